What follows belongs to an exercise in optimizing a design on an open flow for small area; a production flow would make more cautious choices. In this exercise RTL edits were held to simulation tests only and were not proved equivalent to the original. Runs are listed by start time; runs that overlapped did not see each other's results, and the first one shown may already differ from the original design. Not every run is shown, and edits may drop behaviour that the tests do not exercise. In runs 9 and 12 the design's own scripts or RTL, not TritonCTS, make the clock network. The clock input has no modelled driver; a real chip could not lean on it and would need a root buffer or a full tree. Power and IR drop assume default switching activity.

==> flow/design.v <==
module MainLogic(
    clk_50M,rst,clear,start,stop,CounterFlag,ErrorFlag,LED,LED_InRuning
);
input clk_50M,rst,clear,start,stop;
output reg [1:0]CounterFlag;
output reg ErrorFlag;
output reg LED;
output reg LED_InRuning;
localparam [21:0] RAND_RANGE = 22'd200000;   
localparam [21:0] RAND_BASE  = 22'd100000;   
reg [21:0]RandomGenerator;
reg [21:0]RandomNum;
reg clear_temp,start_temp,stop_temp;
reg [21:0]counter;
always @(posedge clk_50M) begin
    if (rst) begin
        clear_temp <= 1'b0;
        start_temp <= 1'b0;
        stop_temp <= 1'b0;
        CounterFlag <= 2'b00;
        ErrorFlag <= 1'b0;
        LED <= 1'b0;
        LED_InRuning <= 1'b0;
        counter <= 22'b0;
        RandomNum <= 22'b0;
        RandomGenerator <= 22'b0;
    end else begin
    RandomGenerator <= RandomGenerator + 1;
    if(clear_temp == 1'b0 && clear == 1'b1) begin
        CounterFlag <= 2'b00;
        ErrorFlag <= 1'b0;
        LED <= 1'b0;
        LED_InRuning <= 1'b0;
        counter <= 22'b0;
        RandomNum <= 22'b0;
    end
    if(start_temp == 1'b0 && start == 1'b1) begin
        LED_InRuning <= 1'b1;
        RandomNum <= RandomGenerator % RAND_RANGE + RAND_BASE;
    end
    if(stop_temp == 1'b0 && stop == 1'b1) begin
        CounterFlag <= 2'b01;
        LED_InRuning <= 1'b0;
        LED <= 1'b0;
    end
    if (RandomNum != 0 && counter == RandomNum && CounterFlag == 2'b00) begin
        CounterFlag <= 2'b10;
        LED <= 1'b1;
    end
    else if (RandomNum != 0 && counter != RandomNum && CounterFlag == 2'b00) begin
        counter <= counter + 1;
    end
    else if (RandomNum != 0 && CounterFlag == 2'b01) begin
        if (counter < RandomNum) begin
            ErrorFlag <= 1'b1;
        end
        else begin
            ErrorFlag <= 1'b0;
        end
    end
    clear_temp <= clear;
    start_temp <= start;
    stop_temp <= stop;
    end
end
endmodule
module Counter(
    clk_50M,rst,CounterFlag,CounterOut
);
input clk_50M,rst;
input [1:0]CounterFlag;
output reg [9:0]CounterOut;
localparam [31:0] MS_LAST = 32'd50;
reg [31:0]counter;
always @(posedge clk_50M) begin
    if (rst) begin
        counter <= 32'b0;
        CounterOut <= 10'b0;
    end else
    case(CounterFlag)
        2'b00:begin
            counter <= 32'b0;
            CounterOut <= 10'b0;
        end
        2'b01:begin
            counter <= counter;
            CounterOut <= CounterOut;
        end
        2'b10:begin
            if (counter != MS_LAST) begin
                counter <= counter + 1;
            end
            else begin
                counter <= 32'b0;
                if (CounterOut != 10'd999) begin
                    CounterOut <= CounterOut + 1;
                end
                else begin
                    CounterOut <= 10'd999;
                end
            end
        end
        default:begin
            counter <= counter;
            CounterOut <= CounterOut;
        end
    endcase
end
endmodule
module DynamicScanTubes(clk_50M, rst, DataIn, ErrorFlag, DIG, codeout);
    input clk_50M;
    input rst;
    input ErrorFlag;      
    input [9:0] DataIn;   
    output reg[7:0] DIG;
    output reg[6:0] codeout;
    localparam [15:0] SCAN_LAST = 16'd15;
    reg [1:0] SEL;
    reg [9:0] Y;
    reg new_clk;
    reg [15:0] counter;
    always @(posedge clk_50M) begin
        if (rst) begin
            counter <= 0;
            new_clk <= 0;
            SEL <= 2'b00;
        end else begin
            if (counter == SCAN_LAST) begin
                counter <= 0;
                new_clk <= ~new_clk;
            end else begin
                counter <= counter + 1;
            end
            if (counter == SCAN_LAST && new_clk == 1'b0) begin
                if (SEL == 2'd2)
                    SEL <= 2'd0;
                else
                    SEL <= SEL + 1;
            end
        end
    end
    always @(*)
    begin
        case (SEL)
            2'd0: Y = DataIn % 10;           
            2'd1: Y = (DataIn / 10) % 10;    
            2'd2: Y = DataIn / 100;          
            default: Y = 4'b0000;
        endcase
    end
    always @(*)
    begin
        if (ErrorFlag == 1)
            codeout = 7'b1111001; 
        else
            case(Y)
            4'd0 : codeout = 7'b0111111; 
            4'd1 : codeout = 7'b0000110;
            4'd2 : codeout = 7'b1011011;
            4'd3 : codeout = 7'b1001111;
            4'd4 : codeout = 7'b1100110;
            4'd5 : codeout = 7'b1101101;
            4'd6 : codeout = 7'b1111101;
            4'd7 : codeout = 7'b0000111;
            4'd8 : codeout = 7'b1111111;
            4'd9 : codeout = 7'b1101111;
            default: codeout = 7'b0000000;
            endcase
    end
    always @(*)
    begin
        case (SEL)
            2'd0: DIG = 8'b0000_0001;
            2'd1: DIG = 8'b0000_0010;
            2'd2: DIG = 8'b0000_0100;
            default: DIG = 8'b0000_0000;
        endcase
    end
endmodule
module FinalDesign (
    clk_50M,rst,clear,start,stop,DIG,codeout,LED,LED_InRuning
);
input clk_50M,rst,clear,start,stop;
output wire[7:0] DIG;
output wire[6:0] codeout;
output wire LED;
output wire LED_InRuning;
wire [9:0]CounterOut_wire;
wire [1:0]CounterFlag_wire;
wire ErrorFlag_wire;
MainLogic ML(
    .clk_50M(clk_50M),
    .rst(rst),
    .clear(clear),
    .start(start),
    .stop(stop),
    .CounterFlag(CounterFlag_wire),
    .ErrorFlag(ErrorFlag_wire),
    .LED(LED),
    .LED_InRuning(LED_InRuning)
);
Counter C(
    .clk_50M(clk_50M),
    .rst(rst),
    .CounterFlag(CounterFlag_wire),
    .CounterOut(CounterOut_wire)
);
DynamicScanTubes DST(
    .clk_50M(clk_50M),
    .rst(rst),
    .DataIn(CounterOut_wire),
    .ErrorFlag(ErrorFlag_wire),
    .DIG(DIG),
    .codeout(codeout)
);
endmodule
==> flow/constraint.sdc <==
create_clock -name core_clock -period 25.0 [get_ports {clk_50M}]
set_input_delay 5.0000 -clock core_clock [delete_from_list [all_inputs] [get_ports {clk_50M}]]
set_output_delay 5.0000 -clock core_clock [all_outputs]
set_load 0.01 [all_outputs]
==> flow/config.mk <==
export PLATFORM = sky130hd
export DESIGN_NAME = FinalDesign
export DESIGN_NICKNAME = FinalDesign
export VERILOG_FILES = /design/flow/design.v
export SDC_FILE = /design/flow/constraint.sdc
export NUM_CORES = 4
export LEC_CHECK = 0
export CAP_MARGIN = 20
export CORE_MARGIN = 2
export CORE_UTILIZATION = 40
export SLEW_MARGIN = 20
==> flow/run.sh <==
#!/bin/bash
# synth_recipe.tcl (not shown) runs the flow's synth.tcl, then flattens the netlist and writes it again
# the make line also repeats each setting of config.mk as NAME=value (left out here)
make -C /OpenROAD-flow-scripts/flow DESIGN_CONFIG=/design/flow/config.mk WORK_HOME=/design/flow/orfs CLKGATE_MAP_FILE= SYNTH_SCRIPT=/design/flow/synth_recipe.tcl finish
==> results of run 1 <==
## kinds of logic after synthesis
family                     count (synthesis)  share of synthesized area (%)
xor gates and xnor gates                 134                           8.74
AOI/OAI and AO/OA                        529                           28.6
adders and majority gates                 52                           4.74
buffers and inverters                    183                           5.77
DFF                                      134                           20.0
muxes                                     33                           2.75
other                                      1                         0.0279
and+or+nand+nor                          789                           29.4
## power breakdown
| part | internal [mW] | switching (mW) | leakage [nW] |
|---|---|---|---|
| clock network | 0.172 | 0.0944 | 0.299 |
| registers | 0.217 | 0.00520 | 1.08 |
| logic | 0.0120 | 0.0198 | 3.85 |
| total | 0.402 | 0.119 | 5.24 |
## metal layers
metal / global-route usage [%] / vias to the layer above
met5: 0 / -
met4: 5.98 / 0
met3: 2.57 / 74
met2: 35.4 / 371
met1: 26.8 / 6354
li1: - / 6696
## path summary, 6_finish.rpt
kind                                              from                to  slack [ps]  cells past startpoint
worst min register to register          DST.counter[0]    DST.counter[0]         470                      1
worst max register to register  ML.RandomGenerator[18]  ML.RandomNum[17]       17060                     25
worst max-delay path                   C.CounterOut[6]        codeout[4]        9980                     32
worst min-delay path                    DST.counter[0]    DST.counter[0]         470                      1
## final cells by class
cell class | instances | area (µm²)
fillers | 3433 | 18900
clock inverters | 11 | 174
repair buffers | 27 | 238
multi-input cells | 1542 | 9980
well taps | 448 | 561
clock buffers | 21 | 460
flip-flops and latches | 134 | 2680
inverters | 75 | 282
## placed cells by master (no fill, tap or decap), types with 9 or more instances in the layout
| cell | netlist | final |
|---|---|---|
| o22ai_1 | 13 | 13 |
| nor4_1 | 23 | 23 |
| o21a_1 | 18 | 18 |
| and2_1 | 22 | 22 |
| nor2b_1 | 27 | 27 |
| nand4_1 | 38 | 38 |
| nor3_1 | 60 | 60 |
| or3_1 | 32 | 32 |
| buf_4 | 10 | 11 |
| a22oi_1 | 17 | 17 |
| clkbuf_16 | 0 | 17 |
| a311oi_1 | 9 | 9 |
| o211ai_1 | 20 | 20 |
| a221oi_1 | 9 | 9 |
| inv_1 | 68 | 68 |
| clkdlybuf4s50_1 | 0 | 15 |
| o31ai_1 | 18 | 18 |
| a22o_1 | 9 | 9 |
| nand2_1 | 157 | 157 |
| a31oi_1 | 22 | 22 |
| a21oi_1 | 104 | 104 |
| a211oi_1 | 21 | 21 |
| xor2_1 | 65 | 65 |
| dfxtp_1 | 134 | 134 |
| nand2b_1 | 17 | 17 |
| o21ai_0 | 95 | 95 |
| xnor2_1 | 69 | 69 |
| nor2_1 | 228 | 228 |
| or2_2 | 17 | 17 |
| nand3_1 | 84 | 84 |
| o21ai_1 | 10 | 10 |
| a21o_1 | 22 | 22 |
| and3_1 | 29 | 29 |
| mux2i_1 | 23 | 23 |
| ha_1 | 46 | 46 |
## cell usage after synthesis, drive strengths merged, types with 23 or more instances
library cell	number
a211oi	24
a21o	23
a21oi	110
a31oi	23
and2	23
and3	29
buf	46
clkbuf	62
dfxtp	134
ha	46
inv	71
mux2i	25
nand2	160
nand3	87
nand4	38
nor2	230
nor2b	27
nor3	64
nor4	24
o21ai	110
or3	33
xnor2	69
xor2	65
## sequential cells by signal, summed over array words and instances (netlist names)
signal and count:
DST.SEL 2, ML.LED_InRuning 1, DST.new_clk 1, C.CounterOut 10, ML.ErrorFlag 1, ML.RandomNum 22, ML.CounterFlag 2, ML.start_temp 1
ML.counter 22, C.counter 32, ML.RandomGenerator 22, DST.counter 16, ML.stop_temp 1, ML.clear_temp 1
## through the flow
stage / hold slack, ps / util (%) / instance area (µm²) / power, mW / cells
after global routing: 507 / 43.2 / 14400 / 0.542 / 2258
final: 468 / 43.2 / 14400 / 0.521 / 2258
after CTS: 469 / 43.2 / 14400 / 0.527 / 2258
after floorplan: 426 / - / 13400 / 0.250 / 1859
after detailed placement: 454 / 41.3 / 13700 / 0.259 / 2226
after global placement: 444 / 41.3 / 13700 / 0.258 / 2226
==> report_table.html, run 1 <==
<table>
<tr><th>Metric</th><th>Value</th></tr>
<tr><th colspan="2">Routing</th></tr>
<tr><td>Wirelength per Cell</td><td>16.4 µm</td></tr>
<tr><td>Post-DRT Antenna Nets</td><td>0</td></tr>
<tr><td>Wire length on met2</td><td>around 18 mm</td></tr>
<tr><td>Total routed wirelength</td><td>37.1 mm</td></tr>
<tr><td>Total DRC errors in the routed layout</td><td>0</td></tr>
<tr><td>Met3 WL</td><td>approximately 1.4 mm</td></tr>
<tr><td>Total iterations of the first detailed-routing run</td><td>5</td></tr>
<tr><td>Ratio of routed vias to standard cells</td><td>approximately 6.0</td></tr>
<tr><td>Detailed Route Iter0 Violations</td><td>roughly 990</td></tr>
<tr><td>Max layer used</td><td>met4</td></tr>
<tr><td>Sum of routed wire segments on met1</td><td>17.3 mm</td></tr>
<tr><td>Total via count after detailed routing</td><td>13,500</td></tr>
<tr><th colspan="2">Place</th></tr>
<tr><td>Number of buffer cells added on primary ports</td><td>16</td></tr>
<tr><td>Final GP Congestion</td><td>around 0.91</td></tr>
<tr><td>Setup slack after placement</td><td>~11,000 ps</td></tr>
<tr><td>Detail Placement HPWL</td><td>between 20 and 30 mm</td></tr>
<tr><th colspan="2">Worst setup path</th></tr>
<tr><td>Required time of the worst setup path</td><td>around 20,000 ps</td></tr>
<tr><td>Cell family with the largest share of critical-path delay</td><td>simple AND/OR/NAND/NOR gates</td></tr>
<tr><td>Longest individual stage delay on the worst path</td><td>980 ps</td></tr>
<tr><td>Worst Setup Path Type</td><td>reg2out</td></tr>
<tr><td>Total buffers and inverters traversed by the critical path</td><td>4</td></tr>
<tr><td>Crit path DAT</td><td>~10,000 ps</td></tr>
<tr><td>Worst-path fanout max</td><td>31</td></tr>
<tr><td>Most frequent CP cell</td><td>ha_1</td></tr>
<tr><td>Worst Setup Start Kind</td><td>flip-flop</td></tr>
<tr><td>Element type at the critical path end</td><td>output port</td></tr>
<tr><td>Critical path's slowest cell</td><td>dfxtp_1</td></tr>
<tr><th colspan="2">Synth</th></tr>
<tr><td>Mean area per synthesized cell</td><td>7.24 µm²</td></tr>
<tr><td>Biggest area consumer among synthesized cells</td><td>dfxtp_1</td></tr>
<tr><td>Proportion of synthesized flip-flops having asynchronous set or reset</td><td>0%</td></tr>
<tr><td>Count of warnings emitted by yosys</td><td>3</td></tr>
<tr><td>Most frequently used flop master after synthesis</td><td>dfxtp_1</td></tr>
<tr><td>Area contributors post-synth</td><td>dfxtp_1, nor2_1, xnor2_1</td></tr>
<tr><td>Post-synthesis sequential element count</td><td>~130</td></tr>
<tr><td>Post-synthesis instance area</td><td>around 13,000 µm²</td></tr>
<tr><td>Share of the synthesized area in the top cell type</td><td>20.0%</td></tr>
<tr><td>Register area share after synthesis</td><td>20.0%</td></tr>
<tr><td>Count of cell types in the netlist</td><td>about 120</td></tr>
<tr><td>Number of synthesized flops with an enable pin</td><td>0</td></tr>
<tr><td>Synth Instances</td><td>between 1,500 and 2,000</td></tr>
<tr><th colspan="2">Layout</th></tr>
<tr><td>Ant diodes</td><td>0</td></tr>
<tr><td>Area Overhead vs Synth</td><td>7.11%</td></tr>
<tr><td>Final net count</td><td>around 1,800</td></tr>
<tr><td>Layout cells sized above 1</td><td>7.46%</td></tr>
<tr><th colspan="2">Clocking</th></tr>
<tr><td>Cts bufs inserted</td><td>17</td></tr>
<tr><td>H-tree depth reported by CTS</td><td>4</td></tr>
<tr><td>Clock tree from TritonCTS</td><td>built</td></tr>
<tr><td>Post-CTS clock slew at the launch and capture registers of the worst setup and hold paths</td><td>roughly 60 ps</td></tr>
<tr><td>Root buffer selected by CTS</td><td>clkbuf_16</td></tr>
<tr><td>Clock sink count</td><td>134</td></tr>
<tr><td>Longest Clk Path Bufs</td><td>2</td></tr>
<tr><td>Hold-fix buffer count after cts</td><td>0</td></tr>
<tr><td>Total of cells resized after clock tree synthesis</td><td>0</td></tr>
<tr><td>Clk Latency, worst-skew pair</td><td>420 ps</td></tr>
<tr><td>Number of buffers inserted to repair setup after CTS</td><td>0</td></tr>
<tr><th colspan="2">Run status</th></tr>
<tr><td>Result of the run</td><td>complete, no violations</td></tr>
<tr><th colspan="2">Global routing</th></tr>
<tr><td>Maximum number of pins on one net before global-route repair</td><td>60</td></tr>
<tr><td>First-pass GRT wire length</td><td>61.5 mm</td></tr>
<tr><td>Gr ovfl total</td><td>0</td></tr>
<tr><td>Initial antenna violation count</td><td>0</td></tr>
<tr><td>Number of global-route vias before repair</td><td>12,400</td></tr>
<tr><td>Global-route usage over all layers</td><td>between 20% and 30%</td></tr>
<tr><th colspan="2">Floorplanning</th></tr>
<tr><td>Effective utilization at floorplan</td><td>40.3%</td></tr>
<tr><td>Core Box Area</td><td>roughly 33,000 µm²</td></tr>
<tr><td>Row Count</td><td>67</td></tr>
<tr><td>Number of placed I/O pins</td><td>22</td></tr>
<tr><td>Y dimension of the die</td><td>roughly 190 µm</td></tr>
<tr><td>Die Width</td><td>187 µm</td></tr>
<tr><td>Die ar.</td><td>around 35,000 µm²</td></tr>
<tr><th colspan="2">STA</th></tr>
<tr><td>Maximum clock rate</td><td>approximately 67 MHz</td></tr>
<tr><td>Number of pins with negative max-slew slack in the final report</td><td>0</td></tr>
<tr><td>Final setup fails</td><td>0</td></tr>
<tr><td>Number of endpoints with negative hold slack in the final report</td><td>0</td></tr>
<tr><td>Worst clock skew</td><td>~7.5 ps</td></tr>
<tr><td>RSZ-0062 raised after global routing</td><td>no</td></tr>
<tr><td>Worst setup margin</td><td>around 10000 ps</td></tr>
<tr><td>Worst Max-Slew Pin Slew</td><td>~1100 ps</td></tr>
<tr><td>Final Cycle Share</td><td>about three fifths</td></tr>
<tr><td>Setup TNS</td><td>0 ps</td></tr>
<tr><td>Clock period minus final worst setup slack</td><td>about 15,000 ps</td></tr>
<tr><td>Worst max-slew margin expressed relative to the limit</td><td>between 20% and 30%</td></tr>
<tr><th colspan="2">Pwr</th></tr>
<tr><td>Static leakage</td><td>5.24 nW</td></tr>
<tr><td>Highest ir drop seen on vdd</td><td>48.9 µV</td></tr>
<tr><td>Total power per unit cell area</td><td>about 36 nW/µm²</td></tr>
<tr><th colspan="2">Flow run</th></tr>
<tr><td>Max-cap violations</td><td>0</td></tr>
<tr><th colspan="2">Worst hold path</th></tr>
<tr><td>Hold Crit Class</td><td>reg2reg</td></tr>
</table>
==> run 2: changes to the inputs <==
==> flow/design.v (replaced) <==
module MainLogic(
    clk_50M,rst,clear,start,stop,CounterFlag,ErrorFlag,LED,LED_InRuning,ScanCnt
);
input clk_50M,rst,clear,start,stop;
output reg [1:0]CounterFlag;
output reg ErrorFlag;
output wire LED;
output reg LED_InRuning;
output wire [4:0]ScanCnt;
localparam [13:0] HP_FIRST = 14'd3125;    
localparam [13:0] HP_LAST  = 14'd9374;    
localparam [13:0] HP_WRAP  = 14'd9196;    
localparam [4:0]  Q_WRAP   = 5'd20;
reg [4:0]Lo;
reg [13:0]Hp;
reg [4:0]Q;
reg [18:0]RandomNum;
reg clear_temp,start_temp,stop_temp;
reg [21:0]counter;
assign LED = CounterFlag[1];
assign ScanCnt = Lo;
wire clear_e = clear & ~clear_temp;
wire start_e = start & ~start_temp;
wire stop_e  = stop & ~stop_temp;
wire drawn = |RandomNum[18:16];
wire idle  = ~CounterFlag[1] & ~CounterFlag[0];
wire stopped = CounterFlag[0];
wire hit   = (counter == {3'b000, RandomNum});
wire early = (counter < {3'b000, RandomNum});
always @(posedge clk_50M) begin
    if (rst) begin
        Lo <= 5'd0;
        Hp <= HP_FIRST;
        Q <= 5'd0;
    end else begin
        Lo <= Lo + 5'd1;
        if (&Lo) begin
            if (Q == Q_WRAP && Hp == HP_WRAP) begin
                Hp <= HP_FIRST;
                Q <= 5'd0;
            end else if (Hp == HP_LAST) begin
                Hp <= HP_FIRST;
                Q <= Q + 5'd1;
            end else begin
                Hp <= Hp + 14'd1;
            end
        end
    end
end
always @(posedge clk_50M) begin
    if (start_e)
        RandomNum[15:0] <= {Hp[10:0], Lo};
end
always @(posedge clk_50M) begin
    if (rst) begin
        clear_temp <= 1'b0;
        start_temp <= 1'b0;
        stop_temp <= 1'b0;
        CounterFlag <= 2'b00;
        ErrorFlag <= 1'b0;
        LED_InRuning <= 1'b0;
        counter <= 22'b0;
        RandomNum[18:16] <= 3'b0;
    end else begin
        if (clear_e) begin
            CounterFlag <= 2'b00;
            ErrorFlag <= 1'b0;
            LED_InRuning <= 1'b0;
            counter <= 22'b0;
            RandomNum[18:16] <= 3'b0;
        end
        if (start_e) begin
            LED_InRuning <= 1'b1;
            RandomNum[18:16] <= Hp[13:11];
        end
        if (stop_e) begin
            CounterFlag <= 2'b01;
            LED_InRuning <= 1'b0;
        end
        if (drawn && idle) begin
            if (hit)
                CounterFlag <= 2'b10;
            else
                counter <= counter + 22'd1;
        end else if (drawn && stopped) begin
            ErrorFlag <= early;
        end
        clear_temp <= clear;
        start_temp <= start;
        stop_temp <= stop;
    end
end
endmodule
module Counter(
    clk_50M,rst,CounterFlag,CounterOut
);
input clk_50M,rst;
input [1:0]CounterFlag;
output reg [11:0]CounterOut;
reg [5:0]counter;
wire run = CounterFlag[1];
wire idle = ~CounterFlag[1] & ~CounterFlag[0];
wire tick = counter[5] & counter[4] & counter[1];
wire nine0 = CounterOut[3] & CounterOut[0];
wire nine1 = CounterOut[7] & CounterOut[4];
wire nine2 = CounterOut[11] & CounterOut[8];
always @(posedge clk_50M) begin
    if (run)
        counter <= tick ? 6'd0 : counter + 6'd1;
    else
        counter <= 6'd0;
end
always @(posedge clk_50M) begin
    if (rst || idle) begin
        CounterOut <= 12'b0;
    end else if (run && tick && !(nine0 && nine1 && nine2)) begin
        if (!nine0) begin
            CounterOut[3:0] <= CounterOut[3:0] + 4'd1;
        end else begin
            CounterOut[3:0] <= 4'd0;
            if (!nine1) begin
                CounterOut[7:4] <= CounterOut[7:4] + 4'd1;
            end else begin
                CounterOut[7:4] <= 4'd0;
                CounterOut[11:8] <= CounterOut[11:8] + 4'd1;
            end
        end
    end
end
endmodule
module DynamicScanTubes(clk_50M, rst, DataIn, ErrorFlag, ScanCnt, DIG, codeout);
    input clk_50M;
    input rst;
    input ErrorFlag;      
    input [11:0] DataIn;  
    input [4:0] ScanCnt;  
    output wire [7:0] DIG;
    output wire [6:0] codeout;
    reg [1:0] SEL;
    always @(posedge clk_50M) begin
        if (rst)
            SEL <= 2'b00;
        else if (ScanCnt == 5'd15)
            SEL <= {SEL[0], ~SEL[1] & ~SEL[0]};
    end
    wire [3:0] Y = SEL[1] ? DataIn[11:8] : (SEL[0] ? DataIn[7:4] : DataIn[3:0]);
    wire A = Y[3], B = Y[2], C = Y[1], D = Y[0];
    wire sa = A | C | (B & D) | (~B & ~D);
    wire sb = ~B | (~C & ~D) | (C & D);
    wire sc = B | ~C | D;
    wire sd = A | (~B & ~D) | (C & ~D) | (B & ~C & D) | (~B & C);
    wire se = (~B & ~D) | (C & ~D);
    wire sf = A | (~C & ~D) | (B & ~C) | (B & ~D);
    wire sg = A | (B & ~C) | (~B & C) | (C & ~D);
    assign codeout = ErrorFlag ? 7'b1111001 : {sg, sf, se, sd, sc, sb, sa};
    assign DIG = {5'b00000, SEL[1], SEL[0], ~SEL[1] & ~SEL[0]};
endmodule
module FinalDesign (
    clk_50M,rst,clear,start,stop,DIG,codeout,LED,LED_InRuning
);
input clk_50M,rst,clear,start,stop;
output wire[7:0] DIG;
output wire[6:0] codeout;
output wire LED;
output wire LED_InRuning;
wire [11:0]CounterOut_wire;
wire [1:0]CounterFlag_wire;
wire ErrorFlag_wire;
wire [4:0]ScanCnt_wire;
MainLogic ML(
    .clk_50M(clk_50M),
    .rst(rst),
    .clear(clear),
    .start(start),
    .stop(stop),
    .CounterFlag(CounterFlag_wire),
    .ErrorFlag(ErrorFlag_wire),
    .LED(LED),
    .LED_InRuning(LED_InRuning),
    .ScanCnt(ScanCnt_wire)
);
Counter C(
    .clk_50M(clk_50M),
    .rst(rst),
    .CounterFlag(CounterFlag_wire),
    .CounterOut(CounterOut_wire)
);
DynamicScanTubes DST(
    .clk_50M(clk_50M),
    .rst(rst),
    .DataIn(CounterOut_wire),
    .ErrorFlag(ErrorFlag_wire),
    .ScanCnt(ScanCnt_wire),
    .DIG(DIG),
    .codeout(codeout)
);
endmodule
--- a/flow/config.mk
+++ b/flow/config.mk
@@ -5,6 +5,7 @@
 export SDC_FILE = /design/flow/constraint.sdc
 export NUM_CORES = 4
 export LEC_CHECK = 0
+export ABC_AREA = 1
 export CAP_MARGIN = 20
 export CORE_MARGIN = 2
 export CORE_UTILIZATION = 40
==> run 2 against run 1 <==
Against the previous run:
- still clean
- via count shrank 67%
- clock power shrank 48%
- routed wire length shrank 70%
- flip-flop and latch count shrank 42
- critical endpoint is now codeout[1]
- highest routed layer unchanged
==> report_table.html, run 2 <==
<table>
<tr><th>Metric</th><th>Value</th></tr>
<tr><th colspan="2">Synth</th></tr>
<tr><td>Proportion of synthesized flip-flops having asynchronous set or reset</td><td>0%</td></tr>
<tr><td>Number of synthesized flops with an enable pin</td><td>16</td></tr>
<tr><td>Biggest area consumer among synthesized cells</td><td>dfxtp_1</td></tr>
<tr><td>Post-synthesis sequential element count</td><td>slightly above 90</td></tr>
<tr><td>Most frequently used flop master after synthesis</td><td>dfxtp_1</td></tr>
<tr><td>Count of warnings emitted by yosys</td><td>3</td></tr>
<tr><td>Mean area per synthesized cell</td><td>slightly above 7 µm²</td></tr>
<tr><td>Count of cell types in the netlist</td><td>38</td></tr>
<tr><td>Post-synthesis instance area</td><td>between 5000 and 6000 µm²</td></tr>
<tr><td>Most common cell in the netlist</td><td>nand2_1</td></tr>
<tr><td>Synth Instances</td><td>approximately 710</td></tr>
<tr><td>Share of the synthesized area in the top cell type</td><td>~30%</td></tr>
<tr><td>Area contributors post-synth</td><td>dfxtp_1, nand2_1, edfxtp_1</td></tr>
<tr><td>Register area share after synthesis</td><td>just under 40%</td></tr>
<tr><td>Top cells by instance count after synthesis</td><td>nand2_1, inv_1, nor2_1</td></tr>
<tr><th colspan="2">Worst setup path</th></tr>
<tr><td>Total buffers and inverters traversed by the critical path</td><td>3</td></tr>
<tr><td>Cell family with the largest share of critical-path delay</td><td>buffers and inverters</td></tr>
<tr><td>Longest individual stage delay on the worst path</td><td>about 520 ps</td></tr>
<tr><td>Element type at the critical path end</td><td>output port</td></tr>
<tr><td>Required time of the worst setup path</td><td>approximately 20,000 ps</td></tr>
<tr><td>Critical path cell sequence</td><td>nand2_1 -&gt; o211ai_1 -&gt; o21ai_0 -&gt; inv_1 -&gt; nor2_1 -&gt; o21ai_0 -&gt; nand2_1 -&gt; inv_1 -&gt; clkdlybuf4s50_1</td></tr>
<tr><td>Worst Setup Start Kind</td><td>flip-flop</td></tr>
<tr><td>Worst Setup Path Type</td><td>reg2out</td></tr>
<tr><td>Crit path DAT</td><td>between 2000 and 2500 ps</td></tr>
<tr><td>Critical path's slowest cell</td><td>dfxtp_1</td></tr>
<tr><td>Worst-path fanout max</td><td>12</td></tr>
<tr><th colspan="2">Floorplanning</th></tr>
<tr><td>Effective utilization at floorplan</td><td>40.9%</td></tr>
<tr><td>Number of placed I/O pins</td><td>22</td></tr>
<tr><td>Row Count</td><td>~40</td></tr>
<tr><td>Die Width</td><td>117 µm</td></tr>
<tr><td>Core Box Area</td><td>~13,000 µm²</td></tr>
<tr><td>Die ar.</td><td>between 10,000 and 15,000 µm²</td></tr>
<tr><td>Y dimension of the die</td><td>117 µm</td></tr>
<tr><th colspan="2">Layout</th></tr>
<tr><td>Most common cell after layout, fill and taps aside</td><td>nand2_1</td></tr>
<tr><td>Layout cells sized above 1</td><td>6.28%</td></tr>
<tr><td>Final net count</td><td>between 700 and 800</td></tr>
<tr><td>Final std cell area, no fill</td><td>approximately 5700 µm²</td></tr>
<tr><td>Biggest regs</td><td>ML.counter x22, ML.RandomNum x19, ML.Hp x14</td></tr>
<tr><td>Final Core Density</td><td>a little under half</td></tr>
<tr><td>Number of flip-flops in the largest register</td><td>22</td></tr>
<tr><td>Top reg by flops</td><td>ML.counter</td></tr>
<tr><td>Highest-count cells in the layout ignoring fill and taps</td><td>nand2_1, inv_1, nor2_1</td></tr>
<tr><td>Area Overhead vs Synth</td><td>11.8%</td></tr>
<tr><td>Ant diodes</td><td>0</td></tr>
<tr><th colspan="2">Pwr</th></tr>
<tr><td>Static leakage</td><td>about 2.4 nW</td></tr>
<tr><td>Total chip power</td><td>just over 0.3 mW</td></tr>
<tr><td>Highest ir drop seen on vdd</td><td>approximately 37 µV</td></tr>
<tr><td>Total power per unit cell area</td><td>between 50 and 60 nW/µm²</td></tr>
<tr><th colspan="2">Routing</th></tr>
<tr><td>Wirelength per Cell</td><td>around 12 µm</td></tr>
<tr><td>Ratio of routed vias to standard cells</td><td>just under 5</td></tr>
<tr><td>Total DRC errors in the routed layout</td><td>0</td></tr>
<tr><td>Total routed wirelength</td><td>around 11 mm</td></tr>
<tr><td>Total via count after detailed routing</td><td>approximately 4,500</td></tr>
<tr><td>Total iterations of the first detailed-routing run</td><td>4</td></tr>
<tr><td>Detailed Route Iter0 Violations</td><td>222</td></tr>
<tr><td>Post-DRT Antenna Nets</td><td>0</td></tr>
<tr><th colspan="2">Worst hold path</th></tr>
<tr><td>Hold Crit Class</td><td>reg2reg</td></tr>
<tr><th colspan="2">Clocking</th></tr>
<tr><td>Longest Clk Path Bufs</td><td>2</td></tr>
<tr><td>Clock sink count</td><td>just over 90</td></tr>
<tr><td>Total of cells resized after clock tree synthesis</td><td>0</td></tr>
<tr><td>Hold-fix buffer count after cts</td><td>0</td></tr>
<tr><td>Clk Latency, worst-skew pair</td><td>around 350 ps</td></tr>
<tr><td>H-tree depth reported by CTS</td><td>3</td></tr>
<tr><td>Clock tree from TritonCTS</td><td>built</td></tr>
<tr><td>Root buffer selected by CTS</td><td>clkbuf_16</td></tr>
<tr><td>Number of buffers inserted to repair setup after CTS</td><td>0</td></tr>
<tr><td>Post-CTS clock slew at the launch and capture registers of the worst setup and hold paths</td><td>70 ps</td></tr>
<tr><td>Cts bufs inserted</td><td>9</td></tr>
<tr><th colspan="2">Place</th></tr>
<tr><td>Number of buffer cells added on primary ports</td><td>16</td></tr>
<tr><td>Detail Placement HPWL</td><td>between 8 and 9 mm</td></tr>
<tr><td>Final GP Congestion</td><td>~0.90</td></tr>
<tr><td>Placement-stage cell area</td><td>5440 µm²</td></tr>
<tr><th colspan="2">STA</th></tr>
<tr><td>Worst clock skew</td><td>slightly above 10 ps</td></tr>
<tr><td>Setup TNS</td><td>0 ps</td></tr>
<tr><td>Worst Max-Slew Pin Slew</td><td>between 700 and 800 ps</td></tr>
<tr><td>Number of endpoints with negative hold slack in the final report</td><td>0</td></tr>
<tr><td>Clock period minus final worst setup slack</td><td>approximately 7400 ps</td></tr>
<tr><td>Final setup fails</td><td>0</td></tr>
<tr><td>Maximum clock rate</td><td>~140 MHz</td></tr>
<tr><td>Final Cycle Share</td><td>roughly 30%</td></tr>
<tr><td>Number of pins with negative max-slew slack in the final report</td><td>0</td></tr>
<tr><td>Worst max-slew margin expressed relative to the limit</td><td>approximately 52%</td></tr>
<tr><td>RSZ-0062 raised after global routing</td><td>no</td></tr>
<tr><th colspan="2">Global routing</th></tr>
<tr><td>Global-route usage over all layers</td><td>between 10% and 20%</td></tr>
<tr><td>Gr ovfl total</td><td>0</td></tr>
<tr><td>Initial antenna violation count</td><td>0</td></tr>
<tr><td>First-pass GRT wire length</td><td>around 19 mm</td></tr>
<tr><td>Number of global-route vias before repair</td><td>between 4,000 and 5,000</td></tr>
<tr><td>Maximum number of pins on one net before global-route repair</td><td>32</td></tr>
<tr><th colspan="2">Run status</th></tr>
<tr><td>Result of the run</td><td>complete, no violations</td></tr>
<tr><th colspan="2">Flow run</th></tr>
<tr><td>Max-cap violations</td><td>0</td></tr>
</table>
==> run 2: changes by cell type after synthesis, sizes merged, moves of 36 or more <==
cell / before / now
clkbuf: 62 / 6
inv: 71 / 118
dfxtp: 134 / 76
o21ai: 110 / 48
xnor2: 69 / 0
buf: 46 / 10
xor2: 65 / 10
a21oi: 110 / 47
nor2: 230 / 102
nand3: 87 / 43
==> run 2: area by class of cell <==
| type | count | area (µm²) |
|---|---|---|
| fill | 1271 | 6820 |
| multi-input combinational | 488 | 2600 |
| sequential | 92 | 2000 |
| inverter | 119 | 447 |
| clock buffer | 10 | 250 |
| tap | 172 | 215 |
| timing repair buffer | 18 | 175 |
| clock inverter | 6 | 61.3 |
==> run 2: kinds of logic after synthesis <==
logic type | count (synthesis) | synth area share [%]
flip-flops | 92 | 38.9
AO/OA/AOI/OAI | 108 | 11.3
XOR/XNOR | 10 | 1.70
adder cells (fa/ha/maj) | 32 | 7.79
other | 1 | 0.0729
AND/OR/NAND/NOR | 333 | 29.3
buffers and inverters | 135 | 10.9
==> run 2: layer usage <==
layer | vias to the layer above | track usage, % | share of wire (%)
met2 | 92 | 29.1 | 48
met4 | 0 | 6.33 | 2.0
met1 | 2033 | 21.4 | 46
met3 | 19 | 3.36 | 4.2
met5 | - | 0 | 0
li1 | 2328 | - | -
==> run 2: final timing paths <==
path | from | end | slack [ps] | cells after the start
setup reg to reg | ML.Lo[0] | ML.Hp[10] | 22810 | 11
hold / removal | C.counter[0] | C.counter[0] | 460 | 1
setup / recovery | DST.SEL[0] | codeout[1] | 17620 | 9
hold reg to reg | C.counter[0] | C.counter[0] | 460 | 1
==> run 2: metrics by stage <==
step	hold slack (ps)	setup WS, ps	instances
floorplan	403	18650	715
global placement	432	17880	889
detailed placement	445	17890	889
CTS	459	17610	905
global route	472	17350	905
finish	458	17620	905
==> run 2: power by group <==
part | leakage [nW] | internal [mW] | switching [mW]
Combinational | 1.44 | 0.00533 | 0.0110
Sequential | 0.765 | 0.153 | 0.00191
Clock | 0.150 | 0.0760 | 0.0642
Total | 2.36 | 0.234 | 0.0771
==> run 3: changes to the inputs <==
--- a/flow/config.mk
+++ b/flow/config.mk
@@ -5,7 +5,6 @@
 export SDC_FILE = /design/flow/constraint.sdc
 export NUM_CORES = 4
 export LEC_CHECK = 0
-export ABC_AREA = 1
 export CAP_MARGIN = 20
 export CORE_MARGIN = 2
 export CORE_UTILIZATION = 40
==> run 3 against run 2 <==
Against the previous run:
- still clean
- non-clock buffer count unchanged
- synthesized cell count fell by 27%
- setup slack worse by 340 ps
==> report_table.html, run 3 <==
<table>
<tr><th>Metric</th><th>Value</th></tr>
<tr><th colspan="2">Run status</th></tr>
<tr><td>Result of the run</td><td>complete, no violations</td></tr>
<tr><th colspan="2">Floorplanning</th></tr>
<tr><td>Die ar.</td><td>about 13,000 µm²</td></tr>
<tr><td>Die Width</td><td>113 µm</td></tr>
<tr><td>Effective utilization at floorplan</td><td>approximately two fifths</td></tr>
<tr><td>Number of placed I/O pins</td><td>22</td></tr>
<tr><td>Core Box Area</td><td>around 11,000 µm²</td></tr>
<tr><td>Row Count</td><td>39</td></tr>
<tr><td>Y dimension of the die</td><td>113 µm</td></tr>
<tr><th colspan="2">Clocking</th></tr>
<tr><td>Clock sink count</td><td>between 90 and 100</td></tr>
<tr><td>Total of cells resized after clock tree synthesis</td><td>0</td></tr>
<tr><td>Post-CTS clock slew at the launch and capture registers of the worst setup and hold paths</td><td>about 60 ps</td></tr>
<tr><td>Number of buffers inserted to repair setup after CTS</td><td>0</td></tr>
<tr><td>Clock tree from TritonCTS</td><td>built</td></tr>
<tr><td>Hold-fix buffer count after cts</td><td>0</td></tr>
<tr><td>Root buffer selected by CTS</td><td>clkbuf_16</td></tr>
<tr><td>Clk Latency, worst-skew pair</td><td>around 340 ps</td></tr>
<tr><td>Longest Clk Path Bufs</td><td>2</td></tr>
<tr><td>H-tree depth reported by CTS</td><td>3</td></tr>
<tr><td>Cts bufs inserted</td><td>9</td></tr>
<tr><th colspan="2">Routing</th></tr>
<tr><td>Wirelength per Cell</td><td>14.4 µm</td></tr>
<tr><td>Ratio of routed vias to standard cells</td><td>5.38</td></tr>
<tr><td>Detailed Route Iter0 Violations</td><td>approximately 270</td></tr>
<tr><td>Total iterations of the first detailed-routing run</td><td>4</td></tr>
<tr><td>Post-DRT Antenna Nets</td><td>0</td></tr>
<tr><td>Total routed wirelength</td><td>around 10 mm</td></tr>
<tr><td>Total DRC errors in the routed layout</td><td>0</td></tr>
<tr><td>Total via count after detailed routing</td><td>between 3,000 and 4,000</td></tr>
<tr><th colspan="2">Synth</th></tr>
<tr><td>Proportion of synthesized flip-flops having asynchronous set or reset</td><td>0%</td></tr>
<tr><td>Count of warnings emitted by yosys</td><td>3</td></tr>
<tr><td>Area contributors post-synth</td><td>dfxtp_1, edfxtp_1, ha_1</td></tr>
<tr><td>Share of the synthesized area in the top cell type</td><td>between 30% and 40%</td></tr>
<tr><td>Most common cell in the netlist</td><td>dfxtp_1</td></tr>
<tr><td>Count of cell types in the netlist</td><td>a little under 60</td></tr>
<tr><td>Most frequently used flop master after synthesis</td><td>dfxtp_1</td></tr>
<tr><td>Register area share after synthesis</td><td>approximately 42%</td></tr>
<tr><td>Biggest area consumer among synthesized cells</td><td>dfxtp_1</td></tr>
<tr><td>Post-synthesis instance area</td><td>4730 µm²</td></tr>
<tr><td>Post-synthesis sequential element count</td><td>between 90 and 100</td></tr>
<tr><td>Number of synthesized flops with an enable pin</td><td>16</td></tr>
<tr><td>Mean area per synthesized cell</td><td>9.10 µm²</td></tr>
<tr><td>Synth Instances</td><td>520</td></tr>
<tr><td>Top cells by instance count after synthesis</td><td>dfxtp_1, nor2_1, nand2_1</td></tr>
<tr><th colspan="2">Worst setup path</th></tr>
<tr><td>Required time of the worst setup path</td><td>~20,000 ps</td></tr>
<tr><td>Cell family with the largest share of critical-path delay</td><td>multiplexers</td></tr>
<tr><td>Crit path DAT</td><td>about 2700 ps</td></tr>
<tr><td>Worst Setup Path Type</td><td>reg2out</td></tr>
<tr><td>Longest individual stage delay on the worst path</td><td>560 ps</td></tr>
<tr><td>Worst Setup Start Kind</td><td>flip-flop</td></tr>
<tr><td>Element type at the critical path end</td><td>output port</td></tr>
<tr><td>Worst-path fanout max</td><td>8</td></tr>
<tr><td>Critical path's slowest cell</td><td>clkdlybuf4s50_1</td></tr>
<tr><td>Critical path cell sequence</td><td>mux2_2 -&gt; mux2i_1 -&gt; nand2_1 -&gt; nor3b_1 -&gt; o21ai_0 -&gt; clkdlybuf4s50_1</td></tr>
<tr><td>Total buffers and inverters traversed by the critical path</td><td>1</td></tr>
<tr><th colspan="2">Pwr</th></tr>
<tr><td>Total power per unit cell area</td><td>56.4 nW/µm²</td></tr>
<tr><td>Highest ir drop seen on vdd</td><td>approximately 47 µV</td></tr>
<tr><td>Static leakage</td><td>about 2.0 nW</td></tr>
<tr><th colspan="2">Global routing</th></tr>
<tr><td>Met3 GRT Util</td><td>under 10%</td></tr>
<tr><td>Met1 capacity usage during global routing</td><td>about 22%</td></tr>
<tr><td>First-pass GRT wire length</td><td>16.6 mm</td></tr>
<tr><td>Most crowded layer after global routing</td><td>met2</td></tr>
<tr><td>Global-route usage over all layers</td><td>about 16%</td></tr>
<tr><td>Gr ovfl total</td><td>0</td></tr>
<tr><td>Number of global-route vias before repair</td><td>approximately 3,400</td></tr>
<tr><td>Initial antenna violation count</td><td>0</td></tr>
<tr><td>Met2 layer usage reported by global route</td><td>between 20% and 30%</td></tr>
<tr><td>Maximum number of pins on one net before global-route repair</td><td>31</td></tr>
<tr><th colspan="2">Layout</th></tr>
<tr><td>Highest-count cells in the layout ignoring fill and taps</td><td>dfxtp_1, nor2_1, nand2_1</td></tr>
<tr><td>Top reg by flops</td><td>ML.counter</td></tr>
<tr><td>Biggest regs</td><td>ML.counter x22, ML.RandomNum x19, ML.Hp x14</td></tr>
<tr><td>Area Overhead vs Synth</td><td>11.9%</td></tr>
<tr><td>Number of flip-flops in the largest register</td><td>22</td></tr>
<tr><td>Number of fill cells</td><td>between 1,000 and 1,500</td></tr>
<tr><td>Ant diodes</td><td>0</td></tr>
<tr><td>Layout cells sized above 1</td><td>just under 7%</td></tr>
<tr><td>Most common cell after layout, fill and taps aside</td><td>dfxtp_1</td></tr>
<tr><td>Area used by sequential logic in the layout</td><td>around 2000 µm²</td></tr>
<tr><td>Total area of multi-input combinational cells</td><td>2510 µm²</td></tr>
<tr><td>Final std cell area, no fill</td><td>about 5300 µm²</td></tr>
<tr><td>Final net count</td><td>570</td></tr>
<tr><th colspan="2">STA</th></tr>
<tr><td>RSZ-0062 raised after global routing</td><td>no</td></tr>
<tr><td>Clock period minus final worst setup slack</td><td>a little under 8000 ps</td></tr>
<tr><td>Number of pins with negative max-slew slack in the final report</td><td>0</td></tr>
<tr><td>Number of endpoints with negative hold slack in the final report</td><td>0</td></tr>
<tr><td>Final setup fails</td><td>0</td></tr>
<tr><td>Setup TNS</td><td>0 ps</td></tr>
<tr><td>Worst clock skew</td><td>roughly 5 ps</td></tr>
<tr><td>Maximum clock rate</td><td>130 MHz</td></tr>
<tr><td>Worst max-slew margin expressed relative to the limit</td><td>between 40% and 50%</td></tr>
<tr><td>Final Cycle Share</td><td>30.9%</td></tr>
<tr><td>Worst Max-Slew Pin Slew</td><td>about 870 ps</td></tr>
<tr><th colspan="2">Flow run</th></tr>
<tr><td>Max-cap violations</td><td>0</td></tr>
<tr><th colspan="2">Worst hold path</th></tr>
<tr><td>Hold Crit Class</td><td>reg2reg</td></tr>
<tr><th colspan="2">Place</th></tr>
<tr><td>Placement-stage cell area</td><td>~5000 µm²</td></tr>
<tr><td>Number of buffer cells added on primary ports</td><td>16</td></tr>
<tr><td>Detail Placement HPWL</td><td>just over 7 mm</td></tr>
<tr><td>Final GP Congestion</td><td>0.823</td></tr>
</table>
==> run 3: cell count changes in the layout (fill, tap and decap cells not counted), moves of 15 or more <==
cell     before  now
inv_1       115   33
nor3_1       24    9
o21ai_0      46    8
nor2_1       95   60
xnor2_1       0   17
nand3_1      41   22
nand2_1     131   41
==> run 3: cell type report <==
type | instances | area share [%]
Sequential cell | 92 | 37.8
Inverter | 33 | 2.34
Clock inverter | 4 | 0.591
Timing Repair Buffer | 18 | 3.31
Multi-Input combinational cell | 379 | 47.5
Tap cell | 143 | 3.38
Clock buffer | 12 | 5.04
==> run 3: per-layer routing <==
layer | vias up | share of wire, %
li1 | 1881 | -
met1 | 1715 | 49
met2 | 57 | 45
met3 | 12 | 3.6
met4 | 0 | 1.5
met5 | - | 0
==> run 3: cell families (layout without fill, tap and decap cells) <==
kind of cell | after synthesis | after routing | share of synthesized area [%]
compound gates | 85 | 85 | 11.5
xor+xnor | 31 | 31 | 5.74
fa+ha+maj | 32 | 32 | 8.47
buf+inv | 53 | 67 | 4.92
flops | 92 | 92 | 42.3
mux | 17 | 17 | 3.78
other cells | 1 | 5 | 0.0793
simple gates | 209 | 209 | 23.1
==> run 3: worst register-to-register path, delay by kind of cell (launching register included) <==
family                     cells  cell delay (ps)
buffers and inverters          1               70
muxes                          1              290
adders and majority gates      1              280
DFF                            1              420
and+or+nand+nor                3              920
AOI/OAI and AO/OA              1              770
==> run 3: power breakdown <==
group	leakage (nW)	internal [mW]	switching, mW	total [mW]
logic	1.09	0.00386	0.00697	0.0108
registers	0.756	0.153	0.00127	0.154
clock network	0.149	0.0761	0.0576	0.134
total	2.00	0.233	0.0659	0.298
==> run 3: path summary, 6_finish.rpt <==
kind            startpoint             end  slack (ps)  depth (start not counted)
min           C.counter[0]    C.counter[0]         450                          1
max reg2reg  ML.counter[0]  ML.counter[18]       22140                          7
min reg2reg   C.counter[0]    C.counter[0]         450                          1
max             DST.SEL[0]      codeout[3]       17280                          6
==> run 3: through the flow <==
step           setup slack [ps]  instances  total power, mW  hold slack [ps]  utilization [%]
4_1_cts                   17280        681            0.302              454             46.1
6_report                  17280        681            0.298              450             46.1
3_5_place_dp              17650        665            0.168              440             43.5
5_1_grt                   17090        681            0.309              481             46.1
2_1_floorplan             18090        524            0.165              418                -
3_3_place_gp              17720        665            0.168              430             43.5
==> run 4: changes to the inputs <==
--- a/flow/design.v
+++ b/flow/design.v
@@ -8,12 +8,13 @@
 output reg LED_InRuning;
 output wire [4:0]ScanCnt;
 localparam [13:0] HP_FIRST = 14'd3125;    
-localparam [13:0] HP_LAST  = 14'd9374;    
-localparam [13:0] HP_WRAP  = 14'd9196;    
-localparam [4:0]  Q_WRAP   = 5'd20;
 reg [4:0]Lo;
 reg [13:0]Hp;
 reg [4:0]Q;
+wire hp_last = Hp[13] & Hp[10] & Hp[7] & Hp[4] & Hp[3] & Hp[2] & Hp[1];
+wire hp_wrap = Hp[13] & Hp[9] & Hp[8] & Hp[7] & Hp[6] & Hp[5] & Hp[3] & Hp[2]
+             & ~Hp[4] & ~Hp[1] & ~Hp[0];
+wire q_last = Q[4] & ~Q[3] & ~Q[1] & ~Q[0];
 reg [18:0]RandomNum;
 reg clear_temp,start_temp,stop_temp;
 reg [21:0]counter;
@@ -35,12 +36,12 @@
     end else begin
         Lo <= Lo + 5'd1;
         if (&Lo) begin
-            if (Q == Q_WRAP && Hp == HP_WRAP) begin
+            if (q_last && hp_wrap) begin
                 Hp <= HP_FIRST;
                 Q <= 5'd0;
-            end else if (Hp == HP_LAST) begin
+            end else if (hp_last) begin
                 Hp <= HP_FIRST;
-                Q <= Q + 5'd1;
+                Q <= {Q[3:0], ~(Q[4] ^ Q[0])};
             end else begin
                 Hp <= Hp + 14'd1;
             end
@@ -100,13 +101,13 @@
 reg [5:0]counter;
 wire run = CounterFlag[1];
 wire idle = ~CounterFlag[1] & ~CounterFlag[0];
-wire tick = counter[5] & counter[4] & counter[1];
+wire tick = counter[5] & counter[2] & counter[1] & counter[0];
 wire nine0 = CounterOut[3] & CounterOut[0];
 wire nine1 = CounterOut[7] & CounterOut[4];
 wire nine2 = CounterOut[11] & CounterOut[8];
 always @(posedge clk_50M) begin
     if (run)
-        counter <= tick ? 6'd0 : counter + 6'd1;
+        counter <= tick ? 6'd0 : {counter[4:0], ~(counter[5] ^ counter[0])};
     else
         counter <= 6'd0;
 end
==> flow/flow/run.sh (new file) <==
#!/bin/bash
# Standard ORFS layout with smaller port buffers and a clock tree without dummy loads.
bash standard.sh \
  BUFFER_PORTS_ARGS="-buffer_cell sky130_fd_sc_hd__buf_1" \
  CTS_ARGS="-sink_clustering_enable -repair_clock_nets -dont_use_dummy_load -buf_list sky130_fd_sc_hd__clkbuf_8" \
  finish > standard.log 2>&1
==> flow/standard.sh (new file) <==
#!/bin/bash
# synth_recipe.tcl (not shown) runs the flow's synth.tcl, then flattens the netlist and writes it again
# the make line also repeats each setting of config.mk as NAME=value (left out here)
make -C /OpenROAD-flow-scripts/flow DESIGN_CONFIG=/design/flow/config.mk WORK_HOME=/design/flow/orfs CLKGATE_MAP_FILE= SYNTH_SCRIPT=/design/flow/synth_recipe.tcl "${@:-finish}"
removed: flow/run.sh
==> run 4 against run 3 <==
Against the previous run:
- still clean
- design area is 8.5% lower
- worst hold slack better by 10 ps
- routed wire length is 6.5% lower
- sequential power hardly changed
- clock-buffer cell count is 3 lower
- synthesized cell count is 5.8% lower
- clock skew is 20 ps higher
- fmax is 4.4% higher
- register-to-register slack better by 90 ps
- die area is 3.4% lower
- largest power group unchanged
==> report_table.html, run 4 <==
<table>
<tr><th>Metric</th><th>Value</th></tr>
<tr><th colspan="2">Synth</th></tr>
<tr><td>Register area share after synthesis</td><td>between 40 and 50%</td></tr>
<tr><td>Synthesized-area fraction occupied by adder cells</td><td>roughly 7.4%</td></tr>
<tr><td>Simple-gate share of the synthesized area</td><td>between 20 and 25%</td></tr>
<tr><td>Count of warnings emitted by yosys</td><td>3</td></tr>
<tr><td>Number of synthesized flops with an enable pin</td><td>16</td></tr>
<tr><td>Share of the synthesized area in the top cell type</td><td>roughly a third</td></tr>
<tr><td>Mux share of post-synthesis cell area</td><td>3.90%</td></tr>
<tr><td>Area contributors post-synth</td><td>dfxtp_1, edfxtp_1, ha_1</td></tr>
<tr><td>Post-synthesis instance area</td><td>around 4600 µm²</td></tr>
<tr><td>Synth Instances</td><td>490</td></tr>
<tr><td>Most frequently used flop master after synthesis</td><td>dfxtp_1</td></tr>
<tr><td>Top cells by instance count after synthesis</td><td>dfxtp_1, nor2_1, nand2_1</td></tr>
<tr><td>Count of cell types in the netlist</td><td>51</td></tr>
<tr><td>XOR/XNOR share of the synthesized area</td><td>under 10%</td></tr>
<tr><td>Post-synthesis sequential element count</td><td>92</td></tr>
<tr><td>Biggest area consumer among synthesized cells</td><td>dfxtp_1</td></tr>
<tr><td>Mean area per synthesized cell</td><td>approximately 9.3 µm²</td></tr>
<tr><td>Proportion of synthesized flip-flops having asynchronous set or reset</td><td>0%</td></tr>
<tr><td>Fraction of the mapped netlist area in compound gates</td><td>a little under an eighth</td></tr>
<tr><td>Most common cell in the netlist</td><td>dfxtp_1</td></tr>
<tr><td>Main combinational cell family by area after synthesis</td><td>simple AND/OR/NAND/NOR gates</td></tr>
<tr><th colspan="2">STA</th></tr>
<tr><td>Worst clock skew</td><td>about 24 ps</td></tr>
<tr><td>Maximum clock rate</td><td>approximately 140 MHz</td></tr>
<tr><td>Setup TNS</td><td>0 ps</td></tr>
<tr><td>RSZ-0062 raised after global routing</td><td>no</td></tr>
<tr><td>Clock period minus final worst setup slack</td><td>between 7000 and 8000 ps</td></tr>
<tr><td>Number of pins with negative max-slew slack in the final report</td><td>0</td></tr>
<tr><td>Worst max-slew margin expressed relative to the limit</td><td>45.9%</td></tr>
<tr><td>Final setup fails</td><td>0</td></tr>
<tr><td>Number of endpoints with negative hold slack in the final report</td><td>0</td></tr>
<tr><td>Worst Max-Slew Pin Slew</td><td>805 ps</td></tr>
<tr><td>Final Cycle Share</td><td>29.6%</td></tr>
<tr><th colspan="2">Layout</th></tr>
<tr><td>Number of fill cells</td><td>~1,100</td></tr>
<tr><td>Most common cell after layout, fill and taps aside</td><td>dfxtp_1</td></tr>
<tr><td>Final std cell area, no fill</td><td>4840 µm²</td></tr>
<tr><td>Ant diodes</td><td>0</td></tr>
<tr><td>Cell Count, Final, Fillers Out</td><td>around 640</td></tr>
<tr><td>Area Overhead vs Synth</td><td>6.12%</td></tr>
<tr><td>Biggest regs</td><td>ML.counter x22, ML.RandomNum x19, ML.Hp x14</td></tr>
<tr><td>Top reg by flops</td><td>ML.counter</td></tr>
<tr><td>Number of flip-flops in the largest register</td><td>22</td></tr>
<tr><td>Final net count</td><td>~540</td></tr>
<tr><td>Highest-count cells in the layout ignoring fill and taps</td><td>dfxtp_1, nor2_1, nand2_1</td></tr>
<tr><td>Layout cells sized above 1</td><td>under 10%</td></tr>
<tr><th colspan="2">Global routing</th></tr>
<tr><td>Initial antenna violation count</td><td>0</td></tr>
<tr><td>First-pass GRT wire length</td><td>about 16 mm</td></tr>
<tr><td>Global-route usage over all layers</td><td>15.6%</td></tr>
<tr><td>Maximum number of pins on one net before global-route repair</td><td>27</td></tr>
<tr><td>Gr ovfl total</td><td>0</td></tr>
<tr><td>Number of global-route vias before repair</td><td>~3,200</td></tr>
<tr><th colspan="2">Clocking</th></tr>
<tr><td>H-tree depth reported by CTS</td><td>3</td></tr>
<tr><td>Hold-fix buffer count after cts</td><td>0</td></tr>
<tr><td>Total of cells resized after clock tree synthesis</td><td>0</td></tr>
<tr><td>Clk Latency, worst-skew pair</td><td>approximately 360 ps</td></tr>
<tr><td>Longest Clk Path Bufs</td><td>2</td></tr>
<tr><td>Post-CTS clock slew at the launch and capture registers of the worst setup and hold paths</td><td>around 90 ps</td></tr>
<tr><td>Cts bufs inserted</td><td>9</td></tr>
<tr><td>Clock sink count</td><td>92</td></tr>
<tr><td>Root buffer selected by CTS</td><td>clkbuf_8</td></tr>
<tr><td>Number of buffers inserted to repair setup after CTS</td><td>0</td></tr>
<tr><td>Clock tree from TritonCTS</td><td>built</td></tr>
<tr><th colspan="2">Worst setup path</th></tr>
<tr><td>Cell family with the largest share of critical-path delay</td><td>multiplexers</td></tr>
<tr><td>Worst Reg2Reg Path Length in Cells</td><td>7</td></tr>
<tr><td>Crit path DAT</td><td>about 2400 ps</td></tr>
<tr><td>FF-to-FF setup slack</td><td>around 22,000 ps</td></tr>
<tr><td>Worst-path fanout max</td><td>9</td></tr>
<tr><td>Element type at the critical path end</td><td>output port</td></tr>
<tr><td>Cell count along the critical path</td><td>6</td></tr>
<tr><td>Worst Setup Start Kind</td><td>flip-flop</td></tr>
<tr><td>Required time of the worst setup path</td><td>around 20,000 ps</td></tr>
<tr><td>Critical path's slowest cell</td><td>dfxtp_1</td></tr>
<tr><td>Critical path cell sequence</td><td>mux2_2 -&gt; mux2i_1 -&gt; nand2_1 -&gt; nor3b_1 -&gt; o21ai_0 -&gt; buf_1</td></tr>
<tr><td>Destination of the critical timing path</td><td>codeout[3]</td></tr>
<tr><td>Longest individual stage delay on the worst path</td><td>approximately 510 ps</td></tr>
<tr><td>Timing startpoint of the critical path</td><td>DST.SEL[0]</td></tr>
<tr><td>Worst Setup Path Type</td><td>reg2out</td></tr>
<tr><td>Total buffers and inverters traversed by the critical path</td><td>1</td></tr>
<tr><td>Capture point of the worst reg-to-reg path</td><td>ML.counter[20]</td></tr>
<tr><td>R2r startpoint</td><td>ML.RandomNum[16]</td></tr>
<tr><th colspan="2">Routing</th></tr>
<tr><td>Total iterations of the first detailed-routing run</td><td>4</td></tr>
<tr><td>Wirelength per Cell</td><td>about 14 µm</td></tr>
<tr><td>Detailed Route Iter0 Violations</td><td>around 240</td></tr>
<tr><td>Post-DRT Antenna Nets</td><td>0</td></tr>
<tr><td>Total routed wirelength</td><td>~9.1 mm</td></tr>
<tr><td>Ratio of routed vias to standard cells</td><td>5.37</td></tr>
<tr><td>Total via count after detailed routing</td><td>3,450</td></tr>
<tr><td>Total DRC errors in the routed layout</td><td>0</td></tr>
<tr><th colspan="2">Run status</th></tr>
<tr><td>Result of the run</td><td>complete, no violations</td></tr>
<tr><th colspan="2">Pwr</th></tr>
<tr><td>Total chip power</td><td>0.240 mW</td></tr>
<tr><td>Total power per unit cell area</td><td>between 40 and 50 nW/µm²</td></tr>
<tr><td>Static leakage</td><td>~1.8 nW</td></tr>
<tr><td>Highest ir drop seen on vdd</td><td>~27 µV</td></tr>
<tr><th colspan="2">Floorplanning</th></tr>
<tr><td>Y dimension of the die</td><td>111 µm</td></tr>
<tr><td>Row Count</td><td>38</td></tr>
<tr><td>Number of placed I/O pins</td><td>22</td></tr>
<tr><td>Die Width</td><td>111 µm</td></tr>
<tr><td>Effective utilization at floorplan</td><td>approximately two fifths</td></tr>
<tr><td>Die ar.</td><td>~12,000 µm²</td></tr>
<tr><td>Core Box Area</td><td>~11,000 µm²</td></tr>
<tr><th colspan="2">Worst hold path</th></tr>
<tr><td>Hold Crit Class</td><td>reg2reg</td></tr>
<tr><th colspan="2">Place</th></tr>
<tr><td>Final GP Congestion</td><td>0.829</td></tr>
<tr><td>Placed cells</td><td>between 600 and 700</td></tr>
<tr><td>Placement-stage cell area</td><td>4720 µm²</td></tr>
<tr><td>Detail Placement HPWL</td><td>about 6.6 mm</td></tr>
<tr><td>Number of buffer cells added on primary ports</td><td>16</td></tr>
<tr><th colspan="2">Flow run</th></tr>
<tr><td>Max-cap violations</td><td>0</td></tr>
</table>
## run 4: changes by cell type after synthesis, moves of 3 or more
cell and delta:
or4_1 -4, ha_1 -5, nand3_1 -7, o31ai_1 -5, nand4_1 -3, a21o_1 -3
nor2_1 -8, or3_1 +4, and3_1 +10, o21ai_0 +7, inv_1 -4
## run 4: area by class of cell
| type | instances | area [µm²] | area share, % |
|---|---|---|---|
| flip-flops and latches | 92 | 2000 | 41.4 |
| clock buffers | 9 | 124 | 2.56 |
| inverters | 29 | 109 | 2.25 |
| multi-input cells | 352 | 2340 | 48.3 |
| well taps | 140 | 175 | 3.62 |
| repair buffers | 20 | 90.1 | 1.86 |
## run 4: worst reg2reg max path: cells and delay by family, from the launching register on
kind | cells | cell delay, ps
buffers and inverters | 1 | 50
DFF | 1 | 360
and+or+nand+nor | 3 | 960
adders and majority gates | 1 | 280
muxes | 1 | 280
AOI/OAI and AO/OA | 1 | 720
## run 4: where the power goes
group | leakage [nW] | total, mW | switching, mW | internal (mW)
registers | 0.756 | 0.154 | 0.00117 | 0.153
logic | 0.977 | 0.00968 | 0.00674 | 0.00294
clock network | 0.0647 | 0.0771 | 0.0448 | 0.0323
total | 1.80 | 0.240 | 0.0527 | 0.188
## run 4: layer usage
layer	up-vias	part of all wire [%]	GRT usage, %
met3	10	4.3	3.66
met1	1622	50	22.6
li1	1763	-	-
met4	0	1.1	4.17
met2	55	44	23.3
met5	-	0	0
## run 4: worst min path at each step
stage | startpoint | to | slack (ps) | cells past startpoint
2_1_floorplan | ML.Lo[0] | ML.Lo[0] | 410 | 1
3_3_place_gp | ML.Lo[0] | ML.Lo[0] | 430 | 1
3_5_place_dp | ML.Lo[0] | ML.Lo[0] | 440 | 1
4_1_cts | ML.Lo[0] | ML.Lo[0] | 460 | 1
5_1_grt | ML.Lo[0] | ML.Lo[0] | 470 | 1
6_report | ML.Lo[0] | ML.Lo[0] | 460 | 1
## run 4: through the flow
stage                     utilization (%)  setup slack (ps)  hold WS [ps]
after global routing                 44.1             17410           474
after detailed placement             42.9             18020           442
after floorplan                         -             18060           407
after global placement               42.9             18130           427
final                                44.1             17610           460
after CTS                            44.1             17620           465
## run 4: logic make-up (layout without fill, tap and decap cells)
group           Yosys count  count (layout)
simple gates            190             190
fa+ha+maj                27              27
compound gates           82              82
mux                      17              17
buf+inv                  50              58
xor+xnor                 31              31
flops                    92              92
other cells               1               5
==> run 5: changes to the inputs <==
==> flow/run.sh (new file) <==
#!/bin/bash
# synth_recipe.tcl (not shown) runs the flow's synth.tcl, then flattens the netlist and writes it again
# the make line also repeats each setting of config.mk as NAME=value (left out here)
make -C /OpenROAD-flow-scripts/flow DESIGN_CONFIG=/design/flow/config.mk WORK_HOME=/design/flow/orfs CLKGATE_MAP_FILE= SYNTH_SCRIPT=/design/flow/synth_recipe.tcl finish
--- a/flow/config.mk
+++ b/flow/config.mk
@@ -7,5 +7,6 @@
 export LEC_CHECK = 0
 export CAP_MARGIN = 20
 export CORE_MARGIN = 2
-export CORE_UTILIZATION = 40
+export CORE_UTILIZATION = 70
+export PLACE_DENSITY = 0.85
 export SLEW_MARGIN = 20
removed: flow/flow/run.sh
removed: flow/standard.sh
==> run 5 against run 4 <==
Against the previous run:
- still clean
- fmax fell by 6.2%
- utilization rose by 34 points
- synthesized cell count did not move
- design area rose by 1.3%
- combinational power rose by 11%
- worst hold slack improved by 15 ps
- synthesized area did not move
- non-clock buffer count did not move
- largest cell class unchanged
- highest routed layer unchanged
==> report_table.html, run 5 <==
<table>
<tr><th>Metric</th><th>Value</th></tr>
<tr><th colspan="2">Global routing</th></tr>
<tr><td>Met1 capacity usage during global routing</td><td>36.3%</td></tr>
<tr><td>Initial antenna violation count</td><td>0</td></tr>
<tr><td>Met3 GRT Util</td><td>~4.6%</td></tr>
<tr><td>Gr ovfl total</td><td>0</td></tr>
<tr><td>First-pass GRT wire length</td><td>between 15 and 20 mm</td></tr>
<tr><td>Most crowded layer after global routing</td><td>met2</td></tr>
<tr><td>Met2 layer usage reported by global route</td><td>between 40 and 50%</td></tr>
<tr><td>Number of global-route vias before repair</td><td>3,489</td></tr>
<tr><td>Maximum number of pins on one net before global-route repair</td><td>26</td></tr>
<tr><td>Global-route usage over all layers</td><td>27.9%</td></tr>
<tr><th colspan="2">Routing</th></tr>
<tr><td>Ratio of routed vias to standard cells</td><td>6.33</td></tr>
<tr><td>Total iterations of the first detailed-routing run</td><td>5</td></tr>
<tr><td>Total routed wirelength</td><td>just under 10 mm</td></tr>
<tr><td>Post-DRT Antenna Nets</td><td>0</td></tr>
<tr><td>Wirelength per Cell</td><td>16.4 µm</td></tr>
<tr><td>Total via count after detailed routing</td><td>3,708</td></tr>
<tr><td>Detailed Route Iter0 Violations</td><td>240</td></tr>
<tr><td>Total DRC errors in the routed layout</td><td>0</td></tr>
<tr><th colspan="2">Clocking</th></tr>
<tr><td>Longest Clk Path Bufs</td><td>2</td></tr>
<tr><td>H-tree depth reported by CTS</td><td>3</td></tr>
<tr><td>Post-CTS clock slew at the launch and capture registers of the worst setup and hold paths</td><td>approximately 90 ps</td></tr>
<tr><td>Number of buffers inserted to repair setup after CTS</td><td>0</td></tr>
<tr><td>Total of cells resized after clock tree synthesis</td><td>0</td></tr>
<tr><td>Clk Latency, worst-skew pair</td><td>between 300 and 400 ps</td></tr>
<tr><td>Root buffer selected by CTS</td><td>clkbuf_8</td></tr>
<tr><td>Cts bufs inserted</td><td>9</td></tr>
<tr><td>Hold-fix buffer count after cts</td><td>0</td></tr>
<tr><td>Clock tree from TritonCTS</td><td>built</td></tr>
<tr><td>Clock sink count</td><td>roughly 90</td></tr>
<tr><th colspan="2">STA</th></tr>
<tr><td>Number of pins with negative max-slew slack in the final report</td><td>0</td></tr>
<tr><td>Worst Max-Slew Pin Slew</td><td>796 ps</td></tr>
<tr><td>RSZ-0062 raised after global routing</td><td>no</td></tr>
<tr><td>Number of endpoints with negative hold slack in the final report</td><td>0</td></tr>
<tr><td>Maximum clock rate</td><td>127 MHz</td></tr>
<tr><td>Final setup fails</td><td>0</td></tr>
<tr><td>Worst clock skew</td><td>~13 ps</td></tr>
<tr><td>Setup TNS</td><td>0 ps</td></tr>
<tr><td>Worst hold margin</td><td>approximately 480 ps</td></tr>
<tr><td>Clock period minus final worst setup slack</td><td>7880 ps</td></tr>
<tr><td>Final Cycle Share</td><td>31.5%</td></tr>
<tr><td>Worst max-slew margin expressed relative to the limit</td><td>46.6%</td></tr>
<tr><th colspan="2">Place</th></tr>
<tr><td>Number of buffer cells added on primary ports</td><td>16</td></tr>
<tr><td>Detail Placement HPWL</td><td>roughly 7 mm</td></tr>
<tr><td>Placed cells</td><td>between 500 and 600</td></tr>
<tr><td>Final GP Congestion</td><td>roughly 0.9</td></tr>
<tr><th colspan="2">Pwr</th></tr>
<tr><td>Highest ir drop seen on vdd</td><td>between 30 and 40 µV</td></tr>
<tr><td>Static leakage</td><td>~1.9 nW</td></tr>
<tr><td>Total power per unit cell area</td><td>roughly 52 nW/µm²</td></tr>
<tr><td>Total chip power</td><td>0.253 mW</td></tr>
<tr><th colspan="2">Worst setup path</th></tr>
<tr><td>Crit path DAT</td><td>between 2000 and 3000 ps</td></tr>
<tr><td>Total buffers and inverters traversed by the critical path</td><td>1</td></tr>
<tr><td>Worst Setup Path Type</td><td>reg2out</td></tr>
<tr><td>R2r startpoint</td><td>ML.counter[14]</td></tr>
<tr><td>Required time of the worst setup path</td><td>roughly 20,000 ps</td></tr>
<tr><td>Worst-path fanout max</td><td>9</td></tr>
<tr><td>Element type at the critical path end</td><td>output port</td></tr>
<tr><td>FF-to-FF setup slack</td><td>about 22,000 ps</td></tr>
<tr><td>Capture point of the worst reg-to-reg path</td><td>ML.counter[16]</td></tr>
<tr><td>Critical path's slowest cell</td><td>clkdlybuf4s50_1</td></tr>
<tr><td>Worst Reg2Reg Path Length in Cells</td><td>6</td></tr>
<tr><td>Longest individual stage delay on the worst path</td><td>roughly 570 ps</td></tr>
<tr><td>Critical path cell sequence</td><td>mux2_2 -&gt; mux2i_1 -&gt; nand2_1 -&gt; nor3b_1 -&gt; o21ai_0 -&gt; clkdlybuf4s50_1</td></tr>
<tr><td>Worst Setup Start Kind</td><td>flip-flop</td></tr>
<tr><td>Cell family with the largest share of critical-path delay</td><td>multiplexers</td></tr>
<tr><th colspan="2">Run status</th></tr>
<tr><td>Result of the run</td><td>complete, no violations</td></tr>
<tr><th colspan="2">Synth</th></tr>
<tr><td>Mean area per synthesized cell</td><td>9.31 µm²</td></tr>
<tr><td>Most frequently used flop master after synthesis</td><td>dfxtp_1</td></tr>
<tr><td>Number of synthesized flops with an enable pin</td><td>16</td></tr>
<tr><td>Biggest area consumer among synthesized cells</td><td>dfxtp_1</td></tr>
<tr><td>Synth Instances</td><td>490</td></tr>
<tr><td>Proportion of synthesized flip-flops having asynchronous set or reset</td><td>0%</td></tr>
<tr><td>Top cells by instance count after synthesis</td><td>dfxtp_1, nor2_1, nand2_1</td></tr>
<tr><td>Count of cell types in the netlist</td><td>between 50 and 60</td></tr>
<tr><td>Share of the synthesized area in the top cell type</td><td>between 30% and 40%</td></tr>
<tr><td>Post-synthesis instance area</td><td>approximately 4600 µm²</td></tr>
<tr><td>Post-synthesis sequential element count</td><td>92</td></tr>
<tr><td>Most common cell in the netlist</td><td>dfxtp_1</td></tr>
<tr><td>Register area share after synthesis</td><td>43.9%</td></tr>
<tr><td>Area contributors post-synth</td><td>dfxtp_1, edfxtp_1, ha_1</td></tr>
<tr><td>Count of warnings emitted by yosys</td><td>3</td></tr>
<tr><th colspan="2">Layout</th></tr>
<tr><td>Highest-count cells in the layout ignoring fill and taps</td><td>dfxtp_1, nor2_1, nand2_1</td></tr>
<tr><td>Number of fill cells</td><td>between 400 and 500</td></tr>
<tr><td>Ant diodes</td><td>0</td></tr>
<tr><td>Cell Count, Final, Fillers Out</td><td>between 500 and 600</td></tr>
<tr><td>Most common cell after layout, fill and taps aside</td><td>dfxtp_1</td></tr>
<tr><td>Number of flip-flops in the largest register</td><td>22</td></tr>
<tr><td>Area Overhead vs Synth</td><td>7.54%</td></tr>
<tr><td>Top reg by flops</td><td>ML.counter</td></tr>
<tr><td>Final net count</td><td>536</td></tr>
<tr><td>Biggest regs</td><td>ML.counter x22, ML.RandomNum x19, ML.Hp x14</td></tr>
<tr><td>Layout cells sized above 1</td><td>6.29%</td></tr>
<tr><td>Final Core Density</td><td>around 78%</td></tr>
<tr><th colspan="2">Flow run</th></tr>
<tr><td>Max-cap violations</td><td>0</td></tr>
<tr><th colspan="2">Worst hold path</th></tr>
<tr><td>Number of cells traversed by the worst hold path</td><td>1</td></tr>
<tr><td>Hold Crit Class</td><td>reg2reg</td></tr>
<tr><td>Worst hold path startpoint</td><td>C.counter[3]</td></tr>
<tr><td>Endpoint of the worst hold path</td><td>C.counter[4]</td></tr>
<tr><th colspan="2">Floorplanning</th></tr>
<tr><td>Die Width</td><td>approximately 85 µm</td></tr>
<tr><td>Core Box Area</td><td>~6300 µm²</td></tr>
<tr><td>Row Count</td><td>29</td></tr>
<tr><td>Die ar.</td><td>7180 µm²</td></tr>
<tr><td>Y dimension of the die</td><td>84.7 µm</td></tr>
<tr><td>Number of placed I/O pins</td><td>22</td></tr>
<tr><td>Effective utilization at floorplan</td><td>between 70% and 80%</td></tr>
</table>
-- run 5: cell families after synthesis --
group,Yosys count,share of synthesized area (%)
multiplexers,17,3.90
other,1,0.0822
flip-flops,92,43.9
AND/OR/NAND/NOR,190,22.0
buffers and inverters,50,5.13
AO/OA/AOI/OAI,82,11.6
adder cells (fa/ha/maj),27,7.41
XOR/XNOR,31,5.95
-- run 5: report_power, final --
group / switching [mW] / total (mW) / internal (mW)
Clock: 0.0527 / 0.0889 / 0.0362
Sequential: 0.00122 / 0.154 / 0.153
Combinational: 0.00698 / 0.0107 / 0.00369
-- run 5: worst max path at each step --
stage	startpoint	endpoint	slack (ps)	depth (start not counted)
2_1_floorplan	DST.SEL[0]	codeout[3]	18060	6
3_3_place_gp	DST.SEL[0]	codeout[3]	17750	6
3_5_place_dp	DST.SEL[0]	codeout[6]	17580	6
4_1_cts	DST.SEL[0]	codeout[3]	17180	6
5_1_grt	DST.SEL[0]	codeout[6]	17040	6
6_report	DST.SEL[0]	codeout[3]	17120	6
-- run 5: metrics by stage --
| step | worst slack (ps) | cell area (µm²) |
|---|---|---|
| after floorplan | 18060 | 4580 |
| after detailed placement | 17580 | 4740 |
| after global placement | 17750 | 4740 |
| after CTS | 17180 | 4900 |
| final | 17120 | 4900 |
| after global routing | 17040 | 4900 |
-- run 5: cell type report --
cell class              instances  area [µm²]  share of cell area, %
clock buffers                  10         128                   2.60
flip-flops and latches         92        2000                   40.8
clock inverters                 6        40.0                  0.816
inverters                      29         109                   2.22
multi-input cells             352        2340                   47.7
well taps                      77        96.3                   1.96
repair buffers                 20         190                   3.88
-- run 5: layer usage --
layer | up-vias | routed length (µm)
met5 | - | 0
met4 | 0 | 322
met3 | 34 | 631
met2 | 171 | 4580
met1 | 1740 | 4090
li1 | 1763 | -
==> run 6: changes to the inputs <==
==> flow/flow/run.sh (new file) <==
#!/bin/bash
# Standard ORFS layout with smaller port buffers, a clock tree without dummy
# loads, and gate downsizing where timing allows.
bash standard.sh \
  BUFFER_PORTS_ARGS="-buffer_cell sky130_fd_sc_hd__buf_1" \
  CTS_ARGS="-sink_clustering_enable -repair_clock_nets -dont_use_dummy_load -buf_list sky130_fd_sc_hd__clkbuf_8" \
  RECOVER_POWER=100 \
  finish > standard.log 2>&1
==> flow/standard.sh (new file) <==
#!/bin/bash
# synth_recipe.tcl (not shown) runs the flow's synth.tcl, then flattens the netlist and writes it again
# the make line also repeats each setting of config.mk as NAME=value (left out here)
make -C /OpenROAD-flow-scripts/flow DESIGN_CONFIG=/design/flow/config.mk WORK_HOME=/design/flow/orfs CLKGATE_MAP_FILE= SYNTH_SCRIPT=/design/flow/synth_recipe.tcl "${@:-finish}"
--- a/flow/config.mk
+++ b/flow/config.mk
@@ -8,5 +8,6 @@
 export CAP_MARGIN = 20
 export CORE_MARGIN = 2
 export CORE_UTILIZATION = 70
+export GPL_TIMING_DRIVEN = 0
 export PLACE_DENSITY = 0.85
 export SLEW_MARGIN = 20
removed: flow/run.sh
==> run 6 against run 5 <==
Against the previous run:
- clock skew rose by 11 ps
- die area unchanged
- sequential power hardly changed
==> report_table.html, run 6 <==
<table>
<tr><th>Metric</th><th>Value</th></tr>
<tr><th colspan="2">Run status</th></tr>
<tr><td>Result of the run</td><td>complete, no violations</td></tr>
<tr><th colspan="2">Clocking</th></tr>
<tr><td>Number of buffers inserted to repair setup after CTS</td><td>0</td></tr>
<tr><td>Longest Clk Path Bufs</td><td>2</td></tr>
<tr><td>H-tree depth reported by CTS</td><td>3</td></tr>
<tr><td>Clock tree from TritonCTS</td><td>built</td></tr>
<tr><td>Clk Latency, worst-skew pair</td><td>~360 ps</td></tr>
<tr><td>Post-CTS clock slew at the launch and capture registers of the worst setup and hold paths</td><td>around 90 ps</td></tr>
<tr><td>Root buffer selected by CTS</td><td>clkbuf_8</td></tr>
<tr><td>Hold-fix buffer count after cts</td><td>0</td></tr>
<tr><td>Total of cells resized after clock tree synthesis</td><td>0</td></tr>
<tr><td>Clock sink count</td><td>92</td></tr>
<tr><td>Cts bufs inserted</td><td>9</td></tr>
<tr><th colspan="2">Synth</th></tr>
<tr><td>Post-synthesis instance area</td><td>between 4000 and 5000 µm²</td></tr>
<tr><td>Most frequently used flop master after synthesis</td><td>dfxtp_1</td></tr>
<tr><td>Post-synthesis sequential element count</td><td>92</td></tr>
<tr><td>Biggest area consumer among synthesized cells</td><td>dfxtp_1</td></tr>
<tr><td>Synth Instances</td><td>490</td></tr>
<tr><td>Most common cell in the netlist</td><td>dfxtp_1</td></tr>
<tr><td>Proportion of synthesized flip-flops having asynchronous set or reset</td><td>0%</td></tr>
<tr><td>Register area share after synthesis</td><td>between 40% and 50%</td></tr>
<tr><td>Top cells by instance count after synthesis</td><td>dfxtp_1, nor2_1, nand2_1</td></tr>
<tr><td>Share of the synthesized area in the top cell type</td><td>between 30% and 40%</td></tr>
<tr><td>Count of warnings emitted by yosys</td><td>3</td></tr>
<tr><td>Mean area per synthesized cell</td><td>approximately 9.3 µm²</td></tr>
<tr><td>Area contributors post-synth</td><td>dfxtp_1, edfxtp_1, ha_1</td></tr>
<tr><td>Number of synthesized flops with an enable pin</td><td>16</td></tr>
<tr><td>Count of cell types in the netlist</td><td>51</td></tr>
<tr><th colspan="2">STA</th></tr>
<tr><td>Worst Max-Slew Pin Slew</td><td>900 ps</td></tr>
<tr><td>Setup TNS</td><td>0 ps</td></tr>
<tr><td>Number of endpoints with negative hold slack in the final report</td><td>0</td></tr>
<tr><td>Worst max-slew margin expressed relative to the limit</td><td>between 40% and 50%</td></tr>
<tr><td>Final setup fails</td><td>0</td></tr>
<tr><td>Worst setup margin</td><td>about 17,000 ps</td></tr>
<tr><td>Maximum clock rate</td><td>roughly 130 MHz</td></tr>
<tr><td>Final Cycle Share</td><td>a little over 30%</td></tr>
<tr><td>Number of pins with negative max-slew slack in the final report</td><td>0</td></tr>
<tr><td>Clock period minus final worst setup slack</td><td>around 7600 ps</td></tr>
<tr><td>Worst clock skew</td><td>around 24 ps</td></tr>
<tr><td>RSZ-0062 raised after global routing</td><td>no</td></tr>
<tr><th colspan="2">Layout</th></tr>
<tr><td>Ant diodes</td><td>0</td></tr>
<tr><td>Biggest regs</td><td>ML.counter x22, ML.RandomNum x19, ML.Hp x14</td></tr>
<tr><td>Top reg by flops</td><td>ML.counter</td></tr>
<tr><td>Number of fill cells</td><td>443</td></tr>
<tr><td>Layout cells sized above 1</td><td>a little over 6%</td></tr>
<tr><td>Final std cell area, no fill</td><td>between 4000 and 5000 µm²</td></tr>
<tr><td>Area used by sequential logic in the layout</td><td>around 2000 µm²</td></tr>
<tr><td>Final net count</td><td>553</td></tr>
<tr><td>Number of flip-flops in the largest register</td><td>22</td></tr>
<tr><td>Most common cell after layout, fill and taps aside</td><td>dfxtp_1</td></tr>
<tr><td>Total area of multi-input combinational cells</td><td>2340 µm²</td></tr>
<tr><td>Highest-count cells in the layout ignoring fill and taps</td><td>dfxtp_1, nor2_1, nand2_1</td></tr>
<tr><td>Area Overhead vs Synth</td><td>6.42%</td></tr>
<tr><th colspan="2">Global routing</th></tr>
<tr><td>Met1 capacity usage during global routing</td><td>36.6%</td></tr>
<tr><td>Met3 GRT Util</td><td>~6.6%</td></tr>
<tr><td>Most crowded layer after global routing</td><td>met2</td></tr>
<tr><td>Gr ovfl total</td><td>0</td></tr>
<tr><td>First-pass GRT wire length</td><td>between 15 and 20 mm</td></tr>
<tr><td>Met2 layer usage reported by global route</td><td>a little over two fifths</td></tr>
<tr><td>Initial antenna violation count</td><td>0</td></tr>
<tr><td>Maximum number of pins on one net before global-route repair</td><td>19</td></tr>
<tr><td>Number of global-route vias before repair</td><td>3,464</td></tr>
<tr><td>Global-route usage over all layers</td><td>27.3%</td></tr>
<tr><th colspan="2">Worst setup path</th></tr>
<tr><td>Worst Setup Path Type</td><td>reg2out</td></tr>
<tr><td>Worst Setup Start Kind</td><td>flip-flop</td></tr>
<tr><td>Required time of the worst setup path</td><td>~20,000 ps</td></tr>
<tr><td>Crit path DAT</td><td>~2600 ps</td></tr>
<tr><td>Worst-path fanout max</td><td>8</td></tr>
<tr><td>Element type at the critical path end</td><td>output port</td></tr>
<tr><th colspan="2">Floorplanning</th></tr>
<tr><td>Core Box Area</td><td>approximately 6300 µm²</td></tr>
<tr><td>Y dimension of the die</td><td>between 80 and 90 µm</td></tr>
<tr><td>Number of placed I/O pins</td><td>22</td></tr>
<tr><td>Die ar.</td><td>between 7000 and 8000 µm²</td></tr>
<tr><td>Die Width</td><td>~85 µm</td></tr>
<tr><td>Row Count</td><td>29</td></tr>
<tr><td>Effective utilization at floorplan</td><td>between 70% and 80%</td></tr>
<tr><th colspan="2">Place</th></tr>
<tr><td>Number of buffer cells added on primary ports</td><td>15</td></tr>
<tr><td>Setup slack after placement</td><td>17,810 ps</td></tr>
<tr><td>Final GP Congestion</td><td>0.899</td></tr>
<tr><td>Placement-stage cell area</td><td>between 4000 and 5000 µm²</td></tr>
<tr><td>Detail Placement HPWL</td><td>6.73 mm</td></tr>
<tr><th colspan="2">Pwr</th></tr>
<tr><td>Total power per unit cell area</td><td>~50 nW/µm²</td></tr>
<tr><td>Static leakage</td><td>around 1.8 nW</td></tr>
<tr><td>Highest ir drop seen on vdd</td><td>51.4 µV</td></tr>
<tr><td>Total chip power</td><td>between 0.2 and 0.25 mW</td></tr>
<tr><th colspan="2">Routing</th></tr>
<tr><td>Total iterations of the first detailed-routing run</td><td>5</td></tr>
<tr><td>Total via count after detailed routing</td><td>approximately 3,600</td></tr>
<tr><td>Total DRC errors in the routed layout</td><td>0</td></tr>
<tr><td>Post-DRT Antenna Nets</td><td>0</td></tr>
<tr><td>Ratio of routed vias to standard cells</td><td>between 6 and 7</td></tr>
<tr><td>Wirelength per Cell</td><td>15.6 µm</td></tr>
<tr><td>Total routed wirelength</td><td>9.31 mm</td></tr>
<tr><td>Detailed Route Iter0 Violations</td><td>210</td></tr>
<tr><th colspan="2">Worst hold path</th></tr>
<tr><td>Hold Crit Class</td><td>reg2reg</td></tr>
<tr><th colspan="2">Flow run</th></tr>
<tr><td>Max-cap violations</td><td>0</td></tr>
</table>
[run 6: cell count changes in the layout (fill, tap and decap cells not counted)]
| cell | change |
|---|---|
| buf_1 | +15 |
| buf_2 | +2 |
| buf_4 | +1 |
| buf_6 | +3 |
| clkbuf_1 | +11 |
| clkdlybuf4s50_1 | -16 |
| clkinv_2 | -3 |
| clkinv_4 | -1 |
| clkinvlp_4 | -1 |
| inv_6 | -1 |
[run 6: final timing paths]
path               endpoint  depth (start not counted)     startpoint  slack (ps)
max              codeout[3]                          7     DST.SEL[0]       17390
min                ML.Lo[0]                          1       ML.Lo[0]         450
max reg2reg  ML.counter[20]                          7  ML.counter[7]       22540
min reg2reg        ML.Lo[0]                          1       ML.Lo[0]         450
[run 6: cell type report]
type / instances / area share [%]
Multi-Input combinational cell: 352 / 48.2
Sequential cell: 92 / 41.2
Clock buffer: 9 / 2.55
Buffer: 21 / 2.53
Inverter: 29 / 2.24
Tap cell: 77 / 1.99
Timing Repair Buffer: 16 / 1.24
[run 6: layer usage]
metal  part of all wire, %  up-vias
li1                      -     1791
met2                    46      105
met1                    46     1685
met4                   2.4        0
met5                     0        -
met3                   5.8       29
[run 6: worst max-delay path, cell delays in order, from the launching register on]
cell      delay [ps]
dfxtp_1          330
clkbuf_1         340
mux2_2           390
mux2i_1          490
nand2_1          150
nor3b_1          170
o21ai_0          190
buf_1            180
[run 6: logic make-up (layout without fill, tap and decap cells)]
kind of cell    after synthesis  after routing  share of synthesized area [%]
fa+ha+maj                    27             27                           7.41
buf+inv                      50             75                           5.13
flops                        92             92                           43.9
xor+xnor                     31             31                           5.95
mux                          17             17                           3.90
simple gates                190            190                           22.0
compound gates               82             82                           11.6
other cells                   1              5                         0.0822
[run 6: stage by stage]
stage	hold WS (ps)	instances	util, %
2_1_floorplan	407	494	-
3_3_place_gp	424	586	74.9
3_5_place_dp	433	587	75.1
4_1_cts	449	596	77.1
5_1_grt	493	596	76.9
6_report	448	596	76.9
[run 6: power by group]
group	switching, mW	internal (mW)	total, mW
registers	0.00125	0.153	0.154
logic	0.00718	0.00344	0.0106
clock network	0.0448	0.0323	0.0771
==> run 7: changes to the inputs <==
==> flow/flow/run.sh (replaced) <==
#!/bin/bash
# The standard ORFS layout (standard.sh), with these changes:
# - synthesis maps logic with an area-oriented ABC script and without ORFS's
#   half/full-adder cells (registers are mapped as in the standard synthesis)
# - port buffers are buf_1
# - the clock tree uses clkbuf_8 and no dummy loads
# Each tool's output goes to the ORFS logs under orfs/logs; make's output to standard.log.
set -euo pipefail
here=$(pwd)
export MY_ABC_SCRIPT=$here/flow/area.abc
bash standard.sh \
  SYNTH_SCRIPT=$here/flow/synth.tcl \
  ADDER_MAP_FILE= \
  REMOVE_ABC_BUFFERS=1 \
  BUFFER_PORTS_ARGS="-buffer_cell sky130_fd_sc_hd__buf_1" \
  CTS_ARGS="-sink_clustering_enable -repair_clock_nets -dont_use_dummy_load -buf_list sky130_fd_sc_hd__clkbuf_8" \
  finish > standard.log 2>&1
==> flow/flow/area.abc (new file) <==
strash; dc2; dc2; strash; &get -n; &dch -f; &nf -R 1000; &put; strash; dc2; strash; &get -n; &dch -f; &nf -R 1000; &put; strash; dc2; strash; &get -n; &dch -f; &nf -R 1000; &put;
==> flow/flow/synth.tcl (new file) <==
# synth_recipe.tcl with an area-oriented ABC script in place of ORFS's speed script.
# Registers are mapped exactly as in the standard synthesis; only the
# combinational mapping differs.
proc synth {args} { yosys synth -nofsm -noshare {*}$args }
proc abc {args} {
  set i [lsearch -exact $args -script]
  if {$i >= 0} { set args [lreplace $args $i [expr {$i + 1}] -script $::env(MY_ABC_SCRIPT)] }
  yosys abc {*}$args
}
source $::env(SCRIPTS_DIR)/synth.tcl
# left out here: clear keep_hierarchy, flatten, clean up, hide names made inside functions, write 1_2_yosys.v
--- a/flow/config.mk
+++ b/flow/config.mk
@@ -7,7 +7,7 @@
 export LEC_CHECK = 0
 export CAP_MARGIN = 20
 export CORE_MARGIN = 2
-export CORE_UTILIZATION = 70
+export CORE_UTILIZATION = 60
 export GPL_TIMING_DRIVEN = 0
-export PLACE_DENSITY = 0.85
+export PLACE_DENSITY = 0.75
 export SLEW_MARGIN = 20
==> run 7 against run 6 <==
Against the previous run:
- global-route usage is 5.9 points lower
- die area decreased by 3.8%
- flip-flop and latch count stayed put
- sequential share of layout area up 8.5 points
- clock skew rose by 12 ps
- first-iteration DRC count down 37%
- clock power decreased by 3.1%
- worst hold slack worse by 21 ps
- non-clock buffer count shrank 20
- critical path depth increased by 1
==> report_table.html, run 7 <==
<table>
<tr><th>Metric</th><th>Value</th></tr>
<tr><th colspan="2">Run status</th></tr>
<tr><td>Result of the run</td><td>complete, no violations</td></tr>
<tr><th colspan="2">Worst setup path</th></tr>
<tr><td>Element type at the critical path end</td><td>output port</td></tr>
<tr><td>Cell count along the critical path</td><td>8</td></tr>
<tr><td>Worst-path fanout max</td><td>8</td></tr>
<tr><td>Longest individual stage delay on the worst path</td><td>550 ps</td></tr>
<tr><td>Capture point of the worst reg-to-reg path</td><td>ML.counter[20]</td></tr>
<tr><td>Critical path cell sequence</td><td>mux2i_1 -&gt; nor2_1 -&gt; a21oi_1 -&gt; nor2_1 -&gt; nor2_1 -&gt; nand2_1 -&gt; a211o_1 -&gt; buf_1</td></tr>
<tr><td>Crit path DAT</td><td>around 2400 ps</td></tr>
<tr><td>FF-to-FF setup slack</td><td>just under 20,000 ps</td></tr>
<tr><td>Worst Reg2Reg Path Length in Cells</td><td>18</td></tr>
<tr><td>Cell family with the largest share of critical-path delay</td><td>compound AO/OA/AOI/OAI gates</td></tr>
<tr><td>Destination of the critical timing path</td><td>codeout[3]</td></tr>
<tr><td>Worst Setup Path Type</td><td>reg2out</td></tr>
<tr><td>Worst Setup Start Kind</td><td>flip-flop</td></tr>
<tr><td>Total buffers and inverters traversed by the critical path</td><td>1</td></tr>
<tr><td>Timing startpoint of the critical path</td><td>DST.SEL[0]</td></tr>
<tr><td>R2r startpoint</td><td>ML.RandomNum[18]</td></tr>
<tr><td>Most frequent CP cell</td><td>nor2_1</td></tr>
<tr><td>Critical path's slowest cell</td><td>dfxtp_1</td></tr>
<tr><td>Required time of the worst setup path</td><td>roughly 20,000 ps</td></tr>
<tr><th colspan="2">Layout</th></tr>
<tr><td>Number of fill cells</td><td>between 400 and 500</td></tr>
<tr><td>Highest-count cells in the layout ignoring fill and taps</td><td>dfxtp_1, a21oi_1, nor2_1</td></tr>
<tr><td>Area Overhead vs Synth</td><td>7.20%</td></tr>
<tr><td>Most common cell after layout, fill and taps aside</td><td>dfxtp_1</td></tr>
<tr><td>Ant diodes</td><td>0</td></tr>
<tr><td>Layout cells sized above 1</td><td>between 2 and 3%</td></tr>
<tr><td>Final net count</td><td>around 450</td></tr>
<tr><td>Biggest regs</td><td>ML.counter x22, ML.RandomNum x19, ML.Hp x14</td></tr>
<tr><td>Number of flip-flops in the largest register</td><td>22</td></tr>
<tr><td>Top reg by flops</td><td>ML.counter</td></tr>
<tr><th colspan="2">STA</th></tr>
<tr><td>RSZ-0062 raised after global routing</td><td>no</td></tr>
<tr><td>Final Cycle Share</td><td>between 20% and 30%</td></tr>
<tr><td>Number of pins with negative max-slew slack in the final report</td><td>0</td></tr>
<tr><td>Setup TNS</td><td>0 ps</td></tr>
<tr><td>Maximum clock rate</td><td>136 MHz</td></tr>
<tr><td>Worst Max-Slew Pin Slew</td><td>930 ps</td></tr>
<tr><td>Worst clock skew</td><td>36.1 ps</td></tr>
<tr><td>Worst setup margin</td><td>17,620 ps</td></tr>
<tr><td>Final setup fails</td><td>0</td></tr>
<tr><td>Worst max-slew margin expressed relative to the limit</td><td>between 30% and 40%</td></tr>
<tr><td>Number of endpoints with negative hold slack in the final report</td><td>0</td></tr>
<tr><td>Clock period minus final worst setup slack</td><td>roughly 7400 ps</td></tr>
<tr><th colspan="2">Synth</th></tr>
<tr><td>Mean area per synthesized cell</td><td>approximately 9.0 µm²</td></tr>
<tr><td>Number of synthesized flops with an enable pin</td><td>16</td></tr>
<tr><td>Biggest area consumer among synthesized cells</td><td>dfxtp_1</td></tr>
<tr><td>Most common cell in the netlist</td><td>dfxtp_1</td></tr>
<tr><td>Proportion of synthesized flip-flops having asynchronous set or reset</td><td>0%</td></tr>
<tr><td>Top cells by instance count after synthesis</td><td>dfxtp_1, a21oi_1, nor2_1</td></tr>
<tr><td>Most frequently used flop master after synthesis</td><td>dfxtp_1</td></tr>
<tr><td>Register area share after synthesis</td><td>between 50% and 60%</td></tr>
<tr><td>Area contributors post-synth</td><td>dfxtp_1, edfxtp_1, a21oi_1</td></tr>
<tr><td>Count of cell types in the netlist</td><td>between 40 and 50</td></tr>
<tr><td>Share of the synthesized area in the top cell type</td><td>40.5%</td></tr>
<tr><td>Synth Instances</td><td>a little over 400</td></tr>
<tr><td>Post-synthesis sequential element count</td><td>just over 90</td></tr>
<tr><td>Post-synthesis instance area</td><td>between 3000 and 4000 µm²</td></tr>
<tr><td>Count of warnings emitted by yosys</td><td>3</td></tr>
<tr><th colspan="2">Place</th></tr>
<tr><td>Final GP Congestion</td><td>around 0.81</td></tr>
<tr><td>Setup slack after placement</td><td>between 15,000 and 20,000 ps</td></tr>
<tr><td>Detail Placement HPWL</td><td>between 5 and 6 mm</td></tr>
<tr><td>Number of buffer cells added on primary ports</td><td>16</td></tr>
<tr><th colspan="2">Global routing</th></tr>
<tr><td>Global-route usage over all layers</td><td>between 20% and 30%</td></tr>
<tr><td>Initial antenna violation count</td><td>0</td></tr>
<tr><td>Number of global-route vias before repair</td><td>2,609</td></tr>
<tr><td>Gr ovfl total</td><td>0</td></tr>
<tr><td>First-pass GRT wire length</td><td>between 10 and 15 mm</td></tr>
<tr><td>Maximum number of pins on one net before global-route repair</td><td>42</td></tr>
<tr><th colspan="2">Floorplanning</th></tr>
<tr><td>Core Box Area</td><td>between 5000 and 6000 µm²</td></tr>
<tr><td>Row Count</td><td>28</td></tr>
<tr><td>Die Width</td><td>approximately 83 µm</td></tr>
<tr><td>Effective utilization at floorplan</td><td>about 63%</td></tr>
<tr><td>Y dimension of the die</td><td>between 80 and 90 µm</td></tr>
<tr><td>Die ar.</td><td>roughly 7000 µm²</td></tr>
<tr><td>Number of placed I/O pins</td><td>22</td></tr>
<tr><th colspan="2">Pwr</th></tr>
<tr><td>Static leakage</td><td>roughly 1.5 nW</td></tr>
<tr><td>Highest ir drop seen on vdd</td><td>roughly 38 µV</td></tr>
<tr><td>Total power per unit cell area</td><td>between 50 and 60 nW/µm²</td></tr>
<tr><th colspan="2">Routing</th></tr>
<tr><td>Ratio of routed vias to standard cells</td><td>~5.7</td></tr>
<tr><td>Total routed wirelength</td><td>6.96 mm</td></tr>
<tr><td>Post-DRT Antenna Nets</td><td>0</td></tr>
<tr><td>Detailed Route Iter0 Violations</td><td>132</td></tr>
<tr><td>Wirelength per Cell</td><td>around 14 µm</td></tr>
<tr><td>Total DRC errors in the routed layout</td><td>0</td></tr>
<tr><td>Total via count after detailed routing</td><td>about 3,000</td></tr>
<tr><td>Total iterations of the first detailed-routing run</td><td>4</td></tr>
<tr><th colspan="2">Clocking</th></tr>
<tr><td>Total of cells resized after clock tree synthesis</td><td>0</td></tr>
<tr><td>Clock sink count</td><td>slightly above 90</td></tr>
<tr><td>Longest Clk Path Bufs</td><td>2</td></tr>
<tr><td>Cts bufs inserted</td><td>9</td></tr>
<tr><td>Post-CTS clock slew at the launch and capture registers of the worst setup and hold paths</td><td>roughly 100 ps</td></tr>
<tr><td>H-tree depth reported by CTS</td><td>3</td></tr>
<tr><td>Clock tree from TritonCTS</td><td>built</td></tr>
<tr><td>Root buffer selected by CTS</td><td>clkbuf_8</td></tr>
<tr><td>Clk Latency, worst-skew pair</td><td>approximately 360 ps</td></tr>
<tr><td>Number of buffers inserted to repair setup after CTS</td><td>0</td></tr>
<tr><td>Hold-fix buffer count after cts</td><td>0</td></tr>
<tr><th colspan="2">Worst hold path</th></tr>
<tr><td>Hold Crit Class</td><td>reg2reg</td></tr>
<tr><th colspan="2">Flow run</th></tr>
<tr><td>Max-cap violations</td><td>0</td></tr>
</table>
run 7: cell count changes in the layout (fill, tap and decap cells not counted), moves of 10 or more:
| cell | change |
|---|---|
| inv_1 | -29 |
| nor3_1 | +16 |
| o21ai_0 | +13 |
| nand2_1 | -14 |
| ha_1 | -27 |
| xnor2_1 | -13 |
| xor2_1 | -12 |
| and2_0 | +10 |
| clkinv_1 | +25 |
| clkbuf_1 | -12 |
| a21oi_1 | +12 |
run 7: cell type report:
cell class,count,area [µm²],share of cell area (%)
timing repair buffer,17,72.6,1.80
tap,75,93.8,2.33
sequential,92,2000,49.7
inverter,25,93.8,2.33
clock buffer,9,124,3.08
multi-input combinational,297,1640,40.7
run 7: how the worst min path moves through the flow:
stage	from	end	slack (ps)	cells past startpoint
6_report	ML.Lo[2]	ML.RandomNum[2]	430	0
5_1_grt	ML.Lo[2]	ML.RandomNum[2]	440	0
4_1_cts	ML.Lo[2]	ML.RandomNum[2]	420	0
3_5_place_dp	ML.Lo[2]	ML.RandomNum[2]	440	0
3_3_place_gp	ML.Lo[2]	ML.RandomNum[2]	440	0
2_1_floorplan	ML.Lo[2]	ML.RandomNum[2]	420	0
run 7: metal layers:
| metal | global-route usage (%) | wire length [µm] | part of all wire, % |
|---|---|---|---|
| met5 | 0 | 0 | 0 |
| met4 | 6.56 | 73 | 1.0 |
| met3 | 5.47 | 323 | 4.6 |
| met2 | 33.0 | 3100 | 45 |
| met1 | 30.0 | 3450 | 50 |
run 7: power breakdown:
part           switching (mW)  leakage, nW  internal (mW)
Combinational         0.00615        0.637        0.00260
Sequential            0.00123        0.764          0.153
Clock                  0.0424       0.0647         0.0323
run 7: logic make-up after synthesis:
logic type | Yosys count | share of synthesized area (%)
AND/OR/NAND/NOR | 170 | 22.8
AO/OA/AOI/OAI | 111 | 17.5
flip-flops | 92 | 53.3
buffers and inverters | 30 | 3.50
XOR/XNOR | 6 | 1.40
multiplexers | 4 | 1.07
adder cells (fa/ha/maj) | 1 | 0.267
other | 1 | 0.0999
run 7: per-stage QoR:
step           total power [mW]  utilization (%)  hold WS [ps]  cell area, µm²  instances
4_1_cts                   0.239             67.2           424            4030        515
3_5_place_dp              0.166             65.1           439            3900        506
2_1_floorplan             0.163                -           423            3730        414
5_1_grt                   0.247             67.2           438            4030        515
6_report                  0.237             67.2           427            4030        515
3_3_place_gp              0.166             64.9           436            3890        505
==> run 8: changes to the inputs <==
==> flow/flow/run.sh (replaced) <==
#!/bin/bash
# The standard ORFS layout (standard.sh), with these changes:
# - synthesis maps logic with an area-oriented ABC script and without ORFS's
#   half/full-adder cells (registers are mapped as in the standard synthesis)
# - port buffers are buf_1
# - the clock tree uses clkbuf_8 and no dummy loads; after CTS its buffers are
#   downsized while the flip-flop clock-pin slew stays under 115 ps (estimate)
# - one tie cell drives all the constant outputs
# Each tool's output goes to the ORFS logs under orfs/logs; make's output to standard.log.
set -euo pipefail
here=$(pwd)
export MY_ABC_SCRIPT=$here/flow/area.abc
export CLK_SLEW_TARGET_PS=115
bash standard.sh \
  SYNTH_SCRIPT=$here/flow/synth.tcl \
  ADDER_MAP_FILE= \
  REMOVE_ABC_BUFFERS=1 \
  SKIP_REPAIR_TIE_FANOUT=1 \
  BUFFER_PORTS_ARGS="-buffer_cell sky130_fd_sc_hd__buf_1" \
  CTS_ARGS="-sink_clustering_enable -repair_clock_nets -dont_use_dummy_load -buf_list sky130_fd_sc_hd__clkbuf_8" \
  POST_CTS_TCL=$here/flow/post_cts.tcl \
  finish > standard.log 2>&1
==> flow/flow/post_cts.tcl (new file) <==
# Downsize clock-tree buffers while every flip-flop clock pin keeps a slew
# (placement estimate) below the target, leaves first, then the root.
proc clk_pin_slew_max {} {
  worst_slack -max
  set mx 0
  foreach pin [all_registers -clock_pins -edge_triggered] {
    foreach e {rise fall} {
      foreach an {min max} {
        set s [sta::time_ui_sta [get_property $pin slew_${an}_$e]]
        if {$s > $mx} { set mx $s }
      }
    }
  }
  return $mx
}
set clk_slew_target [expr {([info exists ::env(CLK_SLEW_TARGET_PS)] ? $::env(CLK_SLEW_TARGET_PS) : 100) * 1e-12}]
estimate_parasitics -placement
set before [clk_pin_slew_max]
puts "clock slew before downsizing: [expr {$before * 1e12}] ps"
if {$before > $clk_slew_target} { set clk_slew_target $before }
set bufs [get_cells -filter "ref_name=~sky130_fd_sc_hd__clkbuf_*"]
set leaves {}
set roots {}
foreach b $bufs {
  if {![string match "clkbuf_*" [get_name $b]]} { continue }
  if {[string match "clkbuf_0_*" [get_name $b]]} { lappend roots $b } else { lappend leaves $b }
}
foreach b [concat $leaves $roots] {
  set orig [get_property $b ref_name]
  foreach size {1 2 4 8 16} {
    set cell sky130_fd_sc_hd__clkbuf_$size
    if {$cell eq $orig} { break }
    replace_cell $b $cell
    estimate_parasitics -placement
    if {[clk_pin_slew_max] <= $clk_slew_target} { break }
    replace_cell $b $orig
  }
  puts "clock buffer [get_name $b]: $orig -> [get_property $b ref_name]"
}
puts "clock slew after downsizing: [expr {[clk_pin_slew_max] * 1e12}] ps"
==> run 8 against run 7 <==
Against the previous run:
- register-to-register slack improved by 90 ps
- utilization fell by 0.81 points
- synthesized cell count did not move
- cell count fell by 0.78%
- non-clock buffer count did not move
- die area did not move
- sequential share of layout area rose by 0.61 points
- total power fell by 3.9%
- critical path depth did not move
- fmax fell by 2.0%
- synthesized area did not move
- combinational power fell by 0.5%
- largest cell class unchanged
==> report_table.html, run 8 <==
<table>
<tr><th>Metric</th><th>Value</th></tr>
<tr><th colspan="2">Routing</th></tr>
<tr><td>Total routed wirelength</td><td>just over 7 mm</td></tr>
<tr><td>Ratio of routed vias to standard cells</td><td>between 5 and 6</td></tr>
<tr><td>Wirelength per Cell</td><td>approximately 14 µm</td></tr>
<tr><td>Total DRC errors in the routed layout</td><td>0</td></tr>
<tr><td>Total iterations of the first detailed-routing run</td><td>4</td></tr>
<tr><td>Total via count after detailed routing</td><td>between 2,000 and 3,000</td></tr>
<tr><td>Detailed Route Iter0 Violations</td><td>approximately 180</td></tr>
<tr><td>Post-DRT Antenna Nets</td><td>0</td></tr>
<tr><th colspan="2">Layout</th></tr>
<tr><td>Ant diodes</td><td>0</td></tr>
<tr><td>Final Core Density</td><td>66.4%</td></tr>
<tr><td>Layout cells sized above 1</td><td>2.75%</td></tr>
<tr><td>Top reg by flops</td><td>ML.counter</td></tr>
<tr><td>Final net count</td><td>between 400 and 500</td></tr>
<tr><td>Area Overhead vs Synth</td><td>5.90%</td></tr>
<tr><td>Biggest regs</td><td>ML.counter x22, ML.RandomNum x19, ML.Hp x14</td></tr>
<tr><td>Most common cell after layout, fill and taps aside</td><td>dfxtp_1</td></tr>
<tr><td>Final std cell area, no fill</td><td>a little under 4000 µm²</td></tr>
<tr><td>Area used by sequential logic in the layout</td><td>2000 µm²</td></tr>
<tr><td>Number of fill cells</td><td>~510</td></tr>
<tr><td>Number of flip-flops in the largest register</td><td>22</td></tr>
<tr><td>Highest-count cells in the layout ignoring fill and taps</td><td>dfxtp_1, a21oi_1, nor2_1</td></tr>
<tr><td>Total area of multi-input combinational cells</td><td>1620 µm²</td></tr>
<tr><th colspan="2">Global routing</th></tr>
<tr><td>First-pass GRT wire length</td><td>12.5 mm</td></tr>
<tr><td>Global-route usage over all layers</td><td>between 20% and 30%</td></tr>
<tr><td>Initial antenna violation count</td><td>0</td></tr>
<tr><td>Number of global-route vias before repair</td><td>between 2,000 and 3,000</td></tr>
<tr><td>Maximum number of pins on one net before global-route repair</td><td>42</td></tr>
<tr><td>Gr ovfl total</td><td>0</td></tr>
<tr><th colspan="2">STA</th></tr>
<tr><td>Final Cycle Share</td><td>between 30 and 40%</td></tr>
<tr><td>Worst Max-Slew Pin Slew</td><td>around 860 ps</td></tr>
<tr><td>Worst max-slew margin expressed relative to the limit</td><td>around 41%</td></tr>
<tr><td>Number of pins with negative max-slew slack in the final report</td><td>0</td></tr>
<tr><td>Maximum clock rate</td><td>approximately 130 MHz</td></tr>
<tr><td>Final setup fails</td><td>0</td></tr>
<tr><td>RSZ-0062 raised after global routing</td><td>no</td></tr>
<tr><td>Worst clock skew</td><td>a little under 30 ps</td></tr>
<tr><td>Setup TNS</td><td>0 ps</td></tr>
<tr><td>Clock period minus final worst setup slack</td><td>between 7000 and 8000 ps</td></tr>
<tr><td>Number of endpoints with negative hold slack in the final report</td><td>0</td></tr>
<tr><th colspan="2">Synth</th></tr>
<tr><td>Most common cell in the netlist</td><td>dfxtp_1</td></tr>
<tr><td>Register area share after synthesis</td><td>53.3%</td></tr>
<tr><td>Top cells by instance count after synthesis</td><td>dfxtp_1, a21oi_1, nor2_1</td></tr>
<tr><td>Count of cell types in the netlist</td><td>43</td></tr>
<tr><td>Share of the synthesized area in the top cell type</td><td>around two fifths</td></tr>
<tr><td>Count of warnings emitted by yosys</td><td>3</td></tr>
<tr><td>Mean area per synthesized cell</td><td>~9.0 µm²</td></tr>
<tr><td>Biggest area consumer among synthesized cells</td><td>dfxtp_1</td></tr>
<tr><td>Number of synthesized flops with an enable pin</td><td>16</td></tr>
<tr><td>Post-synthesis instance area</td><td>3750 µm²</td></tr>
<tr><td>Area contributors post-synth</td><td>dfxtp_1, edfxtp_1, a21oi_1</td></tr>
<tr><td>Most frequently used flop master after synthesis</td><td>dfxtp_1</td></tr>
<tr><td>Post-synthesis sequential element count</td><td>a little over 90</td></tr>
<tr><td>Synth Instances</td><td>415</td></tr>
<tr><td>Proportion of synthesized flip-flops having asynchronous set or reset</td><td>0%</td></tr>
<tr><th colspan="2">Worst setup path</th></tr>
<tr><td>Worst Setup Path Type</td><td>reg2out</td></tr>
<tr><td>Crit path DAT</td><td>between 2000 and 3000 ps</td></tr>
<tr><td>Element type at the critical path end</td><td>output port</td></tr>
<tr><td>Worst Setup Start Kind</td><td>flip-flop</td></tr>
<tr><td>Worst-path fanout max</td><td>8</td></tr>
<tr><td>Required time of the worst setup path</td><td>about 20,000 ps</td></tr>
<tr><td>FF-to-FF setup slack</td><td>~20,000 ps</td></tr>
<tr><th colspan="2">Clocking</th></tr>
<tr><td>Post-CTS clock slew at the launch and capture registers of the worst setup and hold paths</td><td>about 100 ps</td></tr>
<tr><td>Clock tree from TritonCTS</td><td>built</td></tr>
<tr><td>Clk Latency, worst-skew pair</td><td>530 ps</td></tr>
<tr><td>Clock sink count</td><td>between 90 and 100</td></tr>
<tr><th colspan="2">Pwr</th></tr>
<tr><td>Static leakage</td><td>around 1.4 nW</td></tr>
<tr><td>Highest ir drop seen on vdd</td><td>around 41 µV</td></tr>
<tr><td>Total power per unit cell area</td><td>around 57 nW/µm²</td></tr>
<tr><th colspan="2">Worst hold path</th></tr>
<tr><td>Hold Crit Class</td><td>reg2reg</td></tr>
<tr><th colspan="2">Floorplanning</th></tr>
<tr><td>Die ar.</td><td>just under 7000 µm²</td></tr>
<tr><td>Row Count</td><td>28</td></tr>
<tr><td>Core Box Area</td><td>5990 µm²</td></tr>
<tr><td>Y dimension of the die</td><td>between 80 and 90 µm</td></tr>
<tr><td>Number of placed I/O pins</td><td>22</td></tr>
<tr><td>Effective utilization at floorplan</td><td>a little over three fifths</td></tr>
<tr><td>Die Width</td><td>~83 µm</td></tr>
<tr><th colspan="2">Flow run</th></tr>
<tr><td>Max-cap violations</td><td>0</td></tr>
<tr><th colspan="2">Run status</th></tr>
<tr><td>Result of the run</td><td>complete, no violations</td></tr>
<tr><th colspan="2">Place</th></tr>
<tr><td>Detail Placement HPWL</td><td>between 5 and 6 mm</td></tr>
<tr><td>Number of buffer cells added on primary ports</td><td>16</td></tr>
<tr><td>Placement-stage cell area</td><td>roughly 3900 µm²</td></tr>
<tr><td>Final GP Congestion</td><td>0.821</td></tr>
</table>
## run 8: cell counts after synthesis
Identical to the previous run, type by type.
## run 8: per-layer routing
layer | global-route usage, % | part of all wire (%) | vias up
met5 | 0 | 0 | -
met4 | 9.09 | 1.8 | 0
met3 | 3.78 | 4.3 | 13
met2 | 33.1 | 45 | 46
met1 | 31.5 | 49 | 1343
li1 | - | - | 1533
## run 8: area by class of cell
cell class / instances / area share (%)
clock buffer: 9 / 2.27
timing repair buffer: 17 / 1.83
sequential: 92 / 50.3
multi-input combinational: 293 / 40.8
inverter: 25 / 2.36
tap: 75 / 2.36
## run 8: cells by family after synthesis
family                     after synthesis  share of synthesized area (%)
and+or+nand+nor                        170                           22.8
AOI/OAI and AO/OA                      111                           17.5
DFF                                     92                           53.3
buffers and inverters                   30                           3.50
xor gates and xnor gates                 6                           1.40
muxes                                    4                           1.07
adders and majority gates                1                          0.267
other                                    1                         0.0999
## run 8: metrics by stage
step | power [mW] | setup slack [ps] | hold slack [ps] | cells
floorplan | 0.163 | 18270 | 423 | 410
global placement | 0.165 | 17600 | 436 | 501
detailed placement | 0.166 | 18050 | 452 | 502
global route | 0.237 | 17280 | 488 | 511
finish | 0.228 | 17470 | 465 | 511
## run 8: final timing paths
kind | endpoint | depth (start not counted) | start
worst max-delay path | codeout[3] | 8 | DST.SEL[0]
worst min-delay path | ML.Q[3] | 2 | ML.Q[3]
worst max register to register | ML.counter[20] | 18 | ML.RandomNum[18]
worst min register to register | ML.Q[3] | 2 | ML.Q[3]
## run 8: worst max-delay path: stages, from the launching register on
cell	delay, ps
dfxtp_1	530
mux2i_1	230
nor2_1	70
a21oi_1	470
nor2_1	140
nor2_1	160
nand2_1	90
a211o_1	220
buf_1	120
## run 8: power breakdown
part	switching [mW]	leakage (nW)	internal (mW)
combinational	0.00612	0.624	0.00260
clock	0.0431	0.0513	0.0224
sequential	0.00126	0.764	0.153
total	0.0505	1.44	0.178
==> run 9: changes to the inputs <==
--- a/flow/flow/run.sh
+++ b/flow/flow/run.sh
@@ -3,7 +3,8 @@
 # - synthesis maps logic with an area-oriented ABC script and without ORFS's
 #   half/full-adder cells (registers are mapped as in the standard synthesis)
 # - port buffers are buf_1
-# - the clock tree uses clkbuf_8 and no dummy loads; after CTS its buffers are
+# - after CTS, its tree is replaced by CLK_K clkbuf_16 buffers on the clock port,
+#   each driving one cluster of flip-flops; they are then
 #   downsized while the flip-flop clock-pin slew stays under 115 ps (estimate)
 # - one tie cell drives all the constant outputs
 # Each tool's output goes to the ORFS logs under orfs/logs; make's output to standard.log.
@@ -11,6 +12,8 @@
 here=$(pwd)
 export MY_ABC_SCRIPT=$here/flow/area.abc
 export CLK_SLEW_TARGET_PS=115
+export CLK_K=3
+export CLK_LEAF=sky130_fd_sc_hd__clkbuf_16
 bash standard.sh \
   SYNTH_SCRIPT=$here/flow/synth.tcl \
   ADDER_MAP_FILE= \
--- a/flow/flow/post_cts.tcl
+++ b/flow/flow/post_cts.tcl
@@ -1,5 +1,70 @@
-# Downsize clock-tree buffers while every flip-flop clock pin keeps a slew
-# (placement estimate) below the target, leaves first, then the root.
+# Replace CTS's clock tree by one level of CLK_K buffers (CLK_LEAF cells), each
+# driving the flip-flops of one k-means cluster of their positions and driven by
+# the clock port. CLK_K must stay within the clock port's fanout limit (4).
+proc kmeans {pts k iters} {
+  # pts: list of {x y item}; returns list of k groups (lists of pts)
+  set n [llength $pts]
+  set sorted [lsort -integer -index 0 $pts]
+  set cents {}
+  for {set i 0} {$i < $k} {incr i} {
+    set p [lindex $sorted [expr {int(($i + 0.5) * $n / $k)}]]
+    lappend cents [list [lindex $p 0] [lindex $p 1]]
+  }
+  for {set it 0} {$it < $iters} {incr it} {
+    set groups {}
+    for {set i 0} {$i < $k} {incr i} { lappend groups {} }
+    foreach p $pts {
+      set best 0; set bd 1e30
+      for {set i 0} {$i < $k} {incr i} {
+        set c [lindex $cents $i]
+        set d [expr {abs([lindex $p 0] - [lindex $c 0]) + abs([lindex $p 1] - [lindex $c 1])}]
+        if {$d < $bd} { set bd $d; set best $i }
+      }
+      lset groups $best [concat [lindex $groups $best] [list $p]]
+    }
+    set cents {}
+    foreach g $groups {
+      set sx 0; set sy 0
+      foreach p $g { set sx [expr {$sx + [lindex $p 0]}]; set sy [expr {$sy + [lindex $p 1]}] }
+      set m [expr {max(1, [llength $g])}]
+      lappend cents [list [expr {$sx / $m}] [expr {$sy / $m}]]
+    }
+  }
+  return [list $groups $cents]
+}
+set block [ord::get_db_block]
+set dbu [$block getDbUnitsPerMicron]
+# remove the existing clock buffers
+set old {}
+foreach inst [$block getInsts] {
+  if {[string match "clkbuf_*" [$inst getName]]} { lappend old [get_cells [$inst getName]] }
+}
+if {[llength $old]} { remove_buffers $old }
+set clknet [$block findNet clk_50M]
+set pts {}
+foreach it [$clknet getITerms] {
+  if {![$it isInputSignal]} { continue }
+  set inst [$it getInst]
+  set bb [$inst getBBox]
+  lappend pts [list [expr {([$bb xMin] + [$bb xMax]) / 2}] [expr {([$bb yMin] + [$bb yMax]) / 2}] "[$inst getName]/[[$it getMTerm] getName]"]
+}
+puts "clock sinks [llength $pts]"
+set K $::env(CLK_K)
+lassign [kmeans $pts $K 20] groups cents
+set i 0
+set rx 0; set ry 0
+foreach g $groups c $cents {
+  set pins {}
+  foreach p $g { lappend pins [get_pins [lindex $p 2]] }
+  insert_buffer -buffer_cell $::env(CLK_LEAF) -net clk_50M -load_pins $pins -location [list [expr {[lindex $c 0] / double($dbu)}] [expr {[lindex $c 1] / double($dbu)}]] -buffer_name clkleaf_$i -net_name clk_leaf_$i
+  puts "leaf $i: [llength $g] sinks"
+  set rx [expr {$rx + [lindex $c 0]}]; set ry [expr {$ry + [lindex $c 1]}]
+  incr i
+}
+detailed_placement
+
+# Then downsize the clock buffers while every flip-flop clock pin keeps a slew
+# (placement estimate) below CLK_SLEW_TARGET_PS.
 proc clk_pin_slew_max {} {
   worst_slack -max
   set mx 0
@@ -22,8 +87,8 @@
 set leaves {}
 set roots {}
 foreach b $bufs {
-  if {![string match "clkbuf_*" [get_name $b]]} { continue }
-  if {[string match "clkbuf_0_*" [get_name $b]]} { lappend roots $b } else { lappend leaves $b }
+  if {![string match "clkleaf*" [get_name $b]]} { continue }
+  if {[string match "clkroot*" [get_name $b]]} { lappend roots $b } else { lappend leaves $b }
 }
 foreach b [concat $leaves $roots] {
   set orig [get_property $b ref_name]
==> run 9 against run 8 <==
Against the previous run:
- utilization is 1.5 points lower
- largest cell class unchanged
- synthesized area stayed put
- synthesized cell count stayed put
- combinational power is 19% lower
- via count is 2.2% higher
- still clean
- sequential share of layout area is 1.1 points higher
- cell count is 4.5% lower
- critical endpoint unchanged
==> report_table.html, run 9 <==
<table>
<tr><th>Metric</th><th>Value</th></tr>
<tr><th colspan="2">STA</th></tr>
<tr><td>Clock period minus final worst setup slack</td><td>7240 ps</td></tr>
<tr><td>Final Cycle Share</td><td>between 20% and 30%</td></tr>
<tr><td>Setup TNS</td><td>0 ps</td></tr>
<tr><td>Maximum clock rate</td><td>138 MHz</td></tr>
<tr><td>Worst max-slew margin expressed relative to the limit</td><td>38.9%</td></tr>
<tr><td>Worst clock skew</td><td>roughly 9.7 ps</td></tr>
<tr><td>Number of endpoints with negative hold slack in the final report</td><td>0</td></tr>
<tr><td>Final setup fails</td><td>0</td></tr>
<tr><td>RSZ-0062 raised after global routing</td><td>no</td></tr>
<tr><td>Worst Max-Slew Pin Slew</td><td>slightly below 900 ps</td></tr>
<tr><td>Number of pins with negative max-slew slack in the final report</td><td>0</td></tr>
<tr><th colspan="2">Layout</th></tr>
<tr><td>Ant diodes</td><td>0</td></tr>
<tr><td>Layout cells sized above 1</td><td>less than 1%</td></tr>
<tr><td>Biggest regs</td><td>ML.counter x22, ML.RandomNum x19, ML.Hp x14</td></tr>
<tr><td>Number of flip-flops in the largest register</td><td>22</td></tr>
<tr><td>Highest-count cells in the layout ignoring fill and taps</td><td>dfxtp_1, a21oi_1, nor2_1</td></tr>
<tr><td>Most common cell after layout, fill and taps aside</td><td>dfxtp_1</td></tr>
<tr><td>Final net count</td><td>420</td></tr>
<tr><td>Number of fill cells</td><td>between 500 and 600</td></tr>
<tr><td>Area Overhead vs Synth</td><td>3.57%</td></tr>
<tr><td>Cell Count, Final, Fillers Out</td><td>a little under 500</td></tr>
<tr><td>Final std cell area, no fill</td><td>around 4000 µm²</td></tr>
<tr><td>Top reg by flops</td><td>ML.counter</td></tr>
<tr><th colspan="2">Synth</th></tr>
<tr><td>Post-synthesis sequential element count</td><td>about 90</td></tr>
<tr><td>Mean area per synthesized cell</td><td>around 9 µm²</td></tr>
<tr><td>Top cells by instance count after synthesis</td><td>dfxtp_1, a21oi_1, nor2_1</td></tr>
<tr><td>Count of cell types in the netlist</td><td>43</td></tr>
<tr><td>Register area share after synthesis</td><td>a little over half</td></tr>
<tr><td>Synth Instances</td><td>around 420</td></tr>
<tr><td>Share of the synthesized area in the top cell type</td><td>around two fifths</td></tr>
<tr><td>Most frequently used flop master after synthesis</td><td>dfxtp_1</td></tr>
<tr><td>Most common cell in the netlist</td><td>dfxtp_1</td></tr>
<tr><td>Number of synthesized flops with an enable pin</td><td>16</td></tr>
<tr><td>Proportion of synthesized flip-flops having asynchronous set or reset</td><td>0%</td></tr>
<tr><td>Post-synthesis instance area</td><td>~3800 µm²</td></tr>
<tr><td>Area contributors post-synth</td><td>dfxtp_1, edfxtp_1, a21oi_1</td></tr>
<tr><td>Count of warnings emitted by yosys</td><td>3</td></tr>
<tr><td>Biggest area consumer among synthesized cells</td><td>dfxtp_1</td></tr>
<tr><th colspan="2">Place</th></tr>
<tr><td>Number of buffer cells added on primary ports</td><td>16</td></tr>
<tr><td>Placed cells</td><td>about 500</td></tr>
<tr><td>Placement-stage cell area</td><td>just under 4000 µm²</td></tr>
<tr><td>Detail Placement HPWL</td><td>between 5 and 6 mm</td></tr>
<tr><td>Final GP Congestion</td><td>between 0.8 and 0.9</td></tr>
<tr><th colspan="2">Pwr</th></tr>
<tr><td>Total chip power</td><td>0.218 mW</td></tr>
<tr><td>Highest ir drop seen on vdd</td><td>82.4 µV</td></tr>
<tr><td>Static leakage</td><td>about 1.4 nW</td></tr>
<tr><td>Total power per unit cell area</td><td>56.1 nW/µm²</td></tr>
<tr><th colspan="2">Worst setup path</th></tr>
<tr><td>FF-to-FF setup slack</td><td>just under 20,000 ps</td></tr>
<tr><td>Worst Setup Path Type</td><td>reg2out</td></tr>
<tr><td>Crit path DAT</td><td>~2200 ps</td></tr>
<tr><td>Worst-path fanout max</td><td>8</td></tr>
<tr><td>R2r startpoint</td><td>ML.RandomNum[18]</td></tr>
<tr><td>Required time of the worst setup path</td><td>approximately 20,000 ps</td></tr>
<tr><td>Element type at the critical path end</td><td>output port</td></tr>
<tr><td>Worst Reg2Reg Path Length in Cells</td><td>19</td></tr>
<tr><td>Capture point of the worst reg-to-reg path</td><td>ML.counter[21]</td></tr>
<tr><td>Worst Setup Start Kind</td><td>flip-flop</td></tr>
<tr><th colspan="2">Routing</th></tr>
<tr><td>Wirelength per Cell</td><td>14.7 µm</td></tr>
<tr><td>Met3 WL</td><td>between 400 and 500 µm</td></tr>
<tr><td>Post-DRT Antenna Nets</td><td>0</td></tr>
<tr><td>Detailed Route Iter0 Violations</td><td>slightly below 400</td></tr>
<tr><td>Total DRC errors in the routed layout</td><td>0</td></tr>
<tr><td>Wire length on met2</td><td>roughly 3.3 mm</td></tr>
<tr><td>Total iterations of the first detailed-routing run</td><td>8</td></tr>
<tr><td>Max layer used</td><td>met4</td></tr>
<tr><td>Ratio of routed vias to standard cells</td><td>between 6 and 7</td></tr>
<tr><td>Total via count after detailed routing</td><td>~3,000</td></tr>
<tr><td>Sum of routed wire segments on met1</td><td>3.28 mm</td></tr>
<tr><td>Total routed wirelength</td><td>about 7 mm</td></tr>
<tr><th colspan="2">Run status</th></tr>
<tr><td>Result of the run</td><td>complete, no violations</td></tr>
<tr><th colspan="2">Clocking</th></tr>
<tr><td>Clk Latency, worst-skew pair</td><td>approximately 170 ps</td></tr>
<tr><td>Post-CTS clock slew at the launch and capture registers of the worst setup and hold paths</td><td>100 ps</td></tr>
<tr><td>Clock sink count</td><td>92</td></tr>
<tr><th colspan="2">Floorplanning</th></tr>
<tr><td>Effective utilization at floorplan</td><td>62.7%</td></tr>
<tr><td>Die Width</td><td>between 80 and 90 µm</td></tr>
<tr><td>Y dimension of the die</td><td>~83 µm</td></tr>
<tr><td>Number of placed I/O pins</td><td>22</td></tr>
<tr><td>Die ar.</td><td>6910 µm²</td></tr>
<tr><td>Core Box Area</td><td>5990 µm²</td></tr>
<tr><td>Row Count</td><td>28</td></tr>
<tr><th colspan="2">Worst hold path</th></tr>
<tr><td>Number of cells traversed by the worst hold path</td><td>2</td></tr>
<tr><td>Worst hold path startpoint</td><td>ML.Q[3]</td></tr>
<tr><td>Hold Crit Class</td><td>reg2reg</td></tr>
<tr><td>Endpoint of the worst hold path</td><td>ML.Q[3]</td></tr>
<tr><th colspan="2">Global routing</th></tr>
<tr><td>Number of global-route vias before repair</td><td>about 2,600</td></tr>
<tr><td>Gr ovfl total</td><td>0</td></tr>
<tr><td>Global-route usage over all layers</td><td>roughly a quarter</td></tr>
<tr><td>Maximum number of pins on one net before global-route repair</td><td>42</td></tr>
<tr><td>First-pass GRT wire length</td><td>12.2 mm</td></tr>
<tr><td>Initial antenna violation count</td><td>0</td></tr>
<tr><th colspan="2">Flow run</th></tr>
<tr><td>Max-cap violations</td><td>0</td></tr>
</table>
## run 9: cell types whose count changed in the layout (fill, tap and decap cells not counted)
cell,before,now
buf_1,15,0
buf_2,1,0
buf_6,1,0
clkbuf_16,0,3
clkbuf_2,1,0
clkbuf_4,4,0
clkbuf_8,4,0
## run 9: logic make-up after synthesis
| logic type | share of synthesized area, % |
|---|---|
| AO/OA/AOI/OAI | 17.5 |
| buffers and inverters | 3.50 |
| AND/OR/NAND/NOR | 22.8 |
| multiplexers | 1.07 |
| adder cells (fa/ha/maj) | 0.267 |
| other | 0.0999 |
| XOR/XNOR | 1.40 |
| flip-flops | 53.3 |
## run 9: critical path, cell delays in order, from the launching register on
cell and delay (ps):
dfxtp_1 590, mux2i_1 240, nor2_1 70, a21oi_1 470
nor2_1 140, nor2_1 150, nand2_1 140, a211o_1 290
## run 9: per-stage QoR
step | util (%) | setup slack, ps | hold slack (ps)
after floorplan | - | 18270 | 423
after global placement | 64.6 | 17600 | 436
after detailed placement | 64.9 | 18050 | 452
after global routing | 64.9 | 17580 | 487
final | 64.9 | 17760 | 466
## run 9: worst max path at each step
stage	from	endpoint	slack, ps	depth (start not counted)
after floorplan	DST.SEL[0]	codeout[3]	18270	7
after global placement	rst	ML.Q[2]	17600	3
after detailed placement	DST.SEL[0]	codeout[3]	18050	8
after global routing	DST.SEL[0]	codeout[3]	17580	7
final	DST.SEL[0]	codeout[3]	17760	7
## run 9: power breakdown
group / switching, mW / internal [mW] / leakage [nW]
clock: 0.0350 / 0.0223 / 0.0370
sequential: 0.00132 / 0.153 / 0.764
combinational: 0.00489 / 0.00218 / 0.596
## run 9: layout make-up, clock buffers not listed
| cell class | count | area (µm²) | area share (%) |
|---|---|---|---|
| Sequential cell | 92 | 2000 | 51.5 |
| Tap cell | 75 | 93.8 | 2.41 |
| Multi-Input combinational cell | 293 | 1620 | 41.8 |
| Inverter | 25 | 93.8 | 2.41 |
## run 9: per-layer routing
metal  global-route usage, %  up-vias
met2                    38.0      124
met4                    4.92        0
met3                    2.98       13
li1                        -     1495
met1                    37.1     1369
met5                       0        -
==> run 10: changes to the inputs <==
--- a/flow/flow/run.sh
+++ b/flow/flow/run.sh
@@ -3,8 +3,7 @@
 # - synthesis maps logic with an area-oriented ABC script and without ORFS's
 #   half/full-adder cells (registers are mapped as in the standard synthesis)
 # - port buffers are buf_1
-# - after CTS, its tree is replaced by CLK_K clkbuf_16 buffers on the clock port,
-#   each driving one cluster of flip-flops; they are then
+# - the clock tree uses clkbuf_8 and no dummy loads; after CTS its buffers are
 #   downsized while the flip-flop clock-pin slew stays under 115 ps (estimate)
 # - one tie cell drives all the constant outputs
 # Each tool's output goes to the ORFS logs under orfs/logs; make's output to standard.log.
@@ -12,8 +11,6 @@
 here=$(pwd)
 export MY_ABC_SCRIPT=$here/flow/area.abc
 export CLK_SLEW_TARGET_PS=115
-export CLK_K=3
-export CLK_LEAF=sky130_fd_sc_hd__clkbuf_16
 bash standard.sh \
   SYNTH_SCRIPT=$here/flow/synth.tcl \
   ADDER_MAP_FILE= \
==> flow/flow/post_cts.tcl (replaced) <==
# Downsize clock-tree buffers while every flip-flop clock pin keeps a slew
# (placement estimate) below the target, leaves first, then the root.
proc clk_pin_slew_max {} {
  worst_slack -max
  set mx 0
  foreach pin [all_registers -clock_pins -edge_triggered] {
    foreach e {rise fall} {
      foreach an {min max} {
        set s [sta::time_ui_sta [get_property $pin slew_${an}_$e]]
        if {$s > $mx} { set mx $s }
      }
    }
  }
  return $mx
}
set clk_slew_target [expr {([info exists ::env(CLK_SLEW_TARGET_PS)] ? $::env(CLK_SLEW_TARGET_PS) : 100) * 1e-12}]
estimate_parasitics -placement
set before [clk_pin_slew_max]
puts "clock slew before downsizing: [expr {$before * 1e12}] ps"
if {$before > $clk_slew_target} { set clk_slew_target $before }
set bufs [get_cells -filter "ref_name=~sky130_fd_sc_hd__clkbuf_*"]
set leaves {}
set roots {}
foreach b $bufs {
  if {![string match "clkbuf_*" [get_name $b]]} { continue }
  if {[string match "clkbuf_0_*" [get_name $b]]} { lappend roots $b } else { lappend leaves $b }
}
foreach b [concat $leaves $roots] {
  set orig [get_property $b ref_name]
  foreach size {1 2 4 8 16} {
    set cell sky130_fd_sc_hd__clkbuf_$size
    if {$cell eq $orig} { break }
    replace_cell $b $cell
    estimate_parasitics -placement
    if {[clk_pin_slew_max] <= $clk_slew_target} { break }
    replace_cell $b $orig
  }
  puts "clock buffer [get_name $b]: $orig -> [get_property $b ref_name]"
}
puts "clock slew after downsizing: [expr {[clk_pin_slew_max] * 1e12}] ps"
--- a/flow/config.mk
+++ b/flow/config.mk
@@ -5,9 +5,9 @@
 export SDC_FILE = /design/flow/constraint.sdc
 export NUM_CORES = 4
 export LEC_CHECK = 0
-export CAP_MARGIN = 20
+export CAP_MARGIN = 0
 export CORE_MARGIN = 2
 export CORE_UTILIZATION = 60
 export GPL_TIMING_DRIVEN = 0
 export PLACE_DENSITY = 0.75
-export SLEW_MARGIN = 20
+export SLEW_MARGIN = 0
==> run 10 against run 9 <==
Against the previous run:
- setup slack worse by 120 ps
- register-to-register slack better by 40 ps
- fmax down 1.6%
- worst hold slack worse by 14 ps
- utilization up 1.3 points
- largest power group unchanged
==> report_table.html, run 10 <==
<table>
<tr><th>Metric</th><th>Value</th></tr>
<tr><th colspan="2">Synth</th></tr>
<tr><td>Most common cell in the netlist</td><td>dfxtp_1</td></tr>
<tr><td>Post-synthesis instance area</td><td>3750 µm²</td></tr>
<tr><td>Count of warnings emitted by yosys</td><td>3</td></tr>
<tr><td>Post-synthesis sequential element count</td><td>between 90 and 100</td></tr>
<tr><td>Biggest area consumer among synthesized cells</td><td>dfxtp_1</td></tr>
<tr><td>Proportion of synthesized flip-flops having asynchronous set or reset</td><td>0%</td></tr>
<tr><td>Mean area per synthesized cell</td><td>between 9 and 10 µm²</td></tr>
<tr><td>Most frequently used flop master after synthesis</td><td>dfxtp_1</td></tr>
<tr><td>Share of the synthesized area in the top cell type</td><td>approximately two fifths</td></tr>
<tr><td>Synth Instances</td><td>~420</td></tr>
<tr><td>Count of cell types in the netlist</td><td>43</td></tr>
<tr><td>Area contributors post-synth</td><td>dfxtp_1, edfxtp_1, a21oi_1</td></tr>
<tr><td>Top cells by instance count after synthesis</td><td>dfxtp_1, a21oi_1, nor2_1</td></tr>
<tr><td>Number of synthesized flops with an enable pin</td><td>16</td></tr>
<tr><td>Register area share after synthesis</td><td>53.3%</td></tr>
<tr><th colspan="2">Global routing</th></tr>
<tr><td>Initial antenna violation count</td><td>0</td></tr>
<tr><td>Gr ovfl total</td><td>0</td></tr>
<tr><td>Maximum number of pins on one net before global-route repair</td><td>42</td></tr>
<tr><td>Number of global-route vias before repair</td><td>approximately 2,700</td></tr>
<tr><td>First-pass GRT wire length</td><td>around 12 mm</td></tr>
<tr><td>Global-route usage over all layers</td><td>between 20% and 30%</td></tr>
<tr><th colspan="2">STA</th></tr>
<tr><td>Maximum clock rate</td><td>roughly 140 MHz</td></tr>
<tr><td>Final setup fails</td><td>0</td></tr>
<tr><td>Worst max-slew margin expressed relative to the limit</td><td>40.6%</td></tr>
<tr><td>Clock period minus final worst setup slack</td><td>about 7400 ps</td></tr>
<tr><td>Worst Max-Slew Pin Slew</td><td>between 800 and 900 ps</td></tr>
<tr><td>Final Cycle Share</td><td>29.4%</td></tr>
<tr><td>Setup TNS</td><td>0 ps</td></tr>
<tr><td>Number of pins with negative max-slew slack in the final report</td><td>0</td></tr>
<tr><td>Worst clock skew</td><td>37.0 ps</td></tr>
<tr><td>RSZ-0062 raised after global routing</td><td>no</td></tr>
<tr><td>Number of endpoints with negative hold slack in the final report</td><td>0</td></tr>
<tr><th colspan="2">Place</th></tr>
<tr><td>Number of buffer cells added on primary ports</td><td>16</td></tr>
<tr><td>Final GP Congestion</td><td>0.821</td></tr>
<tr><td>Placement-stage cell area</td><td>a little under 4000 µm²</td></tr>
<tr><td>Detail Placement HPWL</td><td>roughly 5 mm</td></tr>
<tr><td>Placed cells</td><td>501</td></tr>
<tr><th colspan="2">Clocking</th></tr>
<tr><td>Clock sink count</td><td>92</td></tr>
<tr><td>Clk Latency, worst-skew pair</td><td>about 360 ps</td></tr>
<tr><td>Post-CTS clock slew at the launch and capture registers of the worst setup and hold paths</td><td>~120 ps</td></tr>
<tr><td>Clock tree from TritonCTS</td><td>built</td></tr>
<tr><th colspan="2">Layout</th></tr>
<tr><td>Area used by sequential logic in the layout</td><td>roughly 2000 µm²</td></tr>
<tr><td>Number of fill cells</td><td>approximately 510</td></tr>
<tr><td>Area Overhead vs Synth</td><td>5.66%</td></tr>
<tr><td>Final Core Density</td><td>66.2%</td></tr>
<tr><td>Final std cell area, no fill</td><td>3970 µm²</td></tr>
<tr><td>Total area of multi-input combinational cells</td><td>1620 µm²</td></tr>
<tr><td>Layout cells sized above 1</td><td>~2.5%</td></tr>
<tr><td>Ant diodes</td><td>0</td></tr>
<tr><td>Number of flip-flops in the largest register</td><td>22</td></tr>
<tr><td>Most common cell after layout, fill and taps aside</td><td>dfxtp_1</td></tr>
<tr><td>Biggest regs</td><td>ML.counter x22, ML.RandomNum x19, ML.Hp x14</td></tr>
<tr><td>Final net count</td><td>about 440</td></tr>
<tr><td>Highest-count cells in the layout ignoring fill and taps</td><td>dfxtp_1, a21oi_1, nor2_1</td></tr>
<tr><td>Top reg by flops</td><td>ML.counter</td></tr>
<tr><td>Cell Count, Final, Fillers Out</td><td>510</td></tr>
<tr><th colspan="2">Routing</th></tr>
<tr><td>Ratio of routed vias to standard cells</td><td>5.74</td></tr>
<tr><td>Wirelength per Cell</td><td>roughly 14 µm</td></tr>
<tr><td>Total routed wirelength</td><td>7.02 mm</td></tr>
<tr><td>Detailed Route Iter0 Violations</td><td>180</td></tr>
<tr><td>Post-DRT Antenna Nets</td><td>0</td></tr>
<tr><td>Total iterations of the first detailed-routing run</td><td>4</td></tr>
<tr><td>Total DRC errors in the routed layout</td><td>0</td></tr>
<tr><td>Total via count after detailed routing</td><td>just under 3,000</td></tr>
<tr><th colspan="2">Worst setup path</th></tr>
<tr><td>Worst-path fanout max</td><td>8</td></tr>
<tr><td>Element type at the critical path end</td><td>output port</td></tr>
<tr><td>Worst Setup Start Kind</td><td>flip-flop</td></tr>
<tr><td>Crit path DAT</td><td>~2400 ps</td></tr>
<tr><td>Required time of the worst setup path</td><td>approximately 20,000 ps</td></tr>
<tr><td>Worst Setup Path Type</td><td>reg2out</td></tr>
<tr><td>R2r startpoint</td><td>ML.RandomNum[18]</td></tr>
<tr><td>Timing startpoint of the critical path</td><td>DST.SEL[0]</td></tr>
<tr><th colspan="2">Pwr</th></tr>
<tr><td>Switching pwr</td><td>between 0.04 and 0.05 mW</td></tr>
<tr><td>Static leakage</td><td>1.43 nW</td></tr>
<tr><td>Part of the power in registers</td><td>67.5%</td></tr>
<tr><td>Relative contribution of combinational cells to total power</td><td>under 10%</td></tr>
<tr><td>Switching Fraction</td><td>21.5%</td></tr>
<tr><td>Highest ir drop seen on vdd</td><td>56.5 µV</td></tr>
<tr><td>Total power per unit cell area</td><td>57.5 nW/µm²</td></tr>
<tr><td>Total chip power</td><td>0.228 mW</td></tr>
<tr><td>Clock share of power</td><td>28.8%</td></tr>
<tr><td>Internal power component</td><td>about 0.18 mW</td></tr>
<tr><th colspan="2">Floorplanning</th></tr>
<tr><td>Core Box Area</td><td>5990 µm²</td></tr>
<tr><td>Row Count</td><td>28</td></tr>
<tr><td>Y dimension of the die</td><td>around 83 µm</td></tr>
<tr><td>Die Width</td><td>just over 80 µm</td></tr>
<tr><td>Die ar.</td><td>6910 µm²</td></tr>
<tr><td>Number of placed I/O pins</td><td>22</td></tr>
<tr><td>Effective utilization at floorplan</td><td>~63%</td></tr>
<tr><th colspan="2">Run status</th></tr>
<tr><td>Result of the run</td><td>complete, no violations</td></tr>
<tr><th colspan="2">Flow run</th></tr>
<tr><td>Max-cap violations</td><td>0</td></tr>
<tr><th colspan="2">Worst hold path</th></tr>
<tr><td>Hold Crit Class</td><td>reg2reg</td></tr>
<tr><td>Worst hold path startpoint</td><td>ML.Q[2]</td></tr>
</table>
-- run 10: changes by cell type in the layout (fill, tap and decap cells not counted), sizes merged --
| cell | change |
|---|---|
| buf | +16 |
| clkbuf | +6 |
-- run 10: power groups by stage --
stage               logic (mW)  registers, mW  clock network [mW]
finish                 0.00850          0.154              0.0656
global route           0.00968          0.154              0.0744
floorplan              0.00561          0.157                   0
global placement       0.00828          0.157                   0
detailed placement     0.00844          0.157                   0
-- run 10: cells by family after synthesis --
family          after synthesis  synth area share (%)
xor+xnor                      6                  1.40
buf+inv                      30                  3.50
other cells                   1                0.0999
mux                           4                  1.07
simple gates                170                  22.8
flops                        92                  53.3
fa+ha+maj                     1                 0.267
compound gates              111                  17.5
-- run 10: path summary, 6_finish.rpt --
path                    endpoint  slack [ps]  cells after the start
setup / recovery      codeout[3]       17640                      8
hold / removal           ML.Q[3]         450                      2
setup reg to reg  ML.counter[20]       19780                     18
hold reg to reg          ML.Q[3]         450                      2
-- run 10: critical path: stages, from the launching register on --
cell and delay, ps:
dfxtp_1 540, mux2i_1 230, nor2_1 60, a21oi_1 460, nor2_1 140, nor2_1 160, nand2_1 90, a211o_1 220
buf_1 120
-- run 10: layout make-up --
type / instances / area share (%)
inverters: 25 / 2.37
multi-input cells: 293 / 40.9
repair buffers: 16 / 1.55
clock buffers: 9 / 2.33
well taps: 75 / 2.37
flip-flops and latches: 92 / 50.5
-- run 10: through the flow --
stage               hold slack (ps)  setup WS [ps]
floorplan                       423          18270
global placement                436          17600
detailed placement              452          18050
global route                    470          17420
finish                          452          17640
-- run 10: layer usage --
metal	part of all wire [%]	up-vias	global-route usage [%]
li1	-	1533	-
met1	49	1354	30.3
met2	47	36	34.6
met3	3.7	4	6.26
met4	0.47	0	5.07
met5	0	-	0
==> run 11: changes to the inputs <==
--- a/flow/flow/run.sh
+++ b/flow/flow/run.sh
@@ -1,6 +1,7 @@
 #!/bin/bash
 # The standard ORFS layout (standard.sh), with these changes:
-# - synthesis maps logic with an area-oriented ABC script and without ORFS's
+# - synthesis maps logic with an area-oriented ABC script (deepsyn, 30 s, then
+#   rounds of dch + nf) and without ORFS's
 #   half/full-adder cells (registers are mapped as in the standard synthesis)
 # - port buffers are buf_1
 # - the clock tree uses clkbuf_8 and no dummy loads; after CTS its buffers are
==> flow/flow/area.abc (replaced) <==
strash; dc2; dc2; &get -n; &deepsyn -T 30 -S 1; &put; strash; &get -n; &dch -f; &nf -R 1000; &put; strash; dc2; strash; &get -n; &dch -f; &nf -R 1000; &put;
==> run 11 against run 10 <==
Against the previous run:
- still clean
- register-to-register slack got worse by 220 ps
- clock skew about the same
- worst hold slack about the same
- synthesized cell count decreased by 6.7%
- setup slack got worse by 300 ps
- design area decreased by 2.7%
- sequential share of layout area increased by 1.4 points
- first-iteration DRC count decreased by 21%
- critical path type unchanged
- largest power group unchanged
- highest routed layer unchanged
==> report_table.html, run 11 <==
<table>
<tr><th>Metric</th><th>Value</th></tr>
<tr><th colspan="2">Worst setup path</th></tr>
<tr><td>Most frequent CP cell</td><td>o22ai_1</td></tr>
<tr><td>Required time of the worst setup path</td><td>around 20,000 ps</td></tr>
<tr><td>Worst-path fanout max</td><td>8</td></tr>
<tr><td>Worst Setup Path Type</td><td>reg2out</td></tr>
<tr><td>Longest individual stage delay on the worst path</td><td>470 ps</td></tr>
<tr><td>Crit path DAT</td><td>~2700 ps</td></tr>
<tr><td>Critical path's slowest cell</td><td>dfxtp_1</td></tr>
<tr><td>Element type at the critical path end</td><td>output port</td></tr>
<tr><td>Worst Setup Start Kind</td><td>flip-flop</td></tr>
<tr><td>Critical path cell sequence</td><td>or2_0 -&gt; o22ai_1 -&gt; a21oi_1 -&gt; nand2_1 -&gt; a21o_1 -&gt; o22ai_1 -&gt; o211a_1 -&gt; o21ai_0 -&gt; nand2b_1 -&gt; buf_1</td></tr>
<tr><th colspan="2">Routing</th></tr>
<tr><td>Detailed Route Iter0 Violations</td><td>about 140</td></tr>
<tr><td>Total iterations of the first detailed-routing run</td><td>4</td></tr>
<tr><td>Post-DRT Antenna Nets</td><td>0</td></tr>
<tr><td>Wire length on met2</td><td>slightly below 3 mm</td></tr>
<tr><td>Sum of routed wire segments on met1</td><td>3.23 mm</td></tr>
<tr><td>Met3 WL</td><td>around 280 µm</td></tr>
<tr><td>Total DRC errors in the routed layout</td><td>0</td></tr>
<tr><td>Max layer used</td><td>met4</td></tr>
<tr><td>Wirelength per Cell</td><td>13.7 µm</td></tr>
<tr><td>Total routed wirelength</td><td>roughly 6.6 mm</td></tr>
<tr><td>Total via count after detailed routing</td><td>2,786</td></tr>
<tr><td>Ratio of routed vias to standard cells</td><td>between 5 and 6</td></tr>
<tr><th colspan="2">Synth</th></tr>
<tr><td>Fraction of the mapped netlist area in compound gates</td><td>between 10% and 20%</td></tr>
<tr><td>Synthesized-area fraction occupied by adder cells</td><td>0%</td></tr>
<tr><td>Share of the synthesized area in the top cell type</td><td>between 40% and 50%</td></tr>
<tr><td>Mean area per synthesized cell</td><td>roughly 9.4 µm²</td></tr>
<tr><td>Count of warnings emitted by yosys</td><td>3</td></tr>
<tr><td>Top cells by instance count after synthesis</td><td>dfxtp_1, nor2_1, a21oi_1</td></tr>
<tr><td>Most frequently used flop master after synthesis</td><td>dfxtp_1</td></tr>
<tr><td>Post-synthesis sequential element count</td><td>a little over 90</td></tr>
<tr><td>Register area share after synthesis</td><td>about 55%</td></tr>
<tr><td>Most common cell in the netlist</td><td>dfxtp_1</td></tr>
<tr><td>XOR/XNOR share of the synthesized area</td><td>~1.4%</td></tr>
<tr><td>Synth Instances</td><td>387</td></tr>
<tr><td>Post-synthesis instance area</td><td>~3600 µm²</td></tr>
<tr><td>Number of synthesized flops with an enable pin</td><td>16</td></tr>
<tr><td>Mux share of post-synthesis cell area</td><td>0%</td></tr>
<tr><td>Count of cell types in the netlist</td><td>39</td></tr>
<tr><td>Proportion of synthesized flip-flops having asynchronous set or reset</td><td>0%</td></tr>
<tr><td>Main combinational cell family by area after synthesis</td><td>simple AND/OR/NAND/NOR gates</td></tr>
<tr><td>Area contributors post-synth</td><td>dfxtp_1, edfxtp_1, nor2_1</td></tr>
<tr><td>Biggest area consumer among synthesized cells</td><td>dfxtp_1</td></tr>
<tr><td>Simple-gate share of the synthesized area</td><td>a little over a fifth</td></tr>
<tr><th colspan="2">Worst hold path</th></tr>
<tr><td>Hold Crit Class</td><td>reg2reg</td></tr>
<tr><th colspan="2">Floorplanning</th></tr>
<tr><td>Effective utilization at floorplan</td><td>roughly 62%</td></tr>
<tr><td>Die ar.</td><td>6690 µm²</td></tr>
<tr><td>Y dimension of the die</td><td>81.8 µm</td></tr>
<tr><td>Row Count</td><td>28</td></tr>
<tr><td>Core Box Area</td><td>approximately 5900 µm²</td></tr>
<tr><td>Die Width</td><td>81.8 µm</td></tr>
<tr><td>Number of placed I/O pins</td><td>22</td></tr>
<tr><th colspan="2">STA</th></tr>
<tr><td>Clock period minus final worst setup slack</td><td>7660 ps</td></tr>
<tr><td>RSZ-0062 raised after global routing</td><td>no</td></tr>
<tr><td>Number of endpoints with negative hold slack in the final report</td><td>0</td></tr>
<tr><td>Final setup fails</td><td>0</td></tr>
<tr><td>Worst setup margin</td><td>between 15,000 and 20,000 ps</td></tr>
<tr><td>Setup TNS</td><td>0 ps</td></tr>
<tr><td>Final Cycle Share</td><td>30.6%</td></tr>
<tr><td>Worst clock skew</td><td>about 37 ps</td></tr>
<tr><td>Maximum clock rate</td><td>approximately 130 MHz</td></tr>
<tr><td>Worst max-slew margin expressed relative to the limit</td><td>33.4%</td></tr>
<tr><td>Number of pins with negative max-slew slack in the final report</td><td>0</td></tr>
<tr><td>Worst Max-Slew Pin Slew</td><td>about 1000 ps</td></tr>
<tr><td>Worst hold margin</td><td>about 450 ps</td></tr>
<tr><th colspan="2">Run status</th></tr>
<tr><td>Result of the run</td><td>complete, no violations</td></tr>
<tr><th colspan="2">Layout</th></tr>
<tr><td>Area Overhead vs Synth</td><td>6.27%</td></tr>
<tr><td>Top reg by flops</td><td>ML.counter</td></tr>
<tr><td>Highest-count cells in the layout ignoring fill and taps</td><td>dfxtp_1, nor2_1, a21oi_1</td></tr>
<tr><td>Ant diodes</td><td>0</td></tr>
<tr><td>Biggest regs</td><td>ML.counter x22, ML.RandomNum x19, ML.Hp x14</td></tr>
<tr><td>Final net count</td><td>~410</td></tr>
<tr><td>Number of flip-flops in the largest register</td><td>22</td></tr>
<tr><td>Layout cells sized above 1</td><td>2.70%</td></tr>
<tr><td>Most common cell after layout, fill and taps aside</td><td>dfxtp_1</td></tr>
<tr><th colspan="2">Global routing</th></tr>
<tr><td>Maximum number of pins on one net before global-route repair</td><td>23</td></tr>
<tr><td>Number of global-route vias before repair</td><td>2,427</td></tr>
<tr><td>Gr ovfl total</td><td>0</td></tr>
<tr><td>Global-route usage over all layers</td><td>approximately a fifth</td></tr>
<tr><td>First-pass GRT wire length</td><td>10.5 mm</td></tr>
<tr><td>Initial antenna violation count</td><td>0</td></tr>
<tr><th colspan="2">Clocking</th></tr>
<tr><td>Clk Latency, worst-skew pair</td><td>~370 ps</td></tr>
<tr><td>Clock tree from TritonCTS</td><td>built</td></tr>
<tr><td>Clock sink count</td><td>between 90 and 100</td></tr>
<tr><td>Post-CTS clock slew at the launch and capture registers of the worst setup and hold paths</td><td>around 80 ps</td></tr>
<tr><th colspan="2">Place</th></tr>
<tr><td>Setup slack after placement</td><td>approximately 18,000 ps</td></tr>
<tr><td>Detail Placement HPWL</td><td>approximately 4.7 mm</td></tr>
<tr><td>Final GP Congestion</td><td>slightly below 0.9</td></tr>
<tr><td>Number of buffer cells added on primary ports</td><td>16</td></tr>
<tr><th colspan="2">Pwr</th></tr>
<tr><td>Static leakage</td><td>1.37 nW</td></tr>
<tr><td>Highest ir drop seen on vdd</td><td>~37 µV</td></tr>
<tr><td>Total power per unit cell area</td><td>61.4 nW/µm²</td></tr>
<tr><th colspan="2">Flow run</th></tr>
<tr><td>Max-cap violations</td><td>0</td></tr>
</table>
## run 11: cell count changes in the layout (fill, tap and decap cells not counted), moves of 5 or more
| cell | delta |
|---|---|
| a22oi_1 | -5 |
| a21oi_1 | -13 |
| a211oi_1 | +5 |
| nand2_1 | -6 |
| o21ai_0 | -13 |
| and3_1 | -9 |
## run 11: per-stage QoR
stage	util (%)	cell area (µm²)	power (mW)	cells
2_1_floorplan	-	3590	0.166	382
3_3_place_gp	63.7	3750	0.169	473
3_5_place_dp	63.7	3750	0.170	473
5_1_grt	65.6	3860	0.245	482
6_report	65.6	3860	0.237	482
## run 11: worst paths after layout
kind	cells past startpoint	to	slack [ps]	from
worst min register to register	2	ML.LED_InRuning	450	ML.stop_temp
worst min-delay path	2	ML.LED_InRuning	450	ML.stop_temp
worst max-delay path	10	codeout[0]	17340	DST.SEL[1]
worst max register to register	26	ML.counter[21]	19560	ML.RandomNum[1]
## run 11: kinds of logic after synthesis
group           count (synthesis)
simple gates                  155
compound gates                100
flops                          92
buf+inv                        33
xor+xnor                        6
other cells                     1
## run 11: final cells by class
type                    instances  area, µm²
well taps                      75       93.8
inverters                      28        105
multi-input cells             262       1490
clock buffers                   9        105
repair buffers                 16       60.1
flip-flops and latches         92       2000
fillers                       491       2030
## run 11: power breakdown
part	internal [mW]	switching, mW
clock	0.0273	0.0430
sequential	0.154	0.00259
combinational	0.00349	0.00678
## run 11: per-layer routing
metal	up-vias	GRT usage [%]
li1	1431	-
met1	1284	28.5
met2	59	31.1
met3	12	3.85
met4	0	11.0
met5	-	0
## run 11: critical path: cells and delay by family (launching register included)
family                 cells  cell delay [ps]
flip-flops                 1              470
buffers and inverters      1              140
AO/OA/AOI/OAI              6             1150
AND/OR/NAND/NOR            3              570
==> run 12: changes to the inputs <==
--- a/flow/flow/run.sh
+++ b/flow/flow/run.sh
@@ -4,7 +4,8 @@
 #   rounds of dch + nf) and without ORFS's
 #   half/full-adder cells (registers are mapped as in the standard synthesis)
 # - port buffers are buf_1
-# - the clock tree uses clkbuf_8 and no dummy loads; after CTS its buffers are
+# - after CTS, its tree is replaced by CLK_K clkbuf_16 buffers on the clock port,
+#   each driving one cluster of flip-flops; they are then
 #   downsized while the flip-flop clock-pin slew stays under 115 ps (estimate)
 # - one tie cell drives all the constant outputs
 # Each tool's output goes to the ORFS logs under orfs/logs; make's output to standard.log.
@@ -12,6 +13,8 @@
 here=$(pwd)
 export MY_ABC_SCRIPT=$here/flow/area.abc
 export CLK_SLEW_TARGET_PS=115
+export CLK_K=3
+export CLK_LEAF=sky130_fd_sc_hd__clkbuf_16
 bash standard.sh \
   SYNTH_SCRIPT=$here/flow/synth.tcl \
   ADDER_MAP_FILE= \
==> flow/flow/post_cts.tcl: back to that of run 9 <==
==> run 12 against run 11 <==
Against the previous run:
- still clean on timing, DRC and antenna
- flip-flop and latch count did not move
- utilization fell by 1.5 points
- sequential power barely moved
- via count rose by 0.68%
- die area did not move
- synthesized area did not move
- worst hold slack improved by 6.4 ps
- setup slack got worse by 160 ps
- fmax fell by 2.1%
- critical path type unchanged
==> report_table.html, run 12 <==
<table>
<tr><th>Metric</th><th>Value</th></tr>
<tr><th colspan="2">Layout</th></tr>
<tr><td>Final net count</td><td>about 400</td></tr>
<tr><td>Biggest regs</td><td>ML.counter x22, ML.RandomNum x19, ML.Hp x14</td></tr>
<tr><td>Final std cell area, no fill</td><td>~3800 µm²</td></tr>
<tr><td>Highest-count cells in the layout ignoring fill and taps</td><td>dfxtp_1, nor2_1, a21oi_1</td></tr>
<tr><td>Area used by sequential logic in the layout</td><td>2000 µm²</td></tr>
<tr><td>Number of fill cells</td><td>500</td></tr>
<tr><td>Ant diodes</td><td>0</td></tr>
<tr><td>Most common cell after layout, fill and taps aside</td><td>dfxtp_1</td></tr>
<tr><td>Layout cells sized above 1</td><td>under 10%</td></tr>
<tr><td>Top reg by flops</td><td>ML.counter</td></tr>
<tr><td>Number of flip-flops in the largest register</td><td>22</td></tr>
<tr><td>Area Overhead vs Synth</td><td>3.79%</td></tr>
<tr><td>Total area of multi-input combinational cells</td><td>between 1000 and 1500 µm²</td></tr>
<tr><th colspan="2">Pwr</th></tr>
<tr><td>Total power per unit cell area</td><td>between 50 and 60 nW/µm²</td></tr>
<tr><td>Highest ir drop seen on vdd</td><td>approximately 50 µV</td></tr>
<tr><td>Static leakage</td><td>roughly 1.3 nW</td></tr>
<tr><th colspan="2">Synth</th></tr>
<tr><td>Area contributors post-synth</td><td>dfxtp_1, edfxtp_1, nor2_1</td></tr>
<tr><td>Mean area per synthesized cell</td><td>approximately 9.4 µm²</td></tr>
<tr><td>Most common cell in the netlist</td><td>dfxtp_1</td></tr>
<tr><td>Biggest area consumer among synthesized cells</td><td>dfxtp_1</td></tr>
<tr><td>Most frequently used flop master after synthesis</td><td>dfxtp_1</td></tr>
<tr><td>Post-synthesis instance area</td><td>about 3600 µm²</td></tr>
<tr><td>Share of the synthesized area in the top cell type</td><td>41.9%</td></tr>
<tr><td>Count of warnings emitted by yosys</td><td>3</td></tr>
<tr><td>Proportion of synthesized flip-flops having asynchronous set or reset</td><td>0%</td></tr>
<tr><td>Post-synthesis sequential element count</td><td>a little over 90</td></tr>
<tr><td>Count of cell types in the netlist</td><td>39</td></tr>
<tr><td>Register area share after synthesis</td><td>a little under three fifths</td></tr>
<tr><td>Top cells by instance count after synthesis</td><td>dfxtp_1, nor2_1, a21oi_1</td></tr>
<tr><td>Number of synthesized flops with an enable pin</td><td>16</td></tr>
<tr><td>Synth Instances</td><td>just under 400</td></tr>
<tr><th colspan="2">Clocking</th></tr>
<tr><td>Clk Latency, worst-skew pair</td><td>170 ps</td></tr>
<tr><td>Clock sink count</td><td>92</td></tr>
<tr><td>Post-CTS clock slew at the launch and capture registers of the worst setup and hold paths</td><td>110 ps</td></tr>
<tr><th colspan="2">Place</th></tr>
<tr><td>Number of buffer cells added on primary ports</td><td>16</td></tr>
<tr><td>Placement-stage cell area</td><td>between 3000 and 4000 µm²</td></tr>
<tr><td>Detail Placement HPWL</td><td>roughly 4.7 mm</td></tr>
<tr><td>Final GP Congestion</td><td>~0.87</td></tr>
<tr><th colspan="2">Worst hold path</th></tr>
<tr><td>Worst hold path startpoint</td><td>ML.stop_temp</td></tr>
<tr><td>Hold Crit Class</td><td>reg2reg</td></tr>
<tr><th colspan="2">Worst setup path</th></tr>
<tr><td>Total buffers and inverters traversed by the critical path</td><td>0</td></tr>
<tr><td>Crit path DAT</td><td>2820 ps</td></tr>
<tr><td>Worst Setup Path Type</td><td>reg2out</td></tr>
<tr><td>Timing startpoint of the critical path</td><td>DST.SEL[1]</td></tr>
<tr><td>Critical path cell sequence</td><td>or2_0 -&gt; o22ai_1 -&gt; a21oi_1 -&gt; nand2_1 -&gt; a21o_1 -&gt; o22ai_1 -&gt; o211a_1 -&gt; o21ai_0 -&gt; nand2b_1</td></tr>
<tr><td>Cell family with the largest share of critical-path delay</td><td>compound AO/OA/AOI/OAI gates</td></tr>
<tr><td>Most frequent CP cell</td><td>o22ai_1</td></tr>
<tr><td>Longest individual stage delay on the worst path</td><td>530 ps</td></tr>
<tr><td>Worst Setup Start Kind</td><td>flip-flop</td></tr>
<tr><td>Critical path's slowest cell</td><td>dfxtp_1</td></tr>
<tr><td>Required time of the worst setup path</td><td>around 20,000 ps</td></tr>
<tr><td>Element type at the critical path end</td><td>output port</td></tr>
<tr><td>Worst-path fanout max</td><td>8</td></tr>
<tr><td>R2r startpoint</td><td>ML.RandomNum[1]</td></tr>
<tr><th colspan="2">STA</th></tr>
<tr><td>Number of endpoints with negative hold slack in the final report</td><td>0</td></tr>
<tr><td>Final setup fails</td><td>0</td></tr>
<tr><td>RSZ-0062 raised after global routing</td><td>no</td></tr>
<tr><td>Maximum clock rate</td><td>128 MHz</td></tr>
<tr><td>Worst Max-Slew Pin Slew</td><td>approximately 980 ps</td></tr>
<tr><td>Worst clock skew</td><td>around 15 ps</td></tr>
<tr><td>Final Cycle Share</td><td>between 30 and 40%</td></tr>
<tr><td>Setup TNS</td><td>0 ps</td></tr>
<tr><td>Number of pins with negative max-slew slack in the final report</td><td>0</td></tr>
<tr><td>Clock period minus final worst setup slack</td><td>slightly below 8000 ps</td></tr>
<tr><td>Worst max-slew margin expressed relative to the limit</td><td>between 30% and 40%</td></tr>
<tr><th colspan="2">Global routing</th></tr>
<tr><td>Maximum number of pins on one net before global-route repair</td><td>34</td></tr>
<tr><td>Number of global-route vias before repair</td><td>approximately 2,300</td></tr>
<tr><td>Gr ovfl total</td><td>0</td></tr>
<tr><td>First-pass GRT wire length</td><td>a little over 10 mm</td></tr>
<tr><td>Global-route usage over all layers</td><td>a little under a quarter</td></tr>
<tr><td>Initial antenna violation count</td><td>0</td></tr>
<tr><th colspan="2">Floorplanning</th></tr>
<tr><td>Number of placed I/O pins</td><td>22</td></tr>
<tr><td>Die Width</td><td>81.8 µm</td></tr>
<tr><td>Core Box Area</td><td>5890 µm²</td></tr>
<tr><td>Y dimension of the die</td><td>81.8 µm</td></tr>
<tr><td>Die ar.</td><td>about 6700 µm²</td></tr>
<tr><td>Effective utilization at floorplan</td><td>~62%</td></tr>
<tr><td>Row Count</td><td>28</td></tr>
<tr><th colspan="2">Routing</th></tr>
<tr><td>Post-DRT Antenna Nets</td><td>0</td></tr>
<tr><td>Total DRC errors in the routed layout</td><td>0</td></tr>
<tr><td>Total via count after detailed routing</td><td>2,805</td></tr>
<tr><td>Total iterations of the first detailed-routing run</td><td>10</td></tr>
<tr><td>Detailed Route Iter0 Violations</td><td>roughly 260</td></tr>
<tr><td>Ratio of routed vias to standard cells</td><td>6.10</td></tr>
<tr><td>Total routed wirelength</td><td>6.53 mm</td></tr>
<tr><td>Wirelength per Cell</td><td>between 10 and 15 µm</td></tr>
<tr><th colspan="2">Run status</th></tr>
<tr><td>Result of the run</td><td>complete, no violations</td></tr>
<tr><th colspan="2">Flow run</th></tr>
<tr><td>Max-cap violations</td><td>0</td></tr>
</table>
## run 12: cell counts after synthesis
Identical to the previous run, type by type.
## run 12: worst min-delay path, cell delays in order (launching register included)
cell and delay (ps):
dfxtp_1 320, clkinv_1 50, a21oi_1 60
## run 12: logic make-up (layout without fill, tap and decap cells)
family	after synthesis	after routing	synth area share (%)
AND/OR/NAND/NOR	155	155	21.3
AO/OA/AOI/OAI	100	100	18.1
flip-flops	92	92	55.1
buffers and inverters	33	31	3.93
XOR/XNOR	6	6	1.45
other	1	1	0.103
## run 12: routing by layer
layer | up-vias | global-route usage (%) | share of wire (%)
li1 | 1386 | - | -
met1 | 1308 | 34.7 | 46
met2 | 103 | 35.6 | 46
met3 | 8 | 3.08 | 6.1
met4 | 0 | 5.67 | 1.1
met5 | - | 0 | 0
## run 12: stage by stage
step	worst slack (ps)	hold slack (ps)	power [mW]	util [%]	instances
after floorplan	17830	423	0.166	-	382
after global placement	17500	437	0.169	63.7	473
final	17180	459	0.223	64.0	460
after detailed placement	17750	446	0.170	63.7	473
after global routing	16980	479	0.230	64.0	460
## run 12: path summary, 6_finish.rpt
path	end	slack, ps	cells past startpoint
worst max-delay path	codeout[0]	17180	9
worst min-delay path	ML.LED_InRuning	460	2
worst max register to register	ML.counter[21]	19590	26
worst min register to register	ML.LED_InRuning	460	2
## run 12: final cells by class, clock buffers not listed
class	instances	area share, %
multi-input cells	262	39.6
flip-flops and latches	92	53.1
well taps	75	2.49
inverters	28	2.79
## run 12: power breakdown
group | internal, mW | switching (mW) | total [mW]
Clock | 0.0223 | 0.0347 | 0.0570
Sequential | 0.154 | 0.00261 | 0.156
Combinational | 0.00328 | 0.00614 | 0.00942
==> run 13: changes to the inputs <==
--- a/flow/design.v
+++ b/flow/design.v
@@ -1,5 +1,5 @@
 module MainLogic(
-    clk_50M,rst,clear,start,stop,CounterFlag,ErrorFlag,LED,LED_InRuning,ScanCnt
+    clk_50M,rst,clear,start,stop,CounterFlag,ErrorFlag,LED,LED_InRuning,ScanCnt,MsTick
 );
 input clk_50M,rst,clear,start,stop;
 output reg [1:0]CounterFlag;
@@ -7,6 +7,7 @@
 output wire LED;
 output reg LED_InRuning;
 output wire [4:0]ScanCnt;
+output wire MsTick;
 localparam [13:0] HP_FIRST = 14'd3125;    
 reg [4:0]Lo;
 reg [13:0]Hp;
@@ -18,6 +19,10 @@
 reg [18:0]RandomNum;
 reg clear_temp,start_temp,stop_temp;
 reg [21:0]counter;
+reg [2:0]MsLo;
+wire [5:0]ms = {counter[21:19], MsLo};
+assign MsTick = ms[5] & ms[2] & ms[1] & ms[0];
+wire [5:0]ms_next = MsTick ? 6'd0 : {ms[4:0], ~(ms[5] ^ ms[0])};
 assign LED = CounterFlag[1];
 assign ScanCnt = Lo;
 wire clear_e = clear & ~clear_temp;
@@ -25,6 +30,7 @@
 wire stop_e  = stop & ~stop_temp;
 wire drawn = |RandomNum[18:16];
 wire idle  = ~CounterFlag[1] & ~CounterFlag[0];
+wire run   = CounterFlag[1];
 wire stopped = CounterFlag[0];
 wire hit   = (counter == {3'b000, RandomNum});
 wire early = (counter < {3'b000, RandomNum});
@@ -49,6 +55,9 @@
     end
 end
 always @(posedge clk_50M) begin
+    MsLo <= run ? ms_next[2:0] : 3'd0;
+end
+always @(posedge clk_50M) begin
     if (start_e)
         RandomNum[15:0] <= {Hp[10:0], Lo};
 end
@@ -86,6 +95,8 @@
         end else if (drawn && stopped) begin
             ErrorFlag <= early;
         end
+        if (run)
+            counter[21:19] <= (stop_e | clear_e) ? 3'b000 : ms_next[5:3];
         clear_temp <= clear;
         start_temp <= start;
         stop_temp <= stop;
@@ -93,24 +104,18 @@
 end
 endmodule
 module Counter(
-    clk_50M,rst,CounterFlag,CounterOut
+    clk_50M,rst,CounterFlag,MsTick,CounterOut
 );
 input clk_50M,rst;
 input [1:0]CounterFlag;
+input MsTick;
 output reg [11:0]CounterOut;
-reg [5:0]counter;
 wire run = CounterFlag[1];
 wire idle = ~CounterFlag[1] & ~CounterFlag[0];
-wire tick = counter[5] & counter[2] & counter[1] & counter[0];
+wire tick = MsTick;
 wire nine0 = CounterOut[3] & CounterOut[0];
 wire nine1 = CounterOut[7] & CounterOut[4];
 wire nine2 = CounterOut[11] & CounterOut[8];
-always @(posedge clk_50M) begin
-    if (run)
-        counter <= tick ? 6'd0 : {counter[4:0], ~(counter[5] ^ counter[0])};
-    else
-        counter <= 6'd0;
-end
 always @(posedge clk_50M) begin
     if (rst || idle) begin
         CounterOut <= 12'b0;
@@ -168,6 +173,7 @@
 wire [1:0]CounterFlag_wire;
 wire ErrorFlag_wire;
 wire [4:0]ScanCnt_wire;
+wire MsTick_wire;
 MainLogic ML(
     .clk_50M(clk_50M),
     .rst(rst),
@@ -178,12 +184,14 @@
     .ErrorFlag(ErrorFlag_wire),
     .LED(LED),
     .LED_InRuning(LED_InRuning),
-    .ScanCnt(ScanCnt_wire)
+    .ScanCnt(ScanCnt_wire),
+    .MsTick(MsTick_wire)
 );
 Counter C(
     .clk_50M(clk_50M),
     .rst(rst),
     .CounterFlag(CounterFlag_wire),
+    .MsTick(MsTick_wire),
     .CounterOut(CounterOut_wire)
 );
 DynamicScanTubes DST(
--- a/flow/flow/run.sh
+++ b/flow/flow/run.sh
@@ -4,8 +4,7 @@
 #   rounds of dch + nf) and without ORFS's
 #   half/full-adder cells (registers are mapped as in the standard synthesis)
 # - port buffers are buf_1
-# - after CTS, its tree is replaced by CLK_K clkbuf_16 buffers on the clock port,
-#   each driving one cluster of flip-flops; they are then
+# - the clock tree uses clkbuf_8 and no dummy loads; after CTS its buffers are
 #   downsized while the flip-flop clock-pin slew stays under 115 ps (estimate)
 # - one tie cell drives all the constant outputs
 # Each tool's output goes to the ORFS logs under orfs/logs; make's output to standard.log.
@@ -13,8 +12,6 @@
 here=$(pwd)
 export MY_ABC_SCRIPT=$here/flow/area.abc
 export CLK_SLEW_TARGET_PS=115
-export CLK_K=3
-export CLK_LEAF=sky130_fd_sc_hd__clkbuf_16
 bash standard.sh \
   SYNTH_SCRIPT=$here/flow/synth.tcl \
   ADDER_MAP_FILE= \
==> flow/flow/post_cts.tcl (replaced) <==
# Downsize clock-tree buffers while every flip-flop clock pin keeps a slew
# (placement estimate) below the target, leaves first, then the root.
proc clk_pin_slew_max {} {
  worst_slack -max
  set mx 0
  foreach pin [all_registers -clock_pins -edge_triggered] {
    foreach e {rise fall} {
      foreach an {min max} {
        set s [sta::time_ui_sta [get_property $pin slew_${an}_$e]]
        if {$s > $mx} { set mx $s }
      }
    }
  }
  return $mx
}
set clk_slew_target [expr {([info exists ::env(CLK_SLEW_TARGET_PS)] ? $::env(CLK_SLEW_TARGET_PS) : 100) * 1e-12}]
estimate_parasitics -placement
set before [clk_pin_slew_max]
puts "clock slew before downsizing: [expr {$before * 1e12}] ps"
if {$before > $clk_slew_target} { set clk_slew_target $before }
set bufs [get_cells -filter "ref_name=~sky130_fd_sc_hd__clkbuf_*"]
set leaves {}
set roots {}
foreach b $bufs {
  if {![string match "clkbuf_*" [get_name $b]]} { continue }
  if {[string match "clkbuf_0_*" [get_name $b]]} { lappend roots $b } else { lappend leaves $b }
}
foreach b [concat $leaves $roots] {
  set orig [get_property $b ref_name]
  foreach size {1 2 4 8 16} {
    set cell sky130_fd_sc_hd__clkbuf_$size
    if {$cell eq $orig} { break }
    replace_cell $b $cell
    estimate_parasitics -placement
    if {[clk_pin_slew_max] <= $clk_slew_target} { break }
    replace_cell $b $orig
  }
  puts "clock buffer [get_name $b]: $orig -> [get_property $b ref_name]"
}
puts "clock slew after downsizing: [expr {[clk_pin_slew_max] * 1e12}] ps"
==> run 13 against run 12 <==
Against the previous run:
- sequential share of layout area decreased by 1.8 points
- design area increased by 0.46%
- fmax increased by 3.0%
- setup slack improved by 230 ps
- die area decreased by 1.3%
- via count increased by 0.50%
- still clean on timing, DRC and antenna
- critical path type unchanged
- total power decreased by 1.1%
- cell count increased by 2.8%
- critical path depth decreased by 4
- largest power group unchanged
- utilization increased by 0.68 points
- clock power increased by about 10%
==> report_table.html, run 13 <==
<table>
<tr><th>Metric</th><th>Value</th></tr>
<tr><th colspan="2">Clocking</th></tr>
<tr><td>Clock sink count</td><td>89</td></tr>
<tr><td>Post-CTS clock slew at the launch and capture registers of the worst setup and hold paths</td><td>110 ps</td></tr>
<tr><td>Clk Latency, worst-skew pair</td><td>approximately 510 ps</td></tr>
<tr><td>Clock tree from TritonCTS</td><td>built</td></tr>
<tr><th colspan="2">Flow run</th></tr>
<tr><td>Max-cap violations</td><td>0</td></tr>
<tr><th colspan="2">STA</th></tr>
<tr><td>Worst max-slew margin expressed relative to the limit</td><td>39.8%</td></tr>
<tr><td>Final setup fails</td><td>0</td></tr>
<tr><td>RSZ-0062 raised after global routing</td><td>no</td></tr>
<tr><td>Number of pins with negative max-slew slack in the final report</td><td>0</td></tr>
<tr><td>Worst setup margin</td><td>about 17,000 ps</td></tr>
<tr><td>Worst Max-Slew Pin Slew</td><td>between 900 and 1000 ps</td></tr>
<tr><td>Number of endpoints with negative hold slack in the final report</td><td>0</td></tr>
<tr><td>Setup TNS</td><td>0 ps</td></tr>
<tr><td>Worst clock skew</td><td>approximately 39 ps</td></tr>
<tr><td>Clock period minus final worst setup slack</td><td>approximately 7600 ps</td></tr>
<tr><td>Maximum clock rate</td><td>132 MHz</td></tr>
<tr><td>Final Cycle Share</td><td>30.4%</td></tr>
<tr><td>Worst hold margin</td><td>between 400 and 500 ps</td></tr>
<tr><th colspan="2">Synth</th></tr>
<tr><td>Number of synthesized flops with an enable pin</td><td>16</td></tr>
<tr><td>Count of cell types in the netlist</td><td>46</td></tr>
<tr><td>Post-synthesis instance area</td><td>roughly 3600 µm²</td></tr>
<tr><td>Proportion of synthesized flip-flops having asynchronous set or reset</td><td>0%</td></tr>
<tr><td>Top cells by instance count after synthesis</td><td>dfxtp_1, nor2_1, a21oi_1</td></tr>
<tr><td>Most frequently used flop master after synthesis</td><td>dfxtp_1</td></tr>
<tr><td>Synth Instances</td><td>~380</td></tr>
<tr><td>Count of warnings emitted by yosys</td><td>3</td></tr>
<tr><td>Biggest area consumer among synthesized cells</td><td>dfxtp_1</td></tr>
<tr><td>Most common cell in the netlist</td><td>dfxtp_1</td></tr>
<tr><td>Post-synthesis sequential element count</td><td>between 80 and 90</td></tr>
<tr><td>Register area share after synthesis</td><td>54.2%</td></tr>
<tr><td>Share of the synthesized area in the top cell type</td><td>roughly 40%</td></tr>
<tr><td>Area contributors post-synth</td><td>dfxtp_1, edfxtp_1, a21oi_1</td></tr>
<tr><td>Mean area per synthesized cell</td><td>between 9 and 10 µm²</td></tr>
<tr><th colspan="2">Global routing</th></tr>
<tr><td>Gr ovfl total</td><td>0</td></tr>
<tr><td>Maximum number of pins on one net before global-route repair</td><td>21</td></tr>
<tr><td>Initial antenna violation count</td><td>0</td></tr>
<tr><td>First-pass GRT wire length</td><td>11.2 mm</td></tr>
<tr><td>Number of global-route vias before repair</td><td>around 2,500</td></tr>
<tr><td>Global-route usage over all layers</td><td>22.2%</td></tr>
<tr><th colspan="2">Layout</th></tr>
<tr><td>Top reg by flops</td><td>ML.counter</td></tr>
<tr><td>Final net count</td><td>between 400 and 500</td></tr>
<tr><td>Number of flip-flops in the largest register</td><td>22</td></tr>
<tr><td>Highest-count cells in the layout ignoring fill and taps</td><td>dfxtp_1, nor2_1, a21oi_1</td></tr>
<tr><td>Ant diodes</td><td>0</td></tr>
<tr><td>Total area of multi-input combinational cells</td><td>1520 µm²</td></tr>
<tr><td>Layout cells sized above 1</td><td>2.76%</td></tr>
<tr><td>Number of fill cells</td><td>~490</td></tr>
<tr><td>Final Core Density</td><td>64.7%</td></tr>
<tr><td>Biggest regs</td><td>ML.counter x22, ML.RandomNum x19, ML.Hp x14</td></tr>
<tr><td>Area used by sequential logic in the layout</td><td>between 1500 and 2000 µm²</td></tr>
<tr><td>Area Overhead vs Synth</td><td>5.77%</td></tr>
<tr><td>Cell Count, Final, Fillers Out</td><td>roughly 470</td></tr>
<tr><td>Most common cell after layout, fill and taps aside</td><td>dfxtp_1</td></tr>
<tr><td>Final std cell area, no fill</td><td>about 3800 µm²</td></tr>
<tr><th colspan="2">Worst setup path</th></tr>
<tr><td>Total buffers and inverters traversed by the critical path</td><td>1</td></tr>
<tr><td>Critical path cell sequence</td><td>nor2_1 -&gt; a222oi_1 -&gt; a21boi_0 -&gt; nand4b_1 -&gt; buf_1</td></tr>
<tr><td>Element type at the critical path end</td><td>output port</td></tr>
<tr><td>Crit path DAT</td><td>around 2600 ps</td></tr>
<tr><td>Worst-path fanout max</td><td>9</td></tr>
<tr><td>Longest individual stage delay on the worst path</td><td>710 ps</td></tr>
<tr><td>Worst Setup Start Kind</td><td>flip-flop</td></tr>
<tr><td>Required time of the worst setup path</td><td>around 20,000 ps</td></tr>
<tr><td>Critical path's slowest cell</td><td>a222oi_1</td></tr>
<tr><td>Cell family with the largest share of critical-path delay</td><td>compound AO/OA/AOI/OAI gates</td></tr>
<tr><td>Worst Setup Path Type</td><td>reg2out</td></tr>
<tr><th colspan="2">Floorplanning</th></tr>
<tr><td>Effective utilization at floorplan</td><td>between 60 and 70%</td></tr>
<tr><td>Row Count</td><td>28</td></tr>
<tr><td>Die ar.</td><td>between 6000 and 7000 µm²</td></tr>
<tr><td>Y dimension of the die</td><td>81.2 µm</td></tr>
<tr><td>Die Width</td><td>a little over 80 µm</td></tr>
<tr><td>Core Box Area</td><td>between 5000 and 6000 µm²</td></tr>
<tr><td>Number of placed I/O pins</td><td>22</td></tr>
<tr><th colspan="2">Routing</th></tr>
<tr><td>Ratio of routed vias to standard cells</td><td>about 6.0</td></tr>
<tr><td>Total via count after detailed routing</td><td>~2,800</td></tr>
<tr><td>Total DRC errors in the routed layout</td><td>0</td></tr>
<tr><td>Wirelength per Cell</td><td>roughly 14 µm</td></tr>
<tr><td>Post-DRT Antenna Nets</td><td>0</td></tr>
<tr><td>Total routed wirelength</td><td>6.78 mm</td></tr>
<tr><td>Detailed Route Iter0 Violations</td><td>roughly 130</td></tr>
<tr><td>Total iterations of the first detailed-routing run</td><td>5</td></tr>
<tr><th colspan="2">Pwr</th></tr>
<tr><td>Total chip power</td><td>0.220 mW</td></tr>
<tr><td>Total power per unit cell area</td><td>58.2 nW/µm²</td></tr>
<tr><td>Static leakage</td><td>about 1.3 nW</td></tr>
<tr><td>Highest ir drop seen on vdd</td><td>approximately 46 µV</td></tr>
<tr><th colspan="2">Worst hold path</th></tr>
<tr><td>Hold Crit Class</td><td>reg2reg</td></tr>
<tr><th colspan="2">Place</th></tr>
<tr><td>Number of buffer cells added on primary ports</td><td>16</td></tr>
<tr><td>Setup slack after placement</td><td>between 15,000 and 20,000 ps</td></tr>
<tr><td>Placed cells</td><td>~460</td></tr>
<tr><td>Final GP Congestion</td><td>between 0.7 and 0.8</td></tr>
<tr><td>Placement-stage cell area</td><td>between 3000 and 4000 µm²</td></tr>
<tr><td>Detail Placement HPWL</td><td>around 4.9 mm</td></tr>
<tr><th colspan="2">Run status</th></tr>
<tr><td>Result of the run</td><td>complete, no violations</td></tr>
</table>
==> run 13: changes by cell type after synthesis, moves of 3 or more <==
cell | before | now
a21o_1 | 4 | 1
dfxtp_1 | 76 | 73
nor3_1 | 22 | 25
xnor2_1 | 3 | 6
clkinv_1 | 28 | 23
a21oi_1 | 33 | 36
and4_1 | 1 | 5
==> run 13: tightest hold or removal path: stages, from the launching register on <==
cell	delay (ps)
dfxtp_1	310
clkinv_1	50
a21oi_1	50
==> run 13: where the power goes <==
part           switching, mW  total (mW)  internal [mW]
Clock                 0.0419      0.0627         0.0208
Sequential           0.00142       0.149          0.148
Combinational        0.00591     0.00828        0.00237
==> run 13: final cells by class <==
class	instances	area share [%]
clock buffers	9	2.21
inverters	23	2.28
multi-input cells	261	40.2
flip-flops and latches	89	51.3
well taps	75	2.48
repair buffers	16	1.59
==> run 13: final timing paths <==
check	cells past startpoint	start	endpoint	slack (ps)
setup / recovery	5	DST.SEL[1]	codeout[0]	17410
hold / removal	2	ML.stop_temp	ML.LED_InRuning	450
setup reg to reg	26	ML.RandomNum[1]	ML.counter[21]	19490
hold reg to reg	2	ML.stop_temp	ML.LED_InRuning	450
==> run 13: cell families after synthesis <==
family	count (synthesis)	share of synthesized area, %
AND/OR/NAND/NOR	150	21.5
AO/OA/AOI/OAI	103	19.0
flip-flops	89	54.2
buffers and inverters	28	3.46
XOR/XNOR	7	1.71
other	1	0.105
==> run 13: metal layers <==
metal / global-route usage [%] / vias to the layer above / wire length [µm]
li1: - / 1433 / -
met1: 30.4 / 1335 / 3420
met2: 34.1 / 37 / 3070
met3: 4.33 / 14 / 145
met4: 10.0 / 0 / 140
met5: 0 / - / 0
==> run 14: changes to the inputs <==
--- a/flow/flow/run.sh
+++ b/flow/flow/run.sh
@@ -5,13 +5,13 @@
 #   half/full-adder cells (registers are mapped as in the standard synthesis)
 # - port buffers are buf_1
 # - the clock tree uses clkbuf_8 and no dummy loads; after CTS its buffers are
-#   downsized while the flip-flop clock-pin slew stays under 115 ps (estimate)
+#   downsized while the flip-flop clock-pin slew stays under 108 ps (estimate)
 # - one tie cell drives all the constant outputs
 # Each tool's output goes to the ORFS logs under orfs/logs; make's output to standard.log.
 set -euo pipefail
 here=$(pwd)
 export MY_ABC_SCRIPT=$here/flow/area.abc
-export CLK_SLEW_TARGET_PS=115
+export CLK_SLEW_TARGET_PS=108
 bash standard.sh \
   SYNTH_SCRIPT=$here/flow/synth.tcl \
   ADDER_MAP_FILE= \
==> run 14 against run 13 <==
Against the previous run:
- sequential share of layout area decreased by 0.20 points
- total power rose by 2.2%
- worst hold slack worse by 0.60 ps
- routed wire length decreased by 0.12%
- flip-flop and latch count is the same
- combinational power about the same
- synthesized area unchanged
- design area increased by 0.40%
==> report_table.html, run 14 <==
<table>
<tr><th>Metric</th><th>Value</th></tr>
<tr><th colspan="2">Run status</th></tr>
<tr><td>Result of the run</td><td>complete, no violations</td></tr>
<tr><th colspan="2">Routing</th></tr>
<tr><td>Wirelength per Cell</td><td>14.3 µm</td></tr>
<tr><td>Total routed wirelength</td><td>between 6 and 7 mm</td></tr>
<tr><td>Detailed Route Iter0 Violations</td><td>131</td></tr>
<tr><td>Total via count after detailed routing</td><td>about 2,800</td></tr>
<tr><td>Ratio of routed vias to standard cells</td><td>between 5 and 6</td></tr>
<tr><td>Total iterations of the first detailed-routing run</td><td>7</td></tr>
<tr><td>Post-DRT Antenna Nets</td><td>0</td></tr>
<tr><td>Total DRC errors in the routed layout</td><td>0</td></tr>
<tr><th colspan="2">Synth</th></tr>
<tr><td>Synth Instances</td><td>between 300 and 400</td></tr>
<tr><td>Post-synthesis sequential element count</td><td>89</td></tr>
<tr><td>Most frequently used flop master after synthesis</td><td>dfxtp_1</td></tr>
<tr><td>Most common cell in the netlist</td><td>dfxtp_1</td></tr>
<tr><td>Number of synthesized flops with an enable pin</td><td>16</td></tr>
<tr><td>Proportion of synthesized flip-flops having asynchronous set or reset</td><td>0%</td></tr>
<tr><td>Area contributors post-synth</td><td>dfxtp_1, edfxtp_1, a21oi_1</td></tr>
<tr><td>Post-synthesis instance area</td><td>about 3600 µm²</td></tr>
<tr><td>Top cells by instance count after synthesis</td><td>dfxtp_1, nor2_1, a21oi_1</td></tr>
<tr><td>Mean area per synthesized cell</td><td>about 9.5 µm²</td></tr>
<tr><td>Register area share after synthesis</td><td>between 50% and 60%</td></tr>
<tr><td>Count of warnings emitted by yosys</td><td>3</td></tr>
<tr><td>Count of cell types in the netlist</td><td>46</td></tr>
<tr><td>Share of the synthesized area in the top cell type</td><td>about two fifths</td></tr>
<tr><td>Biggest area consumer among synthesized cells</td><td>dfxtp_1</td></tr>
<tr><th colspan="2">STA</th></tr>
<tr><td>Number of endpoints with negative hold slack in the final report</td><td>0</td></tr>
<tr><td>Worst max-slew margin expressed relative to the limit</td><td>39.3%</td></tr>
<tr><td>Number of pins with negative max-slew slack in the final report</td><td>0</td></tr>
<tr><td>Worst clock skew</td><td>31.7 ps</td></tr>
<tr><td>Setup TNS</td><td>0 ps</td></tr>
<tr><td>Final setup fails</td><td>0</td></tr>
<tr><td>RSZ-0062 raised after global routing</td><td>no</td></tr>
<tr><td>Clock period minus final worst setup slack</td><td>approximately 7500 ps</td></tr>
<tr><td>Worst Max-Slew Pin Slew</td><td>between 900 and 1000 ps</td></tr>
<tr><td>Maximum clock rate</td><td>between 100 and 150 MHz</td></tr>
<tr><td>Final Cycle Share</td><td>roughly 30%</td></tr>
<tr><th colspan="2">Floorplanning</th></tr>
<tr><td>Die ar.</td><td>6600 µm²</td></tr>
<tr><td>Effective utilization at floorplan</td><td>between 60% and 70%</td></tr>
<tr><td>Die Width</td><td>81.2 µm</td></tr>
<tr><td>Row Count</td><td>28</td></tr>
<tr><td>Number of placed I/O pins</td><td>22</td></tr>
<tr><td>Y dimension of the die</td><td>81.2 µm</td></tr>
<tr><td>Core Box Area</td><td>around 6000 µm²</td></tr>
<tr><th colspan="2">Layout</th></tr>
<tr><td>Highest-count cells in the layout ignoring fill and taps</td><td>dfxtp_1, nor2_1, a21oi_1</td></tr>
<tr><td>Number of flip-flops in the largest register</td><td>22</td></tr>
<tr><td>Ant diodes</td><td>0</td></tr>
<tr><td>Area used by sequential logic in the layout</td><td>between 1500 and 2000 µm²</td></tr>
<tr><td>Number of fill cells</td><td>486</td></tr>
<tr><td>Area Overhead vs Synth</td><td>6.19%</td></tr>
<tr><td>Biggest regs</td><td>ML.counter x22, ML.RandomNum x19, ML.Hp x14</td></tr>
<tr><td>Most common cell after layout, fill and taps aside</td><td>dfxtp_1</td></tr>
<tr><td>Final Core Density</td><td>between 60 and 70%</td></tr>
<tr><td>Total area of multi-input combinational cells</td><td>1520 µm²</td></tr>
<tr><td>Top reg by flops</td><td>ML.counter</td></tr>
<tr><td>Layout cells sized above 1</td><td>between 2 and 3%</td></tr>
<tr><td>Final net count</td><td>between 400 and 500</td></tr>
<tr><th colspan="2">Place</th></tr>
<tr><td>Number of buffer cells added on primary ports</td><td>16</td></tr>
<tr><td>Final GP Congestion</td><td>around 0.8</td></tr>
<tr><td>Detail Placement HPWL</td><td>approximately 4.9 mm</td></tr>
<tr><th colspan="2">Flow run</th></tr>
<tr><td>Max-cap violations</td><td>0</td></tr>
<tr><th colspan="2">Pwr</th></tr>
<tr><td>Highest ir drop seen on vdd</td><td>45.6 µV</td></tr>
<tr><td>Static leakage</td><td>approximately 1.3 nW</td></tr>
<tr><td>Total power per unit cell area</td><td>59.2 nW/µm²</td></tr>
<tr><td>Total chip power</td><td>0.225 mW</td></tr>
<tr><th colspan="2">Worst setup path</th></tr>
<tr><td>Required time of the worst setup path</td><td>~20,000 ps</td></tr>
<tr><td>Worst-path fanout max</td><td>9</td></tr>
<tr><td>Worst Setup Path Type</td><td>reg2out</td></tr>
<tr><td>FF-to-FF setup slack</td><td>19,480 ps</td></tr>
<tr><td>Element type at the critical path end</td><td>output port</td></tr>
<tr><td>Worst Setup Start Kind</td><td>flip-flop</td></tr>
<tr><td>Crit path DAT</td><td>roughly 2500 ps</td></tr>
<tr><th colspan="2">Global routing</th></tr>
<tr><td>Global-route usage over all layers</td><td>between 20% and 30%</td></tr>
<tr><td>Initial antenna violation count</td><td>0</td></tr>
<tr><td>Gr ovfl total</td><td>0</td></tr>
<tr><td>Maximum number of pins on one net before global-route repair</td><td>21</td></tr>
<tr><td>Number of global-route vias before repair</td><td>around 2,500</td></tr>
<tr><td>First-pass GRT wire length</td><td>about 11 mm</td></tr>
<tr><th colspan="2">Clocking</th></tr>
<tr><td>Post-CTS clock slew at the launch and capture registers of the worst setup and hold paths</td><td>approximately 90 ps</td></tr>
<tr><td>Clk Latency, worst-skew pair</td><td>430 ps</td></tr>
<tr><td>Clock sink count</td><td>89</td></tr>
<tr><td>Clock tree from TritonCTS</td><td>built</td></tr>
<tr><th colspan="2">Worst hold path</th></tr>
<tr><td>Hold Crit Class</td><td>reg2reg</td></tr>
</table>
==> run 14: cell counts after synthesis <==
No cell type changed its count.
==> run 14: kinds of logic (layout without fill, tap and decap cells) <==
kind of cell | count (synthesis) | after routing | synth area share, %
AO/OA/AOI/OAI | 103 | 103 | 19.0
XOR/XNOR | 7 | 7 | 1.71
buffers and inverters | 28 | 48 | 3.46
flip-flops | 89 | 89 | 54.2
other | 1 | 1 | 0.105
AND/OR/NAND/NOR | 150 | 150 | 21.5
==> run 14: worst paths after layout <==
| check | startpoint | endpoint | cells past startpoint |
|---|---|---|---|
| worst max-delay path | DST.SEL[1] | codeout[0] | 5 |
| worst min-delay path | ML.stop_temp | ML.LED_InRuning | 2 |
| worst max register to register | ML.RandomNum[1] | ML.counter[21] | 26 |
| worst min register to register | ML.stop_temp | ML.LED_InRuning | 2 |
==> run 14: worst max-delay path: stages, from the launching register on <==
cell	delay, ps
dfxtp_1	500
nor2_1	170
a222oi_1	710
a21boi_0	280
nand4b_1	240
buf_1	170
==> run 14: area by class of cell <==
| cell class | instances | share of cell area [%] |
|---|---|---|
| Inverter | 23 | 2.27 |
| Timing Repair Buffer | 16 | 1.58 |
| Clock buffer | 9 | 2.60 |
| Sequential cell | 89 | 51.1 |
| Tap cell | 75 | 2.47 |
| Multi-Input combinational cell | 261 | 40.0 |
==> run 14: power by group <==
group	switching, mW	internal [mW]	leakage, nW
Combinational	0.00590	0.00237	0.534
Sequential	0.00142	0.148	0.740
Clock	0.0423	0.0252	0.0544
Total	0.0496	0.175	1.33
==> run 14: per-stage QoR <==
step	instance area [µm²]	hold WS (ps)	worst slack (ps)	instances
after global placement	3700	433	17280	464
final	3800	452	17530	473
after floorplan	3540	423	18160	373
after detailed placement	3700	439	17680	464
after global routing	3800	488	17310	473
==> run 14: routing by layer <==
metal / share of wire, % / global-route usage (%)
met1: 51 / 30.4
met3: 2.2 / 4.33
met2: 45 / 34.0
met4: 1.8 / 10.0
met5: 0 / 0
==> run 15: changes to the inputs <==
--- a/flow/flow/run.sh
+++ b/flow/flow/run.sh
@@ -1,7 +1,7 @@
 #!/bin/bash
 # The standard ORFS layout (standard.sh), with these changes:
-# - synthesis maps logic with an area-oriented ABC script (deepsyn, 30 s, then
-#   rounds of dch + nf) and without ORFS's
+# - synthesis maps logic with an area-oriented ABC script (deepsyn, 25 s, then
+#   rounds of dch + nf; run with seeds 1-4, keeping the smallest) and without ORFS's
 #   half/full-adder cells (registers are mapped as in the standard synthesis)
 # - port buffers are buf_1
 # - the clock tree uses clkbuf_8 and no dummy loads; after CTS its buffers are
@@ -11,6 +11,7 @@
 set -euo pipefail
 here=$(pwd)
 export MY_ABC_SCRIPT=$here/flow/area.abc
+export MY_ABC_SEEDS="1 2 3 4"
 export CLK_SLEW_TARGET_PS=108
 bash standard.sh \
   SYNTH_SCRIPT=$here/flow/synth.tcl \
==> flow/flow/area.abc (replaced) <==
strash; dc2; dc2; &get -n; &deepsyn -T 25 -S SEED; &put; strash; &get -n; &dch -f; &nf -R 1000; &put; strash; dc2; strash; &get -n; &dch -f; &nf -R 1000; &put;
==> flow/flow/synth.tcl (replaced) <==
# synth_recipe.tcl with an area-oriented ABC script in place of ORFS's speed script.
# Registers are mapped exactly as in the standard synthesis; only the
# combinational mapping differs. The ABC script (MY_ABC_SCRIPT) is run once per
# seed in MY_ABC_SEEDS, with SEED in it replaced by the seed, and the mapping
# with the smallest cell area is kept.
proc synth {args} { yosys synth -nofsm -noshare {*}$args }
proc abc {args} {
  set i [lsearch -exact $args -script]
  if {$i < 0} { yosys abc {*}$args; return }
  set libs {}
  for {set j 0} {$j < [llength $args]} {incr j} {
    if {[lindex $args $j] eq "-liberty"} { lappend libs -liberty [lindex $args [expr {$j + 1}]] }
  }
  set template [read [open $::env(MY_ABC_SCRIPT)]]
  set best_area -1
  yosys design -save abc_pre
  foreach seed $::env(MY_ABC_SEEDS) {
    yosys design -load abc_pre
    set script $::env(RESULTS_DIR)/abc_seed_$seed.script
    set f [open $script w]
    puts $f [string map [list SEED $seed] $template]
    close $f
    yosys abc {*}[lreplace $args $i [expr {$i + 1}] -script $script]
    set statfile $::env(RESULTS_DIR)/abc_seed_$seed.stat
    yosys tee -q -o $statfile stat {*}$libs
    set area -1
    regexp {Chip area for module[^:]*:\s*([0-9.]+)} [read [open $statfile]] -> area
    puts "ABC seed $seed: area $area"
    if {$area >= 0 && ($best_area < 0 || $area < $best_area)} {
      set best_area $area
      yosys design -save abc_best
    }
  }
  yosys design -load abc_best
  puts "ABC kept area $best_area"
}
source $::env(SCRIPTS_DIR)/synth.tcl
# left out here: clear keep_hierarchy, flatten, clean up, hide names made inside functions, write 1_2_yosys.v
==> run 15 against run 14 <==
Against the previous run:
- synthesized cell count unchanged
- routed wire length unchanged
- register-to-register slack about the same
- critical path depth unchanged
- via count unchanged
- setup slack unchanged
- non-clock buffer count unchanged
- fmax unchanged
- die area unchanged
- flip-flop and latch count unchanged
- design area unchanged
- critical path type unchanged
==> report_table.html, run 15 <==
<table>
<tr><th>Metric</th><th>Value</th></tr>
<tr><th colspan="2">Synth</th></tr>
<tr><td>Most frequently used flop master after synthesis</td><td>dfxtp_1</td></tr>
<tr><td>Post-synthesis sequential element count</td><td>a little under 90</td></tr>
<tr><td>Post-synthesis instance area</td><td>3580 µm²</td></tr>
<tr><td>Area contributors post-synth</td><td>dfxtp_1, edfxtp_1, a21oi_1</td></tr>
<tr><td>Count of warnings emitted by yosys</td><td>3</td></tr>
<tr><td>Top cells by instance count after synthesis</td><td>dfxtp_1, nor2_1, a21oi_1</td></tr>
<tr><td>Number of synthesized flops with an enable pin</td><td>16</td></tr>
<tr><td>Proportion of synthesized flip-flops having asynchronous set or reset</td><td>0%</td></tr>
<tr><td>Register area share after synthesis</td><td>a little over half</td></tr>
<tr><td>Mean area per synthesized cell</td><td>~9.5 µm²</td></tr>
<tr><td>Synth Instances</td><td>between 300 and 400</td></tr>
<tr><td>Biggest area consumer among synthesized cells</td><td>dfxtp_1</td></tr>
<tr><td>Most common cell in the netlist</td><td>dfxtp_1</td></tr>
<tr><td>Count of cell types in the netlist</td><td>46</td></tr>
<tr><td>Share of the synthesized area in the top cell type</td><td>40.8%</td></tr>
<tr><th colspan="2">Layout</th></tr>
<tr><td>Highest-count cells in the layout ignoring fill and taps</td><td>dfxtp_1, nor2_1, a21oi_1</td></tr>
<tr><td>Number of flip-flops in the largest register</td><td>22</td></tr>
<tr><td>Layout cells sized above 1</td><td>2.76%</td></tr>
<tr><td>Final std cell area, no fill</td><td>3800 µm²</td></tr>
<tr><td>Biggest regs</td><td>ML.counter x22, ML.RandomNum x19, ML.Hp x14</td></tr>
<tr><td>Final net count</td><td>between 400 and 500</td></tr>
<tr><td>Ant diodes</td><td>0</td></tr>
<tr><td>Area Overhead vs Synth</td><td>6.19%</td></tr>
<tr><td>Most common cell after layout, fill and taps aside</td><td>dfxtp_1</td></tr>
<tr><td>Top reg by flops</td><td>ML.counter</td></tr>
<tr><td>Number of fill cells</td><td>roughly 500</td></tr>
<tr><th colspan="2">Pwr</th></tr>
<tr><td>Switching Fraction</td><td>between 20 and 25%</td></tr>
<tr><td>Total power per unit cell area</td><td>approximately 60 nW/µm²</td></tr>
<tr><td>Clock share of power</td><td>about 30%</td></tr>
<tr><td>Switching pwr</td><td>between 0.04 and 0.05 mW</td></tr>
<tr><td>Relative contribution of combinational cells to total power</td><td>under 10%</td></tr>
<tr><td>Internal power component</td><td>about 0.18 mW</td></tr>
<tr><td>Part of the power in registers</td><td>around 66%</td></tr>
<tr><td>Highest ir drop seen on vdd</td><td>between 40 and 50 µV</td></tr>
<tr><td>Static leakage</td><td>1.33 nW</td></tr>
<tr><th colspan="2">Place</th></tr>
<tr><td>Placement-stage cell area</td><td>around 3700 µm²</td></tr>
<tr><td>Detail Placement HPWL</td><td>between 4 and 5 mm</td></tr>
<tr><td>Setup slack after placement</td><td>about 18,000 ps</td></tr>
<tr><td>Number of buffer cells added on primary ports</td><td>16</td></tr>
<tr><td>Final GP Congestion</td><td>about 0.79</td></tr>
<tr><th colspan="2">Clocking</th></tr>
<tr><td>Clock sink count</td><td>between 80 and 90</td></tr>
<tr><td>Clock tree from TritonCTS</td><td>built</td></tr>
<tr><td>Clk Latency, worst-skew pair</td><td>roughly 430 ps</td></tr>
<tr><td>Post-CTS clock slew at the launch and capture registers of the worst setup and hold paths</td><td>around 90 ps</td></tr>
<tr><th colspan="2">Floorplanning</th></tr>
<tr><td>Row Count</td><td>28</td></tr>
<tr><td>Effective utilization at floorplan</td><td>between 60 and 70%</td></tr>
<tr><td>Y dimension of the die</td><td>~80 µm</td></tr>
<tr><td>Die ar.</td><td>6600 µm²</td></tr>
<tr><td>Number of placed I/O pins</td><td>22</td></tr>
<tr><td>Die Width</td><td>between 80 and 90 µm</td></tr>
<tr><td>Core Box Area</td><td>5850 µm²</td></tr>
<tr><th colspan="2">Routing</th></tr>
<tr><td>Post-DRT Antenna Nets</td><td>0</td></tr>
<tr><td>Total routed wirelength</td><td>around 6.8 mm</td></tr>
<tr><td>Ratio of routed vias to standard cells</td><td>between 5 and 6</td></tr>
<tr><td>Wirelength per Cell</td><td>14.3 µm</td></tr>
<tr><td>Total iterations of the first detailed-routing run</td><td>7</td></tr>
<tr><td>Total DRC errors in the routed layout</td><td>0</td></tr>
<tr><td>Detailed Route Iter0 Violations</td><td>131</td></tr>
<tr><td>Total via count after detailed routing</td><td>2,803</td></tr>
<tr><th colspan="2">Worst setup path</th></tr>
<tr><td>Crit path DAT</td><td>2470 ps</td></tr>
<tr><td>Worst-path fanout max</td><td>9</td></tr>
<tr><td>Worst Setup Start Kind</td><td>flip-flop</td></tr>
<tr><td>Element type at the critical path end</td><td>output port</td></tr>
<tr><td>Worst Setup Path Type</td><td>reg2out</td></tr>
<tr><td>Required time of the worst setup path</td><td>20,000 ps</td></tr>
<tr><th colspan="2">Global routing</th></tr>
<tr><td>Number of global-route vias before repair</td><td>2,492</td></tr>
<tr><td>Maximum number of pins on one net before global-route repair</td><td>21</td></tr>
<tr><td>Global-route usage over all layers</td><td>between 20% and 30%</td></tr>
<tr><td>Initial antenna violation count</td><td>0</td></tr>
<tr><td>First-pass GRT wire length</td><td>between 10 and 15 mm</td></tr>
<tr><td>Gr ovfl total</td><td>0</td></tr>
<tr><th colspan="2">STA</th></tr>
<tr><td>Final Cycle Share</td><td>29.9%</td></tr>
<tr><td>Clock period minus final worst setup slack</td><td>between 7000 and 8000 ps</td></tr>
<tr><td>Number of pins with negative max-slew slack in the final report</td><td>0</td></tr>
<tr><td>RSZ-0062 raised after global routing</td><td>no</td></tr>
<tr><td>Worst max-slew margin expressed relative to the limit</td><td>between 30% and 40%</td></tr>
<tr><td>Number of endpoints with negative hold slack in the final report</td><td>0</td></tr>
<tr><td>Setup TNS</td><td>0 ps</td></tr>
<tr><td>Worst setup margin</td><td>between 15,000 and 20,000 ps</td></tr>
<tr><td>Worst Max-Slew Pin Slew</td><td>between 900 and 1000 ps</td></tr>
<tr><td>Final setup fails</td><td>0</td></tr>
<tr><td>Maximum clock rate</td><td>134 MHz</td></tr>
<tr><td>Worst clock skew</td><td>between 30 and 40 ps</td></tr>
<tr><th colspan="2">Flow run</th></tr>
<tr><td>Max-cap violations</td><td>0</td></tr>
<tr><th colspan="2">Run status</th></tr>
<tr><td>Result of the run</td><td>complete, no violations</td></tr>
<tr><th colspan="2">Worst hold path</th></tr>
<tr><td>Hold Crit Class</td><td>reg2reg</td></tr>
</table>
run 15: cell counts in the layout (fill, tap and decap cells not counted):
No cell type changed its count.
run 15: logic make-up (layout without fill, tap and decap cells):
kind of cell / after synthesis / after routing / share of synthesized area, %
flops: 89 / 89 / 54.2
simple gates: 150 / 150 / 21.5
other cells: 1 / 1 / 0.105
xor+xnor: 7 / 7 / 1.71
buf+inv: 28 / 48 / 3.46
compound gates: 103 / 103 / 19.0
run 15: final timing paths:
kind	cells after the start	slack [ps]	endpoint	from
hold reg to reg	2	450	ML.LED_InRuning	ML.stop_temp
setup reg to reg	26	19480	ML.counter[21]	ML.RandomNum[1]
hold / removal	2	450	ML.LED_InRuning	ML.stop_temp
setup / recovery	5	17530	codeout[0]	DST.SEL[1]
run 15: final cells by class:
class                           instances  area [µm²]  area share (%)
Inverter                               23        86.3            2.27
Multi-Input combinational cell        261        1520            40.0
Tap cell                               75        93.8            2.47
Sequential cell                        89        1940            51.1
Clock buffer                            9        98.8            2.60
Timing Repair Buffer                   16        60.1            1.58
run 15: power by group through the flow:
stage / combinational, mW / sequential (mW) / clock (mW)
2_1_floorplan: 0.00578 / 0.152 / 0
3_3_place_gp: 0.00797 / 0.153 / 0
3_5_place_dp: 0.00827 / 0.153 / 0
5_1_grt: 0.00946 / 0.150 / 0.0726
6_report: 0.00827 / 0.149 / 0.0675
run 15: critical path, stage by stage, from the launching register on:
cell and delay [ps]:
dfxtp_1 500, nor2_1 170, a222oi_1 710, a21boi_0 280, nand4b_1 240, buf_1 170
run 15: metal layers:
metal	up-vias	GRT usage (%)	wire (µm)
met3	12	4.33	146
met4	0	10.0	120
li1	1432	-	-
met2	35	34.0	3050
met5	-	0	0
met1	1324	30.4	3450
run 15: per-stage QoR:
| stage | power (mW) | hold WS [ps] | std cells | util [%] |
|---|---|---|---|---|
| 3_5_place_dp | 0.161 | 439 | 464 | 63.2 |
| 3_3_place_gp | 0.161 | 433 | 464 | 63.2 |
| 5_1_grt | 0.232 | 488 | 473 | 65.0 |
| 2_1_floorplan | 0.158 | 423 | 373 | - |
| 6_report | 0.225 | 452 | 473 | 65.0 |
==> run 16: changes to the inputs <==
--- a/flow/config.mk
+++ b/flow/config.mk
@@ -7,7 +7,7 @@
 export LEC_CHECK = 0
 export CAP_MARGIN = 0
 export CORE_MARGIN = 2
-export CORE_UTILIZATION = 60
+export CORE_UTILIZATION = 75
 export GPL_TIMING_DRIVEN = 0
-export PLACE_DENSITY = 0.75
+export PLACE_DENSITY = 0.9
 export SLEW_MARGIN = 0
==> run 16 against run 15 <==
Against the previous run:
- non-clock buffer count is the same
- combinational power rose by 1%
- global-route usage grew 5.3 points
==> report_table.html, run 16 <==
<table>
<tr><th>Metric</th><th>Value</th></tr>
<tr><th colspan="2">STA</th></tr>
<tr><td>Final setup fails</td><td>0</td></tr>
<tr><td>Clock period minus final worst setup slack</td><td>just under 8000 ps</td></tr>
<tr><td>Setup TNS</td><td>0 ps</td></tr>
<tr><td>Worst max-slew margin expressed relative to the limit</td><td>38.1%</td></tr>
<tr><td>Number of endpoints with negative hold slack in the final report</td><td>0</td></tr>
<tr><td>Number of pins with negative max-slew slack in the final report</td><td>0</td></tr>
<tr><td>Worst clock skew</td><td>32.6 ps</td></tr>
<tr><td>RSZ-0062 raised after global routing</td><td>no</td></tr>
<tr><td>Final Cycle Share</td><td>a little over 30%</td></tr>
<tr><td>Maximum clock rate</td><td>between 100 and 150 MHz</td></tr>
<tr><td>Worst Max-Slew Pin Slew</td><td>about 930 ps</td></tr>
<tr><th colspan="2">Synth</th></tr>
<tr><td>Biggest area consumer among synthesized cells</td><td>dfxtp_1</td></tr>
<tr><td>Count of cell types in the netlist</td><td>between 40 and 50</td></tr>
<tr><td>Post-synthesis sequential element count</td><td>89</td></tr>
<tr><td>Most common cell in the netlist</td><td>dfxtp_1</td></tr>
<tr><td>Proportion of synthesized flip-flops having asynchronous set or reset</td><td>0%</td></tr>
<tr><td>Number of synthesized flops with an enable pin</td><td>16</td></tr>
<tr><td>Most frequently used flop master after synthesis</td><td>dfxtp_1</td></tr>
<tr><td>Top cells by instance count after synthesis</td><td>dfxtp_1, nor2_1, a21oi_1</td></tr>
<tr><td>Post-synthesis instance area</td><td>3580 µm²</td></tr>
<tr><td>Register area share after synthesis</td><td>54.2%</td></tr>
<tr><td>Synth Instances</td><td>378</td></tr>
<tr><td>Share of the synthesized area in the top cell type</td><td>approximately 41%</td></tr>
<tr><td>Area contributors post-synth</td><td>dfxtp_1, edfxtp_1, a21oi_1</td></tr>
<tr><td>Count of warnings emitted by yosys</td><td>3</td></tr>
<tr><td>Mean area per synthesized cell</td><td>9.47 µm²</td></tr>
<tr><th colspan="2">Routing</th></tr>
<tr><td>Detailed Route Iter0 Violations</td><td>around 280</td></tr>
<tr><td>Total DRC errors in the routed layout</td><td>0</td></tr>
<tr><td>Post-DRT Antenna Nets</td><td>0</td></tr>
<tr><td>Total routed wirelength</td><td>around 7 mm</td></tr>
<tr><td>Wirelength per Cell</td><td>between 15 and 20 µm</td></tr>
<tr><td>Total via count after detailed routing</td><td>around 2,900</td></tr>
<tr><td>Total iterations of the first detailed-routing run</td><td>5</td></tr>
<tr><td>Ratio of routed vias to standard cells</td><td>6.40</td></tr>
<tr><th colspan="2">Pwr</th></tr>
<tr><td>Highest ir drop seen on vdd</td><td>around 42 µV</td></tr>
<tr><td>Total power per unit cell area</td><td>59.4 nW/µm²</td></tr>
<tr><td>Static leakage</td><td>1.33 nW</td></tr>
<tr><th colspan="2">Worst setup path</th></tr>
<tr><td>Critical path cell sequence</td><td>nor2_1 -&gt; a222oi_1 -&gt; nand2_1 -&gt; a21oi_1 -&gt; nand4b_1 -&gt; buf_1</td></tr>
<tr><td>Worst Setup Path Type</td><td>reg2out</td></tr>
<tr><td>Crit path DAT</td><td>2750 ps</td></tr>
<tr><td>Cell family with the largest share of critical-path delay</td><td>compound AO/OA/AOI/OAI gates</td></tr>
<tr><td>Required time of the worst setup path</td><td>around 20,000 ps</td></tr>
<tr><td>Critical path's slowest cell</td><td>a222oi_1</td></tr>
<tr><td>Element type at the critical path end</td><td>output port</td></tr>
<tr><td>Longest individual stage delay on the worst path</td><td>approximately 800 ps</td></tr>
<tr><td>Total buffers and inverters traversed by the critical path</td><td>1</td></tr>
<tr><td>Worst Setup Start Kind</td><td>flip-flop</td></tr>
<tr><td>Worst-path fanout max</td><td>9</td></tr>
<tr><th colspan="2">Floorplanning</th></tr>
<tr><td>Effective utilization at floorplan</td><td>76.8%</td></tr>
<tr><td>Die Width</td><td>73.1 µm</td></tr>
<tr><td>Y dimension of the die</td><td>73.1 µm</td></tr>
<tr><td>Row Count</td><td>25</td></tr>
<tr><td>Number of placed I/O pins</td><td>22</td></tr>
<tr><td>Die ar.</td><td>between 5000 and 6000 µm²</td></tr>
<tr><td>Core Box Area</td><td>4660 µm²</td></tr>
<tr><th colspan="2">Layout</th></tr>
<tr><td>Top reg by flops</td><td>ML.counter</td></tr>
<tr><td>Highest-count cells in the layout ignoring fill and taps</td><td>dfxtp_1, nor2_1, a21oi_1</td></tr>
<tr><td>Final net count</td><td>approximately 400</td></tr>
<tr><td>Most common cell after layout, fill and taps aside</td><td>dfxtp_1</td></tr>
<tr><td>Number of flip-flops in the largest register</td><td>22</td></tr>
<tr><td>Layout cells sized above 1</td><td>2.76%</td></tr>
<tr><td>Final std cell area, no fill</td><td>around 3800 µm²</td></tr>
<tr><td>Ant diodes</td><td>0</td></tr>
<tr><td>Area Overhead vs Synth</td><td>5.38%</td></tr>
<tr><td>Biggest regs</td><td>ML.counter x22, ML.RandomNum x19, ML.Hp x14</td></tr>
<tr><td>Number of fill cells</td><td>roughly 310</td></tr>
<tr><th colspan="2">Worst hold path</th></tr>
<tr><td>Hold Crit Class</td><td>reg2reg</td></tr>
<tr><th colspan="2">Global routing</th></tr>
<tr><td>Global-route usage over all layers</td><td>about 27%</td></tr>
<tr><td>Maximum number of pins on one net before global-route repair</td><td>21</td></tr>
<tr><td>Gr ovfl total</td><td>0</td></tr>
<tr><td>Initial antenna violation count</td><td>0</td></tr>
<tr><td>Number of global-route vias before repair</td><td>around 2,600</td></tr>
<tr><td>First-pass GRT wire length</td><td>11.3 mm</td></tr>
<tr><th colspan="2">Run status</th></tr>
<tr><td>Result of the run</td><td>complete, no violations</td></tr>
<tr><th colspan="2">Place</th></tr>
<tr><td>Number of buffer cells added on primary ports</td><td>16</td></tr>
<tr><td>Detail Placement HPWL</td><td>between 4 and 5 mm</td></tr>
<tr><td>Final GP Congestion</td><td>0.855</td></tr>
<tr><td>Placement-stage cell area</td><td>approximately 3700 µm²</td></tr>
<tr><th colspan="2">Clocking</th></tr>
<tr><td>Clk Latency, worst-skew pair</td><td>~540 ps</td></tr>
<tr><td>Clock tree from TritonCTS</td><td>built</td></tr>
<tr><td>Post-CTS clock slew at the launch and capture registers of the worst setup and hold paths</td><td>approximately 90 ps</td></tr>
<tr><td>Clock sink count</td><td>89</td></tr>
<tr><th colspan="2">Flow run</th></tr>
<tr><td>Max-cap violations</td><td>0</td></tr>
</table>
## run 16: cell counts after synthesis
Identical to the previous run, type by type.
## run 16: cell families after synthesis
group	count (synthesis)	synth area share (%)
other	1	0.105
buffers and inverters	28	3.46
DFF	89	54.2
and+or+nand+nor	150	21.5
AOI/OAI and AO/OA	103	19.0
xor gates and xnor gates	7	1.71
## run 16: routing by layer
layer  GRT usage [%]  vias to the layer above  wire length (µm)
li1                -                     1426                 -
met1            36.6                     1358              3290
met2            44.3                       93              3320
met3            4.83                       17               297
met4            11.1                        0               133
met5               0                        -                 0
## run 16: worst paths after layout
kind | start | end | slack, ps | cells past startpoint
setup reg to reg | ML.RandomNum[1] | ML.counter[21] | 19580 | 26
hold reg to reg | ML.stop_temp | ML.LED_InRuning | 460 | 2
setup / recovery | DST.SEL[1] | codeout[0] | 17250 | 6
hold / removal | ML.stop_temp | ML.LED_InRuning | 460 | 2
## run 16: cell type report
type	count	area [µm²]	area share (%)
sequential	89	1940	51.5
timing repair buffer	16	60.1	1.59
inverter	23	86.3	2.29
multi-input combinational	261	1520	40.3
clock buffer	9	96.3	2.55
tap	54	67.6	1.79
## run 16: worst min-delay path, cell delays in order, from the launching register on
cell,delay (ps)
dfxtp_1,320
clkinv_1,50
a21oi_1,50
## run 16: stage by stage
step	total power [mW]	hold WS, ps	std cells	util, %	setup WS [ps]
floorplan	0.158	423	373	-	18160
global placement	0.160	436	443	78.7	17290
global route	0.230	472	452	80.9	17120
finish	0.224	457	452	80.9	17250
detailed placement	0.161	447	443	78.8	17720
## run 16: power breakdown
part	internal (mW)	leakage, nW	switching (mW)
clock network	0.0241	0.0539	0.0422
logic	0.00237	0.534	0.00598
registers	0.148	0.740	0.00149
total	0.174	1.33	0.0497
==> run 17: changes to the inputs <==
--- a/flow/flow/run.sh
+++ b/flow/flow/run.sh
@@ -5,14 +5,14 @@
 #   half/full-adder cells (registers are mapped as in the standard synthesis)
 # - port buffers are buf_1
 # - the clock tree uses clkbuf_8 and no dummy loads; after CTS its buffers are
-#   downsized while the flip-flop clock-pin slew stays under 108 ps (estimate)
+#   downsized while the flip-flop clock-pin slew stays under 112 ps (estimate)
 # - one tie cell drives all the constant outputs
 # Each tool's output goes to the ORFS logs under orfs/logs; make's output to standard.log.
 set -euo pipefail
 here=$(pwd)
 export MY_ABC_SCRIPT=$here/flow/area.abc
 export MY_ABC_SEEDS="1 2 3 4"
-export CLK_SLEW_TARGET_PS=108
+export CLK_SLEW_TARGET_PS=112
 bash standard.sh \
   SYNTH_SCRIPT=$here/flow/synth.tcl \
   ADDER_MAP_FILE= \
==> run 17 against run 16 <==
Against the previous run:
- still clean
- via count shrank 0.21%
- critical path depth down 1
- register-to-register slack lost 60 ps
- utilization is 0.21 points lower
- non-clock buffer count unchanged
- design area is 0.27% lower
- global-route usage did not move
- total power down 1.3%
- synthesized cell count unchanged
- setup slack improved by 110 ps
- largest power group unchanged
- highest routed layer unchanged
==> report_table.html, run 17 <==
<table>
<tr><th>Metric</th><th>Value</th></tr>
<tr><th colspan="2">Global routing</th></tr>
<tr><td>Global-route usage over all layers</td><td>between 20% and 30%</td></tr>
<tr><td>Gr ovfl total</td><td>0</td></tr>
<tr><td>First-pass GRT wire length</td><td>between 10 and 15 mm</td></tr>
<tr><td>Initial antenna violation count</td><td>0</td></tr>
<tr><td>Maximum number of pins on one net before global-route repair</td><td>21</td></tr>
<tr><td>Number of global-route vias before repair</td><td>between 2,000 and 3,000</td></tr>
<tr><th colspan="2">Place</th></tr>
<tr><td>Placed cells</td><td>443</td></tr>
<tr><td>Number of buffer cells added on primary ports</td><td>16</td></tr>
<tr><td>Final GP Congestion</td><td>about 0.86</td></tr>
<tr><td>Setup slack after placement</td><td>17,720 ps</td></tr>
<tr><td>Detail Placement HPWL</td><td>a little under 5 mm</td></tr>
<tr><th colspan="2">Floorplanning</th></tr>
<tr><td>Y dimension of the die</td><td>roughly 73 µm</td></tr>
<tr><td>Row Count</td><td>25</td></tr>
<tr><td>Effective utilization at floorplan</td><td>approximately 77%</td></tr>
<tr><td>Number of placed I/O pins</td><td>22</td></tr>
<tr><td>Die Width</td><td>between 70 and 80 µm</td></tr>
<tr><td>Die ar.</td><td>about 5300 µm²</td></tr>
<tr><td>Core Box Area</td><td>approximately 4700 µm²</td></tr>
<tr><th colspan="2">Pwr</th></tr>
<tr><td>Clock share of power</td><td>approximately 29%</td></tr>
<tr><td>Part of the power in registers</td><td>around two thirds</td></tr>
<tr><td>Relative contribution of combinational cells to total power</td><td>3.8%</td></tr>
<tr><td>Switching pwr</td><td>0.0490 mW</td></tr>
<tr><td>Static leakage</td><td>around 1.3 nW</td></tr>
<tr><td>Total power per unit cell area</td><td>between 50 and 60 nW/µm²</td></tr>
<tr><td>Highest ir drop seen on vdd</td><td>about 42 µV</td></tr>
<tr><td>Internal power component</td><td>roughly 0.17 mW</td></tr>
<tr><td>Switching Fraction</td><td>approximately 22%</td></tr>
<tr><th colspan="2">Clocking</th></tr>
<tr><td>Post-CTS clock slew at the launch and capture registers of the worst setup and hold paths</td><td>110 ps</td></tr>
<tr><td>Clock tree from TritonCTS</td><td>built</td></tr>
<tr><td>Clk Latency, worst-skew pair</td><td>440 ps</td></tr>
<tr><td>Clock sink count</td><td>around 90</td></tr>
<tr><th colspan="2">STA</th></tr>
<tr><td>Maximum clock rate</td><td>~130 MHz</td></tr>
<tr><td>Worst setup margin</td><td>roughly 17,000 ps</td></tr>
<tr><td>Final Cycle Share</td><td>a little under a third</td></tr>
<tr><td>Clock period minus final worst setup slack</td><td>~7600 ps</td></tr>
<tr><td>Worst hold margin</td><td>456 ps</td></tr>
<tr><td>Worst Max-Slew Pin Slew</td><td>approximately 930 ps</td></tr>
<tr><td>Final setup fails</td><td>0</td></tr>
<tr><td>Number of pins with negative max-slew slack in the final report</td><td>0</td></tr>
<tr><td>Worst max-slew margin expressed relative to the limit</td><td>38.0%</td></tr>
<tr><td>RSZ-0062 raised after global routing</td><td>no</td></tr>
<tr><td>Number of endpoints with negative hold slack in the final report</td><td>0</td></tr>
<tr><td>Worst clock skew</td><td>approximately 35 ps</td></tr>
<tr><td>Setup TNS</td><td>0 ps</td></tr>
<tr><th colspan="2">Worst setup path</th></tr>
<tr><td>Worst Setup Path Type</td><td>reg2out</td></tr>
<tr><td>Worst-path fanout max</td><td>9</td></tr>
<tr><td>Required time of the worst setup path</td><td>around 20,000 ps</td></tr>
<tr><td>Element type at the critical path end</td><td>output port</td></tr>
<tr><td>Worst Setup Start Kind</td><td>flip-flop</td></tr>
<tr><td>Crit path DAT</td><td>between 2000 and 3000 ps</td></tr>
<tr><th colspan="2">Flow run</th></tr>
<tr><td>Max-cap violations</td><td>0</td></tr>
<tr><th colspan="2">Synth</th></tr>
<tr><td>Count of cell types in the netlist</td><td>46</td></tr>
<tr><td>Most common cell in the netlist</td><td>dfxtp_1</td></tr>
<tr><td>Register area share after synthesis</td><td>between 50% and 60%</td></tr>
<tr><td>Synth Instances</td><td>378</td></tr>
<tr><td>Post-synthesis instance area</td><td>approximately 3600 µm²</td></tr>
<tr><td>Mean area per synthesized cell</td><td>9.47 µm²</td></tr>
<tr><td>Area contributors post-synth</td><td>dfxtp_1, edfxtp_1, a21oi_1</td></tr>
<tr><td>Biggest area consumer among synthesized cells</td><td>dfxtp_1</td></tr>
<tr><td>Number of synthesized flops with an enable pin</td><td>16</td></tr>
<tr><td>Post-synthesis sequential element count</td><td>between 80 and 90</td></tr>
<tr><td>Most frequently used flop master after synthesis</td><td>dfxtp_1</td></tr>
<tr><td>Share of the synthesized area in the top cell type</td><td>between 40% and 50%</td></tr>
<tr><td>Top cells by instance count after synthesis</td><td>dfxtp_1, nor2_1, a21oi_1</td></tr>
<tr><td>Proportion of synthesized flip-flops having asynchronous set or reset</td><td>0%</td></tr>
<tr><td>Count of warnings emitted by yosys</td><td>3</td></tr>
<tr><th colspan="2">Run status</th></tr>
<tr><td>Result of the run</td><td>complete, no violations</td></tr>
<tr><th colspan="2">Layout</th></tr>
<tr><td>Top reg by flops</td><td>ML.counter</td></tr>
<tr><td>Total area of multi-input combinational cells</td><td>about 1500 µm²</td></tr>
<tr><td>Number of fill cells</td><td>316</td></tr>
<tr><td>Ant diodes</td><td>0</td></tr>
<tr><td>Number of flip-flops in the largest register</td><td>22</td></tr>
<tr><td>Final net count</td><td>~410</td></tr>
<tr><td>Biggest regs</td><td>ML.counter x22, ML.RandomNum x19, ML.Hp x14</td></tr>
<tr><td>Most common cell after layout, fill and taps aside</td><td>dfxtp_1</td></tr>
<tr><td>Cell Count, Final, Fillers Out</td><td>between 400 and 500</td></tr>
<tr><td>Highest-count cells in the layout ignoring fill and taps</td><td>dfxtp_1, nor2_1, a21oi_1</td></tr>
<tr><td>Layout cells sized above 1</td><td>under 10%</td></tr>
<tr><td>Area Overhead vs Synth</td><td>5.10%</td></tr>
<tr><td>Area used by sequential logic in the layout</td><td>about 2000 µm²</td></tr>
<tr><th colspan="2">Worst hold path</th></tr>
<tr><td>Hold Crit Class</td><td>reg2reg</td></tr>
<tr><th colspan="2">Routing</th></tr>
<tr><td>Post-DRT Antenna Nets</td><td>0</td></tr>
<tr><td>Detailed Route Iter0 Violations</td><td>280</td></tr>
<tr><td>Ratio of routed vias to standard cells</td><td>between 6 and 7</td></tr>
<tr><td>Total iterations of the first detailed-routing run</td><td>7</td></tr>
<tr><td>Total via count after detailed routing</td><td>2,888</td></tr>
<tr><td>Total DRC errors in the routed layout</td><td>0</td></tr>
<tr><td>Wirelength per Cell</td><td>15.5 µm</td></tr>
<tr><td>Total routed wirelength</td><td>7.00 mm</td></tr>
</table>
-- run 17: cell counts after synthesis --
No cell type changed its count.
-- run 17: path summary, 6_finish.rpt --
| kind | startpoint | endpoint | slack (ps) | depth (start not counted) |
|---|---|---|---|---|
| hold reg to reg | ML.stop_temp | ML.LED_InRuning | 460 | 2 |
| hold / removal | ML.stop_temp | ML.LED_InRuning | 460 | 2 |
| setup reg to reg | ML.RandomNum[1] | ML.counter[21] | 19520 | 26 |
| setup / recovery | DST.SEL[1] | codeout[0] | 17360 | 5 |
-- run 17: stage by stage --
stage | power, mW | utilization (%) | instance area [µm²]
3_5_place_dp | 0.161 | 78.8 | 3670
5_1_grt | 0.227 | 80.7 | 3760
6_report | 0.221 | 80.7 | 3760
3_3_place_gp | 0.160 | 78.7 | 3670
2_1_floorplan | 0.158 | - | 3540
-- run 17: cells by family (layout without fill, tap and decap cells) --
kind of cell,Yosys count,in the layout,synth area share [%]
and+or+nand+nor,150,150,21.5
xor gates and xnor gates,7,7,1.71
DFF,89,89,54.2
other,1,1,0.105
AOI/OAI and AO/OA,103,103,19.0
buffers and inverters,28,48,3.46
-- run 17: area by class of cell --
type / instances / area share (%)
flip-flops and latches: 89 / 51.6
multi-input cells: 261 / 40.4
clock buffers: 9 / 2.29
inverters: 23 / 2.29
well taps: 54 / 1.80
repair buffers: 16 / 1.60
-- run 17: routing by layer --
layer  share of wire (%)  wire length (µm)  up-vias  track usage [%]
met5                   0                 0        -                0
met4                 1.6               111        0             11.1
met3                 4.4               305       14             4.83
met2                  47              3320       91             44.3
met1                  47              3260     1360             36.6
li1                    -                 -     1423                -
-- run 17: worst max-delay path: stages (launching register included) --
cell and delay (ps):
dfxtp_1 500, nor2_1 170, a222oi_1 770, a21boi_0 330, nand4b_1 250, buf_1 170
-- run 17: power by group through the flow --
stage / clock [mW] / combinational (mW) / sequential (mW)
after floorplan: 0 / 0.00578 / 0.152
after global placement: 0 / 0.00787 / 0.152
after detailed placement: 0 / 0.00819 / 0.153
after global routing: 0.0678 / 0.00941 / 0.150
final: 0.0634 / 0.00834 / 0.149

-- afterwards: timing with drivers on the ports --
No port has a modelled driver above. Below, the same layouts with a new extraction and two added sets of constraints. Step 1 (the two cells are an assumption about what drives the block):
set clk [get_ports {clk_50M}]
set_driving_cell -lib_cell sky130_fd_sc_hd__clkbuf_16 $clk
set_driving_cell -lib_cell sky130_fd_sc_hd__buf_2 [delete_from_list [all_inputs] $clk]
Step 2 moves the port delays by t, midway between the first and last clock arrival at a register: inputs arrive t later, outputs are due t later. That takes back most of the time a late clock gives input paths. Three values: no drivers, after step 1, after step 2; two values: the first two.
run	t (ns)	setup slack, ns	worst setup path at the end
run 1	0.466	9.984 / 9.936 / 10.402	register to output
run 2	0.385	17.622 / 17.583 / 17.898	input to register
run 3	0.379	17.284 / 17.247 / 17.625	register to output
run 4	0.382	17.612 / 17.579 / 17.961	register to output
run 5	0.387	17.120 / 17.090 / 17.477	register to output
run 6	0.384	17.393 / 17.361 / 17.744	register to output
run 7	0.376	17.623 / 17.591 / 17.967	register to output
run 8	0.540	17.468 / 17.442 / 17.982	register to output
run 9	0.229	17.758 / 17.695 / 17.924	register to output
run 10	0.371	17.639 / 17.606 / 17.977	register to output
run 11	0.380	17.343 / 17.313 / 17.692	register to output
run 12	0.227	17.182 / 17.120 / 17.348	register to output
run 13	0.516	17.409 / 17.383 / 17.682	input to register
run 14	0.441	17.529 / 17.503 / 17.681	input to register
run 15	0.441	17.529 / 17.503 / 17.681	input to register
run 16	0.543	17.255 / 17.230 / 17.692	input to register
run 17	0.442	17.362 / 17.339 / 17.682	input to register
After both steps every run listed still meets setup and hold.
